Background: an optimization exercise with open tools, aiming at small area. Do not read the settings as production practice. RTL that was checked went through simulation tests only; none was proved equivalent to the original. Order is by start time. A run may have started before the one above it ended, and the first run may already hold edits. Some runs may be left out. An edit can pass the tests and still lose a function that they never use. No functional check of the RTL was part of runs 2, 4 and 5. In runs 13 to 16 the design's own scripts or RTL, not TritonCTS, make the clock network. No driver is modelled on the clock port, so clock power and skew are understated where the tree is cut down; a real chip needs a root buffer or a tree. Power is estimated from default activity; no workload was simulated.

`design/flow/run.sh`:
```
#!/bin/bash
# synth_recipe.tcl (not shown) runs the flow's synth.tcl, then flattens the netlist and writes it again
# the make line also repeats each setting of config.mk as NAME=value (left out here)
make -C /OpenROAD-flow-scripts/flow DESIGN_CONFIG=/design/flow/config.mk WORK_HOME=/design/flow/orfs CLKGATE_MAP_FILE= SYNTH_SCRIPT=/design/flow/synth_recipe.tcl finish
```
`design/flow/config.mk`:
```
export PLATFORM = sky130hd
export DESIGN_NAME = elevator_controller_top
export DESIGN_NICKNAME = elevator_controller_top
export VERILOG_FILES = /design/flow/design.v
export SDC_FILE = /design/flow/constraint.sdc
export NUM_CORES = 4
export LEC_CHECK = 0
export CAP_MARGIN = 20
export CORE_MARGIN = 2
export CORE_UTILIZATION = 40
export SLEW_MARGIN = 20
```
`design/flow/constraint.sdc`:
```
create_clock -name core_clock -period 10.0 [get_ports {clk}]
set_input_delay 2.0000 -clock core_clock [delete_from_list [all_inputs] [get_ports {clk}]]
set_output_delay 2.0000 -clock core_clock [all_outputs]
set_load 0.01 [all_outputs]
```
`design/flow/design.v`:
```
module request_handler(
    input wire clk,
    input wire rst,
    input wire call_up_0,
    input wire call_up_1,
    input wire call_down_1,
    input wire call_down_2,
    input wire select_floor_0,
    input wire select_floor_1,
    input wire select_floor_2,
    input wire [1:0] current_floor,
    input wire floor_reached,
    output reg [2:0] floor_requests,   
    output reg [1:0] target_floor
);
    reg passenger_inside;
    reg [1:0] passenger_destination;
    reg return_to_zero;  
    always @(posedge clk or posedge rst) begin
        if (rst) begin
            floor_requests <= 3'b000;
            target_floor <= 2'd0;
            passenger_inside <= 1'b0;
            passenger_destination <= 2'd0;
            return_to_zero <= 1'b0;
        end else begin
            if (floor_reached) begin
                floor_requests[current_floor] <= 1'b0;
                if (passenger_inside && current_floor == passenger_destination) begin
                    passenger_inside <= 1'b0;
                    if (current_floor != 2'd0) begin
                        return_to_zero <= 1'b1;
                    end
                end
                if (return_to_zero && current_floor == 2'd0) begin
                    return_to_zero <= 1'b0;
                end
            end
            if (return_to_zero && !floor_reached) begin
                floor_requests[0] <= 1'b1;
            end
            if (!passenger_inside && !return_to_zero) begin
                if (call_up_0) begin
                    floor_requests[0] <= 1'b1;
                end
                if (call_up_1 || call_down_1) begin
                    floor_requests[1] <= 1'b1;
                end
                if (call_down_2) begin
                    floor_requests[2] <= 1'b1;
                end
            end
            if (!passenger_inside && !return_to_zero) begin
                if (select_floor_0) begin
                    floor_requests[0] <= 1'b1;
                    passenger_inside <= 1'b1;
                    passenger_destination <= 2'd0;
                end
                if (select_floor_1) begin
                    floor_requests[1] <= 1'b1;
                    passenger_inside <= 1'b1;
                    passenger_destination <= 2'd1;
                end
                if (select_floor_2) begin
                    floor_requests[2] <= 1'b1;
                    passenger_inside <= 1'b1;
                    passenger_destination <= 2'd2;
                end
            end
            if (return_to_zero) begin
                target_floor <= 2'd0;
            end else if (passenger_inside) begin
                target_floor <= passenger_destination;
            end else if (floor_requests != 3'b000) begin
                if (floor_requests[current_floor]) begin
                    target_floor <= current_floor;
                end else if (current_floor == 2'd0) begin
                    if (floor_requests[1]) target_floor <= 2'd1;
                    else if (floor_requests[2]) target_floor <= 2'd2;
                end else if (current_floor == 2'd1) begin
                    if (floor_requests[0]) target_floor <= 2'd0;
                    else if (floor_requests[2]) target_floor <= 2'd2;
                end else begin  
                    if (floor_requests[1]) target_floor <= 2'd1;
                    else if (floor_requests[0]) target_floor <= 2'd0;
                end
            end else begin
                target_floor <= current_floor;
            end
        end
    end
endmodule
module movement_controller(
    input wire clk,
    input wire rst,
    input wire [2:0] floor_requests,
    input wire [1:0] target_floor,
    output reg [1:0] current_floor,
    output reg floor_reached,
    output reg moving_up,
    output reg moving_down
);
    reg [28:0] move_counter;
    parameter MOVE_DELAY = 29'd30000;  
    localparam IDLE = 2'd0;
    localparam MOVING = 2'd1;
    localparam ARRIVED = 2'd2;
    reg [1:0] state;
    reg [28:0] door_timer;
    parameter DOOR_DELAY = 29'd50000;  
    always @(posedge clk or posedge rst) begin
        if (rst) begin
            current_floor <= 2'd0;
            floor_reached <= 1'b0;
            moving_up <= 1'b0;
            moving_down <= 1'b0;
            move_counter <= 28'd0;
            state <= IDLE;
            door_timer <= 28'd0;
        end else begin
            case (state)
                IDLE: begin
                    floor_reached <= 1'b0;
                    moving_up <= 1'b0;
                    moving_down <= 1'b0;
                    if (floor_requests[current_floor]) begin
                        state <= ARRIVED;
                        door_timer <= 28'd0;
                        floor_reached <= 1'b1;
                    end else if (floor_requests != 3'b000 && target_floor != current_floor) begin
                        state <= MOVING;
                        move_counter <= 28'd0;
                        if (target_floor > current_floor) begin
                            moving_up <= 1'b1;
                        end else begin
                            moving_down <= 1'b1;
                        end
                    end
                end
                MOVING: begin
                    move_counter <= move_counter + 1;
                    if (move_counter >= MOVE_DELAY) begin
                        move_counter <= 28'd0;
                        if (moving_up && current_floor < 2'd2) begin
                            current_floor <= current_floor + 1;
                        end else if (moving_down && current_floor > 2'd0) begin
                            current_floor <= current_floor - 1;
                        end
                        if ((moving_up && current_floor + 1 == target_floor) ||
                            (moving_down && current_floor - 1 == target_floor) ||
                            (current_floor == target_floor)) begin
                            state <= ARRIVED;
                            door_timer <= 28'd0;
                            floor_reached <= 1'b1;
                            moving_up <= 1'b0;
                            moving_down <= 1'b0;
                        end else if ((moving_up && current_floor >= 2'd1) ||
                                     (moving_down && current_floor <= 2'd1)) begin
                            state <= IDLE;
                            moving_up <= 1'b0;
                            moving_down <= 1'b0;
                        end
                    end
                end
                ARRIVED: begin
                    door_timer <= door_timer + 1;
                    if (door_timer >= DOOR_DELAY) begin
                        floor_reached <= 1'b0;
                        state <= IDLE;
                    end
                end
                default: state <= IDLE;
            endcase
        end
    end
endmodule
module door_controller(
    input wire clk,
    input wire rst,
    input wire floor_reached,
    input wire moving_up,
    input wire moving_down,
    output reg door_open
);
    reg [25:0] blink_counter;
    parameter BLINK_PERIOD = 26'd500;  
    reg [25:0] door_timer;
    parameter DOOR_OPEN_TIME = 26'd5000;  
    reg door_state;  
    reg blinking;
    always @(posedge clk or posedge rst) begin
        if (rst) begin
            door_open <= 1'b0;
            blink_counter <= 26'd0;
            door_timer <= 26'd0;
            door_state <= 1'b0;
            blinking <= 1'b0;
        end else begin
            if (floor_reached && !moving_up && !moving_down && !door_state) begin
                blinking <= 1'b1;
                door_timer <= 26'd0;
                door_state <= 1'b1;
            end
            if (blinking) begin
                blink_counter <= blink_counter + 1;
                door_timer <= door_timer + 1;
                if (blink_counter >= BLINK_PERIOD) begin
                    door_open <= ~door_open;
                    blink_counter <= 26'd0;
                end
                if (door_timer >= DOOR_OPEN_TIME) begin
                    blinking <= 1'b0;
                    door_open <= 1'b0;
                    door_state <= 1'b0;
                end
            end else if (!floor_reached) begin
                door_open <= 1'b0;
                door_state <= 1'b0;
            end
        end
    end
endmodule
module elevator_controller_top(
    input wire clk,
    input wire rst,
    input wire call_up_0,       
    input wire call_up_1,       
    input wire call_down_1,     
    input wire call_down_2,     
    input wire select_floor_0,
    input wire select_floor_1,
    input wire select_floor_2,
    output wire [1:0] current_floor,
    output wire door_open,
    output wire moving_up,
    output wire moving_down
);
    wire [2:0] floor_requests;
    wire floor_reached;
    wire [1:0] target_floor;
    request_handler req_handler(
        .clk(clk),
        .rst(rst),
        .call_up_0(call_up_0),
        .call_up_1(call_up_1),
        .call_down_1(call_down_1),
        .call_down_2(call_down_2),
        .select_floor_0(select_floor_0),
        .select_floor_1(select_floor_1),
        .select_floor_2(select_floor_2),
        .current_floor(current_floor),
        .floor_reached(floor_reached),
        .floor_requests(floor_requests),
        .target_floor(target_floor)
    );
    movement_controller move_ctrl(
        .clk(clk),
        .rst(rst),
        .floor_requests(floor_requests),
        .target_floor(target_floor),
        .current_floor(current_floor),
        .floor_reached(floor_reached),
        .moving_up(moving_up),
        .moving_down(moving_down)
    );
    door_controller door_ctrl(
        .clk(clk),
        .rst(rst),
        .floor_reached(floor_reached),
        .moving_up(moving_up),
        .moving_down(moving_down),
        .door_open(door_open)
    );
endmodule
```
==> results of run 1 <==
==> state kept, by name, indices dropped and copies added, names as in the netlist <==
name	cells
move_ctrl.state	2
move_ctrl.moving_up	1
move_ctrl.floor_reached	1
door_ctrl.door_open	1
req_handler.passenger_inside	1
move_ctrl.current_floor	2
door_ctrl.blink_counter	26
move_ctrl.moving_down	1
req_handler.floor_requests	3
req_handler.passenger_destination	2
req_handler.target_floor	2
move_ctrl.door_timer	29
move_ctrl.move_counter	29
door_ctrl.door_timer	26
door_ctrl.door_state	1
req_handler.return_to_zero	1
door_ctrl.blinking	1
==> Yosys cell counts, drive strengths merged, types with 8 or more instances <==
| library cell | n |
|---|---|
| nand3 | 55 |
| a21oi | 28 |
| inv | 37 |
| a22o | 9 |
| clkbuf | 27 |
| a31oi | 17 |
| nor2 | 79 |
| nor4 | 12 |
| nand2 | 74 |
| o21ai | 61 |
| nand2b | 8 |
| and3 | 17 |
| buf | 8 |
| a21o | 10 |
| ha | 18 |
| xor2 | 15 |
| o211ai | 8 |
| nor3 | 13 |
| nand4 | 22 |
| dfrtp | 129 |
| xnor2 | 11 |
| o31ai | 20 |
==> per-stage QoR <==
step | instance area [µm²] | power (µW) | cells | util, % | setup slack (ns)
after global routing | 7870 | 1340 | 1006 | 46.0 | 6.27
after detailed placement | 7230 | 636 | 973 | 42.2 | 6.01
final | 7870 | 1290 | 1006 | 46.0 | 6.34
after floorplan | 6940 | 613 | 768 | - | 4.56
after CTS | 7850 | 1300 | 1005 | 45.9 | 6.32
after global placement | 7230 | 636 | 973 | 42.2 | 6.06
==> layer usage <==
| layer | GRT usage, % | vias up | routed length, µm |
|---|---|---|---|
| li1 | - | 2788 | - |
| met1 | 24.2 | 2736 | 7400 |
| met4 | 6.31 | 0 | 215 |
| met5 | 0 | - | 0 |
| met2 | 26.9 | 100 | 6930 |
| met3 | 3.55 | 22 | 472 |
==> cell type report <==
cell class / count / area share, %
Inverter: 37 / 1.80
Clock inverter: 13 / 2.34
Multi-Input combinational cell: 567 / 43.7
Sequential cell: 129 / 41.0
Timing Repair Buffer: 16 / 1.99
Clock buffer: 19 / 5.63
Tap cell: 225 / 3.58
==> worst reg2reg max path, stage by stage (launching register included) <==
cell and delay, ns:
dfrtp_1 0.61, inv_1 0.17, ha_1 0.32, nand2b_1 0.19
or2_1 0.24, o2111ai_2 0.22, or4b_1 0.89, or4_1 0.65
nand3_1 0.09
==> logic make-up (layout without fill, tap and decap cells) <==
logic type      Yosys count  in the layout
simple gates            323            323
compound gates          194            194
flops                   129            129
buf+inv                  72             85
xor+xnor                 26             26
fa+ha+maj                18             18
mux                       6              6
==> power groups by stage <==
stage          Sequential [µW]  Combinational [µW]  Clock [µW]
2_1_floorplan              550                63.4           0
3_3_place_gp               557                79.6           0
3_5_place_dp               556                79.5           0
4_1_cts                    547                80.3         674
5_1_grt                    549                91.9         697
6_report                   548                80.0         663
==> cell usage in the layout, fill, tap and decap left out, drive strengths merged, types with 11 or more instances in the layout <==
master         count
inv               39
clkdlybuf4s50     13
clkbuf            19
xor2              15
nor2              79
ha                18
nor4              12
nand3             55
and3              17
nor3              13
o31ai             20
xnor2             11
a31oi             17
o21ai             61
a21oi             28
nand4             22
dfrtp            129
nand2             74
==> final timing paths <==
| path | cells past startpoint | end |
|---|---|---|
| max | 1 | current_floor[1] |
| min in group asynchronous | 2 | move_ctrl.current_floor[1] |
| max in group asynchronous | 3 | door_ctrl.door_timer[9] |
| min | 1 | door_ctrl.door_timer[25] |
| max reg2reg | 8 | move_ctrl.door_timer[9] |
| min reg2reg | 1 | door_ctrl.door_timer[25] |
==> run_results.csv, run 1 <==
group,metric,value,unit
die,dieArea,0.0184,mm²
pwr,ir_worst_vdd,110,µV
logic_synthesis,synth_compound_area_share,18.8,%
pwr,comb_power_share,6.2,%
logic_synthesis,synthSimpleGateAreaFrac,23.2,%
setup_path,worstPathRequired,8.00,ns
placement,routabilityCongestion,0.838,
timing,finalHoldViolCount,0,
timing,rsz0062_at_grt,"false",
logic_synthesis,synth_cell_type_count,63,
setup_path,worstPathMaxFanout,13,
clocking,clkTransAtPathRegs,0.06,ns
setup_path,path_class,"register to primary output",
placement,port_buffers,13,
route,routed_wl,15.0,mm
logic_synthesis,synth_cells,768,
timing,clock.fmax,273,MHz
grt,overflow,0,
grt,grtUsageTotal,17.4,%
timing,setup_tns,0,ns
layout,multiInputGateArea,0.00344,mm²
logic_synthesis,yosys.area_share.adder,3.24,%
layout,diodes,0,
layout,drive_above_1_share,6.27,%
logic_synthesis,synth_top_cell_area_share,46.5,%
clocking,post_cts_buffers,0,
clocking,cts_resized,0,
logic_synthesis,synth_edf_count,0,
logic_synthesis,synth.area.mux_share,0.901,%
die,die_height,136,µm
die,num_io_pins,14,
setup_path,path_cells,"clkdlybuf4s50_1",
layout,seq_area,0.00323,mm²
setup_path,cp_top_family,"buffers and inverters",
timing,worstMarginPinSlew,0.947,ns
timing,relSlewSlack,35.9,%
pwr,clkPwrFrac,51.4,%
clocking,cts_num_sinks,129,
route,via_per_inst,5.61,
setup_path,cpPeakStageDelay,0.63,ns
route,drt-initial-drc-count,431,
route,dr.pass1.iters,7,
setup_path,crit_slowest_cell,"clkdlybuf4s50_1",
logic_synthesis,yosys.area_share.xor_xnor,3.28,%
logic_synthesis,postSynthAreaPerCell,9.04,µm²
logic_synthesis,synth_top_family_by_area,"simple AND/OR/NAND/NOR gates",
logic_synthesis,yosysTopAreaCell,"dfrtp_1",
route,final_antenna_net_count,0,
timing,fin_crit_sh,36.6,%
clocking,insertion_delay,0.42,ns
route,drc_errors,0,
clocking,cts_made_buffers,17,
logic_synthesis,ys_seq_area_share,46.5,%
die,core,0.0171,mm²
setup_path,worst-r2r-setup-slack,6.56,ns
layout,area_growth,13.3,%
setup_path,arrival,1.66,ns
clocking,clockBufferDepth,2,
timing,finalMaxSlewViolations,0,
clocking,root_buffer,"clkbuf_16",
logic_synthesis,synth-async-reset-ratio,100,%
route,vias,5646,
placement,dpl.hpwl,10.0,mm
die,rows,48,
route,wl_per_cell,14.9,µm
pwr,power.density,164,mW/mm²
run_status,status,"complete, no violations",
pwr,p_leak,0.00347,µW
grt,grt_max_degree,70,
flow_run,cap_violations,0,
pwr,switching_share,23.5,%
logic_synthesis,synth_ff_type,"dfrtp_1",
logic_synthesis,ys_warn_count,3,
pwr,internal-power,988,µW
logic_synthesis,synth_nets,795,
pwr,p_switching,303,µW
setup_path,end_kind,"primary output",
die,die_w,136,µm
min_path,min_from,"door_ctrl.door_timer[25]",
clocking,cts_hold_buf,0,
clocking,cts_tree,"yes",
timing,whs,0.483,ns
grt,grt_pass1_vias,5365,
grt,grt_pass1_wl,26.0,mm
setup_path,critical_path.startpoint,"move_ctrl.current_floor[1]",
setup_path,cp-start-kind,"register",
setup_path,rr_startpoint,"move_ctrl.current_floor[1]",
logic_synthesis,syn_area,0.00694,mm²
pwr,pwr-share-seq,42.4,%
setup_path,crit_buf_inv,1,
min_path,hold_class,"register to register",
layout,fill_cells,1605,
layout,final_net_count,795,
logic_synthesis,synthTopCellsByArea,"dfrtp_1, o21ai_0, nor2_1, nand2_1, nand3_1",
logic_synthesis,ys_ff_latch,129,
timing,min_period,3.66,ns
clocking,h-tree-depth,4,
timing,worst_clock_skew,0.00652,ns
die,initial_core_util,40.6,%
grt,antenna_found_initial,0,
timing,setup_viol,0,
==> inputs of run 2 (changes only) <==
==> design/flow/design.v (replaced) <==
module elevator_controller_top(
    input wire clk,
    input wire rst,
    input wire call_up_0,
    input wire call_up_1,
    input wire call_down_1,
    input wire call_down_2,
    input wire select_floor_0,
    input wire select_floor_1,
    input wire select_floor_2,
    output reg [1:0] current_floor,
    output reg door_open,
    output reg moving_up,
    output reg moving_down
);
    reg floor_reached;
    reg [15:0] mc;              
    reg [2:0] req;
    reg passenger_inside;
    reg return_to_zero;
    reg [1:0] dest;             
    reg [1:0] target;           
    reg blinking;
    reg [8:0] bc;               
    reg [12:0] dt;              
    wire idle = !floor_reached && !moving_up && !moving_down;
    wire moving = moving_up || moving_down;
    wire move_done = mc[14] & mc[13] & mc[12] & mc[10] & mc[8] & mc[5] & mc[4];
    wire stop_done = mc[15] & mc[14] & mc[9] & mc[8] & mc[6] & mc[4];
    wire blink_wrap = bc[8] & bc[7] & bc[6] & bc[5] & bc[4] & bc[2];
    wire window_end = dt[12] & dt[9] & dt[8] & dt[7] & dt[3];
    wire req_here = (current_floor == 2'd0) ? req[0] :
                    (current_floor == 2'd1) ? req[1] : req[2];
    wire any_req = |req;
    wire [1:0] next_floor = moving_up ? current_floor + 2'd1 : current_floor - 2'd1;
    wire arrive = (target == next_floor) || (target == current_floor);
    wire end_floor = next_floor != 2'd1;
    always @(posedge clk) begin
        if (idle || (moving && move_done))
            mc <= 16'd0;
        else
            mc <= mc + 16'd1;
    end
    always @(posedge clk or posedge rst) begin
        if (rst) begin
            current_floor <= 2'd0;
            floor_reached <= 1'b0;
            moving_up <= 1'b0;
            moving_down <= 1'b0;
        end else if (idle) begin
            if (req_here) begin
                floor_reached <= 1'b1;
            end else if (any_req && target != current_floor) begin
                moving_up <= target > current_floor;
                moving_down <= !(target > current_floor);
            end
        end else if (moving) begin
            if (move_done) begin
                current_floor <= next_floor;
                if (arrive) begin
                    floor_reached <= 1'b1;
                    moving_up <= 1'b0;
                    moving_down <= 1'b0;
                end else if (end_floor) begin
                    moving_up <= 1'b0;
                    moving_down <= 1'b0;
                end
            end
        end else begin
            if (stop_done)
                floor_reached <= 1'b0;
        end
    end
    wire accept = !passenger_inside && !return_to_zero;
    wire drop = floor_reached && passenger_inside && current_floor == dest;
    always @(posedge clk or posedge rst) begin
        if (rst) begin
            req <= 3'b000;
            passenger_inside <= 1'b0;
            return_to_zero <= 1'b0;
        end else begin
            if (floor_reached) begin
                case (current_floor)
                    2'd0: req[0] <= 1'b0;
                    2'd1: req[1] <= 1'b0;
                    2'd2: req[2] <= 1'b0;
                    default: ;
                endcase
                if (drop) begin
                    passenger_inside <= 1'b0;
                    if (current_floor != 2'd0)
                        return_to_zero <= 1'b1;
                end
                if (return_to_zero && current_floor == 2'd0)
                    return_to_zero <= 1'b0;
            end
            if (return_to_zero && !floor_reached)
                req[0] <= 1'b1;
            if (accept) begin
                if (call_up_0 || select_floor_0) req[0] <= 1'b1;
                if (call_up_1 || call_down_1 || select_floor_1) req[1] <= 1'b1;
                if (call_down_2 || select_floor_2) req[2] <= 1'b1;
                if (select_floor_0 || select_floor_1 || select_floor_2)
                    passenger_inside <= 1'b1;
            end
        end
    end
    always @(posedge clk) begin
        if (accept) begin
            if (select_floor_2) dest <= 2'd2;
            else if (select_floor_1) dest <= 2'd1;
            else if (select_floor_0) dest <= 2'd0;
        end
        if (return_to_zero)
            target <= 2'd0;
        else if (passenger_inside)
            target <= dest;
        else if (any_req) begin
            if (req_here)
                target <= current_floor;
            else if (current_floor == 2'd0)
                target <= req[1] ? 2'd1 : 2'd2;
            else if (current_floor == 2'd1)
                target <= req[0] ? 2'd0 : 2'd2;
            else
                target <= req[1] ? 2'd1 : 2'd0;
        end else
            target <= current_floor;
    end
    always @(posedge clk) begin
        if (blinking)
            dt <= dt + 13'd1;
        else
            dt <= 13'd0;
    end
    always @(posedge clk or posedge rst) begin
        if (rst) begin
            blinking <= 1'b0;
            door_open <= 1'b0;
            bc <= 9'd0;
        end else if (blinking) begin
            bc <= blink_wrap ? 9'd0 : bc + 9'd1;
            if (window_end) begin
                blinking <= 1'b0;
                door_open <= 1'b0;
            end else if (blink_wrap)
                door_open <= !door_open;
        end else if (floor_reached)
            blinking <= 1'b1;
    end
endmodule
==> run 2 against run 1 <==
Fmax increased by 9.1%. Design area decreased by 63%. First-iteration DRC count decreased by 86%. Clock skew increased by 0.0055 ns. Power decreased by 67%. Register-to-register slack improved by 1.3 ns. Synthesized cell count decreased by 63%. Core utilization increased by 0.089 points. Sequential share of layout area increased by 0.21 points. Non-clock buffer count decreased by 3. Wire length decreased by 69%. Critical path type unchanged. Highest routed layer unchanged.
==> run_results.csv, run 2 <==
group,metric,value,unit
run_status,status,"complete, no violations",
pwr,ir_worst_vdd,79.4,µV
setup_path,worstPathRequired,8.00,ns
clocking,cts_made_buffers,5,
placement,routabilityCongestion,0.803,
route,routed_wl,4.60,mm
logic_synthesis,synth_ff_type,"dfxtp_1",
timing,clock.fmax,298,MHz
die,dieArea,0.00722,mm²
setup_path,path_class,"register to primary output",
timing,worst_clock_skew,0.0121,ns
setup_path,arrival,1.35,ns
setup_path,cp-start-kind,"register",
logic_synthesis,synth_top_cell_area_share,23.7,%
layout,final_net_count,315,
clocking,clockBufferDepth,2,
placement,port_buffers,13,
grt,grt_pass1_wl,8.45,mm
logic_synthesis,synth-async-reset-ratio,38.9,%
die,die_height,85.0,µm
layout,mostFrequentLayoutCells,"nor2_1, dfxtp_1, nand2_1, dfrtp_1, xnor2_1",
logic_synthesis,synth_edf_count,2,
timing,finalMaxSlewViolations,0,
route,dr.pass1.iters,4,
flow_run,cap_violations,0,
logic_synthesis,ys_seq_area_share,46.0,%
clocking,root_buffer,"clkbuf_8",
layout,drive_above_1_share,4.68,%
die,core,0.00635,mm²
layout,layout_commonest_cell,"nor2_1",
logic_synthesis,synth_common_cells,"nor2_1, dfxtp_1, dfrtp_1, nand2_1, xnor2_1",
timing,setup_viol,0,
min_path,hold_class,"register to register",
route,wl_per_cell,12.2,µm
route,final_antenna_net_count,0,
setup_path,cp_top_family,"buffers and inverters",
die,rows,29,
clocking,post_cts_buffers,0,
min_path,min_from,"dt[0]",
min_path,min_delay_path_depth,1,
layout,largest_register_ffs,16,
die,initial_core_util,41.3,%
timing,setup_tns,0,ns
route,via_per_inst,5.17,
grt,antenna_found_initial,0,
timing,worstMarginPinSlew,0.811,ns
setup_path,rr_startpoint,"current_floor[0]",
clocking,cts_tree,"yes",
logic_synthesis,postSynthAreaPerCell,9.23,µm²
setup_path,cpPeakStageDelay,0.58,ns
clocking,insertion_delay,0.31,ns
clocking,cts_num_sinks,54,
logic_synthesis,ys_ff_latch,54,
die,die_w,85.0,µm
setup_path,path_cells,"clkdlybuf4s50_1",
clocking,h-tree-depth,2,
clocking,cts_hold_buf,0,
die,num_io_pins,14,
route,drc_errors,0,
logic_synthesis,yosysMostFrequentCell,"nor2_1",
setup_path,worstPathMaxFanout,7,
pwr,power.density,146,mW/mm²
setup_path,end_kind,"primary output",
timing,fin_crit_sh,33.5,%
logic_synthesis,synth.area.mux_share,1.24,%
timing,whs,0.455,ns
grt,grtUsageTotal,14.2,%
logic_synthesis,yosys.area_share.adder,3.82,%
layout,area_growth,11.5,%
setup_path,worst-path-stages,1,
logic_synthesis,syn_area,0.00262,mm²
grt,overflow,0,
timing,relSlewSlack,45.9,%
logic_synthesis,synth_nets,301,
pwr,p_leak,0.00115,µW
layout,reg_top3,"mc: 16 flops, dt: 13 flops, bc: 9 flops",
setup_path,critical_path.startpoint,"moving_up",
layout,top_register,"mc",
logic_synthesis,yosys.area_share.xor_xnor,10.2,%
logic_synthesis,synth_cell_type_count,52,
layout,diodes,0,
logic_synthesis,synthTopCellsByArea,"dfxtp_1, dfrtp_1, xnor2_1, nor2_1, ha_1",
grt,grt_pass1_vias,1837,
logic_synthesis,synth_cells,284,
clocking,clkTransAtPathRegs,0.09,ns
timing,finalHoldViolCount,0,
layout,seq_area,0.00121,mm²
setup_path,crit_slowest_cell,"clkdlybuf4s50_1",
placement,dpl.hpwl,3.34,mm
logic_synthesis,synth_top_family_by_area,"simple AND/OR/NAND/NOR gates",
timing,rsz0062_at_grt,"false",
layout,fill_cells,616,
logic_synthesis,synth_compound_area_share,11.3,%
logic_synthesis,yosysTopAreaCell,"dfxtp_1",
setup_path,r2r_cells,6,
logic_synthesis,synthSimpleGateAreaFrac,24.3,%
setup_path,crit_buf_inv,1,
logic_synthesis,ys_warn_count,1,
route,vias,1944,
clocking,cts_resized,0,
timing,min_period,3.35,ns
route,drt-initial-drc-count,62,
grt,grt_max_degree,22,
layout,multiInputGateArea,0.00133,mm²
[run 2: cell count changes after synthesis, moves of 24 or more]
cell      change
clkbuf_1     -24
dfrtp_1     -108
dfxtp_1      +31
inv_1        -24
nand2_1      -53
nand3_1      -41
nor2_1       -39
o21ai_0      -47
[run 2: cells by family (layout without fill, tap and decap cells)]
| group | after synthesis | after routing |
|---|---|---|
| and+or+nand+nor | 126 | 126 |
| xor gates and xnor gates | 29 | 29 |
| DFF | 54 | 54 |
| adders and majority gates | 8 | 8 |
| AOI/OAI and AO/OA | 45 | 45 |
| muxes | 3 | 3 |
| buffers and inverters | 19 | 34 |
[run 2: layout make-up]
cell class | instances | share of cell area, %
multi-input combinational | 211 | 45.6
sequential | 54 | 41.2
timing repair buffer | 13 | 4.45
clock buffer | 8 | 3.81
tap | 77 | 3.29
inverter | 13 | 1.67
[run 2: worst paths after layout]
| kind | end | slack (ns) |
|---|---|---|
| max | moving_up | 6.65 |
| min | dt[0] | 0.46 |
| min reg2reg | dt[0] | 0.46 |
| max in group asynchronous | req[0] | 7.34 |
| max reg2reg | moving_up | 7.83 |
| min in group asynchronous | bc[3] | 2.14 |
[run 2: per-layer routing]
metal | GRT usage (%) | vias to the layer above | wire, µm
li1 | - | 1018 | -
met1 | 19.9 | 898 | 2400
met2 | 21.7 | 21 | 1990
met3 | 3.31 | 7 | 157
met4 | 4.76 | 0 | 50
met5 | 0 | - | 0
[run 2: power by group]
group,internal (µW),switching (µW)
Sequential,228,9.74
Clock,71.7,69.4
Combinational,23.9,25.2
[run 2: per-stage QoR]
| step | cell area [µm²] | utilization (%) | setup slack (ns) | power, µW | instances |
|---|---|---|---|---|---|
| 5_1_grt | 2930 | 46.1 | 6.57 | 450 | 376 |
| 6_report | 2930 | 46.1 | 6.65 | 428 | 376 |
| 4_1_cts | 2930 | 46.1 | 6.62 | 435 | 376 |
| 3_3_place_gp | 2810 | 44.3 | 6.84 | 292 | 368 |
| 2_1_floorplan | 2620 | - | 7.31 | 278 | 284 |
| 3_5_place_dp | 2810 | 44.3 | 6.81 | 292 | 368 |
==> inputs of run 3 (changes only) <==
--- a/design/flow/design.v
+++ b/design/flow/design.v
@@ -25,10 +25,17 @@
     reg [12:0] dt;              
     wire idle = !floor_reached && !moving_up && !moving_down;
     wire moving = moving_up || moving_down;
-    wire move_done = mc[14] & mc[13] & mc[12] & mc[10] & mc[8] & mc[5] & mc[4];
-    wire stop_done = mc[15] & mc[14] & mc[9] & mc[8] & mc[6] & mc[4];
-    wire blink_wrap = bc[8] & bc[7] & bc[6] & bc[5] & bc[4] & bc[2];
-    wire window_end = dt[12] & dt[9] & dt[8] & dt[7] & dt[3];
+    localparam [8:0] BC_M500 = 9'h1ff, BC_T500 = 9'h43;
+    localparam [12:0] DT_M5000 = 13'h1e9f, DT_T5000 = 13'hc10;
+    localparam [15:0] MC_M30000 = 16'hdfe5, MC_T30000 = 16'hdee5;
+    localparam [15:0] MC_M50000 = 16'hfdff, MC_T50000 = 16'ha06d;
+    wire move_done = (mc & MC_M30000) == MC_T30000;
+    wire stop_done = (mc & MC_M50000) == MC_T50000;
+    wire blink_wrap = (bc & BC_M500) == BC_T500;
+    wire window_end = (dt & DT_M5000) == DT_T5000;
+    wire [15:0] mc_step = {mc[14:0], ~(mc[15] ^ mc[8])};
+    wire [8:0] bc_step = {bc[7:0], ~(bc[8] ^ bc[4])};
+    wire [12:0] dt_step = {dt[11:0], ~(dt[12] ^ dt[5])};
     wire req_here = (current_floor == 2'd0) ? req[0] :
                     (current_floor == 2'd1) ? req[1] : req[2];
     wire any_req = |req;
@@ -39,7 +46,7 @@
         if (idle || (moving && move_done))
             mc <= 16'd0;
         else
-            mc <= mc + 16'd1;
+            mc <= mc_step;
     end
     always @(posedge clk or posedge rst) begin
         if (rst) begin
@@ -129,7 +136,7 @@
     end
     always @(posedge clk) begin
         if (blinking)
-            dt <= dt + 13'd1;
+            dt <= dt_step;
         else
             dt <= 13'd0;
     end
@@ -139,7 +146,7 @@
             door_open <= 1'b0;
             bc <= 9'd0;
         end else if (blinking) begin
-            bc <= blink_wrap ? 9'd0 : bc + 9'd1;
+            bc <= blink_wrap ? 9'd0 : bc_step;
             if (window_end) begin
                 blinking <= 1'b0;
                 door_open <= 1'b0;
==> run 3 against run 2 <==
Power shrank 0.67%. Still clean. Clock skew down 0.0022 ns. Die area shrank 16%. Largest cell class is now flip-flops and latches.
==> run_results.csv, run 3 <==
group,metric,value,unit
logic_synthesis,synth-async-reset-ratio,38.9,%
route,wl_per_cell,12.9,µm
timing,finalWorstSetupSlack,6.59,ns
grt,globalRouteMet2Util,18.9,%
layout,top_register,"mc",
grt,grtUsageTotal,13.2,%
setup_path,crit_buf_inv,1,
logic_synthesis,yosysTopAreaCell,"dfxtp_1",
timing,worst_clock_skew,0.00985,ns
logic_synthesis,ys_seq_area_share,55.2,%
clocking,cts_hold_buf,0,
setup_path,path_class,"register to primary output",
die,die_height,77.9,µm
logic_synthesis,synth_common_cells,"dfxtp_1, and2_1, dfrtp_1",
route,vias,1443,
clocking,cts_tree,"yes",
grt,grt_max_degree,31,
layout,layout_commonest_cell,"dfxtp_1",
logic_synthesis,yosys.area_share.xor_xnor,3.44,%
logic_synthesis,synth_top_cell_area_share,28.4,%
clocking,clkTransAtPathRegs,0.10,ns
die,num_io_pins,14,
layout,fin_cells,286,
layout,diodes,0,
logic_synthesis,synth_top_family_by_area,"simple AND/OR/NAND/NOR gates",
grt,met3_usage,3.95,%
layout,final_net_count,229,
setup_path,crit_slowest_cell,"clkdlybuf4s50_1",
die,initial_core_util,42.0,%
placement,placedCellCount,278,
setup_path,worstPathMaxFanout,7,
placement,pre_cts_ws,6.82,ns
die,die_w,77.9,µm
route,via_per_inst,5.05,
run_status,status,"complete, no violations",
logic_synthesis,synth_edf_count,2,
logic_synthesis,yosysMostFrequentCell,"dfxtp_1",
min_path,min_delay_path_depth,1,
clocking,clockBufferDepth,2,
die,core,0.00520,mm²
layout,drive_above_1_share,7.87,%
setup_path,worst-path-stages,1,
timing,relSlewSlack,43.9,%
setup_path,r2r_cells,5,
logic_synthesis,ys_ff_latch,54,
logic_synthesis,synth_compound_area_share,10.5,%
clocking,h-tree-depth,2,
setup_path,path_cells,"clkdlybuf4s50_1",
timing,setup_tns,0,ns
pwr,p_leak,0.00102,µW
layout,largest_register_ffs,16,
logic_synthesis,synth_ff_type,"dfxtp_1",
clocking,cts_num_sinks,54,
setup_path,arrival,1.41,ns
pwr,ir_worst_vdd,86.4,µV
logic_synthesis,ys_warn_count,1,
logic_synthesis,synthTopCellsByArea,"dfxtp_1, dfrtp_1, and2_1, ha_1, edfxtp_1",
route,routed_wl,3.69,mm
flow_run,cap_violations,0,
logic_synthesis,postSynthAreaPerCell,10.9,µm²
clocking,cts_made_buffers,5,
pwr,power.density,171,mW/mm²
route,final_antenna_net_count,0,
route,dr.pass1.iters,4,
placement,port_buffers,13,
min_path,hold_class,"register to register",
timing,finalHoldViolCount,0,
layout,area_growth,13.8,%
clocking,post_cts_buffers,0,
timing,worstMarginPinSlew,0.841,ns
logic_synthesis,synth_cell_type_count,45,
timing,rsz0062_at_grt,"false",
setup_path,worstPathRequired,8.00,ns
timing,setup_viol,0,
grt,grt_pass1_vias,1369,
grt,grt_pass1_wl,6.33,mm
die,rows,26,
layout,mostFrequentLayoutCells,"dfxtp_1, and2_1, dfrtp_1, inv_1",
logic_synthesis,synth_nets,214,
setup_path,end_kind,"primary output",
logic_synthesis,syn_area,0.00218,mm²
setup_path,cpPeakStageDelay,0.60,ns
grt,antenna_found_initial,0,
placement,routabilityCongestion,0.772,
timing,whs,0.443,ns
logic_synthesis,yosys.area_share.adder,2.86,%
grt,met1_usage,19.3,%
clocking,root_buffer,"clkbuf_8",
timing,fin_crit_sh,34.1,%
logic_synthesis,synthSimpleGateAreaFrac,21.6,%
timing,clock.fmax,294,MHz
route,drt-initial-drc-count,71,
clocking,cts_resized,0,
grt,overflow,0,
clocking,insertion_delay,0.30,ns
placement,dpl.hpwl,2.54,mm
setup_path,cp-start-kind,"register",
layout,reg_top3,"mc: 16 flops, dt: 13 flops, bc: 9 flops",
logic_synthesis,synth_cells,200,
setup_path,cp_top_family,"buffers and inverters",
route,drc_errors,0,
timing,min_period,3.41,ns
logic_synthesis,synth.area.mux_share,3.04,%
die,dieArea,0.00607,mm²
timing,finalMaxSlewViolations,0,
grt,busiest_layer,"met1",
==> run 3: cell types whose count changed after synthesis, sizes merged, moves of 6 or more <==
| cell | delta |
|---|---|
| nor2 | -32 |
| xnor2 | -13 |
| a21oi | -6 |
| o21ai | -7 |
| nor3 | -8 |
| o22ai | +6 |
| and2 | +27 |
| nand2 | -8 |
| nand4 | -7 |
| nand3 | -14 |
| xor2 | -9 |
==> run 3: routing by layer <==
layer | share of wire [%] | vias up
met1 | 54 | 693
met5 | 0 | -
met4 | 1.1 | 0
met2 | 42 | 17
met3 | 2.8 | 5
li1 | - | 728
==> run 3: report_power, final <==
part	total [µW]	switching, µW	internal [µW]
registers	238	10.0	228
clock network	135	70.7	63.8
logic	52.4	27.5	24.9
==> run 3: through the flow <==
stage	instance area, µm²	total power [µW]	util (%)
3_3_place_gp	2380	295	45.8
3_5_place_dp	2380	295	45.8
4_1_cts	2490	429	47.8
2_1_floorplan	2180	280	-
6_report	2490	425	47.8
5_1_grt	2490	448	47.8
==> run 3: cells by family after synthesis <==
group	after synthesis
XOR/XNOR	7
AO/OA/AOI/OAI	34
adder cells (fa/ha/maj)	5
multiplexers	6
AND/OR/NAND/NOR	75
flip-flops	54
buffers and inverters	19
==> run 3: cell type report <==
| class | instances | area [µm²] |
|---|---|---|
| clock buffer | 6 | 93.8 |
| clock inverter | 2 | 10.0 |
| fill | 492 | 2720 |
| inverter | 14 | 52.6 |
| multi-input combinational | 127 | 906 |
| sequential | 54 | 1210 |
| tap | 70 | 87.6 |
| timing repair buffer | 13 | 130 |
==> run 3: worst paths after layout <==
path / slack (ns) / start / to
worst min-delay path: 0.44 / dt[8] / dt[9]
worst max register to register: 7.99 / current_floor[0] / moving_down
min in group asynchronous: 2.16 / rst / bc[8]
max in group asynchronous: 7.32 / rst / floor_reached
worst min register to register: 0.44 / dt[8] / dt[9]
worst max-delay path: 6.59 / current_floor[0] / current_floor[0]
==> run 3: worst register-to-register path, stage by stage, from the launching register on <==
cell and delay [ns]:
dfrtp_1 0.51, inv_1 0.17, ha_1 0.36, xnor2_1 0.15
o311ai_0 0.52, a22o_1 0.23
==> inputs of run 4 (changes only) <==
--- a/design/flow/design.v
+++ b/design/flow/design.v
@@ -29,24 +29,32 @@
     localparam [12:0] DT_M5000 = 13'h1e9f, DT_T5000 = 13'hc10;
     localparam [15:0] MC_M30000 = 16'hdfe5, MC_T30000 = 16'hdee5;
     localparam [15:0] MC_M50000 = 16'hfdff, MC_T50000 = 16'ha06d;
-    wire move_done = (mc & MC_M30000) == MC_T30000;
-    wire stop_done = (mc & MC_M50000) == MC_T50000;
+    localparam [15:0] MC_POL = 16'haaaa;
+    localparam [12:0] DT_POL = 13'h0aaa;
+    wire [15:0] mcs = mc ^ MC_POL;      
+    wire [12:0] dts = dt ^ DT_POL;
+    wire move_done = (mcs & MC_M30000) == MC_T30000;
+    wire stop_done = (mcs & MC_M50000) == MC_T50000;
     wire blink_wrap = (bc & BC_M500) == BC_T500;
-    wire window_end = (dt & DT_M5000) == DT_T5000;
-    wire [15:0] mc_step = {mc[14:0], ~(mc[15] ^ mc[8])};
+    wire window_end = (dts & DT_M5000) == DT_T5000;
+    wire [15:0] mc_step = {mcs[14:0], ~(mcs[15] ^ mcs[8])};
     wire [8:0] bc_step = {bc[7:0], ~(bc[8] ^ bc[4])};
-    wire [12:0] dt_step = {dt[11:0], ~(dt[12] ^ dt[5])};
-    wire req_here = (current_floor == 2'd0) ? req[0] :
-                    (current_floor == 2'd1) ? req[1] : req[2];
+    wire [12:0] dt_step = {dts[11:0], ~(dts[12] ^ dts[5])};
+    wire req_here = (~current_floor[1] & ~current_floor[0] & req[0]) |
+                    (current_floor[0] & req[1]) | (current_floor[1] & req[2]);
     wire any_req = |req;
-    wire [1:0] next_floor = moving_up ? current_floor + 2'd1 : current_floor - 2'd1;
-    wire arrive = (target == next_floor) || (target == current_floor);
-    wire end_floor = next_floor != 2'd1;
+    wire [1:0] next_floor = {moving_up & current_floor[0],
+                             moving_up ? ~current_floor[0] : current_floor[1]};
+    wire pass_on = (moving_up & ~current_floor[0] & ~current_floor[1] & target[1]) |
+                   (moving_down & current_floor[1] & ~target[1] & ~target[0]);
+    wire arrive = !((moving_up & current_floor[0] & ~target[1] & ~target[0]) |
+                    (moving_down & current_floor[0] & target[1])) & !pass_on;
+    wire go_up = target[1] ? ~current_floor[1] : (target[0] & ~current_floor[1] & ~current_floor[0]);
     always @(posedge clk) begin
         if (idle || (moving && move_done))
-            mc <= 16'd0;
+            mc <= MC_POL;
         else
-            mc <= mc_step;
+            mc <= mc_step ^ MC_POL;
     end
     always @(posedge clk or posedge rst) begin
         if (rst) begin
@@ -58,8 +66,8 @@
             if (req_here) begin
                 floor_reached <= 1'b1;
             end else if (any_req && target != current_floor) begin
-                moving_up <= target > current_floor;
-                moving_down <= !(target > current_floor);
+                moving_up <= go_up;
+                moving_down <= !go_up;
             end
         end else if (moving) begin
             if (move_done) begin
@@ -68,7 +76,7 @@
                     floor_reached <= 1'b1;
                     moving_up <= 1'b0;
                     moving_down <= 1'b0;
-                end else if (end_floor) begin
+                end else if (!pass_on) begin
                     moving_up <= 1'b0;
                     moving_down <= 1'b0;
                 end
@@ -136,9 +144,9 @@
     end
     always @(posedge clk) begin
         if (blinking)
-            dt <= dt_step;
+            dt <= dt_step ^ DT_POL;
         else
-            dt <= 13'd0;
+            dt <= DT_POL;
     end
     always @(posedge clk or posedge rst) begin
         if (rst) begin
==> run 4 against run 3 <==
Setup slack got worse by 0.21 ns. Fmax fell by 5.7%. Combinational power fell by 28%. Die area fell by 3.1%. Power fell by 3.1%. Sequential power barely moved. Design area fell by 3.3%. Via count rose by 0.49%. Critical endpoint unchanged.
==> run_results.csv, run 4 <==
group,metric,value,unit
logic_synthesis,synth_cells,201,
timing,worstMarginPinSlew,0.825,ns
setup_path,r2r_cells,4,
setup_path,crit-reg2reg-capture,"moving_up",
route,vias,1450,
logic_synthesis,ys_warn_count,1,
logic_synthesis,synth_nets,210,
layout,largest_register_ffs,16,
die,die_w,76.7,µm
die,dieArea,0.00588,mm²
layout,diodes,0,
clocking,cts_hold_buf,0,
placement,placedCellCount,277,
setup_path,rr_startpoint,"current_floor[0]",
clocking,cts_made_buffers,5,
layout,fin_area,0.00240,mm²
clocking,cts_tree,"yes",
run_status,status,"complete, no violations",
layout,top_register,"mc",
pwr,power.density,171,mW/mm²
setup_path,path_cells,"clkdlybuf4s50_1",
placement,port_buffers,13,
route,drt-initial-drc-count,40,
logic_synthesis,synth_cell_type_count,55,
logic_synthesis,synth_edf_count,2,
route,routed_wl,3.55,mm
timing,clock.fmax,277,MHz
pwr,ir_worst_vdd,90.9,µV
layout,layout_commonest_cell,"dfxtp_1",
pwr,p_leak,0.000995,µW
clocking,clkTransAtPathRegs,0.09,ns
grt,overflow,0,
layout,reg_top3,"mc: 16 flops, dt: 13 flops, bc: 9 flops",
placement,routabilityCongestion,0.774,
logic_synthesis,ys_ff_latch,54,
timing,finalMaxSlewViolations,0,
logic_synthesis,synth_ff_type,"dfxtp_1",
min_path,min_delay_path_depth,1,
logic_synthesis,ys_seq_area_share,57.1,%
timing,setup_tns,0,ns
timing,rsz0062_at_grt,"false",
die,initial_core_util,41.4,%
setup_path,worst-r2r-setup-slack,8.27,ns
setup_path,worstPathMaxFanout,17,
layout,area_growth,13.7,%
pwr,power,412,µW
setup_path,cp-start-kind,"register",
setup_path,crit_slowest_cell,"dfrtp_1",
layout,drive_above_1_share,8.37,%
grt,grt_pass1_vias,1446,
layout,final_net_count,223,
setup_path,arrival,1.61,ns
placement,place_area,0.00230,mm²
logic_synthesis,syn_area,0.00211,mm²
timing,setup_viol,0,
grt,grt_max_degree,29,
setup_path,cp-endpoint,"current_floor[0]",
layout,fill_cells,499,
route,dr.pass1.iters,4,
logic_synthesis,postSynthAreaPerCell,10.5,µm²
timing,whs,0.376,ns
logic_synthesis,synthTopCellsByArea,"dfxtp_1, dfrtp_1, nand2_1, nor2_1, nor2b_1",
route,drc_errors,0,
route,via_per_inst,5.09,
die,rows,26,
route,final_antenna_net_count,0,
logic_synthesis,yosysTopAreaCell,"dfxtp_1",
min_path,hold_class,"register to register",
timing,finalHoldViolCount,0,
route,wl_per_cell,12.4,µm
logic_synthesis,synth_common_cells,"dfxtp_1, nand2_1, dfrtp_1, nor2_1, nor2b_1",
die,core,0.00511,mm²
logic_synthesis,yosysMostFrequentCell,"dfxtp_1",
layout,mostFrequentLayoutCells,"dfxtp_1, nand2_1, nor2_1, dfrtp_1, clkdlybuf4s50_1",
clocking,cts_num_sinks,54,
clocking,clockBufferDepth,2,
logic_synthesis,synth-async-reset-ratio,38.9,%
layout,fin_cells,285,
clocking,insertion_delay,0.31,ns
clocking,root_buffer,"clkbuf_8",
setup_path,end_kind,"primary output",
setup_path,worst-path-stages,1,
clocking,post_cts_buffers,0,
timing,min_period,3.61,ns
clocking,cts_resized,0,
grt,antenna_found_initial,0,
timing,fin_crit_sh,36.1,%
setup_path,crit_buf_inv,1,
flow_run,cap_violations,0,
die,num_io_pins,14,
timing,worst_clock_skew,0.00670,ns
clocking,h-tree-depth,2,
logic_synthesis,synth_top_cell_area_share,29.4,%
placement,dpl.hpwl,2.45,mm
grt,grtUsageTotal,13.3,%
timing,relSlewSlack,44.9,%
grt,grt_pass1_wl,6.32,mm
die,die_height,76.7,µm
setup_path,path_class,"register to primary output",
setup_path,critical_path.startpoint,"current_floor[0]",
setup_path,worstPathRequired,8.00,ns
setup_path,cp_top_family,"flip-flops",
setup_path,cpPeakStageDelay,0.68,ns
run 4: worst register-to-register path, stage by stage, from the launching register on:
cell       delay [ns]
dfrtp_1          0.68
nor2_1           0.22
a2111oi_4        0.40
o311ai_1         0.21
o2bb2ai_1        0.16
run 4: per-layer routing:
metal,GRT usage [%],part of all wire [%]
met1,17.3,51
met2,21.0,45
met4,4.91,0.71
met3,4.00,3.5
met5,0,0
run 4: final cells by class:
cell class	count	area, µm²	share of cell area, %
Clock inverter	1	8.76	0.364
Inverter	9	33.8	1.41
Sequential cell	54	1210	50.2
Timing Repair Buffer	13	130	5.41
Multi-Input combinational cell	131	841	35.0
Clock buffer	7	96.3	4.01
Tap cell	70	87.6	3.64
run 4: report_power, final:
group	internal, µW	switching (µW)
logic	19.3	18.3
registers	228	13.7
clock network	63.5	69.5
total	310	101
run 4: cells by family (layout without fill, tap and decap cells):
kind of cell	after synthesis	count (layout)	synth area share, %
xor+xnor	7	7	2.90
flops	54	54	57.1
compound gates	41	41	15.0
buf+inv	16	30	3.14
simple gates	78	78	19.2
mux	5	5	2.66
run 4: stage by stage:
stage                     worst slack (ns)  utilization, %
after floorplan                       7.42               -
after global placement                6.75            45.0
final                                 6.39            47.1
after detailed placement              6.74            45.0
after global routing                  6.33            47.1
after CTS                             6.39            47.1
run 4: how the worst min path moves through the flow:
stage | start | end | slack (ns)
after global routing | dt[8] | dt[9] | 0.39
final | dt[8] | dt[9] | 0.38
after detailed placement | dt[8] | dt[9] | 0.36
after global placement | dt[6] | dt[7] | 0.35
after CTS | dt[8] | dt[9] | 0.38
after floorplan | dt[6] | dt[7] | 0.35
==> inputs of run 5 (changes only) <==
--- a/design/flow/config.mk
+++ b/design/flow/config.mk
@@ -8,4 +8,6 @@
 export CAP_MARGIN = 20
 export CORE_MARGIN = 2
 export CORE_UTILIZATION = 40
+export CTS_CLUSTER_DIAMETER = 500
+export CTS_CLUSTER_SIZE = 100
 export SLEW_MARGIN = 20
==> run 5 against run 4 <==
Register-to-register slack about the same. Final cell count unchanged. Still clean on timing, DRC and antenna. Wire length stayed put. Setup slack stayed put. Combinational power barely moved. Sequential power barely moved. Global-route usage stayed put. Synthesized cell count stayed put. Design area stayed put. Non-clock buffer count stayed put. Clock power hardly changed.
==> run_results.csv, run 5 <==
group,metric,value,unit
pwr,ir_worst_vdd,90.9,µV
layout,mostFrequentLayoutCells,"dfxtp_1, nand2_1, nor2_1, dfrtp_1, clkdlybuf4s50_1",
logic_synthesis,synth_top_cell_area_share,29.4,%
clocking,clkTransAtPathRegs,0.09,ns
grt,overflow,0,
layout,area_growth,13.7,%
timing,fin_crit_sh,36.1,%
placement,place_area,0.00230,mm²
run_status,status,"complete, no violations",
timing,finalMaxSlewViolations,0,
route,wl_per_cell,12.4,µm
clocking,cts_made_buffers,5,
logic_synthesis,ys_warn_count,1,
setup_path,cp-start-kind,"register",
die,die_height,76.7,µm
die,dieArea,0.00588,mm²
pwr,p_leak,0.000995,µW
setup_path,arrival,1.61,ns
min_path,min_delay_path_depth,1,
flow_run,cap_violations,0,
timing,setup_tns,0,ns
setup_path,crit_buf_inv,1,
setup_path,r2r_cells,4,
route,final_antenna_net_count,0,
layout,drive_above_1_share,8.37,%
logic_synthesis,synthSimpleGateAreaFrac,19.2,%
setup_path,worstPathRequired,8.00,ns
timing,finalHoldViolCount,0,
logic_synthesis,yosys.area_share.xor_xnor,2.90,%
setup_path,cpPeakStageDelay,0.68,ns
timing,setup_viol,0,
route,vias,1450,
timing,clock.fmax,277,MHz
logic_synthesis,postSynthAreaPerCell,10.5,µm²
setup_path,worstPathMaxFanout,17,
route,drc_errors,0,
die,core,0.00511,mm²
clocking,cts_num_sinks,54,
logic_synthesis,yosys.area_share.adder,0,%
die,die_w,76.7,µm
logic_synthesis,synth-async-reset-ratio,38.9,%
logic_synthesis,yosysTopAreaCell,"dfxtp_1",
setup_path,end_kind,"primary output",
logic_synthesis,synth.area.mux_share,2.66,%
grt,antenna_found_initial,0,
timing,relSlewSlack,44.9,%
setup_path,worst-path-stages,1,
layout,layout_commonest_cell,"dfxtp_1",
clocking,post_cts_buffers,0,
logic_synthesis,synth_top_family_by_area,"simple AND/OR/NAND/NOR gates",
logic_synthesis,synth_cell_type_count,55,
logic_synthesis,synth_cells,201,
setup_path,worst-r2r-setup-slack,8.27,ns
layout,diodes,0,
setup_path,path_class,"register to primary output",
layout,top_register,"mc",
pwr,power.density,171,mW/mm²
grt,grt_pass1_wl,6.32,mm
die,rows,26,
timing,worst_clock_skew,0.00670,ns
setup_path,crit_slowest_cell,"dfrtp_1",
route,routed_wl,3.55,mm
setup_path,rr_startpoint,"current_floor[0]",
clocking,cts_resized,0,
logic_synthesis,yosysMostFrequentCell,"dfxtp_1",
logic_synthesis,synthTopCellsByArea,"dfxtp_1, dfrtp_1, nand2_1, nor2_1, nor2b_1",
layout,final_net_count,223,
route,via_per_inst,5.09,
layout,multiInputGateArea,841,µm²
layout,largest_register_ffs,16,
layout,fin_area,0.00240,mm²
timing,finalWorstSetupSlack,6.39,ns
logic_synthesis,synth_ff_type,"dfxtp_1",
grt,grt_pass1_vias,1446,
layout,reg_top3,"mc: 16 flops, dt: 13 flops, bc: 9 flops",
placement,pre_cts_ws,6.74,ns
setup_path,crit-reg2reg-capture,"moving_up",
clocking,insertion_delay,0.31,ns
min_path,min_from,"dt[8]",
clocking,h-tree-depth,2,
route,dr.pass1.iters,4,
logic_synthesis,synth_common_cells,"dfxtp_1, nand2_1, dfrtp_1, nor2_1, nor2b_1",
min_path,worstHoldEndpoint,"dt[9]",
grt,grtUsageTotal,13.3,%
setup_path,cp_top_family,"flip-flops",
timing,rsz0062_at_grt,"false",
die,initial_core_util,41.4,%
min_path,hold_class,"register to register",
logic_synthesis,synth_compound_area_share,15.0,%
logic_synthesis,synth_nets,210,
grt,grt_max_degree,29,
placement,routabilityCongestion,0.774,
setup_path,path_cells,"clkdlybuf4s50_1",
clocking,cts_tree,"yes",
layout,fill_cells,499,
logic_synthesis,syn_area,0.00211,mm²
timing,min_period,3.61,ns
logic_synthesis,synth_edf_count,2,
placement,dpl.hpwl,2.45,mm
route,drt-initial-drc-count,40,
clocking,clockBufferDepth,2,
logic_synthesis,ys_seq_area_share,57.1,%
layout,seq_area,0.00121,mm²
die,num_io_pins,14,
timing,worstMarginPinSlew,0.825,ns
placement,port_buffers,13,
clocking,cts_hold_buf,0,
logic_synthesis,ys_ff_latch,54,
clocking,root_buffer,"clkbuf_8",
[run 5: how the worst max path moves through the flow]
stage	startpoint	end	slack [ns]
6_report	current_floor[0]	current_floor[0]	6.39
2_1_floorplan	select_floor_1	passenger_inside	7.42
3_3_place_gp	current_floor[0]	current_floor[0]	6.75
5_1_grt	current_floor[0]	current_floor[0]	6.33
4_1_cts	current_floor[0]	current_floor[0]	6.39
3_5_place_dp	current_floor[0]	current_floor[0]	6.74
[run 5: per-stage QoR]
| step | util (%) | power (µW) | hold WS (ns) | instances |
|---|---|---|---|---|
| 6_report | 47.1 | 412 | 0.376 | 285 |
| 5_1_grt | 47.1 | 432 | 0.387 | 285 |
| 4_1_cts | 47.1 | 416 | 0.382 | 285 |
| 3_5_place_dp | 45.0 | 284 | 0.359 | 277 |
| 3_3_place_gp | 45.0 | 284 | 0.355 | 277 |
| 2_1_floorplan | - | 271 | 0.352 | 201 |
[run 5: routing by layer]
layer	global-route usage, %	up-vias	wire, µm
met2	21.0	27	1600
li1	-	727	-
met1	17.3	692	1800
met5	0	-	0
met4	4.91	0	25
met3	4.00	4	123
[run 5: cell families after synthesis]
kind of cell / Yosys count
xor+xnor: 7
flops: 54
buf+inv: 16
simple gates: 78
mux: 5
compound gates: 41
[run 5: area by class of cell]
class	count	share of cell area, %
sequential	54	50.2
multi-input combinational	131	35.0
timing repair buffer	13	5.41
clock buffer	7	4.01
tap	70	3.64
inverter	9	1.41
clock inverter	1	0.364
[run 5: power by group]
group	switching, µW	total (µW)	leakage, µW	internal, µW
Combinational	18.3	37.6	0.000412	19.3
Sequential	13.7	241	0.000528	228
Clock	69.5	133	0.0000544	63.5
Total	101	412	0.000995	310
==> inputs of run 6 (changes only) <==
==> design/flow/design.v (replaced) <==
module elevator_controller_top(
    input wire clk,
    input wire rst,
    input wire call_up_0,
    input wire call_up_1,
    input wire call_down_1,
    input wire call_down_2,
    input wire select_floor_0,
    input wire select_floor_1,
    input wire select_floor_2,
    output reg [1:0] current_floor,
    output wire door_open,
    output wire moving_up,
    output wire moving_down
);
    reg moving;
    reg sx;
    reg [15:0] mc;              
    reg [2:0] req;
    reg passenger_inside;
    reg [1:0] pd;               
    reg [1:0] target;           
    reg blinking;
    reg door_q;
    reg bc_live;                
    reg [8:0] bc;               
    reg [12:0] dt;              
    assign moving_up = moving & sx;
    assign moving_down = moving & ~sx;
    assign door_open = door_q;
    wire floor_reached = ~moving & sx;
    wire idle = ~moving & ~sx;
    wire return_to_zero = ~passenger_inside & pd[0];
    localparam [8:0] BC_M500 = 9'h1ff, BC_T500 = 9'h43;
    localparam [12:0] DT_M5000 = 13'h1e9f, DT_T5000 = 13'hc10;
    localparam [15:0] MC_M30000 = 16'hdfe5, MC_T30000 = 16'hdee5;
    localparam [15:0] MC_M50000 = 16'hfdff, MC_T50000 = 16'ha06d;
    localparam [15:0] MC_POL = 16'haaaa;
    localparam [12:0] DT_POL = 13'h0aaa;
    wire [15:0] mcs = mc ^ MC_POL;      
    wire [12:0] dts = dt ^ DT_POL;
    wire move_done = (mcs & MC_M30000) == MC_T30000;
    wire stop_done = (mcs & MC_M50000) == MC_T50000;
    wire blink_wrap = (bc & BC_M500) == BC_T500;
    wire window_end = (dts & DT_M5000) == DT_T5000;
    wire [15:0] mc_step = {mcs[14:0], ~(mcs[15] ^ mcs[8])};
    wire [8:0] bc_step = {bc[7:0], ~(bc[8] ^ bc[4])};
    wire [12:0] dt_step = {dts[11:0], ~(dts[12] ^ dts[5])};
    wire [1:0] cf = current_floor;
    wire req_here = (~cf[1] & ~cf[0] & req[0]) | (cf[0] & req[1]) | (cf[1] & req[2]);
    wire any_req = |req;
    wire [1:0] next_floor = {sx & cf[0], sx ? ~cf[0] : cf[1]};
    wire pass_on = (sx & ~cf[0] & ~cf[1] & target[1]) |
                   (~sx & cf[1] & ~target[1] & ~target[0]);
    wire arrive = !((sx & cf[0] & ~target[1] & ~target[0]) |
                    (~sx & cf[0] & target[1])) & !pass_on;
    wire go_up = target[1] ? ~cf[1] : (target[0] & ~cf[1] & ~cf[0]);
    always @(posedge clk) begin
        if (idle || (moving && move_done))
            mc <= MC_POL;
        else
            mc <= mc_step ^ MC_POL;
    end
    always @(posedge clk or posedge rst) begin
        if (rst) begin
            current_floor <= 2'd0;
            moving <= 1'b0;
            sx <= 1'b0;
        end else if (moving) begin
            if (move_done) begin
                current_floor <= next_floor;
                if (arrive) begin
                    moving <= 1'b0;
                    sx <= 1'b1;
                end else if (!pass_on) begin
                    moving <= 1'b0;
                    sx <= 1'b0;
                end
            end
        end else if (sx) begin
            if (stop_done)
                sx <= 1'b0;
        end else begin
            if (req_here) begin
                sx <= 1'b1;
            end else if (any_req && target != cf) begin
                moving <= 1'b1;
                sx <= go_up;
            end
        end
    end
    wire accept = !passenger_inside && !pd[0];
    wire any_sel = select_floor_0 || select_floor_1 || select_floor_2;
    wire drop = floor_reached && passenger_inside && cf == pd;
    always @(posedge clk or posedge rst) begin
        if (rst) begin
            req <= 3'b000;
            passenger_inside <= 1'b0;
            pd[0] <= 1'b0;
        end else begin
            if (floor_reached) begin
                case (cf)
                    2'd0: req[0] <= 1'b0;
                    2'd1: req[1] <= 1'b0;
                    2'd2: req[2] <= 1'b0;
                    default: ;
                endcase
            end
            if (drop) begin
                passenger_inside <= 1'b0;
                pd[0] <= cf != 2'd0;
            end else if (floor_reached && return_to_zero && cf == 2'd0)
                pd[0] <= 1'b0;
            if (return_to_zero && !floor_reached)
                req[0] <= 1'b1;
            if (accept) begin
                if (call_up_0 || select_floor_0) req[0] <= 1'b1;
                if (call_up_1 || call_down_1 || select_floor_1) req[1] <= 1'b1;
                if (call_down_2 || select_floor_2) req[2] <= 1'b1;
                if (any_sel) begin
                    passenger_inside <= 1'b1;
                    pd[0] <= !select_floor_2 && select_floor_1;
                end
            end
        end
    end
    always @(posedge clk) begin
        if (accept && any_sel)
            pd[1] <= select_floor_2;
        if (return_to_zero)
            target <= 2'd0;
        else if (passenger_inside)
            target <= pd;
        else if (any_req) begin
            if (req_here)
                target <= cf;
            else if (cf == 2'd0)
                target <= req[1] ? 2'd1 : 2'd2;
            else if (cf == 2'd1)
                target <= req[0] ? 2'd0 : 2'd2;
            else
                target <= req[1] ? 2'd1 : 2'd0;
        end else
            target <= cf;
    end
    always @(posedge clk) begin
        if (blinking)
            dt <= dt_step ^ DT_POL;
        else
            dt <= DT_POL;
        if (blinking)
            bc <= blink_wrap ? 9'd0 : bc_step;
        else if (!bc_live)
            bc <= 9'd0;
    end
    always @(posedge clk or posedge rst) begin
        if (rst) begin
            blinking <= 1'b0;
            door_q <= 1'b0;
            bc_live <= 1'b0;
        end else begin
            if (blinking)
                bc_live <= 1'b1;
            if (blinking) begin
                if (window_end) begin
                    blinking <= 1'b0;
                    door_q <= 1'b0;
                end else if (blink_wrap)
                    door_q <= !door_q;
            end else if (floor_reached)
                blinking <= 1'b1;
        end
    end
endmodule
--- a/design/flow/config.mk
+++ b/design/flow/config.mk
@@ -8,6 +8,4 @@
 export CAP_MARGIN = 20
 export CORE_MARGIN = 2
 export CORE_UTILIZATION = 40
-export CTS_CLUSTER_DIAMETER = 500
-export CTS_CLUSTER_SIZE = 100
 export SLEW_MARGIN = 20
==> run 6 against run 5 <==
Core utilization is 0.76 points lower. Critical path depth is 1 higher. Hold slack worse by 0.00094 ns. Count of clock-buffer cells in the layout is 1 higher. Register-to-register slack better by 0.11 ns. Fmax is 0.71% lower.
==> run_results.csv, run 6 <==
group,metric,value,unit
logic_synthesis,postSynthAreaPerCell,10.5,µm²
run_status,status,"complete, no violations",
timing,setup_tns,0,ns
timing,worst_clock_skew,0.00306,ns
layout,fill_cells,509,
layout,multiInputGateArea,827,µm²
logic_synthesis,synth-async-reset-ratio,22.6,%
logic_synthesis,synth_top_cell_area_share,29.2,%
timing,min_period,3.64,ns
grt,grt_pass1_vias,1387,
clocking,cts_hold_buf,0,
route,dr.pass1.iters,4,
min_path,hold_class,"register to register",
setup_path,worstPathMaxFanout,15,
setup_path,rr_startpoint,"current_floor[0]",
logic_synthesis,yosysMostFrequentCell,"dfxtp_1",
logic_synthesis,ys_ff_latch,53,
flow_run,cap_violations,0,
layout,post-route-util,46.3,%
layout,seq_area,0.00122,mm²
min_path,worstHoldEndpoint,"dt[9]",
setup_path,arrival,1.64,ns
grt,grt_pass1_wl,6.52,mm
logic_synthesis,yosysTopAreaCell,"dfxtp_1",
logic_synthesis,synth_top_family_by_area,"simple AND/OR/NAND/NOR gates",
layout,top_register,"mc",
clocking,cts_tree,"yes",
logic_synthesis,yosys.area_share.xor_xnor,2.88,%
clocking,cts_made_buffers,5,
die,die_height,76.9,µm
setup_path,crit_slowest_cell,"dfrtp_1",
logic_synthesis,synthTopCellsByArea,"dfxtp_1, dfrtp_1, edfxtp_1, nand2_1, nor2_1",
timing,setup_viol,0,
layout,mostFrequentLayoutCells,"dfxtp_1, nand2_1, nor2_1, clkdlybuf4s50_1, dfrtp_1",
placement,dpl.hpwl,2.54,mm
clocking,cts_num_sinks,53,
clocking,post_cts_buffers,0,
timing,finalHoldViolCount,0,
grt,grtUsageTotal,14.0,%
setup_path,end_kind,"primary output",
die,initial_core_util,41.7,%
logic_synthesis,synth_ff_type,"dfxtp_1",
layout,reg_top3,"mc: 16 flops, dt: 13 flops, bc: 9 flops",
grt,grt_max_degree,29,
timing,clock.fmax,275,MHz
setup_path,cp_top_family,"flip-flops",
die,num_io_pins,14,
logic_synthesis,synth_compound_area_share,11.1,%
logic_synthesis,synth.area.mux_share,0.529,%
clocking,clkTransAtPathRegs,0.09,ns
clocking,root_buffer,"clkbuf_8",
placement,port_buffers,13,
logic_synthesis,synth_cell_type_count,53,
setup_path,r2r_cells,4,
clocking,insertion_delay,0.30,ns
die,die_w,76.9,µm
die,dieArea,0.00592,mm²
layout,largest_register_ffs,16,
logic_synthesis,ys_warn_count,1,
logic_synthesis,yosys.area_share.adder,0,%
timing,fin_crit_sh,36.4,%
route,via_per_inst,5.14,
timing,worstMarginPinSlew,0.609,ns
logic_synthesis,synth_common_cells,"dfxtp_1, nand2_1, nor2_1",
logic_synthesis,synth_edf_count,10,
setup_path,crit-reg2reg-capture,"target[0]",
die,core,0.00511,mm²
grt,antenna_found_initial,0,
layout,layout_commonest_cell,"dfxtp_1",
layout,diodes,0,
logic_synthesis,syn_area,0.00213,mm²
setup_path,path_cells,"and2_2, clkdlybuf4s50_1",
die,rows,26,
setup_path,cp-start-kind,"register",
setup_path,crit_buf_inv,1,
logic_synthesis,synth_nets,211,
setup_path,cpPeakStageDelay,0.58,ns
route,vias,1449,
route,drc_errors,0,
layout,final_net_count,220,
timing,finalMaxSlewViolations,0,
route,final_antenna_net_count,0,
min_path,min_from,"dt[8]",
layout,drive_above_1_share,7.08,%
route,wl_per_cell,13.0,µm
logic_synthesis,ys_seq_area_share,57.4,%
timing,relSlewSlack,59.1,%
route,drt-initial-drc-count,91,
min_path,min_delay_path_depth,1,
layout,area_growth,11.1,%
setup_path,worstPathRequired,8.00,ns
logic_synthesis,synth_cells,202,
logic_synthesis,synthSimpleGateAreaFrac,24.4,%
clocking,clockBufferDepth,2,
clocking,h-tree-depth,2,
setup_path,path_class,"register to primary output",
route,routed_wl,3.67,mm
grt,overflow,0,
setup_path,worst-r2r-setup-slack,8.38,ns
timing,rsz0062_at_grt,"false",
placement,routabilityCongestion,0.796,
clocking,cts_resized,0,
==> run 6: cell count changes in the layout (fill, tap and decap cells not counted), moves of 4 or more <==
cell	previous run	this run
and3_1	1	6
o21ai_0	6	10
dfrtp_1	21	12
nor2_1	21	17
inv_1	9	5
edfxtp_1	2	10
nor2b_1	10	6
nor3b_1	1	5
==> run 6: cell type report <==
type | count | share of cell area [%]
inverter | 5 | 0.794
timing repair buffer | 13 | 5.50
clock buffer | 8 | 3.39
sequential | 53 | 51.6
multi-input combinational | 133 | 35.0
tap | 70 | 3.70
==> run 6: cell families after synthesis <==
kind of cell,Yosys count
buf+inv,16
flops,53
simple gates,90
mux,1
xor+xnor,7
compound gates,35
==> run 6: worst max-delay path by stage <==
stage	start	cells after the start	slack (ns)	endpoint
2_1_floorplan	sx	2	7.28	moving_up
3_3_place_gp	current_floor[1]	1	6.71	current_floor[1]
3_5_place_dp	sx	2	6.69	moving_up
4_1_cts	current_floor[1]	1	6.36	current_floor[1]
5_1_grt	current_floor[1]	1	6.26	current_floor[1]
6_report	sx	2	6.36	moving_up
==> run 6: per-layer routing <==
layer	part of all wire [%]	routed length, µm	GRT usage, %	vias to the layer above
met5	0	0	0	-
met1	52	1900	19.6	694
li1	-	-	-	728
met2	43	1600	20.4	19
met4	1.7	63	6.00	0
met3	3.1	114	3.53	8
==> run 6: stage by stage <==
stage	setup slack (ns)	hold WS (ns)	area, µm²	std cells
after floorplan	7.28	0.352	2130	202
after global placement	6.71	0.355	2280	274
after CTS	6.36	0.379	2360	282
final	6.36	0.375	2360	282
after detailed placement	6.69	0.359	2280	274
after global routing	6.26	0.397	2360	282
==> run 6: worst reg2reg max path: cells and delay by family, from the launching register on <==
kind,cells,cell delay (ns)
AOI/OAI and AO/OA,2,0.52
DFF,1,0.57
muxes,1,0.35
and+or+nand+nor,1,0.08
Power of run 6 is not shown: the default activity estimate is doubtful for this run.
==> inputs of run 7 (changes only) <==
==> design/flow/flow/run.sh (new file) <==
#!/bin/bash
# The standard layout (standard.sh), with three changes that only make it smaller:
# - synthesis maps the logic with an area-oriented ABC script (flow/area.abc);
# - the port buffers are sky130_fd_sc_hd__buf_1;
# - clock tree synthesis uses clkbuf_8 buffers without dummy loads.
set -euo pipefail
W=$(pwd)
export FLOW_ABC_SCRIPT=$W/flow/area.abc
bash standard.sh \
  SYNTH_SCRIPT=$W/flow/synth.tcl \
  BUFFER_PORTS_ARGS="-buffer_cell sky130_fd_sc_hd__buf_1" \
  CTS_ARGS="-sink_clustering_enable -repair_clock_nets -buf_list sky130_fd_sc_hd__clkbuf_8 -root_buf sky130_fd_sc_hd__clkbuf_8 -sink_clustering_size 60 -sink_clustering_max_diameter 300 -dont_use_dummy_load" \
  finish > $W/standard.log 2>&1
==> design/flow/flow/area.abc (new file) <==
&get -n
&st
&syn2
&dch -f
&nf -R 1000
&put
topo
dnsize
==> design/flow/flow/synth.tcl (new file) <==
# The standard synthesis (synth_recipe.tcl), with ABC's technology mapping run from
# this flow's area-oriented script instead of ORFS's speed script. Registers are mapped
# before ABC runs, so they come out the same as in the standard synthesis.
proc synth {args} { yosys synth -nofsm -noshare {*}$args }
proc abc {args} {
  set i [lsearch -exact $args -script]
  if { $i >= 0 } {
    lset args [expr { $i + 1 }] $::env(FLOW_ABC_SCRIPT)
  }
  yosys abc {*}$args
}
source $::env(SCRIPTS_DIR)/synth.tcl
# left out here: clear keep_hierarchy, flatten, clean up, hide names made inside functions, write 1_2_yosys.v
==> design/flow/standard.sh (new file) <==
#!/bin/bash
# synth_recipe.tcl (not shown) runs the flow's synth.tcl, then flattens the netlist and writes it again
# the make line also repeats each setting of config.mk as NAME=value (left out here)
make -C /OpenROAD-flow-scripts/flow DESIGN_CONFIG=/design/flow/config.mk WORK_HOME=/design/flow/orfs CLKGATE_MAP_FILE= SYNTH_SCRIPT=/design/flow/synth_recipe.tcl "${@:-finish}"
--- a/design/flow/config.mk
+++ b/design/flow/config.mk
@@ -7,5 +7,6 @@
 export LEC_CHECK = 0
 export CAP_MARGIN = 20
 export CORE_MARGIN = 2
-export CORE_UTILIZATION = 40
+export CORE_UTILIZATION = 70
+export PLACE_DENSITY = 0.9
 export SLEW_MARGIN = 20
removed: design/flow/run.sh
==> run 7 against run 6 <==
Fmax is 14% higher. Wire length is 4.3% higher. Highest routed layer unchanged. Synthesized cell count is 6.9% lower. Critical path depth stayed put.
==> run_results.csv, run 7 <==
group,metric,value,unit
setup_path,path_cells,"and2_0, buf_1",
min_path,hold_class,"register to register",
min_path,min_delay_path_depth,1,
grt,overflow,0,
setup_path,crit-reg2reg-capture,"mc[0]",
setup_path,path_class,"register to primary output",
die,die_w,57.0,µm
timing,min_period,3.19,ns
grt,grt_max_degree,28,
logic_synthesis,ys_warn_count,1,
clocking,root_buffer,"clkbuf_8",
timing,finalHoldViolCount,0,
placement,port_buffers,13,
clocking,insertion_delay,0.30,ns
route,drt-initial-drc-count,148,
layout,fin_area,0.00212,mm²
grt,grtUsageTotal,26.2,%
layout,reg_top3,"mc: 16 flops, dt: 13 flops, bc: 9 flops",
run_status,status,"complete, no violations",
logic_synthesis,ys_seq_area_share,62.2,%
placement,routabilityCongestion,0.880,
setup_path,end_kind,"primary output",
setup_path,r2r_cells,6,
route,wl_per_cell,16.2,µm
timing,setup_viol,0,
layout,final_net_count,217,
placement,placedCellCount,232,
setup_path,arrival,1.19,ns
timing,rsz0062_at_grt,"false",
timing,worst_clock_skew,0.0187,ns
route,vias,1490,
logic_synthesis,ys_ff_latch,53,
route,final_antenna_net_count,0,
logic_synthesis,synth_top_cell_area_share,31.6,%
route,drc_errors,0,
timing,fin_crit_sh,31.9,%
grt,grt_pass1_wl,6.42,mm
setup_path,worstPathMaxFanout,13,
layout,largest_register_ffs,16,
layout,fill_cells,170,
clocking,cts_num_sinks,53,
die,die_height,57.0,µm
die,num_io_pins,14,
clocking,cts_resized,0,
logic_synthesis,synth_cells,188,
setup_path,worstPathRequired,8.00,ns
layout,area_growth,7.97,%
flow_run,cap_violations,0,
die,initial_core_util,72.4,%
logic_synthesis,synth_nets,197,
route,routed_wl,3.83,mm
grt,antenna_found_initial,0,
die,dieArea,0.00324,mm²
timing,worstMarginPinSlew,0.921,ns
logic_synthesis,synth_common_cells,"dfxtp_1, nand2_1, nor2_1",
clocking,post_cts_buffers,0,
placement,place_area,0.00205,mm²
clocking,h-tree-depth,2,
setup_path,critical_path.startpoint,"sx",
grt,grt_pass1_vias,1472,
setup_path,worst-r2r-setup-slack,7.93,ns
setup_path,cpPeakStageDelay,0.58,ns
clocking,cts_hold_buf,0,
min_path,min_from,"dt[6]",
timing,finalMaxSlewViolations,0,
logic_synthesis,syn_area,0.00196,mm²
logic_synthesis,synth_edf_count,10,
layout,mostFrequentLayoutCells,"dfxtp_1, nand2_1, nor2_1, buf_1",
layout,post-route-util,78.2,%
timing,clock.fmax,314,MHz
die,core,0.00271,mm²
logic_synthesis,synth_ff_type,"dfxtp_1",
min_path,worstHoldEndpoint,"dt[7]",
logic_synthesis,synthTopCellsByArea,"dfxtp_1, dfrtp_1, edfxtp_1, nand2_1, o21ai_0",
logic_synthesis,yosysTopAreaCell,"dfxtp_1",
setup_path,crit_slowest_cell,"dfrtp_1",
placement,dpl.hpwl,2.70,mm
setup_path,crit_buf_inv,1,
setup_path,cp_top_family,"flip-flops",
logic_synthesis,synth_cell_type_count,39,
layout,diodes,0,
route,dr.pass1.iters,4,
clocking,cts_made_buffers,5,
setup_path,cp-start-kind,"register",
setup_path,rr_startpoint,"mc[8]",
logic_synthesis,postSynthAreaPerCell,10.4,µm²
clocking,clockBufferDepth,2,
layout,layout_commonest_cell,"dfxtp_1",
logic_synthesis,synth-async-reset-ratio,22.6,%
layout,fin_cells,237,
layout,drive_above_1_share,2.43,%
logic_synthesis,yosysMostFrequentCell,"dfxtp_1",
die,rows,19,
route,via_per_inst,6.29,
layout,top_register,"mc",
clocking,cts_tree,"yes",
timing,setup_tns,0,ns
clocking,clkTransAtPathRegs,0.09,ns
timing,relSlewSlack,37.9,%
run 7: cell count changes in the layout (fill, tap and decap cells not counted), moves of 4 or more:
cell / previous run / this run
a21oi_1: 4 / 10
clkinv_1: 0 / 4
inv_1: 5 / 0
a31oi_1: 1 / 5
and2_0: 0 / 5
clkdlybuf4s50_1: 13 / 0
and2_1: 4 / 0
buf_1: 0 / 13
xor2_1: 5 / 0
run 7: kinds of logic (layout without fill, tap and decap cells):
family	Yosys count	in the layout	share of synthesized area, %
AND/OR/NAND/NOR	83	83	21.2
flip-flops	53	53	62.2
AO/OA/AOI/OAI	43	43	13.6
XOR/XNOR	4	4	1.78
buffers and inverters	4	22	0.765
multiplexers	1	1	0.510
run 7: area by class of cell:
class                   instances  area (µm²)  share of cell area (%)
clock buffers                   5        68.8                    3.25
inverters                       4        15.0                   0.708
multi-input cells             131         727                    34.3
flip-flops and latches         53        1220                    57.6
well taps                      31        38.8                    1.83
repair buffers                 13        48.8                    2.30
run 7: worst register-to-register path, stage by stage (launching register included):
cell,delay (ns)
dfxtp_1,0.34
nor4b_1,0.31
nand3_1,0.14
nor4_1,0.40
nand2_1,0.22
o21ai_0,0.40
nor2_1,0.11
run 7: through the flow:
stage / setup slack, ns / hold WS [ns]
final: 6.81 / 0.384
after global routing: 6.73 / 0.396
after CTS: 6.81 / 0.378
after detailed placement: 7.13 / 0.367
after global placement: 7.17 / 0.355
after floorplan: 7.27 / 0.352
run 7: worst max-delay path by stage:
| stage | endpoint | depth (start not counted) |
|---|---|---|
| global route | moving_up | 2 |
| detailed placement | moving_up | 2 |
| finish | moving_up | 2 |
| global placement | moving_up | 2 |
| floorplan | moving_up | 1 |
| CTS | moving_up | 2 |
run 7: layer usage:
| metal | up-vias | wire length [µm] | GRT usage [%] | share of wire (%) |
|---|---|---|---|---|
| met5 | - | 0 | 0 | 0 |
| met4 | 0 | 61 | 8.31 | 1.6 |
| met3 | 7 | 177 | 8.84 | 4.6 |
| met2 | 44 | 1930 | 45.2 | 50 |
| met1 | 731 | 1660 | 31.2 | 43 |
| li1 | 708 | - | - | - |
Power of run 7 is not shown: the default activity estimate is doubtful for this run.
==> inputs of run 8 (changes only) <==
--- a/design/flow/config.mk
+++ b/design/flow/config.mk
@@ -7,6 +7,5 @@
 export LEC_CHECK = 0
 export CAP_MARGIN = 20
 export CORE_MARGIN = 2
-export CORE_UTILIZATION = 70
-export PLACE_DENSITY = 0.9
+export CORE_UTILIZATION = 40
 export SLEW_MARGIN = 20
==> run 8 against run 7 <==
Sequential share of layout area fell by 1.2 points. Clock skew rose by 0.0093 ns. Via count fell by 8.1%. Still clean on timing, DRC and antenna. Global-route usage fell by 12 points. Core utilization fell by 32 points. Count of clock-buffer cells in the layout did not move. Wire length fell by 12%. Synthesized area did not move. Flip-flop and latch count did not move. Non-clock buffer count did not move. First-iteration DRC count fell by 4.7%.
==> run_results.csv, run 8 <==
group,metric,value,unit
run_status,status,"complete, no violations",
layout,reg_top3,"mc: 16 flops, dt: 13 flops, bc: 9 flops",
setup_path,worstPathRequired,8.00,ns
route,vias,1370,
logic_synthesis,synth_edf_count,10,
logic_synthesis,postSynthAreaPerCell,10.4,µm²
layout,area_growth,10.3,%
layout,largest_register_ffs,16,
timing,finalHoldViolCount,0,
die,core,0.00472,mm²
die,initial_core_util,41.6,%
grt,grtUsageTotal,14.1,%
setup_path,arrival,1.17,ns
logic_synthesis,ys_warn_count,1,
timing,relSlewSlack,38.2,%
clocking,cts_made_buffers,5,
placement,routabilityCongestion,0.802,
timing,rsz0062_at_grt,"false",
grt,grt_pass1_vias,1232,
layout,mostFrequentLayoutCells,"dfxtp_1, nand2_1, nor2_1, buf_1",
die,dieArea,0.00548,mm²
placement,dpl.hpwl,2.38,mm
clocking,post_cts_buffers,0,
timing,clock.fmax,315,MHz
timing,setup_viol,0,
logic_synthesis,synth_cells,188,
timing,finalMaxSlewViolations,0,
clocking,cts_hold_buf,0,
route,dr.pass1.iters,4,
clocking,h-tree-depth,2,
logic_synthesis,ys_ff_latch,53,
die,num_io_pins,14,
layout,fill_cells,455,
setup_path,path_class,"register to primary output",
logic_synthesis,synth-async-reset-ratio,22.6,%
grt,grt_max_degree,28,
setup_path,cp_top_family,"flip-flops",
timing,worstMarginPinSlew,0.918,ns
layout,top_register,"mc",
timing,min_period,3.17,ns
clocking,cts_num_sinks,53,
setup_path,r2r_cells,6,
layout,drive_above_1_share,2.43,%
clocking,cts_resized,0,
setup_path,cp-start-kind,"register",
layout,post-route-util,45.8,%
route,via_per_inst,5.02,
clocking,insertion_delay,0.30,ns
clocking,clkTransAtPathRegs,0.08,ns
route,drc_errors,0,
flow_run,cap_violations,0,
clocking,root_buffer,"clkbuf_8",
route,wl_per_cell,12.4,µm
setup_path,end_kind,"primary output",
logic_synthesis,synth_common_cells,"dfxtp_1, nand2_1, nor2_1",
placement,place_area,0.00210,mm²
grt,grt_pass1_wl,5.85,mm
min_path,hold_class,"register to register",
placement,port_buffers,13,
die,die_w,74.1,µm
route,routed_wl,3.38,mm
grt,overflow,0,
layout,final_net_count,217,
clocking,cts_tree,"yes",
logic_synthesis,yosysMostFrequentCell,"dfxtp_1",
timing,worst_clock_skew,0.0281,ns
logic_synthesis,synth_top_cell_area_share,31.6,%
setup_path,worstPathMaxFanout,13,
logic_synthesis,synth_ff_type,"dfxtp_1",
logic_synthesis,synth_cell_type_count,39,
setup_path,cpPeakStageDelay,0.57,ns
setup_path,crit_slowest_cell,"dfrtp_1",
layout,fin_area,0.00216,mm²
setup_path,worst-path-stages,2,
logic_synthesis,syn_area,0.00196,mm²
layout,diodes,0,
setup_path,path_cells,"and2_0, buf_1",
grt,antenna_found_initial,0,
min_path,min_delay_path_depth,1,
die,rows,25,
setup_path,crit_buf_inv,1,
logic_synthesis,ys_seq_area_share,62.2,%
logic_synthesis,synthTopCellsByArea,"dfxtp_1, dfrtp_1, edfxtp_1, nand2_1, o21ai_0",
timing,setup_tns,0,ns
logic_synthesis,synth_nets,197,
layout,layout_commonest_cell,"dfxtp_1",
clocking,clockBufferDepth,2,
route,final_antenna_net_count,0,
timing,fin_crit_sh,31.7,%
route,drt-initial-drc-count,141,
logic_synthesis,yosysTopAreaCell,"dfxtp_1",
die,die_height,74.1,µm
==> run 8: cell counts in the layout (fill, tap and decap cells not counted) <==
Identical to the previous run, type by type.
==> run 8: worst reg2reg max path: cells and delay by family (launching register included) <==
family             cells  cell delay (ns)
AOI/OAI and AO/OA      1             0.39
and+or+nand+nor        5             1.11
DFF                    1             0.34
==> run 8: final timing paths <==
path,startpoint,to,slack (ns)
setup / recovery,sx,moving_up,6.83
hold / removal,dt[8],dt[9],0.38
hold reg to reg,dt[8],dt[9],0.38
setup reg to reg,mc[8],mc[0],8.01
max in group asynchronous,rst,moving,8.10
min in group asynchronous,rst,req[0],1.61
==> run 8: stage by stage <==
step	setup slack [ns]	hold WS [ns]	cells
global route	6.71	0.391	273
finish	6.83	0.376	273
global placement	7.13	0.354	268
floorplan	7.27	0.352	188
detailed placement	7.12	0.357	268
CTS	6.81	0.378	273
==> run 8: area by class of cell <==
type                       count  area (µm²)  area share (%)
tap                           67        83.8            3.87
timing repair buffer          13        48.8            2.25
sequential                    53        1220            56.4
inverter                       4        15.0           0.694
clock buffer                   5        68.8            3.18
multi-input combinational    131         727            33.6
==> run 8: cells by family (layout without fill, tap and decap cells) <==
logic type | after synthesis | in the layout | share of synthesized area [%]
AND/OR/NAND/NOR | 83 | 83 | 21.2
AO/OA/AOI/OAI | 43 | 43 | 13.6
flip-flops | 53 | 53 | 62.2
buffers and inverters | 4 | 22 | 0.765
XOR/XNOR | 4 | 4 | 1.78
multiplexers | 1 | 1 | 0.510
==> run 8: layer usage <==
metal	part of all wire, %	GRT usage, %	up-vias
met5	0	0	-
met4	1.2	4.85	0
met3	4.0	4.47	5
met2	44	20.4	23
met1	51	20.1	630
li1	-	-	712
Power of run 8 is not shown: the default activity estimate is doubtful for this run.
==> inputs of run 9 (changes only) <==
--- a/design/flow/design.v
+++ b/design/flow/design.v
@@ -22,7 +22,6 @@
     reg [1:0] target;           
     reg blinking;
     reg door_q;
-    reg bc_live;                
     reg [8:0] bc;               
     reg [12:0] dt;              
     assign moving_up = moving & sx;
@@ -31,21 +30,25 @@
     wire floor_reached = ~moving & sx;
     wire idle = ~moving & ~sx;
     wire return_to_zero = ~passenger_inside & pd[0];
-    localparam [8:0] BC_M500 = 9'h1ff, BC_T500 = 9'h43;
-    localparam [12:0] DT_M5000 = 13'h1e9f, DT_T5000 = 13'hc10;
-    localparam [15:0] MC_M30000 = 16'hdfe5, MC_T30000 = 16'hdee5;
-    localparam [15:0] MC_M50000 = 16'hfdff, MC_T50000 = 16'ha06d;
+    localparam [8:0] BC_SEED = 9'h1fd;
+    localparam [8:0] BC_M500 = 9'hef, BC_T500 = 9'hef;   
+    localparam [12:0] DT_SEED = 13'h9b7;
+    localparam [12:0] DT_M5000 = 13'h17ce, DT_T5000 = 13'h34c;   
+    localparam [15:0] MC_SEED = 16'h676b;
+    localparam [15:0] MC_M30000 = 16'h5fef, MC_T30000 = 16'h1de5;   
+    localparam [15:0] MC_M50000 = 16'hf5fa, MC_T50000 = 16'hf5fa;   
     localparam [15:0] MC_POL = 16'haaaa;
     localparam [12:0] DT_POL = 13'h0aaa;
     wire [15:0] mcs = mc ^ MC_POL;      
     wire [12:0] dts = dt ^ DT_POL;
+    wire [8:0] bcs = bc ^ BC_SEED;
     wire move_done = (mcs & MC_M30000) == MC_T30000;
     wire stop_done = (mcs & MC_M50000) == MC_T50000;
-    wire blink_wrap = (bc & BC_M500) == BC_T500;
+    wire blink_wrap = (bcs & BC_M500) == BC_T500;
     wire window_end = (dts & DT_M5000) == DT_T5000;
-    wire [15:0] mc_step = {mcs[14:0], ~(mcs[15] ^ mcs[8])};
-    wire [8:0] bc_step = {bc[7:0], ~(bc[8] ^ bc[4])};
-    wire [12:0] dt_step = {dts[11:0], ~(dts[12] ^ dts[5])};
+    wire [15:0] mc_step = {mcs[14:0], ~(mcs[15] ^ mcs[6])};
+    wire [8:0] bc_step = {bcs[7:0], ~(bcs[8] ^ bcs[3])};
+    wire [12:0] dt_step = {dts[11:0], ~(dts[12] ^ dts[2])};
     wire [1:0] cf = current_floor;
     wire req_here = (~cf[1] & ~cf[0] & req[0]) | (cf[0] & req[1]) | (cf[1] & req[2]);
     wire any_req = |req;
@@ -57,7 +60,7 @@
     wire go_up = target[1] ? ~cf[1] : (target[0] & ~cf[1] & ~cf[0]);
     always @(posedge clk) begin
         if (idle || (moving && move_done))
-            mc <= MC_POL;
+            mc <= MC_SEED ^ MC_POL;
         else
             mc <= mc_step ^ MC_POL;
     end
@@ -147,20 +150,16 @@
         if (blinking)
             dt <= dt_step ^ DT_POL;
         else
-            dt <= DT_POL;
-        if (blinking)
-            bc <= blink_wrap ? 9'd0 : bc_step;
-        else if (!bc_live)
-            bc <= 9'd0;
+            dt <= DT_SEED ^ DT_POL;
     end
     always @(posedge clk or posedge rst) begin
         if (rst) begin
             blinking <= 1'b0;
             door_q <= 1'b0;
-            bc_live <= 1'b0;
+            bc <= 9'd0;
         end else begin
             if (blinking)
-                bc_live <= 1'b1;
+                bc <= blink_wrap ? 9'd0 : bc_step ^ BC_SEED;
             if (blinking) begin
                 if (window_end) begin
                     blinking <= 1'b0;
==> run 9 against run 8 <==
Still clean on timing, DRC and antenna. Die area fell by 1.6%. Via count rose by 2.1%. Synthesized area fell by 1.7%. First-iteration DRC count fell by 38%. Global-route usage rose by 0.36 points. Clock skew fell by 0.0035 ns. Critical path depth did not move. Setup slack got worse by 0.031 ns. Critical path type unchanged.
==> run_results.csv, run 9 <==
group,metric,value,unit
clocking,cts_resized,0,
timing,finalMaxSlewViolations,0,
die,core,0.00469,mm²
layout,final_net_count,221,
route,routed_wl,3.39,mm
logic_synthesis,synth_edf_count,1,
route,final_antenna_net_count,0,
route,dr.pass1.iters,5,
clocking,cts_hold_buf,0,
grt,grt_max_degree,21,
setup_path,path_class,"register to primary output",
setup_path,r2r_cells,3,
logic_synthesis,synth_compound_area_share,12.5,%
min_path,worstHoldEndpoint,"dt[6]",
layout,fill_cells,461,
grt,antenna_found_initial,0,
placement,pre_cts_ws,7.13,ns
setup_path,cp-start-kind,"register",
logic_synthesis,synthTopCellsByArea,"dfxtp_1, dfrtp_1, nand2_1, nor2_1, o21ai_0",
setup_path,worst-r2r-setup-slack,8.07,ns
clocking,cts_made_buffers,5,
logic_synthesis,yosysTopAreaCell,"dfxtp_1",
min_path,hold_class,"register to register",
timing,clock.fmax,312,MHz
logic_synthesis,synth_cell_type_count,34,
layout,mostFrequentLayoutCells,"nand2_1, dfxtp_1, nor2_1, dfrtp_1",
die,die_w,73.5,µm
route,drt-initial-drc-count,87,
logic_synthesis,yosys.area_share.xor_xnor,3.63,%
grt,busiest_layer,"met2",
logic_synthesis,yosys.area_share.adder,0,%
logic_synthesis,synth_top_cell_area_share,32.2,%
logic_synthesis,postSynthAreaPerCell,10.0,µm²
placement,dpl.hpwl,2.29,mm
setup_path,worstPathMaxFanout,12,
timing,rsz0062_at_grt,"false",
setup_path,crit-reg2reg-capture,"door_q",
setup_path,rr_startpoint,"blinking",
die,die_height,73.5,µm
timing,relSlewSlack,42.4,%
clocking,h-tree-depth,2,
grt,grt_pass1_vias,1305,
route,wl_per_cell,12.9,µm
clocking,post_cts_buffers,0,
timing,min_period,3.20,ns
grt,met1_usage,18.3,%
layout,area_growth,9.60,%
min_path,min_delay_path_depth,1,
clocking,root_buffer,"clkbuf_8",
die,rows,25,
logic_synthesis,ys_ff_latch,52,
timing,finalHoldViolCount,0,
logic_synthesis,syn_area,0.00193,mm²
clocking,cts_num_sinks,52,
clocking,clkTransAtPathRegs,0.10,ns
placement,routabilityCongestion,0.786,
die,num_io_pins,14,
clocking,clockBufferDepth,2,
timing,worst_clock_skew,0.0246,ns
die,dieArea,0.00539,mm²
timing,setup_viol,0,
logic_synthesis,synth-async-reset-ratio,38.5,%
grt,grtUsageTotal,14.5,%
route,vias,1399,
run_status,status,"complete, no violations",
grt,met3_usage,5.35,%
logic_synthesis,synth_nets,201,
placement,port_buffers,13,
logic_synthesis,synth_common_cells,"dfxtp_1, nand2_1, nor2_1",
route,via_per_inst,5.30,
grt,grt_pass1_wl,5.84,mm
setup_path,critical_path.startpoint,"sx",
layout,drive_above_1_share,2.38,%
setup_path,worstPathRequired,8.00,ns
timing,worstMarginPinSlew,0.855,ns
setup_path,end_kind,"primary output",
route,drc_errors,0,
setup_path,arrival,1.20,ns
layout,largest_register_ffs,16,
layout,top_register,"mc",
min_path,min_from,"dt[5]",
timing,setup_tns,0,ns
logic_synthesis,synthSimpleGateAreaFrac,20.6,%
clocking,insertion_delay,0.31,ns
grt,overflow,0,
timing,fin_crit_sh,32.0,%
logic_synthesis,synth_ff_type,"dfxtp_1",
logic_synthesis,ys_warn_count,1,
grt,globalRouteMet2Util,22.1,%
logic_synthesis,synth.area.mux_share,2.92,%
logic_synthesis,synth_top_family_by_area,"simple AND/OR/NAND/NOR gates",
logic_synthesis,ys_seq_area_share,59.7,%
timing,finalWorstSetupSlack,6.80,ns
layout,diodes,0,
logic_synthesis,synth_cells,192,
die,initial_core_util,41.1,%
clocking,cts_tree,"yes",
flow_run,cap_violations,0,
layout,reg_top3,"mc: 16 flops, dt: 13 flops, bc: 9 flops",
-- run 9: worst max-delay path by stage --
stage,end,depth (start not counted)
2_1_floorplan,moving_up,1
3_3_place_gp,moving_up,2
3_5_place_dp,moving_up,2
4_1_cts,moving_up,2
5_1_grt,moving_up,2
6_report,moving_up,2
-- run 9: worst max-delay path, cell delays in order (launching register included) --
cell	delay [ns]
dfrtp_1	0.57
and2_0	0.17
buf_1	0.15
-- run 9: cells by family (layout without fill, tap and decap cells) --
family          after synthesis  count (layout)
xor+xnor                      8               8
mux                           5               5
compound gates               38              38
buf+inv                       4              22
simple gates                 85              85
flops                        52              52
-- run 9: layout make-up --
type                            count  area [µm²]  area share, %
Multi-Input combinational cell    136         763           36.1
Timing Repair Buffer               13        48.8           2.31
Inverter                            4        15.0          0.710
Sequential cell                    52        1150           54.4
Tap cell                           54        67.6           3.20
Clock buffer                        5        68.8           3.25
-- run 9: stage by stage --
step	instances	utilization, %	hold slack (ns)	cell area (µm²)
CTS	264	45.1	0.383	2110
global placement	259	43.6	0.363	2050
floorplan	192	-	0.355	1930
finish	264	45.1	0.378	2110
global route	264	45.1	0.398	2110
detailed placement	259	43.6	0.369	2050
-- run 9: routing by layer --
metal	vias up	routed length [µm]
met5	-	0
met4	0	43
met3	4	136
met2	23	1580
met1	658	1640
li1	714	-
Power of run 9 is not shown: the default activity estimate is doubtful for this run.
==> inputs of run 10 (changes only) <==
==> design/flow/flow/run.sh (replaced) <==
#!/bin/bash
# The standard layout (standard.sh), with four changes that only make it smaller:
# - synthesis maps the logic with an area-oriented ABC script (flow/area.abc);
# - the port buffers are sky130_fd_sc_hd__buf_1;
# - clock tree synthesis uses clkbuf_8 buffers without dummy loads;
# - the clock tree's root buffer, which drives only the leaf buffers, is a clkbuf_2
#   (flow/post_cts.tcl).
set -euo pipefail
W=$(pwd)
export FLOW_ABC_SCRIPT=$W/flow/area.abc
bash standard.sh \
  SYNTH_SCRIPT=$W/flow/synth.tcl \
  BUFFER_PORTS_ARGS="-buffer_cell sky130_fd_sc_hd__buf_1" \
  CTS_ARGS="-sink_clustering_enable -repair_clock_nets -buf_list sky130_fd_sc_hd__clkbuf_8 -root_buf sky130_fd_sc_hd__clkbuf_8 -sink_clustering_size 60 -sink_clustering_max_diameter 300 -dont_use_dummy_load" \
  POST_CTS_TCL=$W/flow/post_cts.tcl \
  finish > $W/standard.log 2>&1
==> design/flow/flow/post_cts.tcl (new file) <==
# The clock tree's root buffer drives only the leaf clock buffers, so a small
# buffer is enough there: resize every clock buffer whose loads are all clock buffers.
foreach inst [get_cells -filter "ref_name =~ sky130_fd_sc_hd__clkbuf_*"] {
  set out [get_pins -of_objects $inst -filter "direction == output"]
  set loads [get_pins -of_objects [get_nets -of_objects $out] -filter "direction == input"]
  set all_bufs 1
  foreach p $loads {
    if { ![string match "sky130_fd_sc_hd__clkbuf_*" [get_property [get_cells -of_objects $p] ref_name]] } {
      set all_bufs 0
    }
  }
  if { $all_bufs && [llength $loads] > 0 } {
    puts "post_cts: [get_property $inst name] -> sky130_fd_sc_hd__clkbuf_2"
    replace_cell $inst sky130_fd_sc_hd__clkbuf_2
  }
}
estimate_parasitics -placement
==> run 10 against run 9 <==
Still clean. Synthesized area is the same. First-iteration DRC count is 5.7% lower. Synthesized cell count stayed put. Critical path type unchanged. Clock skew hardly changed. Global-route usage is 0.086 points lower.
==> run_results.csv, run 10 <==
group,metric,value,unit
layout,reg_top3,"mc: 16 flops, dt: 13 flops, bc: 9 flops",
setup_path,cp-start-kind,"register",
placement,routabilityCongestion,0.786,
route,drc_errors,0,
die,initial_core_util,41.1,%
setup_path,worstPathRequired,8.00,ns
route,drt-initial-drc-count,82,
route,final_antenna_net_count,0,
route,dr.pass1.iters,4,
setup_path,path_class,"register to primary output",
die,dieArea,0.00539,mm²
setup_path,arrival,1.28,ns
logic_synthesis,postSynthAreaPerCell,10.0,µm²
clocking,cts_num_sinks,52,
route,wl_per_cell,12.7,µm
logic_synthesis,synth_common_cells,"dfxtp_1, nand2_1, nor2_1",
timing,setup_tns,0,ns
layout,fill_cells,461,
timing,min_period,3.28,ns
layout,area_growth,9.14,%
setup_path,r2r_cells,3,
logic_synthesis,synth_nets,201,
die,num_io_pins,14,
clocking,insertion_delay,0.39,ns
route,routed_wl,3.36,mm
timing,worst_clock_skew,0.0244,ns
logic_synthesis,synth-async-reset-ratio,38.5,%
logic_synthesis,yosysTopAreaCell,"dfxtp_1",
timing,finalHoldViolCount,0,
setup_path,cpPeakStageDelay,0.57,ns
die,rows,25,
logic_synthesis,synth_top_cell_area_share,32.2,%
logic_synthesis,synth_edf_count,1,
setup_path,crit-reg2reg-capture,"door_q",
placement,port_buffers,13,
logic_synthesis,ys_seq_area_share,59.7,%
run_status,status,"complete, no violations",
timing,fin_crit_sh,32.8,%
setup_path,rr_startpoint,"blinking",
grt,grtUsageTotal,14.4,%
layout,largest_register_ffs,16,
setup_path,worst-r2r-setup-slack,8.07,ns
logic_synthesis,synth_ff_type,"dfxtp_1",
die,core,0.00469,mm²
grt,grt_max_degree,21,
flow_run,cap_violations,0,
layout,drive_above_1_share,2.38,%
logic_synthesis,ys_ff_latch,52,
logic_synthesis,synth_cells,192,
logic_synthesis,syn_area,0.00193,mm²
setup_path,end_kind,"primary output",
die,die_height,73.5,µm
die,die_w,73.5,µm
min_path,min_from,"dt[5]",
route,via_per_inst,5.26,
timing,relSlewSlack,42.9,%
setup_path,path_cells,"and2_0, buf_1",
setup_path,crit_slowest_cell,"dfrtp_1",
logic_synthesis,synthTopCellsByArea,"dfxtp_1, dfrtp_1, nand2_1, nor2_1, o21ai_0",
grt,grt_pass1_vias,1303,
timing,setup_viol,0,
timing,finalWorstSetupSlack,6.72,ns
logic_synthesis,ys_warn_count,1,
grt,antenna_found_initial,0,
clocking,cts_tree,"yes",
setup_path,worstPathMaxFanout,12,
placement,pre_cts_ws,7.13,ns
grt,overflow,0,
placement,dpl.hpwl,2.29,mm
layout,top_register,"mc",
min_path,min_delay_path_depth,1,
timing,whs,0.379,ns
layout,mostFrequentLayoutCells,"nand2_1, dfxtp_1, nor2_1, dfrtp_1",
min_path,hold_class,"register to register",
timing,clock.fmax,305,MHz
timing,finalMaxSlewViolations,0,
layout,final_net_count,221,
timing,rsz0062_at_grt,"false",
min_path,worstHoldEndpoint,"dt[6]",
timing,worstMarginPinSlew,0.847,ns
route,vias,1389,
grt,grt_pass1_wl,5.84,mm
layout,diodes,0,
logic_synthesis,synth_cell_type_count,34,
clocking,clkTransAtPathRegs,0.10,ns
## run 10: final cells by class
cell class                 instances  area (µm²)  share of cell area, %
sequential                        52        1150                   54.7
multi-input combinational        136         763                   36.2
tap                               54        67.6                   3.21
clock buffer                       5        60.1                   2.85
timing repair buffer              13        48.8                   2.32
inverter                           4        15.0                  0.713
## run 10: critical path: cells and delay by family (launching register included)
family / cells / cell delay [ns]
buffers and inverters: 1 / 0.15
AND/OR/NAND/NOR: 1 / 0.17
flip-flops: 1 / 0.57
## run 10: metal layers
metal  vias to the layer above  track usage, %  share of wire [%]
met5                         -               0                  0
met4                         0            6.67               0.77
met3                         2            4.94                3.3
met2                        20            22.1                 48
met1                       656            18.3                 48
li1                        711               -                  -
## run 10: worst max-delay path by stage
| stage | endpoint | depth (start not counted) | from |
|---|---|---|---|
| finish | moving_up | 2 | sx |
| global placement | moving_up | 2 | sx |
| floorplan | moving_up | 1 | sx |
| global route | moving_up | 2 | sx |
| detailed placement | moving_up | 2 | sx |
## run 10: stage by stage
step,utilization (%),area (µm²),instances
floorplan,-,1930,192
global placement,43.6,2050,259
detailed placement,43.6,2050,259
global route,44.9,2110,264
finish,44.9,2110,264
## run 10: logic make-up (layout without fill, tap and decap cells)
kind of cell,count (synthesis),after routing,share of synthesized area (%)
and+or+nand+nor,85,85,20.6
buffers and inverters,4,22,0.778
xor gates and xnor gates,8,8,3.63
AOI/OAI and AO/OA,38,38,12.5
DFF,52,52,59.7
muxes,5,5,2.92
Power of run 10 is not shown: the default activity estimate is doubtful for this run.
==> inputs of run 11 (changes only) <==
==> design/flow/flow/area.abc (replaced) <==
&get -n
&st
&syn2
&dc2
&dch -f
&nf -R 1000
&put
topo
dnsize
==> run 11 against run 10 <==
Wire length is 0.71% higher. Register-to-register slack worse by 0.29 ns. Via count is 3.2% lower. First-iteration DRC count is 22% higher. Die area is 1.3% lower. Flip-flop and latch count stayed put. Synthesized cell count is 1.6% lower. Setup slack better by 0.035 ns. Synthesized area is 1.4% lower. Final cell count is 1.1% lower. Critical endpoint unchanged. Highest routed layer unchanged.
==> run_results.csv, run 11 <==
group,metric,value,unit
run_status,status,"complete, no violations",
clocking,insertion_delay,0.38,ns
die,die_w,73.0,µm
route,dr.pass1.iters,4,
timing,whs,0.380,ns
logic_synthesis,yosysTopAreaCell,"dfxtp_1",
setup_path,cp-endpoint,"moving_up",
timing,finalHoldViolCount,0,
logic_synthesis,synth_top_cell_area_share,32.6,%
grt,grtUsageTotal,14.1,%
die,core,0.00466,mm²
die,die_height,73.0,µm
timing,relSlewSlack,35.8,%
logic_synthesis,yosysMostFrequentCell,"nand2_1",
logic_synthesis,synth_cell_type_count,31,
logic_synthesis,synth_cells,189,
layout,top_register,"mc",
clocking,cts_tree,"yes",
layout,mostFrequentLayoutCells,"nand2_1, dfxtp_1, nor2_1, dfrtp_1, buf_1",
timing,worst_clock_skew,0.0199,ns
die,rows,25,
placement,port_buffers,13,
grt,grt_max_degree,21,
setup_path,cp_top_family,"flip-flops",
route,via_per_inst,5.15,
die,initial_core_util,40.8,%
layout,reg_top3,"mc: 16 flops, dt: 13 flops, bc: 9 flops",
layout,largest_register_ffs,16,
logic_synthesis,synth_nets,198,
setup_path,worstPathMaxFanout,9,
route,vias,1344,
timing,rsz0062_at_grt,"false",
layout,area_growth,9.27,%
placement,routabilityCongestion,0.819,
timing,worstMarginPinSlew,0.953,ns
route,wl_per_cell,13.0,µm
grt,overflow,0,
timing,finalMaxSlewViolations,0,
route,routed_wl,3.39,mm
logic_synthesis,postSynthAreaPerCell,10.1,µm²
setup_path,crit_slowest_cell,"dfrtp_1",
timing,clock.fmax,308,MHz
logic_synthesis,synth_edf_count,1,
setup_path,cp-start-kind,"register",
placement,dpl.hpwl,2.33,mm
route,drt-initial-drc-count,100,
timing,fin_crit_sh,32.4,%
setup_path,path_class,"register to primary output",
setup_path,crit_buf_inv,1,
route,drc_errors,0,
route,final_antenna_net_count,0,
setup_path,end_kind,"primary output",
min_path,hold_class,"register to register",
flow_run,cap_violations,0,
layout,final_net_count,218,
logic_synthesis,ys_seq_area_share,60.5,%
clocking,clkTransAtPathRegs,0.09,ns
logic_synthesis,ys_ff_latch,52,
grt,antenna_found_initial,0,
logic_synthesis,synth-async-reset-ratio,38.5,%
layout,diodes,0,
setup_path,worstPathRequired,8.00,ns
logic_synthesis,synthTopCellsByArea,"dfxtp_1, dfrtp_1, nand2_1, nor2_1, o21ai_0",
timing,setup_tns,0,ns
logic_synthesis,ys_warn_count,1,
timing,setup_viol,0,
logic_synthesis,synth_ff_type,"dfxtp_1",
grt,grt_pass1_vias,1248,
die,dieArea,0.00533,mm²
timing,min_period,3.24,ns
setup_path,cpPeakStageDelay,0.48,ns
clocking,cts_num_sinks,52,
logic_synthesis,synth_common_cells,"nand2_1, dfxtp_1, nor2_1",
setup_path,path_cells,"and2_0, buf_1",
setup_path,arrival,1.24,ns
setup_path,critical_path.startpoint,"sx",
setup_path,crit-reg2reg-capture,"mc[12]",
setup_path,r2r_cells,6,
setup_path,worst-path-stages,2,
logic_synthesis,syn_area,0.00190,mm²
setup_path,rr_startpoint,"mc[6]",
setup_path,worst-r2r-setup-slack,7.78,ns
grt,grt_pass1_wl,5.71,mm
layout,drive_above_1_share,2.42,%
layout,layout_commonest_cell,"nand2_1",
die,num_io_pins,14,
run 11: cell types whose count changed after synthesis, moves of 3 or more:
cell	previous run	this run
nand2b_1	3	6
o21ai_0	13	10
nor4b_1	4	0
xor2_1	7	3
run 11: metal layers:
metal  vias to the layer above  track usage, %  part of all wire (%)
met5                         -               0                     0
met4                         0            6.79                   1.9
met3                         7            4.14                   3.9
met2                        29            19.7                    42
met1                       615            20.0                    52
li1                        693               -                     -
run 11: cell type report:
cell class,count,area (µm²)
inverter,3,11.3
sequential,52,1150
multi-input combinational,134,741
tap,54,67.6
timing repair buffer,13,48.8
clock buffer,5,60.1
fill,445,2580
run 11: worst min path at each step:
stage / start / slack [ns] / depth (start not counted) / endpoint
floorplan: mc[7] / 0.35 / 1 / mc[8]
global placement: dt[0] / 0.36 / 1 / dt[1]
detailed placement: mc[7] / 0.36 / 1 / mc[8]
global route: dt[11] / 0.39 / 1 / dt[12]
finish: dt[0] / 0.38 / 1 / dt[1]
run 11: cell families (layout without fill, tap and decap cells):
logic type             after synthesis  in the layout  synth area share (%)
multiplexers                         5              5                  2.89
buffers and inverters                3             21                 0.592
AND/OR/NAND/NOR                     92             92                  22.9
XOR/XNOR                             6              6                  2.76
AO/OA/AOI/OAI                       31             31                  10.4
flip-flops                          52             52                  60.5
run 11: worst register-to-register path: cells and delay by family (launching register included):
family	cells	cell delay, ns
and+or+nand+nor	5	1.28
DFF	1	0.40
AOI/OAI and AO/OA	1	0.41
run 11: metrics by stage:
step | instances | worst slack, ns | instance area, µm² | utilization, %
floorplan | 189 | 7.33 | 1900 | -
global placement | 256 | 7.19 | 2020 | 43.3
detailed placement | 256 | 7.17 | 2020 | 43.3
global route | 261 | 6.66 | 2080 | 44.6
finish | 261 | 6.76 | 2080 | 44.6
Power of run 11 is not shown: the default activity estimate is doubtful for this run.
==> inputs of run 12 (changes only) <==
==> design/flow/flow/area.abc (replaced) <==
&get -n
&st
&syn2
&dc2
&dch -f
&nf -R 1000
&put
topo
dnsize
strash
&get -n
&st
&syn2
&dc2
&dch -f
&nf -R 1000
&put
topo
dnsize
==> run 12 against run 11 <==
Register-to-register slack gained 0.05 ns. Final cell count shrank 1.9%. Non-clock buffer count is the same. Synthesized area shrank 0.59%. Critical endpoint unchanged. Via count shrank 0.45%. Critical path depth is the same. Fmax shrank 1.4%. Design area shrank 0.54%. Hold slack lost 0.0089 ns. Synthesized cell count shrank 2.6%. Setup slack lost 0.047 ns. Sequential share of layout area grew 0.30 points.
==> run_results.csv, run 12 <==
group,metric,value,unit
setup_path,path_cells,"and2_0, buf_1",
die,core,0.00463,mm²
route,drc_errors,0,
logic_synthesis,ys_seq_area_share,60.8,%
setup_path,path_class,"register to primary output",
timing,worst_clock_skew,0.0143,ns
layout,drive_above_1_share,2.48,%
setup_path,r2r_cells,6,
setup_path,worstPathRequired,8.00,ns
layout,fin_cells,256,
die,die_w,72.8,µm
clocking,cts_tree,"yes",
flow_run,cap_violations,0,
setup_path,arrival,1.29,ns
setup_path,worst-path-stages,2,
grt,grtUsageTotal,14.8,%
setup_path,cpPeakStageDelay,0.50,ns
timing,min_period,3.29,ns
route,drt-initial-drc-count,107,
min_path,min_delay_path_depth,1,
die,rows,25,
logic_synthesis,synth_top_cell_area_share,32.8,%
placement,dpl.hpwl,2.35,mm
route,final_antenna_net_count,0,
min_path,hold_class,"register to register",
timing,finalHoldViolCount,0,
grt,grt_max_degree,21,
logic_synthesis,synth_edf_count,1,
clocking,insertion_delay,0.39,ns
grt,antenna_found_initial,0,
layout,largest_register_ffs,16,
logic_synthesis,postSynthAreaPerCell,10.3,µm²
timing,setup_tns,0,ns
setup_path,cp-start-kind,"register",
logic_synthesis,synth_cell_type_count,34,
timing,rsz0062_at_grt,"false",
die,initial_core_util,40.9,%
layout,area_growth,9.33,%
run_status,status,"complete, no violations",
logic_synthesis,synth_common_cells,"dfxtp_1, nand2_1, nor2_1",
setup_path,crit_slowest_cell,"dfrtp_1",
layout,final_net_count,213,
setup_path,worstPathMaxFanout,10,
placement,port_buffers,13,
logic_synthesis,synth_cells,184,
setup_path,crit_buf_inv,1,
timing,fin_crit_sh,32.9,%
setup_path,cp_top_family,"flip-flops",
logic_synthesis,syn_area,0.00189,mm²
route,via_per_inst,5.23,
route,dr.pass1.iters,4,
logic_synthesis,synth_nets,193,
logic_synthesis,yosysTopAreaCell,"dfxtp_1",
grt,overflow,0,
die,num_io_pins,14,
grt,grt_pass1_vias,1301,
logic_synthesis,ys_ff_latch,52,
layout,top_register,"mc",
timing,relSlewSlack,43.4,%
layout,fill_cells,467,
logic_synthesis,ys_warn_count,1,
timing,worstMarginPinSlew,0.840,ns
route,vias,1338,
grt,grt_pass1_wl,6.09,mm
placement,routabilityCongestion,0.807,
placement,place_area,0.00201,mm²
logic_synthesis,synthTopCellsByArea,"dfxtp_1, dfrtp_1, nand2_1, nor2_1, o21ai_0",
logic_synthesis,yosysMostFrequentCell,"dfxtp_1",
die,die_height,72.8,µm
timing,clock.fmax,304,MHz
timing,finalMaxSlewViolations,0,
route,routed_wl,3.29,mm
logic_synthesis,synth_ff_type,"dfxtp_1",
layout,layout_commonest_cell,"dfxtp_1",
clocking,cts_num_sinks,52,
placement,placedCellCount,251,
die,dieArea,0.00530,mm²
setup_path,end_kind,"primary output",
clocking,clkTransAtPathRegs,0.08,ns
route,wl_per_cell,12.9,µm
logic_synthesis,synth-async-reset-ratio,38.5,%
layout,fin_area,0.00207,mm²
layout,reg_top3,"mc: 16 flops, dt: 13 flops, bc: 9 flops",
layout,diodes,0,
timing,setup_viol,0,
layout,mostFrequentLayoutCells,"dfxtp_1, nand2_1, nor2_1, dfrtp_1, o21ai_0",
## run 12: cell types whose count changed after synthesis, moves of 2 or more
cell      delta
a211oi_1     +2
nand2_1      -5
nand3_1      -2
nand4b_1     +2
nor2_1       -4
nor3_1       -2
o21ai_0      +7
o41ai_1      -2
## run 12: logic make-up (layout without fill, tap and decap cells)
kind of cell	Yosys count	after routing	share of synthesized area, %
compound gates	39	39	12.6
flops	52	52	60.8
simple gates	78	78	20.0
mux	5	5	2.91
buf+inv	4	22	0.793
xor+xnor	6	6	2.78
## run 12: per-stage QoR
stage	setup WS, ns	hold slack, ns	util, %
after floorplan	7.31	0.354	-
after global placement	7.15	0.364	43.4
after detailed placement	7.13	0.366	43.4
after global routing	6.58	0.379	44.7
final	6.71	0.371	44.7
## run 12: layout make-up
class | instances | area (µm²) | share of cell area [%]
Tap cell | 54 | 67.6 | 3.27
Timing Repair Buffer | 13 | 48.8 | 2.36
Inverter | 4 | 15.0 | 0.726
Multi-Input combinational cell | 128 | 726 | 35.1
Clock buffer | 5 | 60.1 | 2.90
Sequential cell | 52 | 1150 | 55.7
## run 12: path summary, 6_finish.rpt
check / startpoint / end / slack [ns]
max: sx / moving_up / 6.71
min: dt[4] / dt[5] / 0.37
max reg2reg: mc[6] / mc[13] / 7.83
min reg2reg: dt[4] / dt[5] / 0.37
max in group asynchronous: rst / req[1] / 8.05
min in group asynchronous: rst / bc[7] / 1.60
## run 12: layer usage
| metal | track usage, % | share of wire (%) | routed length, µm | vias up |
|---|---|---|---|---|
| met5 | 0 | 0 | 0 | - |
| li1 | - | - | - | 684 |
| met1 | 21.1 | 51 | 1690 | 627 |
| met4 | 6.17 | 1.6 | 54 | 0 |
| met2 | 20.6 | 43 | 1410 | 21 |
| met3 | 4.97 | 3.9 | 127 | 6 |
Power of run 12 is not shown: the default activity estimate is doubtful for this run.
==> inputs of run 13 (changes only) <==
==> design/flow/flow/run.sh (replaced) <==
#!/bin/bash
# The standard layout (standard.sh), with three changes that only make it smaller:
# - synthesis maps the logic with an area-oriented ABC script (flow/area.abc, run by
#   flow/synth.tcl, which is synth_recipe.tcl with only the ABC script changed);
# - the port buffers are sky130_fd_sc_hd__buf_1;
# - the clock tree is built by flow/manual_cts.tcl: three clkbuf_8 leaf buffers, each
#   driving a third of the registers, under one clkbuf_2 root buffer.
# Everything else, including the repair and routing steps, is standard.sh's.
set -euo pipefail
W=$(pwd)
export FLOW_ABC_SCRIPT=$W/flow/area.abc
export FLOW_CLOCK_LEAVES=3
export FLOW_CLOCK_LEAF_BUF=sky130_fd_sc_hd__clkbuf_8
export FLOW_CLOCK_ROOT_BUF=sky130_fd_sc_hd__clkbuf_2
bash standard.sh \
  SYNTH_SCRIPT=$W/flow/synth.tcl \
  BUFFER_PORTS_ARGS="-buffer_cell sky130_fd_sc_hd__buf_1" \
  PRE_CTS_TCL=$W/flow/manual_cts.tcl \
  finish > $W/standard.log 2>&1
==> design/flow/flow/area.abc (replaced) <==
&get -n
&st
&syn2
&dc2
&dch -f
&nf -R 1000
&put
topo
dnsize
==> design/flow/flow/manual_cts.tcl (new file) <==
# Clock tree by hand, in place of clock_tree_synthesis (cts.tcl calls it right after
# this file is sourced). The clock pins are split into FLOW_CLOCK_LEAVES groups of
# nearly equal size by position (k-means with a size cap); each group gets a leaf
# buffer at its centre, and a root buffer at the centre of the leaves, driven by the
# clock port, drives the leaf buffers. Every register sees the same two buffers.
proc clock_tree_synthesis {args} {
  set K $::env(FLOW_CLOCK_LEAVES)
  set block [ord::get_db_block]
  set clk_net [$block findNet clk]
  set pins {}
  foreach iterm [$clk_net getITerms] {
    set inst [$iterm getInst]
    set box [$inst getBBox]
    set x [expr {([$box xMin] + [$box xMax]) / 2.0}]
    set y [expr {([$box yMin] + [$box yMax]) / 2.0}]
    lappend pins [list $iterm $x $y]
  }
  set n [llength $pins]
  set cap [expr {($n + $K - 1) / $K}]
  set pins [lsort -real -index 1 $pins]
  set cx {}; set cy {}
  for {set k 0} {$k < $K} {incr k} {
    set p [lindex $pins [expr {int(($k + 0.5) * $n / $K)}]]
    lappend cx [lindex $p 1]; lappend cy [lindex $p 2]
  }
  for {set it 0} {$it < 30} {incr it} {
    # order pins by how much they lose if not given their nearest centre
    set order {}
    set i 0
    foreach p $pins {
      set ds {}
      for {set k 0} {$k < $K} {incr k} {
        lappend ds [expr {hypot([lindex $p 1] - [lindex $cx $k], [lindex $p 2] - [lindex $cy $k])}]
      }
      set sorted [lsort -real $ds]
      lappend order [list $i [expr {[lindex $sorted end] - [lindex $sorted 0]}] $ds]
      incr i
    }
    set order [lsort -real -decreasing -index 1 $order]
    set count [lrepeat $K 0]
    set assign [lrepeat $n 0]
    foreach o $order {
      set ds [lindex $o 2]
      set best -1; set bd 1e30
      for {set k 0} {$k < $K} {incr k} {
        if {[lindex $count $k] < $cap && [lindex $ds $k] < $bd} { set bd [lindex $ds $k]; set best $k }
      }
      lset assign [lindex $o 0] $best
      lset count $best [expr {[lindex $count $best] + 1}]
    }
    set sx [lrepeat $K 0.0]; set sy [lrepeat $K 0.0]
    foreach p $pins a $assign {
      lset sx $a [expr {[lindex $sx $a] + [lindex $p 1]}]
      lset sy $a [expr {[lindex $sy $a] + [lindex $p 2]}]
    }
    for {set k 0} {$k < $K} {incr k} {
      lset cx $k [expr {[lindex $sx $k] / [lindex $count $k]}]
      lset cy $k [expr {[lindex $sy $k] / [lindex $count $k]}]
    }
  }
  set db [ord::get_db]
  set leaf_master [$db findMaster $::env(FLOW_CLOCK_LEAF_BUF)]
  set root_master [$db findMaster $::env(FLOW_CLOCK_ROOT_BUF)]
  set root [odb::dbInst_create $block $root_master clkbuf_root]
  set root_net [odb::dbNet_create $block clknet_root]
  $root_net setSigType CLOCK
  set rx 0.0; set ry 0.0
  for {set k 0} {$k < $K} {incr k} {
    set leaf [odb::dbInst_create $block $leaf_master clkbuf_leaf_$k]
    set net [odb::dbNet_create $block clknet_leaf_$k]
    $net setSigType CLOCK
    [$leaf findITerm A] connect $root_net
    [$leaf findITerm X] connect $net
    set w [[$leaf getMaster] getWidth]; set h [[$leaf getMaster] getHeight]
    $leaf setLocation [expr {int([lindex $cx $k] - $w / 2)}] [expr {int([lindex $cy $k] - $h / 2)}]
    $leaf setPlacementStatus PLACED
    set rx [expr {$rx + [lindex $cx $k]}]; set ry [expr {$ry + [lindex $cy $k]}]
    foreach p $pins a $assign {
      if {$a == $k} { set t [lindex $p 0]; $t disconnect; $t connect $net }
    }
    puts "manual_cts: leaf $k drives [lindex $count $k] clock pins"
  }
  [$root findITerm A] connect $clk_net
  [$root findITerm X] connect $root_net
  $root setLocation [expr {int($rx / $K)}] [expr {int($ry / $K)}]
  $root setPlacementStatus PLACED
}
removed: design/flow/flow/post_cts.tcl
==> run 13 against run 12 <==
Hold slack gained 0.012 ns. Final cell count grew 1.6%. Clock skew is essentially flat. Setup slack improved by 0.066 ns. Largest cell class unchanged. Synthesized area rose by 0.60%.
==> run_results.csv, run 13 <==
group,metric,value,unit
clocking,insertion_delay,0.36,ns
route,wl_per_cell,12.9,µm
setup_path,worstPathRequired,8.00,ns
logic_synthesis,postSynthAreaPerCell,10.1,µm²
setup_path,path_class,"register to primary output",
setup_path,crit-reg2reg-capture,"mc[12]",
grt,overflow,0,
layout,diodes,0,
clocking,clkTransAtPathRegs,0.11,ns
run_status,status,"complete, no violations",
min_path,min_from,"dt[0]",
timing,worstMarginPinSlew,0.953,ns
timing,finalMaxSlewViolations,0,
logic_synthesis,synth-async-reset-ratio,38.5,%
layout,drive_above_1_share,1.94,%
setup_path,worst-r2r-setup-slack,7.78,ns
logic_synthesis,synth_edf_count,1,
placement,port_buffers,13,
setup_path,crit_buf_inv,1,
logic_synthesis,synth_nets,198,
setup_path,cpPeakStageDelay,0.66,ns
timing,clock.fmax,310,MHz
logic_synthesis,yosysTopAreaCell,"dfxtp_1",
placement,routabilityCongestion,0.819,
route,routed_wl,3.36,mm
die,die_height,73.0,µm
route,drc_errors,0,
min_path,hold_class,"register to register",
grt,grt_pass1_vias,1232,
setup_path,r2r_cells,6,
setup_path,cp_top_family,"flip-flops",
timing,worst_clock_skew,0.0143,ns
grt,antenna_found_initial,0,
logic_synthesis,synth_cells,189,
logic_synthesis,synth_common_cells,"nand2_1, dfxtp_1, nor2_1",
layout,post-route-util,44.3,%
setup_path,critical_path.startpoint,"current_floor[1]",
die,core,0.00466,mm²
layout,final_net_count,217,
clocking,cts_resized,0,
layout,reg_top3,"mc: 16 flops, dt: 13 flops, bc: 9 flops",
clocking,cts_hold_buf,0,
route,dr.pass1.iters,4,
die,num_io_pins,14,
logic_synthesis,ys_warn_count,1,
setup_path,crit_slowest_cell,"dfrtp_1",
timing,relSlewSlack,35.8,%
route,final_antenna_net_count,0,
setup_path,cp-start-kind,"register",
grt,grt_max_degree,21,
placement,placedCellCount,256,
logic_synthesis,synth_cell_type_count,31,
route,vias,1332,
layout,layout_commonest_cell,"nand2_1",
min_path,min_delay_path_depth,1,
layout,fin_cells,260,
setup_path,worst-path-stages,1,
route,via_per_inst,5.12,
route,drt-initial-drc-count,89,
logic_synthesis,yosysMostFrequentCell,"nand2_1",
setup_path,worstPathMaxFanout,16,
layout,area_growth,8.55,%
flow_run,cap_violations,0,
die,initial_core_util,40.8,%
setup_path,cp-endpoint,"current_floor[1]",
layout,top_register,"mc",
timing,setup_tns,0,ns
setup_path,path_cells,"buf_1",
die,rows,25,
grt,grtUsageTotal,12.7,%
die,die_w,73.0,µm
logic_synthesis,synthTopCellsByArea,"dfxtp_1, dfrtp_1, nand2_1, nor2_1, o21ai_0",
timing,fin_crit_sh,32.2,%
placement,dpl.hpwl,2.33,mm
logic_synthesis,synth_ff_type,"dfxtp_1",
logic_synthesis,synth_top_cell_area_share,32.6,%
clocking,post_cts_buffers,0,
timing,setup_viol,0,
layout,mostFrequentLayoutCells,"nand2_1, dfxtp_1, nor2_1, dfrtp_1, buf_1",
logic_synthesis,ys_ff_latch,52,
setup_path,arrival,1.22,ns
layout,largest_register_ffs,16,
setup_path,rr_startpoint,"mc[6]",
timing,min_period,3.22,ns
logic_synthesis,ys_seq_area_share,60.5,%
setup_path,end_kind,"primary output",
timing,finalHoldViolCount,0,
grt,grt_pass1_wl,5.64,mm
logic_synthesis,syn_area,0.00190,mm²
die,dieArea,0.00533,mm²
timing,rsz0062_at_grt,"false",
[run 13: changes by cell type in the layout (fill, tap and decap cells not counted), sizes merged, moves of 2 or more]
cell | previous run | this run
nand2 | 28 | 33
o41ai | 0 | 2
nand3 | 2 | 4
nor3 | 2 | 4
nor2 | 24 | 28
a211oi | 2 | 0
o21ai | 17 | 10
nand4b | 4 | 2
[run 13: final cells by class]
| type | instances | area (µm²) |
|---|---|---|
| sequential | 52 | 1150 |
| buffer | 4 | 46.3 |
| timing repair buffer | 13 | 48.8 |
| multi-input combinational | 134 | 741 |
| fill | 443 | 2590 |
| inverter | 3 | 11.3 |
| tap | 54 | 67.6 |
[run 13: layer usage]
layer,part of all wire (%),track usage [%]
met5,0,0
met3,3.2,1.24
met1,53,20.1
met4,1.4,1.85
met2,43,19.3
[run 13: stage by stage]
step                      area (µm²)  hold slack (ns)  worst slack (ns)
after floorplan                 1900            0.354              7.33
after global placement          2020            0.364              7.19
after CTS                       2070            0.367              7.17
after detailed placement        2020            0.362              7.17
after global routing            2070            0.395              6.66
final                           2070            0.383              6.78
[run 13: logic make-up (layout without fill, tap and decap cells)]
family                    Yosys count  after routing  share of synthesized area, %
and+or+nand+nor                    92             92                          22.9
muxes                               5              5                          2.89
buffers and inverters               3             20                         0.592
AOI/OAI and AO/OA                  31             31                          10.4
xor gates and xnor gates            6              6                          2.76
DFF                                52             52                          60.5
[run 13: worst min-delay path by stage]
stage	end	slack (ns)
CTS	mc[11]	0.37
detailed placement	mc[8]	0.36
finish	dt[1]	0.38
global route	dt[12]	0.40
floorplan	mc[8]	0.35
global placement	dt[1]	0.36
Power of run 13 is not shown: the default activity estimate is doubtful for this run.
==> inputs of run 14 (changes only) <==
==> design/flow/flow/area.abc (replaced) <==
&get -n
&st
&syn2
&dc2
&dch -f
&nf -R 1000
&put
topo
dnsize
strash
&get -n
&st
&syn2
&dc2
&dch -f
&nf -R 1000
&put
topo
dnsize
==> run 14 against run 13 <==
Largest cell class unchanged. Design area fell by 0.55%. Setup slack got worse by 0.064 ns. Flip-flop and latch count did not move. Fmax fell by 2.0%. Clock skew rose by 0.0027 ns. Final cell count fell by 1.9%. Core utilization rose by 0.056 points. Critical path type unchanged. Still clean. Critical path depth rose by 1. Critical endpoint is now moving_up. Sequential share of layout area rose by 0.31 points. Synthesized area fell by 0.59%. Hold slack got worse by 0.0032 ns. First-iteration DRC count rose by 94%.
==> run_results.csv, run 14 <==
group,metric,value,unit
setup_path,cpPeakStageDelay,0.51,ns
placement,port_buffers,13,
clocking,cts_resized,0,
logic_synthesis,synth_cell_type_count,34,
min_path,hold_class,"register to register",
logic_synthesis,ys_seq_area_share,60.8,%
placement,dpl.hpwl,2.35,mm
route,wl_per_cell,13.0,µm
logic_synthesis,postSynthAreaPerCell,10.3,µm²
placement,place_area,0.00201,mm²
grt,grt_pass1_wl,6.03,mm
timing,clock.fmax,304,MHz
route,vias,1327,
layout,mostFrequentLayoutCells,"dfxtp_1, nand2_1, nor2_1, dfrtp_1, o21ai_0",
layout,diodes,0,
setup_path,path_cells,"and2_0, buf_1",
run_status,status,"complete, no violations",
grt,antenna_found_initial,0,
logic_synthesis,synth-async-reset-ratio,38.5,%
timing,worstMarginPinSlew,0.838,ns
setup_path,worstPathMaxFanout,10,
setup_path,crit_slowest_cell,"dfrtp_1",
logic_synthesis,synth_common_cells,"dfxtp_1, nand2_1, nor2_1",
die,rows,25,
timing,setup_tns,0,ns
setup_path,worstPathRequired,8.00,ns
timing,worst_clock_skew,0.0170,ns
clocking,insertion_delay,0.37,ns
grt,grt_pass1_vias,1283,
timing,whs,0.379,ns
setup_path,arrival,1.29,ns
die,core,0.00463,mm²
logic_synthesis,synth_ff_type,"dfxtp_1",
layout,post-route-util,44.4,%
grt,overflow,0,
route,via_per_inst,5.20,
logic_synthesis,ys_warn_count,1,
route,dr.pass1.iters,4,
logic_synthesis,synthTopCellsByArea,"dfxtp_1, dfrtp_1, nand2_1, nor2_1, o21ai_0",
layout,largest_register_ffs,16,
logic_synthesis,syn_area,0.00189,mm²
layout,reg_top3,"mc: 16 flops, dt: 13 flops, bc: 9 flops",
layout,fin_area,0.00205,mm²
route,final_antenna_net_count,0,
flow_run,cap_violations,0,
timing,finalHoldViolCount,0,
timing,fin_crit_sh,32.9,%
setup_path,cp-start-kind,"register",
placement,routabilityCongestion,0.807,
logic_synthesis,yosysTopAreaCell,"dfxtp_1",
die,dieArea,0.00530,mm²
clocking,cts_hold_buf,0,
die,die_w,72.8,µm
die,initial_core_util,40.9,%
clocking,clkTransAtPathRegs,0.11,ns
setup_path,path_class,"register to primary output",
die,die_height,72.8,µm
setup_path,end_kind,"primary output",
logic_synthesis,synth_edf_count,1,
layout,drive_above_1_share,1.99,%
grt,grt_max_degree,21,
logic_synthesis,synth_nets,193,
layout,layout_commonest_cell,"dfxtp_1",
timing,finalMaxSlewViolations,0,
route,drt-initial-drc-count,173,
layout,top_register,"mc",
route,drc_errors,0,
logic_synthesis,synth_cells,184,
timing,min_period,3.29,ns
die,num_io_pins,14,
layout,final_net_count,212,
route,routed_wl,3.31,mm
timing,relSlewSlack,43.6,%
timing,setup_viol,0,
layout,area_growth,8.60,%
timing,rsz0062_at_grt,"false",
grt,grtUsageTotal,13.6,%
clocking,post_cts_buffers,0,
logic_synthesis,synth_top_cell_area_share,32.8,%
logic_synthesis,ys_ff_latch,52,
logic_synthesis,yosysMostFrequentCell,"dfxtp_1",
[run 14: worst paths after layout]
| check | from | end | slack (ns) | cells past startpoint |
|---|---|---|---|---|
| min | dt[5] | dt[6] | 0.38 | 1 |
| max in group asynchronous | rst | passenger_inside | 8.03 | 2 |
| max reg2reg | mc[6] | mc[13] | 7.84 | 6 |
| max | sx | moving_up | 6.71 | 2 |
| min reg2reg | dt[5] | dt[6] | 0.38 | 1 |
| min in group asynchronous | rst | moving | 1.61 | 2 |
[run 14: final cells by class]
cell class	count	area (µm²)
tap	54	67.6
fill	470	2570
buffer	4	46.3
multi-input combinational	128	726
timing repair buffer	13	48.8
inverter	4	15.0
sequential	52	1150
[run 14: worst max-delay path, delay by kind of cell, from the launching register on]
kind	cells	cell delay, ns
flip-flops	1	0.51
AND/OR/NAND/NOR	1	0.25
buffers and inverters	1	0.17
[run 14: per-layer routing]
layer	GRT usage, %	up-vias	wire length [µm]
li1	-	684	-
met1	21.4	618	1710
met2	20.2	20	1410
met3	1.66	5	122
met4	2.88	0	69
met5	0	-	0
[run 14: cell families after synthesis]
logic type	after synthesis	synth area share, %
xor+xnor	6	2.78
mux	5	2.91
flops	52	60.8
buf+inv	4	0.793
compound gates	39	12.6
simple gates	78	20.0
[run 14: through the flow]
step	setup WS [ns]	cells
5_1_grt	6.58	255
2_1_floorplan	7.31	184
6_report	6.71	255
4_1_cts	7.13	255
3_5_place_dp	7.13	251
3_3_place_gp	7.15	251
Power of run 14 is not shown: the default activity estimate is doubtful for this run.
==> inputs of run 15 (changes only) <==
--- a/design/flow/design.v
+++ b/design/flow/design.v
@@ -34,9 +34,9 @@
     localparam [8:0] BC_M500 = 9'hef, BC_T500 = 9'hef;   
     localparam [12:0] DT_SEED = 13'h9b7;
     localparam [12:0] DT_M5000 = 13'h17ce, DT_T5000 = 13'h34c;   
-    localparam [15:0] MC_SEED = 16'h676b;
-    localparam [15:0] MC_M30000 = 16'h5fef, MC_T30000 = 16'h1de5;   
-    localparam [15:0] MC_M50000 = 16'hf5fa, MC_T50000 = 16'hf5fa;   
+    localparam [15:0] MC_SEED = 16'h3192;
+    localparam [15:0] MC_M30000 = 16'hb7fb, MC_T30000 = 16'h925a;   
+    localparam [15:0] MC_M50000 = 16'hbfff, MC_T50000 = 16'h9a5d;   
     localparam [15:0] MC_POL = 16'haaaa;
     localparam [12:0] DT_POL = 13'h0aaa;
     wire [15:0] mcs = mc ^ MC_POL;      
@@ -46,7 +46,7 @@
     wire stop_done = (mcs & MC_M50000) == MC_T50000;
     wire blink_wrap = (bcs & BC_M500) == BC_T500;
     wire window_end = (dts & DT_M5000) == DT_T5000;
-    wire [15:0] mc_step = {mcs[14:0], ~(mcs[15] ^ mcs[6])};
+    wire [15:0] mc_step = {mcs[14:0], ~(mcs[15] ^ mcs[12])};
     wire [8:0] bc_step = {bcs[7:0], ~(bcs[8] ^ bcs[3])};
     wire [12:0] dt_step = {dts[11:0], ~(dts[12] ^ dts[2])};
     wire [1:0] cf = current_floor;
--- a/design/flow/flow/run.sh
+++ b/design/flow/flow/run.sh
@@ -4,14 +4,14 @@
 #   flow/synth.tcl, which is synth_recipe.tcl with only the ABC script changed);
 # - the port buffers are sky130_fd_sc_hd__buf_1;
 # - the clock tree is built by flow/manual_cts.tcl: three clkbuf_8 leaf buffers, each
-#   driving a third of the registers, under one clkbuf_2 root buffer.
+#   driving a third of the registers, under one clkbuf_1 root buffer.
 # Everything else, including the repair and routing steps, is standard.sh's.
 set -euo pipefail
 W=$(pwd)
 export FLOW_ABC_SCRIPT=$W/flow/area.abc
 export FLOW_CLOCK_LEAVES=3
 export FLOW_CLOCK_LEAF_BUF=sky130_fd_sc_hd__clkbuf_8
-export FLOW_CLOCK_ROOT_BUF=sky130_fd_sc_hd__clkbuf_2
+export FLOW_CLOCK_ROOT_BUF=sky130_fd_sc_hd__clkbuf_1
 bash standard.sh \
   SYNTH_SCRIPT=$W/flow/synth.tcl \
   BUFFER_PORTS_ARGS="-buffer_cell sky130_fd_sc_hd__buf_1" \
==> run 15 against run 14 <==
Flip-flop and latch count stayed put. Critical endpoint unchanged. Via count is essentially flat. Hold slack worse by 0.0085 ns. Final cell count grew 1.2%. Fmax is 3.5% lower.
==> run_results.csv, run 15 <==
group,metric,value,unit
setup_path,arrival,1.41,ns
placement,dpl.hpwl,2.29,mm
setup_path,crit-reg2reg-capture,"door_q",
layout,largest_register_ffs,16,
timing,whs,0.371,ns
timing,rsz0062_at_grt,"false",
placement,place_area,0.00200,mm²
layout,seq_area,0.00115,mm²
route,vias,1326,
logic_synthesis,synth_cells,189,
logic_synthesis,ys_seq_area_share,61.0,%
timing,fin_crit_sh,34.1,%
flow_run,cap_violations,0,
logic_synthesis,syn_area,0.00189,mm²
logic_synthesis,synth_top_cell_area_share,32.9,%
logic_synthesis,yosysTopAreaCell,"dfxtp_1",
logic_synthesis,postSynthAreaPerCell,9.98,µm²
placement,port_buffers,13,
setup_path,worstPathRequired,8.00,ns
setup_path,cp-start-kind,"register",
clocking,insertion_delay,0.47,ns
grt,grt_pass1_vias,1302,
timing,finalHoldViolCount,0,
route,final_antenna_net_count,0,
layout,fill_cells,441,
layout,final_net_count,217,
grt,overflow,0,
run_status,status,"complete, no violations",
setup_path,end_kind,"primary output",
route,wl_per_cell,12.7,µm
timing,setup_tns,0,ns
timing,worstMarginPinSlew,0.897,ns
logic_synthesis,synth_nets,198,
logic_synthesis,ys_warn_count,1,
min_path,hold_class,"register to register",
logic_synthesis,synth_cell_type_count,34,
logic_synthesis,synth_common_cells,"dfxtp_1, nand2_1, nor2_1",
setup_path,rr_startpoint,"blinking",
setup_path,critical_path.startpoint,"sx",
layout,top_register,"mc",
timing,relSlewSlack,39.6,%
setup_path,path_cells,"and2_0, buf_1",
logic_synthesis,ys_ff_latch,52,
route,via_per_inst,5.14,
route,drt-initial-drc-count,65,
die,initial_core_util,42.4,%
timing,min_period,3.41,ns
grt,grt_max_degree,21,
setup_path,path_class,"register to primary output",
layout,diodes,0,
grt,antenna_found_initial,0,
timing,worst_clock_skew,0.0105,ns
layout,fin_area,0.00204,mm²
grt,grt_pass1_wl,5.87,mm
logic_synthesis,synth-async-reset-ratio,38.5,%
route,dr.pass1.iters,4,
clocking,clkTransAtPathRegs,0.11,ns
logic_synthesis,synth_ff_type,"dfxtp_1",
route,drc_errors,0,
grt,grtUsageTotal,13.3,%
setup_path,worstPathMaxFanout,10,
clocking,cts_hold_buf,0,
die,num_io_pins,14,
setup_path,cp-endpoint,"moving_up",
die,die_w,72.7,µm
die,die_height,72.7,µm
placement,routabilityCongestion,0.810,
logic_synthesis,synth_edf_count,1,
setup_path,crit_slowest_cell,"dfrtp_1",
die,rows,24,
route,routed_wl,3.27,mm
setup_path,cpPeakStageDelay,0.55,ns
layout,fin_cells,258,
clocking,post_cts_buffers,0,
layout,multiInputGateArea,716,µm²
logic_synthesis,synthTopCellsByArea,"dfxtp_1, dfrtp_1, nand2_1, nor2_1, o21ai_0",
layout,reg_top3,"mc: 16 flops, dt: 13 flops, bc: 9 flops",
setup_path,worst-r2r-setup-slack,8.03,ns
timing,clock.fmax,294,MHz
die,dieArea,0.00528,mm²
timing,setup_viol,0,
setup_path,r2r_cells,5,
placement,placedCellCount,254,
clocking,cts_resized,0,
layout,area_growth,8.43,%
timing,finalMaxSlewViolations,0,
die,core,0.00444,mm²
layout,drive_above_1_share,1.46,%
layout,mostFrequentLayoutCells,"nand2_1, dfxtp_1, nor2_1, dfrtp_1, buf_1",
run 15: critical path, delay by kind of cell (launching register included):
kind,cells,cell delay (ns)
buf+inv,1,0.16
flops,1,0.55
simple gates,1,0.23
run 15: metrics by stage:
stage | utilization [%] | setup WS (ns)
2_1_floorplan | - | 7.28
3_3_place_gp | 45.0 | 7.13
3_5_place_dp | 45.0 | 7.12
4_1_cts | 46.0 | 7.11
5_1_grt | 46.0 | 6.49
6_report | 46.0 | 6.59
run 15: layout make-up:
| cell class | instances | area share [%] |
|---|---|---|
| Sequential cell | 52 | 56.3 |
| Multi-Input combinational cell | 132 | 35.0 |
| Tap cell | 52 | 3.18 |
| Timing Repair Buffer | 13 | 2.39 |
| Buffer | 4 | 2.20 |
| Inverter | 5 | 0.918 |
run 15: how the worst min path moves through the flow:
| stage | start | slack [ns] | depth (start not counted) | endpoint |
|---|---|---|---|---|
| 3_5_place_dp | mc[14] | 0.36 | 1 | mc[15] |
| 6_report | dt[11] | 0.37 | 1 | dt[12] |
| 2_1_floorplan | mc[14] | 0.34 | 1 | mc[15] |
| 5_1_grt | dt[11] | 0.39 | 1 | dt[12] |
| 4_1_cts | mc[14] | 0.35 | 1 | mc[15] |
| 3_3_place_gp | mc[14] | 0.35 | 1 | mc[15] |
run 15: per-layer routing:
layer	share of wire (%)	up-vias	global-route usage, %
li1	-	686	-
met1	51	617	19.3
met4	0.83	0	1.23
met5	0	-	0
met3	3.2	4	1.38
met2	45	19	22.3
run 15: cell families (layout without fill, tap and decap cells):
| family | after synthesis | in the layout | share of synthesized area (%) |
|---|---|---|---|
| multiplexers | 6 | 6 | 3.45 |
| AO/OA/AOI/OAI | 34 | 34 | 11.3 |
| XOR/XNOR | 6 | 6 | 2.79 |
| flip-flops | 52 | 52 | 61.0 |
| buffers and inverters | 5 | 22 | 0.995 |
| AND/OR/NAND/NOR | 86 | 86 | 20.4 |
Power of run 15 is not shown: the default activity estimate is doubtful for this run.
==> inputs of run 16 (changes only) <==
==> design/flow/flow/run.sh (replaced) <==
#!/bin/bash
# The standard layout (standard.sh), with three changes that only make it smaller:
# - synthesis maps the logic with an area-oriented ABC script (flow/area.abc, run by
#   flow/synth.tcl, which is synth_recipe.tcl with only the ABC script changed);
# - the port buffers are sky130_fd_sc_hd__buf_1;
# - the clock tree is built by flow/manual_cts.tcl: three buf_6 leaf buffers, each
#   driving a third of the registers, under one clkbuf_1 root buffer.
# Everything else, including the repair and routing steps, is standard.sh's.
set -euo pipefail
W=$(pwd)
export FLOW_ABC_SCRIPT=$W/flow/area.abc
export FLOW_CLOCK_LEAVES=3
export FLOW_CLOCK_LEAF_BUF=sky130_fd_sc_hd__buf_6
export FLOW_CLOCK_ROOT_BUF=sky130_fd_sc_hd__clkbuf_1
bash standard.sh \
  SYNTH_SCRIPT=$W/flow/synth.tcl \
  BUFFER_PORTS_ARGS="-buffer_cell sky130_fd_sc_hd__buf_1" \
  PRE_CTS_TCL=$W/flow/manual_cts.tcl \
  finish > $W/standard.log 2>&1
--- a/design/flow/config.mk
+++ b/design/flow/config.mk
@@ -8,4 +8,5 @@
 export CAP_MARGIN = 20
 export CORE_MARGIN = 2
 export CORE_UTILIZATION = 40
+export PLACE_DENSITY = 0.9
 export SLEW_MARGIN = 20
==> run 16 against run 15 <==
Setup slack got worse by 0.044 ns. Core utilization is 0.17 points lower. Highest routed layer unchanged. Flip-flop and latch count is the same. Synthesized cell count unchanged. Final cell count unchanged. Fmax shrank 1.3%. Critical endpoint unchanged.
==> run_results.csv, run 16 <==
group,metric,value,unit
timing,worst_clock_skew,0.0141,ns
logic_synthesis,postSynthAreaPerCell,9.98,µm²
route,dr.pass1.iters,4,
setup_path,rr_startpoint,"blinking",
setup_path,arrival,1.45,ns
timing,worstMarginPinSlew,0.821,ns
timing,setup_viol,0,
setup_path,critical_path.startpoint,"sx",
placement,dpl.hpwl,2.22,mm
setup_path,path_class,"register to primary output",
layout,final_net_count,217,
die,dieArea,0.00528,mm²
grt,grt_max_degree,21,
logic_synthesis,synth_cell_type_count,34,
route,drt-initial-drc-count,65,
setup_path,cp-start-kind,"register",
route,via_per_inst,5.23,
clocking,cts_resized,0,
timing,clock.fmax,290,MHz
die,die_height,72.7,µm
flow_run,cap_violations,0,
route,routed_wl,3.08,mm
logic_synthesis,synth_nets,198,
logic_synthesis,synth_ff_type,"dfxtp_1",
layout,area_growth,8.03,%
die,rows,24,
route,final_antenna_net_count,0,
timing,fin_crit_sh,34.5,%
timing,relSlewSlack,44.7,%
route,vias,1349,
die,core,0.00444,mm²
setup_path,worstPathRequired,8.00,ns
setup_path,crit_buf_inv,1,
grt,grt_pass1_vias,1254,
logic_synthesis,synth_common_cells,"dfxtp_1, nand2_1, nor2_1",
placement,routabilityCongestion,0.871,
logic_synthesis,ys_warn_count,1,
die,num_io_pins,14,
route,drc_errors,0,
logic_synthesis,syn_area,0.00189,mm²
placement,port_buffers,13,
grt,grt_pass1_wl,5.35,mm
route,wl_per_cell,11.9,µm
logic_synthesis,ys_ff_latch,52,
clocking,cts_hold_buf,0,
timing,setup_tns,0,ns
setup_path,worstPathMaxFanout,10,
clocking,clkTransAtPathRegs,0.11,ns
setup_path,cpPeakStageDelay,0.54,ns
clocking,post_cts_buffers,0,
logic_synthesis,synth_edf_count,1,
grt,overflow,0,
layout,fill_cells,418,
layout,largest_register_ffs,16,
layout,top_register,"mc",
logic_synthesis,synth_cells,189,
timing,min_period,3.45,ns
layout,reg_top3,"mc: 16 flops, dt: 13 flops, bc: 9 flops",
layout,drive_above_1_share,1.46,%
grt,grtUsageTotal,12.1,%
layout,mostFrequentLayoutCells,"nand2_1, dfxtp_1, nor2_1, dfrtp_1, buf_1",
logic_synthesis,ys_seq_area_share,61.0,%
setup_path,path_cells,"and2_0, buf_1",
die,initial_core_util,42.4,%
timing,finalHoldViolCount,0,
logic_synthesis,yosysTopAreaCell,"dfxtp_1",
logic_synthesis,synthTopCellsByArea,"dfxtp_1, dfrtp_1, nand2_1, nor2_1, o21ai_0",
min_path,min_from,"mc[14]",
clocking,insertion_delay,0.48,ns
die,die_w,72.7,µm
layout,diodes,0,
run_status,status,"complete, no violations",
timing,rsz0062_at_grt,"false",
layout,seq_area,0.00115,mm²
logic_synthesis,synth-async-reset-ratio,38.5,%
timing,finalMaxSlewViolations,0,
setup_path,end_kind,"primary output",
grt,antenna_found_initial,0,
min_path,hold_class,"register to register",
setup_path,crit_slowest_cell,"dfrtp_1",
setup_path,cp_top_family,"flip-flops",
layout,multiInputGateArea,716,µm²
logic_synthesis,synth_top_cell_area_share,32.9,%
-- run 16: changes by cell type in the layout (fill, tap and decap cells not counted) --
cell | previous run | this run
clkbuf_8 | 3 | 0
buf_6 | 0 | 3
-- run 16: path summary, 6_finish.rpt --
| check | slack [ns] | to | cells past startpoint |
|---|---|---|---|
| worst max-delay path | 6.55 | moving_up | 2 |
| worst min-delay path | 0.38 | mc[15] | 1 |
| worst max register to register | 8.04 | door_q | 5 |
| worst min register to register | 0.38 | mc[15] | 1 |
| max in group asynchronous | 8.14 | current_floor[1] | 2 |
| min in group asynchronous | 1.50 | bc[1] | 2 |
-- run 16: metrics by stage --
stage,instances,utilization (%),setup slack [ns],instance area (µm²),hold slack (ns)
after CTS,258,45.8,7.07,2040,0.356
after floorplan,189,-,7.28,1890,0.343
after global placement,254,45.0,7.14,2000,0.350
final,258,45.8,6.55,2040,0.380
after global routing,258,45.8,6.48,2040,0.398
after detailed placement,254,45.0,7.08,2000,0.359
-- run 16: cell type report --
cell class | count | share of cell area, %
Sequential cell | 52 | 56.5
Multi-Input combinational cell | 132 | 35.1
Tap cell | 52 | 3.19
Timing Repair Buffer | 13 | 2.40
Buffer | 4 | 1.84
Inverter | 5 | 0.921
-- run 16: routing by layer --
metal / GRT usage, % / vias up / part of all wire [%]
li1: - / 686 / -
met3: 0.967 / 8 / 3.8
met1: 16.9 / 625 / 48
met5: 0 / - / 0
met2: 20.2 / 30 / 46
met4: 3.50 / 0 / 2.6
-- run 16: cells by family (layout without fill, tap and decap cells) --
family	Yosys count	in the layout	synth area share (%)
flip-flops	52	52	61.0
buffers and inverters	5	22	0.995
multiplexers	6	6	3.45
XOR/XNOR	6	6	2.79
AND/OR/NAND/NOR	86	86	20.4
AO/OA/AOI/OAI	34	34	11.3
Power of run 16 is not shown: the default activity estimate is doubtful for this run.

-- re-timing with driven ports --
No port has a modelled driver above. Below, the same layouts with a new extraction and two added sets of constraints. Step 1 (the two cells are an assumption about what drives the block):
set clk [get_ports {clk}]
set_driving_cell -lib_cell sky130_fd_sc_hd__clkbuf_16 $clk
set_driving_cell -lib_cell sky130_fd_sc_hd__buf_2 [delete_from_list [all_inputs] $clk]
Step 2, shift: input delay + t, output delay - t, t = (earliest + latest rising clock arrival at the registers) / 2. This alone moves slack from input paths to output paths. Three values: ideal ports, drivers, drivers and shift; two values: the first two.
run	t (ns)	slack for setup (ns)	slew at the worst register clock pin (ns)
run 1	0.458	6.343 / 6.301 / 6.130	0.06 / 0.06
run 2	0.329	6.648 / 6.621 / 6.837	0.10 / 0.10
run 3	0.324	6.594 / 6.566 / 6.832	0.10 / 0.10
run 4	0.328	6.388 / 6.363 / 6.690	0.10 / 0.10
run 5	0.328	6.388 / 6.363 / 6.690	0.10 / 0.10
run 6	0.327	6.362 / 6.334 / 6.660	0.09 / 0.09
run 7	0.311	6.811 / 6.787 / 7.098	0.09 / 0.09
run 8	0.316	6.827 / 6.801 / 7.117	0.10 / 0.10
run 9	0.324	6.796 / 6.770 / 7.093	0.10 / 0.10
run 10	0.402	6.722 / 6.698 / 7.100	0.10 / 0.10
run 11	0.397	6.757 / 6.733 / 7.130	0.09 / 0.09
run 12	0.401	6.711 / 6.688 / 7.089	0.09 / 0.09
run 13	0.375	6.776 / 6.753 / 7.128	0.11 / 0.11
run 14	0.383	6.712 / 6.687 / 7.070	0.11 / 0.11
run 15	0.481	6.593 / 6.571 / 7.052	0.11 / 0.11
run 16	0.498	6.549 / 6.526 / 7.024	0.11 / 0.11
After both steps every run listed still meets setup and hold. For run 1, which loses most, drivers alone change the setup slack by -0.042 ns; drivers and shift together by -0.213 ns. Setup slack includes reset recovery checks.
